What follows belongs to an exercise in optimizing a design on an open flow for small area; a production flow would make more cautious choices. At most, simulation tests tie the RTL to the original design; equivalence was not proved. The runs stand in the order in which they began. Some may have run side by side, so a run need not build on the results above it, and the first need not be the original design. Not every run is shown, and edits may drop behaviour that the tests do not exercise. No functional check of the RTL was part of runs 8 to 11. In runs 13 to 19 and 21 the design's own scripts or RTL, not TritonCTS, make the clock network. The clock input has no modelled driver; a real chip could not lean on it and would need a root buffer or a full tree. Power is estimated from default activity; no workload was simulated.

==> flow/design.v <==
`timescale 1ns / 1ps
module display7(clk, seg_number, an_number, seg, an, btnU
    );
    input clk, btnU;
    output reg [7:0] seg;
    output reg [3:0] an;
    input wire [3:0] seg_number;
    input wire [1:0] an_number;
    always @ (*)
    begin 
        case(seg_number)
            4'h0: seg = 8'b11000000;
            4'h1: seg = 8'b11111001;
            4'h2: seg = 8'b10100100;
            4'h3: seg = 8'b10110000;
            4'h4: seg = 8'b10011001;
            4'h5: seg = 8'b10010010;
            4'h6: seg = 8'b10000010;
            4'h7: seg = 8'b11111000;
            4'h8: seg = 8'b10000000;
            4'h9: seg = 8'b10010000;
            default: seg = 8'b00000000;
        endcase
        case(an_number)
            2'b00: an = 4'b0111;
            2'b01:
            begin
            an = 4'b1011;
            seg[7] = 0;
            end
            2'b10: an = 4'b1101;
            2'b11: an = 4'b1110;
            default: an = 4'b0000;
        endcase
     end 
endmodule
`timescale 1ns / 1ps
module notes(clk, rst, speaker, signal
    );
    input clk;
    input rst;
    input [1:0] signal;
    output reg speaker;
    reg [3:0] seg_number;
    reg [1:0] an_number;
    reg [7:0] counter;
    always @(posedge clk)
    begin
        if (rst)
        begin
            counter <= 0;
            speaker <= 0;
        end
        else if (signal == 2'b00)
        begin
            counter <= 0;
            speaker <= 0;
        end  
        else if (signal == 2'b01)
        begin
            if(counter==55) counter <= 0; else counter <= counter+1;
            speaker <= counter[5];
        end
        else  
        begin
            if(counter==221) counter <= 0; else counter <= counter+1;
            speaker <= counter[7];
        end
    end
endmodule
`timescale 1ns / 1ps
module randomNumber #(parameter BITS = 5)(
    input clk,
    input rst,
    output reg [4:0] data
    );
   reg [4:0] data_next;
   always @* begin
    data_next[4] = data[4]^data[1];
    data_next[3] = data[3]^data[0];
    data_next[2] = data[2]^data_next[4];
    data_next[1] = data[1]^data_next[3];
    data_next[0] = data[0]^data_next[2];
   end
   always @(posedge clk) begin
    if(rst)
        data <= 5'h1f;
    else
        data <= data_next;
   end
endmodule
`timescale 1ns / 1ps
module clock_1hz(clk, rst, clk_1hz
    );
    input clk;
    input rst;
    output clk_1hz;
    reg clk_1hz;
    reg [12:0] counter;
    always @ (posedge clk)
        if (rst)
            begin
                counter <= 0;
                clk_1hz <= 0;
            end
        else if (counter == 13'd4999)
            begin
                counter <= 0;
                clk_1hz <= 1;
            end
        else
            begin
                clk_1hz <= 0;
                counter <= counter + 1;
            end    
endmodule
`timescale 1ns / 1ps
module clock_500hz(clk, rst, clk_500hz
    );
    input clk;
    input rst;
    output clk_500hz;
    reg clk_500hz;
    reg [3:0] counter;
    always @ (posedge clk)
        begin
            if (rst)
            begin
                counter <= 0;
                clk_500hz <= 0;
            end
            else if (counter == 4'd9)
            begin
                counter <= 0;
                clk_500hz <= 1;
            end
            else
            begin
                clk_500hz <= 0;
                counter <= counter + 1;
            end    
        end
endmodule
`timescale 1ns / 1ps
module bopit(clk, rst, btnR, btnD, btnL, btnU, btnS, sw, seg, an, led, speaker 
    );
    input clk;
    input rst;
    input btnR, btnS, btnD, btnU, btnL;
    input [7:0] sw;
    output reg [7:0] led;
    output [7:0] seg;
    output [3:0] an;
    reg [3:0] seg_number;
    reg [1:0] an_number;
    wire clk_1hz;  
    wire clk_500hz;  
    wire [4:0] randomBop;  
    output wire speaker;
    reg [1:0] signal;  
    reg [7:0] ledCode;
    reg [3:0] bopCode; 
    reg [3:0] ones_seconds;
    reg [3:0] tens_seconds;
    reg [3:0] ones_score;
    reg [3:0] tens_score;
    integer an_toggle;
    integer an_index;
    integer gameOn;
    integer command_type;
    integer command_number;
    integer roundWon;
    integer roundDelay;
    integer fail_count;
    notes bop_notes(
        .clk(clk),
        .rst(rst),
        .signal(signal),
        .speaker(speaker)
    );
    randomNumber randomNum (
        .clk(clk),
        .rst(rst),
        .data(randomBop)
    );
    clock_1hz clock_1 (
		.clk(clk), 
		.rst(rst),
		.clk_1hz(clk_1hz)
	);
    clock_500hz clock_500 (
        .clk(clk),
        .rst(rst),
        .clk_500hz(clk_500hz)
    );
    display7 segmentDisplay (
            .clk(clk), 
            .seg_number(seg_number), 
            .an_number(an_number), 
            .seg(seg), 
            .an(an), 
            .btnU(btnU) 
    );
    always @ (posedge clk)
    if (rst)
    begin
        ones_seconds <= 0;
        tens_seconds <= 0;
        command_type <= 10;
        command_number <= 8;
        an_toggle <= 0;
        an_index <= 0;
        ones_score <= 0;
        tens_score <= 0;
        bopCode <= 0;
        ledCode <= 0;
        gameOn <= 1;
        roundWon <= 0;
        roundDelay <= 0;
        signal <= 0;
        fail_count <= 0;
        seg_number <= 0;
        an_number <= 0;
        led <= 0;
    end
    else
    begin
        if (btnS)
        begin
            roundWon <= 0;
            roundDelay <= 0;
            gameOn <= 1;
            ones_score <= 0;
            tens_score <= 0;
            ones_seconds <= 0;
            tens_seconds <= 0;
            bopCode <= randomBop % 12;
            fail_count <= 0;
        end
        if (!roundWon)
        begin
        case(bopCode)
            0:
            begin  
                if (sw[0])
                begin
                    roundWon <= 1;
                end
                else if(sw[7:0] || btnU || btnL || btnD || btnR)
                begin
                    gameOn <= 0;
                end
            end
            1:
            begin  
                if (sw[1])
                begin
                    roundWon <= 1;
                end
                else if(sw[7:0] || btnU || btnL || btnD || btnR)
                begin
                    gameOn <= 0;
                end
            end
            2:
            begin  
                if (sw[2])
                begin
                    roundWon <= 1;
                end
                else if(sw[7:0] || btnU || btnL || btnD || btnR)
                begin
                    gameOn <= 0;
                end
            end
            3:
            begin  
                if (sw[3])
                begin
                    roundWon <= 1;
                end
                else if(sw[7:0] || btnU || btnL || btnD || btnR)
                begin
                    gameOn <= 0;
                end
            end
            4:
            begin  
                if (sw[4])
                begin
                    roundWon <= 1;
                end
                else if(sw[7:0] || btnU || btnL || btnD || btnR)
                begin
                    gameOn <= 0;
                end
            end
            5:
            begin  
                if (sw[5])
                begin
                    roundWon <= 1;
                end
                else if(sw[7:0] || btnU || btnL || btnD || btnR)
                begin
                    gameOn <= 0;
                end
            end
            6:
            begin  
                if (sw[6])
                begin
                    roundWon <= 1;
                end
                else if(sw[7:0] || btnU || btnL || btnD || btnR)
                begin
                    gameOn <= 0;
                end
            end
            7:
            begin  
                if (sw[7])
                begin
                    roundWon <= 1;
                end
                else if(sw[7:0] || btnU || btnL || btnD || btnR)
                begin
                    gameOn <= 0;
                end
            end
            8:
            begin  
                if (btnU)
                begin
                    roundWon <= 1;
                end
                else if(sw[7:0] || btnU || btnL || btnD || btnR)
                begin
                    gameOn <= 0;
                end
            end
            9:
            begin  
                if (btnR)
                begin
                    roundWon <= 1;
                end
                else if(sw[7:0] || btnU || btnL || btnD || btnR)
                begin
                    gameOn <= 0;
                end
            end
            10:
            begin  
                if (btnD)
                begin
                    roundWon <= 1;
                end
                else if(sw[7:0] || btnU || btnL || btnD || btnR)
                begin
                    gameOn <= 0;
                end
            end
            11:
            begin  
                if (btnL)
                begin
                    roundWon <= 1;
                end
                else if(sw[7:0] || btnU || btnL || btnD || btnR)
                begin
                    gameOn <= 0;
                end
            end
        endcase
        end
        if (clk_1hz && gameOn)
        begin
            if (roundWon)
            begin
                if (roundDelay == 0)
                    signal <= 1;
                if (roundDelay == 1)
                    signal <= 0;
                if (roundDelay == 3)
                begin
                    roundWon <= 0;
                    roundDelay <= 0;
                    bopCode <= randomBop % 12;
                    if (ones_score == 4'b1001)
                    begin
                       ones_score <= 0; 
                       tens_score <= tens_score + 1;
                    end
                    else
                    begin
                       ones_score <= ones_score + 1;
                    end
                end
                else
                begin
                    roundDelay <= roundDelay + 1;
                end
                   ones_seconds <= 0;
                   tens_seconds <= 0;
            end
            else
            begin 
                ones_seconds <= ones_seconds + 1;
                if (ones_seconds == 4'b1001)
                begin
                    ones_seconds <= 0; 
                    tens_seconds <= tens_seconds + 1;
                end
            end
        end
        if (tens_seconds == 4'b0001)
        begin
            ones_seconds <= 0;
            tens_seconds <= 0;
            gameOn <= 0;
        end
        if (clk_500hz && gameOn)  
        begin
            an_index <= an_toggle % 4;
            case(an_index)
                0:
                begin
                    if (bopCode > 4'b0111)  
                    begin
                        seg_number <= 4'b1000;
                        ledCode <= 8'b00000000;
                        led [7:0] <= ledCode [7:0];
                    end
                    else  
                    begin
                        seg_number <= 4'b0101;
                        ledCode <= 8'b00000001 << (bopCode % 8);
                        led [7:0] <= ledCode [7:0];
                    end
                    an_number <= an_index;
                end
                1:
                begin
                    seg_number <= bopCode % 8; 
                    an_number <= an_index;
                end
                2:
                begin
                    seg_number <= tens_seconds;
                    an_number <= an_index;
                end
                3:
                begin
                    seg_number <= ones_seconds;
                    an_number <= an_index;                  
                end
                default:
                begin
                    seg_number <= 0;
                    an_number <= 0;
                end
            endcase
            an_toggle <= an_toggle + 1;
        end
        else if (clk_500hz && !gameOn)
        begin
            if (fail_count != 500)
            begin
                signal <= 2;
                fail_count <= fail_count + 1;
            end
            if (fail_count == 500)
                signal <= 0;
            an_index <= an_toggle % 4;
            case(an_index)
                0:
                begin
                    seg_number <= 0;
                    an_number <= an_index;
                end
                1:
                begin
                    seg_number <= 0;
                    an_number <= an_index;
                end
                2:
                begin
                    seg_number <= tens_score;
                    an_number <= an_index;
                end
                3:
                begin
                    seg_number <= ones_score;
                    an_number <= an_index;                  
                end
                default:
                begin
                    seg_number <= 0;
                    an_number <= 0;
                end
            endcase
            an_toggle <= an_toggle + 1;
        end
    end
endmodule
==> flow/run.sh <==
#!/bin/bash
# synth_recipe.tcl (not shown) runs the flow's synth.tcl, then flattens the netlist and writes it again
# the make line also repeats each setting of config.mk as NAME=value (left out here)
make -C /OpenROAD-flow-scripts/flow DESIGN_CONFIG=/design/flow/config.mk WORK_HOME=/design/flow/orfs CLKGATE_MAP_FILE= SYNTH_SCRIPT=/design/flow/synth_recipe.tcl finish
==> flow/config.mk <==
export PLATFORM = sky130hd
export DESIGN_NAME = bopit
export DESIGN_NICKNAME = bopit
export VERILOG_FILES = /design/flow/design.v
export SDC_FILE = /design/flow/constraint.sdc
export NUM_CORES = 4
export LEC_CHECK = 0
export CAP_MARGIN = 20
export CORE_MARGIN = 2
export CORE_UTILIZATION = 40
export SLEW_MARGIN = 20
==> flow/constraint.sdc <==
create_clock -name core_clock -period 10.0 [get_ports {clk}]
set_input_delay 2.0000 -clock core_clock [delete_from_list [all_inputs] [get_ports {clk}]]
set_output_delay 2.0000 -clock core_clock [all_outputs]
set_load 0.01 [all_outputs]
==> summary.txt, run 1 <==
Run status
  • Status: timing/DRC/antenna clean

Worst hold path
  • Hold Crit Start: ledCode[1]$_SDFFE_PP0P_
  • HP Class: reg2reg

Detailed routing
  • Drt total wl: between 20000 and 25000 um
  • Via count: 8934
  • 1st-pass router iterations: 5
  • Drt drc: 0
  • Wirelength per Cell: about 14 um
  • Final ANT Viol Nets: 0
  • Vias/cell: 5.27
  • Initial drt markers: 455

Critical path
  • Crit. Startpoint: sw[1]
  • Critical path class: in2reg
  • Reg-to-reg endpoint: fail_count[25]$_SDFF_PP0_
  • Crit path to: gameOn[25]$_SDFF_PP0_
  • Worst reg2reg setup slack: between 6000 and 7000 ps
  • R2R cell count: 7
  • Setup crit end kind: register
  • Worst R2R Start: gameOn[17]$_SDFF_PP0_
  • Peak fanout along the critical path: 31
  • Critical Path AT: between 4000 and 5000 ps
  • CP required: 10460 ps
  • CP Launch Type: input port

Synth
  • Unique masters post-synth: 66
  • Yosys warns: 6
  • Dominant synthesized flop cell: dfxtp_1
  • EDFF count, synth: 0
  • Post-synthesis async set-or-reset flop share: 0%
  • Seq/Total Area, Yosys: 44.4%
  • Yosys reg bits: 248
  • Mapped Avg Cell Area: approximately 8.6 um2
  • Synth area leaders: dfxtp_1, nor2_1, and2_1
  • Mapped Area: about 0.011 mm2
  • Syn Inst Count: between 1000 and 1500
  • Post-synth top area share: between 40 and 50%
  • Area leader, netlist: dfxtp_1
  • Synth Net Count: approximately 1300

Layout
  • Finished layout cell area: between 0.01 and 0.015 mm2
  • Register area: just under 0.005 mm2
  • Area of the multi-input gates: between 0.005 and 0.006 mm2
  • Final non-filler cell total: between 1500 and 2000
  • Fin nets: 1338
  • Fillcell total: 2775
  • Layout cell share with drive strength beyond 1: under 10%
  • Area growth from synthesis to layout: 12.4%
  • # diodes: 0

Timing
  • Fmax: 0.252 GHz
  • Pins Over Slew Limit: 0
  • Clock Skew: 13.1 ps
  • Final setup fails: 0
  • Fin crit share: about 40%
  • RSZ-0062 raised after global routing: no
  • Max-slew headroom: just under 30%
  • Hold Vio Cnt, Final: 0
  • Setup total negative slack: 0 ps
  • Tightest Pin Transition: about 1100 ps
  • Crit path time final: just under 4000 ps
  • Worst setup margin: a little over 6000 ps

Floorplan
  • Full die area: approximately 0.029 mm2
  • I/O pin count: 36
  • Die H: approximately 170 um
  • Core Rows: ~60
  • Initial Util: 40.4%
  • Core ar.: between 0.02 and 0.03 mm2
  • Die W: around 170 um

Clock network
  • Setup Buffers After CTS: 0
  • CTS tree: done
  • Clock sinks: around 250
  • Post-cts gate resize count: 0
  • Root Driver: clkbuf_16
  • CTS Hold Buffers Added: 0
  • Clock transition at path regs: about 60 ps
  • Worst-Skew Late Latency: 530 ps
  • H-tree Lvls: 1
  • Number of buffers created by CTS: 27
  • Clock buffer depth: 3

Pwr
  • Leak: roughly 4.5 nW
  • Worst vdd ir: approximately 0.00011 V
  • Tot Pwr: about 2.1 mW
  • Pwr dens: between 150 and 200 mW/mm2

Global routing
  • Largest net degree at the start of global routing: between 70 and 80
  • Vias in the first global route: about 8300
  • Total gr overflow: 0
  • GRT Util Overall: about 16%
  • First-pass GRT wire length: around 40000 um
  • Initial antenna violation count: 0

Placed design
  • Placed inst area: between 0.01 and 0.015 mm2
  • Placer Congestion: a little over 0.8
  • Placed cell count: 1648
  • I/O Buffers: 35
  • Post-Place Worst Slack: about 5500 ps
  • Post-DP HPWL: between 15000 and 20000 um

Run
  • Max Cap Viol: 0
==> worst min-delay path by stage <==
stage / end / slack, ps / cells after the start
after floorplan: clock_1.counter[0]$_SDFF_PP0_ / 420 / 1
after global placement: clock_1.counter[0]$_SDFF_PP0_ / 430 / 1
after detailed placement: gameOn[7]$_SDFF_PP0_ / 440 / 1
after CTS: ledCode[1]$_SDFFE_PP0P_ / 450 / 2
after global routing: ledCode[4]$_SDFFE_PP0P_ / 470 / 2
final: ledCode[1]$_SDFFE_PP0P_ / 450 / 2
==> worst max-delay path, stage by stage <==
cell	delay, ps
clkdlybuf4s50_1	440
nor4_1	300
and3_1	270
o22ai_1	110
a211oi_1	370
o31a_1	710
and2_1	220
==> power breakdown <==
| part | switching, mW | total (mW) | internal, mW |
|---|---|---|---|
| Clock | 0.391 | 0.921 | 0.531 |
| Sequential | 0.0370 | 1.04 | 1.01 |
| Combinational | 0.106 | 0.174 | 0.0682 |
==> through the flow <==
stage,hold slack (ps),util (%)
global placement,430,42.4
finish,451,45.4
detailed placement,445,42.4
floorplan,418,-
global route,472,45.4
CTS,455,45.4
==> cell usage in the layout (no fill, tap or decap), drive strengths merged, types with 5 or more instances in the layout <==
cell type	netlist	final
clkinv	1	9
and3	31	31
clkbuf	61	37
nand3b	9	9
a211oi	11	11
a21oi	77	77
nor3b	7	7
dfxtp	248	248
a31oi	15	15
o21ai	54	54
nand2b	14	14
nor2b	10	10
xnor2	32	32
or3	26	26
nand2	95	95
mux2	5	5
and2	79	79
a22oi	5	5
inv	23	23
nor2	164	164
nand3	58	58
clkdlybuf4s50	0	34
nor4	46	46
ha	24	24
nand4	31	31
xor2	40	40
nor3	24	24
or4	10	10
mux2i	29	29
or2	7	7
o21a	10	10
==> synthesized netlist by cell type (3+ instances only) <==
| library cell | count |
|---|---|
| dfxtp_1 | 248 |
| nor2_1 | 163 |
| nand2_1 | 95 |
| a21oi_1 | 77 |
| and2_1 | 77 |
| clkbuf_1 | 61 |
| nand3_1 | 58 |
| o21ai_0 | 53 |
| xor2_1 | 40 |
| nor4_1 | 37 |
| xnor2_1 | 32 |
| and3_1 | 31 |
| nand4_1 | 31 |
| mux2i_1 | 29 |
| or3_1 | 26 |
| ha_1 | 24 |
| inv_1 | 23 |
| nor3_1 | 22 |
| a31oi_1 | 15 |
| nand2b_1 | 14 |
| a211oi_1 | 11 |
| nor2b_1 | 10 |
| o21a_1 | 10 |
| or4_1 | 10 |
| nand3b_1 | 9 |
| nor3b_1 | 7 |
| nor4_2 | 7 |
| buf_1 | 6 |
| or2_2 | 6 |
| a22oi_1 | 5 |
| mux2_2 | 5 |
| and4_1 | 4 |
| nand4b_1 | 4 |
| o31a_1 | 4 |
| o31ai_1 | 4 |
| a311oi_1 | 3 |
| buf_2 | 3 |
| buf_6 | 3 |
| nor4b_1 | 3 |
| o22ai_1 | 3 |
==> flip-flops by register name, summed over array words and instances (netlist names), 5 cells and up, named ones only <==
name,cells
clock_1.counter,13
ledCode,8
gameOn,32
bop_notes.counter,8
led,8
roundWon,32
randomNum.data,5
roundDelay,32
an_toggle,32
seg,7
fail_count,32
==> logic make-up (layout without fill, tap and decap cells) <==
kind of cell | Yosys count | count (layout) | synth area share, %
buffers and inverters | 97 | 109 | 3.49
XOR/XNOR | 72 | 72 | 5.65
flip-flops | 248 | 248 | 44.4
AND/OR/NAND/NOR | 625 | 625 | 29.7
multiplexers | 34 | 34 | 3.10
adder cells (fa/ha/maj) | 24 | 24 | 2.69
AO/OA/AOI/OAI | 205 | 205 | 10.9
==> layout make-up <==
cell class                 count  area share, %
clock inverter                10          0.468
tap                          378           3.77
sequential                   248           39.5
inverter                      24          0.718
multi-input combinational    960           46.5
timing repair buffer          38           2.95
clock buffer                  37           6.08
==> layer usage <==
layer	vias up	routed length (um)	track usage [%]
li1	4564	-	-
met1	4183	11700	22.3
met2	144	9990	25.2
met3	43	920	2.71
met4	0	639	4.72
met5	-	0	0
==> run 2: changes to the inputs <==
==> flow/design.v (replaced) <==
module display7(seg_number, an_number, seg, an);
    input wire [3:0] seg_number;
    input wire [1:0] an_number;
    output reg [7:0] seg;
    output reg [3:0] an;
    always @(*)
    begin
        case(seg_number)
            4'h0: seg = 8'b11000000;
            4'h1: seg = 8'b11111001;
            4'h2: seg = 8'b10100100;
            4'h3: seg = 8'b10110000;
            4'h4: seg = 8'b10011001;
            4'h5: seg = 8'b10010010;
            4'h6: seg = 8'b10000010;
            4'h7: seg = 8'b11111000;
            4'h8: seg = 8'b10000000;
            4'h9: seg = 8'b10010000;
            default: seg = 8'b00000000;
        endcase
        if (an_number == 2'b01)
            seg[7] = 1'b0;
        case(an_number)
            2'b00: an = 4'b0111;
            2'b01: an = 4'b1011;
            2'b10: an = 4'b1101;
            default: an = 4'b1110;
        endcase
    end
endmodule
module notes(clk, rst, speaker, signal);
    input clk;
    input rst;
    input [1:0] signal;      
    output reg speaker;
    reg [7:0] counter;
    always @(posedge clk)
    begin
        if (signal == 2'b00)
            counter <= 0;
        else if (!signal[1])
            counter <= (counter == 8'd55) ? 8'd0 : counter + 8'd1;
        else
            counter <= (counter == 8'd221) ? 8'd0 : counter + 8'd1;
        if (rst || signal == 2'b00)
            speaker <= 0;
        else if (!signal[1])
            speaker <= counter[5];
        else
            speaker <= counter[7];
    end
endmodule
module randomNumber(
    input clk,
    input rst,
    output reg [4:0] data
    );
   reg [4:0] data_next;
   always @* begin
    data_next[4] = data[4]^data[1];
    data_next[3] = data[3]^data[0];
    data_next[2] = data[2]^data_next[4];
    data_next[1] = data[1]^data_next[3];
    data_next[0] = data[0]^data_next[2];
   end
   always @(posedge clk) begin
    if(rst)
        data <= 5'h1f;
    else
        data <= data_next;
   end
endmodule
module clock_1hz(clk, rst, wrap, clk_500hz, clk_1hz);
    input clk;
    input rst;
    input wrap;
    input clk_500hz;
    output clk_1hz;
    reg [8:0] hi;
    assign clk_1hz = clk_500hz & (hi == 9'd0);
    always @(posedge clk)
        if (rst)
            hi <= 9'd0;
        else if (wrap)
            hi <= (hi == 9'd499) ? 9'd0 : hi + 9'd1;
endmodule
module clock_500hz(clk, rst, clk_500hz, wrap);
    input clk;
    input rst;
    output clk_500hz;    
    output wrap;         
    reg [3:0] lo;
    assign clk_500hz = lo[3] & lo[1];
    assign wrap = lo[3] & lo[0];
    always @(posedge clk)
        if (rst)
            lo <= 4'd0;
        else if (clk_500hz)
            lo <= 4'd1;
        else
            lo <= lo + 4'd1;
endmodule
module bopit(clk, rst, btnR, btnD, btnL, btnU, btnS, sw, seg, an, led, speaker);
    input clk;
    input rst;
    input btnR, btnS, btnD, btnU, btnL;
    input [7:0] sw;
    output [7:0] led;
    output [7:0] seg;
    output [3:0] an;
    output speaker;
    wire clk_1hz, clk_500hz, wrap;
    wire [4:0] randomBop;
    reg [1:0] signal;
    reg [3:0] seg_number;
    reg [3:0] ledCode;       
    reg [3:0] ledReg;
    reg [3:0] bopCode;
    reg [3:0] ones_seconds;
    reg tens_seconds;
    reg [3:0] ones_score;
    reg [3:0] tens_score;
    reg gameOn;
    reg roundWon;
    reg [1:0] roundDelay;
    reg [8:0] fail_count;
    reg scan_start;
    reg [1:0] scan_c;
    wire [1:0] an_number = scan_start ? 2'd0 : scan_c;
    wire [1:0] an_index = scan_start ? 2'd0 : scan_c + 2'd1;
    notes bop_notes(.clk(clk), .rst(rst), .signal(signal), .speaker(speaker));
    randomNumber randomNum(.clk(clk), .rst(rst), .data(randomBop));
    clock_500hz clock_500(.clk(clk), .rst(rst), .clk_500hz(clk_500hz), .wrap(wrap));
    clock_1hz clock_1(.clk(clk), .rst(rst), .wrap(wrap), .clk_500hz(clk_500hz), .clk_1hz(clk_1hz));
    display7 segmentDisplay(.seg_number(seg_number), .an_number(an_number), .seg(seg), .an(an));
    assign led = ledReg[3] ? 8'd0 : (8'd1 << ledReg[2:0]);
    wire [3:0] newCode = randomBop % 12;
    wire anyPress = (|sw) | btnU | btnL | btnD | btnR;
    reg correct;
    always @(*)
        case (bopCode)
            4'd8: correct = btnU;
            4'd9: correct = btnR;
            4'd10: correct = btnD;
            4'd11: correct = btnL;
            default: correct = sw[bopCode[2:0]];
        endcase
    always @(posedge clk)
    if (rst)
    begin
        ones_seconds <= 0;
        tens_seconds <= 0;
        scan_start <= 1;
        scan_c <= 2;
        ones_score <= 0;
        tens_score <= 0;
        bopCode <= 0;
        ledCode <= 4'b1000;
        gameOn <= 1;
        roundWon <= 0;
        roundDelay <= 0;
        signal <= 0;
        fail_count <= 0;
        seg_number <= 0;
        ledReg <= 4'b1000;
    end
    else
    begin
        if (btnS)
        begin
            roundWon <= 0;
            roundDelay <= 0;
            gameOn <= 1;
            ones_score <= 0;
            tens_score <= 0;
            ones_seconds <= 0;
            tens_seconds <= 0;
            bopCode <= newCode;
            fail_count <= 0;
        end
        if (!roundWon)
        begin
            if (correct)
                roundWon <= 1;
            else if (anyPress)
                gameOn <= 0;
        end
        if (clk_1hz && gameOn)
        begin
            if (roundWon)
            begin
                if (roundDelay == 0)
                    signal <= 1;
                if (roundDelay == 1)
                    signal <= 0;
                if (roundDelay == 3)
                begin
                    roundWon <= 0;
                    roundDelay <= 0;
                    bopCode <= newCode;
                    if (ones_score == 4'd9)
                    begin
                        ones_score <= 0;
                        tens_score <= tens_score + 4'd1;
                    end
                    else
                        ones_score <= ones_score + 4'd1;
                end
                else
                    roundDelay <= roundDelay + 2'd1;
                ones_seconds <= 0;
                tens_seconds <= 0;
            end
            else
            begin
                ones_seconds <= ones_seconds + 4'd1;
                if (ones_seconds == 4'd9)
                begin
                    ones_seconds <= 0;
                    tens_seconds <= 1;
                end
            end
        end
        if (tens_seconds)
        begin
            ones_seconds <= 0;
            tens_seconds <= 0;
            gameOn <= 0;
        end
        if (clk_500hz)
        begin
            scan_c <= scan_c + 2'd1;
            if (scan_c == 2'd3)
                scan_start <= 0;
            if (gameOn)
            begin
                case (an_index)
                    2'd0:
                    begin
                        seg_number <= bopCode[3] ? 4'd8 : 4'd5;
                        ledCode <= bopCode;
                        ledReg <= ledCode;
                    end
                    2'd1: seg_number <= {1'b0, bopCode[2:0]};
                    2'd2: seg_number <= 4'd0;
                    default: seg_number <= ones_seconds;
                endcase
            end
            else
            begin
                if (fail_count != 9'd500)
                begin
                    signal <= 2;
                    fail_count <= fail_count + 9'd1;
                end
                else
                    signal <= 0;
                case (an_index)
                    2'd2: seg_number <= tens_score;
                    2'd3: seg_number <= ones_score;
                    default: seg_number <= 4'd0;
                endcase
            end
        end
    end
endmodule
==> summary.txt, run 2 <==
Run
  • Max Cap Viol: 0 (unchanged)

Clock network
  • Number of buffers created by CTS: 9 (-67%)
  • Clock transition at path regs: 80 ps (+20 ps)
  • CTS tree: done
  • Setup Buffers After CTS: 0 (unchanged)
  • Clock buffer depth: 2 (-1)
  • H-tree Lvls: 3 (+2)
  • Root Driver: clkbuf_8
  • Worst-Skew Late Latency: 360 ps (-170 ps)
  • CTS Hold Buffers Added: 0 (unchanged)
  • Clock sinks: 82 (-67%)
  • Post-cts gate resize count: 0 (unchanged)

Placed design
  • Placer Congestion: 0.780 (-3.8%)
  • Placed inst area: 0.00458 mm2 (-61%)
  • I/O Buffers: 35 (unchanged)
  • Post-DP HPWL: 5980 um (-60%)
  • Placed cell count: 624 (-62%)

Synth
  • Yosys warns: 6 (unchanged)
  • Mapped Area: 0.00413 mm2 (-63%)
  • Post-synthesis async set-or-reset flop share: 0% (unchanged)
  • Synth area leaders: dfxtp_1, nor2_1, ha_1
  • Top cells by count, synth: dfxtp_1, nor2_1, nand2_1
  • Seq/Total Area, Yosys: 39.7% (-4.7 points)
  • EDFF count, synth: 0 (unchanged)
  • Syn Inst Count: 466 (-64%)
  • Top-count cell post-synth: dfxtp_1
  • Yosys reg bits: 82 (-67%)
  • Area leader, netlist: dfxtp_1
  • Unique masters post-synth: 72 (+9.1%)
  • Post-synth top area share: 39.7% (-4.7 points)
  • Dominant synthesized flop cell: dfxtp_1
  • Mapped Avg Cell Area: 8.86 um2 (+3.6%)
  • Synth Net Count: 500 (-63%)

Layout
  • Area growth from synthesis to layout: 16.1%
  • Layout cell share with drive strength beyond 1: 8.33% (+2.7 points)
  • Final non-filler cell total: 640 (-62%)
  • Fillcell total: 992 (-64%)
  • Core Util, Final: 47.1% (+1.7 points)
  • Finished layout cell area: 0.00480 mm2 (-62%)
  • Area of the multi-input gates: 0.00234 mm2 (-60%)
  • Most common cell after layout, fill and taps aside: dfxtp_1
  • Fin nets: 533 (-60%)
  • # diodes: 0 (unchanged)
  • Register area: 0.00164 mm2 (-67%)
  • Commonest non-fill, non-tap cells in the layout: dfxtp_1, nor2_1, clkdlybuf4s50_1
  • Top flop regs: clock_1.hi x9, fail_count x9, bop_notes.counter x8

Timing
  • Hold Vio Cnt, Final: 0 (unchanged)
  • Pins Over Slew Limit: 0 (unchanged)
  • RSZ-0062 raised after global routing: no
  • Max-slew headroom: 53.9% (+25 points)
  • Fin crit share: 41.7% (+2.0 points)
  • Fmax: 0.240 GHz (-4.9%)
  • Min Hold Slack: 472 ps (+21.8 ps)
  • Setup total negative slack: 0 ps (unchanged)
  • Final setup fails: 0 (unchanged)
  • Clock Skew: 9.66 ps (-3.48 ps)
  • Tightest Pin Transition: 684 ps (-375 ps)
  • Crit path time final: 4170 ps (+205 ps)

Critical path
  • Peak fanout along the critical path: 14 (-55%)
  • Critical Path AT: 2170 ps (-2260 ps)
  • CP required: 8000 ps (-2460 ps)
  • Buffer and inverter count on the worst path: 1 (unchanged)
  • Worst reg2reg setup slack: 6860 ps (+100 ps)
  • Reg-to-reg endpoint: seg[4]$_DFF_P_
  • CP max stage cell: dfxtp_1
  • Critical path class: reg2out
  • R2R cell count: 9 (+2)
  • CP Launch Type: register
  • CP max stage delay: 670 ps (-40 ps)
  • Worst R2R Start: scan_c[0]$_SDFFE_PP0P_
  • Crit path cell chain: or3b_2 -> and2_1 -> clkdlybuf4s50_1
  • Crit path max-delay family: flip-flops
  • Crit. Startpoint: scan_c[0]$_SDFFE_PP0P_
  • Setup crit end kind: output pin

Floorplan
  • I/O pin count: 36 (unchanged)
  • Die W: 106 um (-38%)
  • Initial Util: 40.6% (+0.13 points)
  • Full die area: 0.0112 mm2 (-62%)
  • Die H: 106 um (-38%)
  • Core Rows: 37 (-39%)
  • Core ar.: 0.0102 mm2 (-63%)

Detailed routing
  • Drt total wl: 8550 um (-63%)
  • 1st-pass router iterations: 4 (-1)
  • Initial drt markers: 153 (-66%)
  • Via count: 3345 (-63%)
  • Wirelength per Cell: 13.4 um (-2.8%)
  • Drt drc: 0 (unchanged)
  • Vias/cell: 5.23 (-0.84%)
  • Final ANT Viol Nets: 0 (unchanged)

Global routing
  • GRT Util Overall: 16.1% (+0.19 points)
  • Largest net degree at the start of global routing: 61 (-19%)
  • Total gr overflow: 0 (unchanged)
  • Initial antenna violation count: 0 (unchanged)
  • Vias in the first global route: 3149 (-62%)
  • First-pass GRT wire length: 14700 um (-63%)

Pwr
  • Pwr dens: 146 mW/mm2 (-14%)
  • Leak: 1.76 nW (-61%)
  • Worst vdd ir: 0.0000802 V (-27%)

Worst hold path
  • Hold path endpoint: bop_notes.counter[0]$_SDFF_PP0_
  • Hold path cells: 1 (-1)
  • Hold Crit Start: bop_notes.counter[0]$_SDFF_PP0_
  • HP Class: reg2reg

Run status
  • Status: timing/DRC/antenna clean
==> run 2: cell types whose count changed in the layout (fill, tap and decap cells not counted), sizes merged, moves of 42 or more <==
cell | previous run | this run
nand3 | 58 | 16
a21oi | 77 | 25
nor2 | 164 | 72
dfxtp | 248 | 82
and2 | 79 | 9
nand2 | 95 | 33
==> run 2: worst max path at each step <==
stage                          end  slack, ps  cells after the start
floorplan           seg[4]$_DFF_P_       6460                      7
global placement    seg[4]$_DFF_P_       5790                      9
detailed placement  seg[4]$_DFF_P_       5690                      9
CTS                         seg[7]       5810                      3
global route                seg[7]       5710                      3
finish                      seg[7]       5830                      3
==> run 2: area by class of cell <==
cell class | instances | area share [%]
clock buffers | 10 | 2.66
well taps | 136 | 3.55
inverters | 19 | 1.49
repair buffers | 36 | 7.36
multi-input cells | 351 | 48.8
flip-flops and latches | 82 | 34.2
clock inverters | 6 | 1.90
==> run 2: cells by family (layout without fill, tap and decap cells) <==
kind of cell	count (synthesis)	count (layout)	synth area share [%]
buf+inv	33	71	3.73
flops	82	82	39.7
mux	18	18	5.42
xor+xnor	26	26	5.51
compound gates	83	83	13.7
fa+ha+maj	19	19	5.76
simple gates	205	205	26.1
==> run 2: layer usage <==
metal	vias up	wire [um]	track usage, %
met1	1590	4200	21.1
li1	1711	-	-
met3	5	299	4.08
met4	0	63	5.45
met5	-	0	0
met2	39	3980	25.9
==> run 2: report_power, final <==
| group | switching, mW | total (mW) | internal [mW] |
|---|---|---|---|
| clock | 0.123 | 0.265 | 0.142 |
| sequential | 0.0246 | 0.366 | 0.342 |
| combinational | 0.0337 | 0.0695 | 0.0358 |
| total | 0.181 | 0.700 | 0.519 |
==> run 2: per-stage QoR <==
| stage | power, mW | worst slack (ps) |
|---|---|---|
| global placement | 0.440 | 5790 |
| detailed placement | 0.444 | 5690 |
| finish | 0.700 | 5830 |
| global route | 0.735 | 5710 |
| floorplan | 0.421 | 6460 |
| CTS | 0.713 | 5810 |
==> run 3: changes to the inputs <==
--- a/flow/design.v
+++ b/flow/design.v
@@ -1,32 +1,22 @@
 module display7(seg_number, an_number, seg, an);
     input wire [3:0] seg_number;
     input wire [1:0] an_number;
-    output reg [7:0] seg;
-    output reg [3:0] an;
-    always @(*)
-    begin
-        case(seg_number)
-            4'h0: seg = 8'b11000000;
-            4'h1: seg = 8'b11111001;
-            4'h2: seg = 8'b10100100;
-            4'h3: seg = 8'b10110000;
-            4'h4: seg = 8'b10011001;
-            4'h5: seg = 8'b10010010;
-            4'h6: seg = 8'b10000010;
-            4'h7: seg = 8'b11111000;
-            4'h8: seg = 8'b10000000;
-            4'h9: seg = 8'b10010000;
-            default: seg = 8'b00000000;
-        endcase
-        if (an_number == 2'b01)
-            seg[7] = 1'b0;
-        case(an_number)
-            2'b00: an = 4'b0111;
-            2'b01: an = 4'b1011;
-            2'b10: an = 4'b1101;
-            default: an = 4'b1110;
-        endcase
-    end
+    output wire [7:0] seg;
+    output wire [3:0] an;
+    localparam [15:0] S0 = 16'h0012, S1 = 16'h0060, S2 = 16'h0004, S3 = 16'h0092,
+                      S4 = 16'h02ba, S5 = 16'h008e, S6 = 16'h0083, S7 = 16'h03ff;
+    assign seg[0] = S0[seg_number];
+    assign seg[1] = S1[seg_number];
+    assign seg[2] = S2[seg_number];
+    assign seg[3] = S3[seg_number];
+    assign seg[4] = S4[seg_number];
+    assign seg[5] = S5[seg_number];
+    assign seg[6] = S6[seg_number];
+    assign seg[7] = S7[seg_number] & (an_number != 2'b01);
+    assign an[3] = an_number != 2'd0;
+    assign an[2] = an_number != 2'd1;
+    assign an[1] = an_number != 2'd2;
+    assign an[0] = an_number != 2'd3;
 endmodule
 module notes(clk, rst, speaker, signal);
     input clk;
==> summary.txt, run 3 <==
Run status
  • Status: timing/DRC/antenna clean

Timing
  • RSZ-0062 raised after global routing: no
  • Hold Vio Cnt, Final: 0 (unchanged)
  • Crit path time final: 4080 ps (-88.5 ps)
  • Fmax: 0.245 GHz (+2.2%)
  • Setup total negative slack: 0 ps (unchanged)
  • Pins Over Slew Limit: 0 (unchanged)
  • Clock Skew: 17.6 ps (+7.95 ps)
  • Tightest Pin Transition: 562 ps (-123 ps)
  • Final setup fails: 0 (unchanged)
  • Worst setup margin: 5920 ps (+88.5 ps)
  • Fin crit share: 40.8% (-0.88 points)
  • Max-slew headroom: 62.3% (+8.4 points)

Pwr
  • Reg power frac: 49.6% (-2.7 points)
  • Comb power frac: 11.9% (+2.0 points)
  • Pwr dens: 146 mW/mm2 (-0.19%)
  • Part of the power in the clock network: 38.5% (+0.7 points)
  • Tot Pwr: 681 uW (-2.8%)
  • Fraction of power spent switching nets: 27.2% (+1.3 points)
  • Int Pwr: 496 uW (-4.5%)
  • Leak: 1.70 nW (-3.2%)
  • Worst vdd ir: 0.0000638 V (-20%)
  • Psw: 185 uW (+2.2%)

Floorplan
  • Full die area: 0.0109 mm2 (-2.2%)
  • Initial Util: 41.3% (+0.76 points)
  • Die H: 104 um (-1.1%)
  • I/O pin count: 36 (unchanged)
  • Die W: 104 um (-1.1%)
  • Core Rows: 36 (-2.7%)
  • Core ar.: 0.00977 mm2 (-4.0%)

Placed design
  • Placed cell count: 610 (-2.2%)
  • I/O Buffers: 35 (unchanged)
  • Post-DP HPWL: 6020 um (+0.51%)
  • Post-Place Worst Slack: 5820 ps (+125 ps)
  • Placer Congestion: 0.760 (-2.6%)

Synth
  • Dominant synthesized flop cell: dfxtp_1
  • EDFF count, synth: 0 (unchanged)
  • Post-synthesis async set-or-reset flop share: 0% (unchanged)
  • Mapped Area: 0.00404 mm2 (-2.2%)
  • Syn Inst Count: 462 (-0.86%)
  • Top cells by count, synth: dfxtp_1, nor2_1, nand2_1
  • Area leader, netlist: dfxtp_1
  • Post-synth top area share: 36.7% (-3.1 points)
  • Synth area leaders: dfxtp_1, ha_1, nor2_1
  • Mapped Avg Cell Area: 8.74 um2 (-1.4%)
  • Seq/Total Area, Yosys: 36.7% (-3.1 points)
  • Yosys reg bits: 74 (-9.8%)
  • Top-count cell post-synth: dfxtp_1
  • Synth Net Count: 497 (-0.60%)
  • Unique masters post-synth: 61 (-15%)
  • Yosys warns: 5 (-1)

Global routing
  • GRT Util Overall: 16.0% (-0.17 points)
  • First-pass GRT wire length: 14500 um (-1.2%)
  • Vias in the first global route: 3138 (-0.35%)
  • Total gr overflow: 0 (unchanged)
  • Largest net degree at the start of global routing: 45 (-26%)
  • Initial antenna violation count: 0 (unchanged)

Clock network
  • Worst-Skew Late Latency: 360 ps (about the same)
  • Setup Buffers After CTS: 0 (unchanged)
  • CTS Hold Buffers Added: 0 (unchanged)
  • Root Driver: clkbuf_8
  • H-tree Lvls: 3 (unchanged)
  • Clock sinks: 74 (-9.8%)
  • CTS tree: done
  • Number of buffers created by CTS: 9 (unchanged)
  • Post-cts gate resize count: 0 (unchanged)
  • Clock buffer depth: 2 (unchanged)
  • Clock transition at path regs: 90 ps (about the same)

Detailed routing
  • DR WL met2: 3810 um (-4.2%)
  • Wirelength per Cell: 13.4 um (+0.36%)
  • Vias/cell: 5.28 (+1.0%)
  • Max layer used: met4
  • Wire length on met1: 4140 um (-1.5%)
  • Drt total wl: 8390 um (-1.8%)
  • Initial drt markers: 106 (-31%)
  • Via count: 3305 (-1.2%)
  • 1st-pass router iterations: 4 (unchanged)
  • Drt drc: 0 (unchanged)
  • Final ANT Viol Nets: 0 (unchanged)
  • Met3 wire len: 296 um (-1.0%)

Critical path
  • Critical Path AT: 2080 ps (-90 ps)
  • CP Launch Type: register
  • R2R cell count: 6 (-3)
  • CP required: 8000 ps (about the same)
  • Peak fanout along the critical path: 11 (-3)
  • Critical path class: reg2out
  • Setup crit end kind: output pin

Layout
  • Fin nets: 523 (-1.9%)
  • Final non-filler cell total: 626 (-2.2%)
  • Top flop regs: clock_1.hi x9, fail_count x9, bop_notes.counter x8
  • Commonest non-fill, non-tap cells in the layout: dfxtp_1, nor2_1, nand2_1
  • Area growth from synthesis to layout: 15.7%
  • Layout cell share with drive strength beyond 1: 9.74% (+1.4 points)
  • # diodes: 0 (unchanged)
  • Most common cell after layout, fill and taps aside: dfxtp_1

Worst hold path
  • HP Class: reg2reg
  • Hold path cells: 1 (unchanged)

Run
  • Max Cap Viol: 0 (unchanged)
==> run 3: changes by cell type in the layout (fill, tap and decap cells not counted), moves of 5 or more <==
cell      before  now
a21boi_0       0    5
dfxtp_1       82   74
inv_1         18   13
mux2_2         4    9
nand3_1       16   29
nor2_1        71   45
==> run 3: final cells by class <==
type                       count  area, um2
fill                         970       5100
multi-input combinational    353       2390
sequential                    74       1480
timing repair buffer          36        358
tap                          133        166
clock buffer                   9        124
clock inverter                 7       98.8
inverter                      14       52.6
==> run 3: worst max-delay path: stages, from the launching register on <==
cell and delay (ps):
dfxtp_1 590, or3b_2 490, a21boi_0 140, clkdlybuf4s50_1 500
==> run 3: through the flow <==
step / instance area (um2) / hold slack, ps / util, %
after floorplan: 4040 / 433 / -
after global placement: 4450 / 453 / 45.5
final: 4670 / 479 / 47.8
after detailed placement: 4450 / 465 / 45.5
after CTS: 4670 / 483 / 47.8
after global routing: 4670 / 508 / 47.8
==> run 3: final timing paths <==
kind / startpoint / endpoint / slack (ps)
worst min register to register: bop_notes.counter[0]$_SDFF_PP0_ / bop_notes.counter[0]$_SDFF_PP0_ / 480
worst max register to register: clock_1.hi[0]$_SDFFE_PP0P_ / bopCode[2]$_SDFF_PP0_ / 8050
worst min-delay path: bop_notes.counter[0]$_SDFF_PP0_ / bop_notes.counter[0]$_SDFF_PP0_ / 480
worst max-delay path: scan_c[0]$_SDFFE_PP0P_ / seg[7] / 5920
==> run 3: metal layers <==
| metal | up-vias | track usage, % |
|---|---|---|
| li1 | 1710 | - |
| met1 | 1529 | 20.9 |
| met2 | 52 | 25.6 |
| met3 | 14 | 3.51 |
| met4 | 0 | 5.79 |
| met5 | - | 0 |
==> run 3: kinds of logic (layout without fill, tap and decap cells) <==
group                    count (synthesis)  after routing  share of synthesized area [%]
AND/OR/NAND/NOR                        207            207                           28.5
AO/OA/AOI/OAI                           78             78                           12.9
flip-flops                              74             74                           36.7
buffers and inverters                   35             66                           4.06
XOR/XNOR                                25             25                           5.42
multiplexers                            23             23                           6.29
adder cells (fa/ha/maj)                 20             20                           6.20
==> run 3: power groups by stage <==
stage | Clock [mW] | Sequential (mW) | Combinational [mW]
floorplan | 0 | 0.333 | 0.0704
global placement | 0 | 0.345 | 0.0785
detailed placement | 0 | 0.345 | 0.0809
CTS | 0.269 | 0.338 | 0.0818
global route | 0.279 | 0.343 | 0.0913
finish | 0.262 | 0.338 | 0.0812
==> run 4: changes to the inputs <==
--- a/flow/config.mk
+++ b/flow/config.mk
@@ -7,5 +7,6 @@
 export LEC_CHECK = 0
 export CAP_MARGIN = 20
 export CORE_MARGIN = 2
-export CORE_UTILIZATION = 40
+export CORE_UTILIZATION = 60
+export CTS_BUF_LIST = sky130_fd_sc_hd__clkbuf_2 sky130_fd_sc_hd__clkbuf_4
 export SLEW_MARGIN = 20
==> summary.txt, run 4 <==
Layout
  • Layout cell share with drive strength beyond 1: 9.33% (-0.41 points)
  • Final non-filler cell total: 570 (-8.9%)
  • Most common cell after layout, fill and taps aside: dfxtp_1
  • Commonest non-fill, non-tap cells in the layout: dfxtp_1, nor2_1, nand2_1
  • Fillcell total: 541 (-44%)
  • Finished layout cell area: 0.00456 mm2 (-2.4%)
  • # diodes: 0 (unchanged)
  • Area growth from synthesis to layout: 13.0%
  • Core Util, Final: 71.0% (+23 points)
  • Fin nets: 523 (unchanged)
  • Register area: 0.00148 mm2 (unchanged)
  • Area of the multi-input gates: 0.00239 mm2 (unchanged)
  • Top flop regs: clock_1.hi x9, fail_count x9, bop_notes.counter x8

Detailed routing
  • Final ANT Viol Nets: 0 (unchanged)
  • Via count: 3391 (+2.6%)
  • 1st-pass router iterations: 5 (+1)
  • Vias/cell: 5.95 (+13%)
  • Initial drt markers: 172 (+62%)
  • Drt drc: 0 (unchanged)
  • Drt total wl: 8320 um (-0.87%)
  • Wirelength per Cell: 14.6 um (+8.9%)

Clock network
  • CTS tree: done
  • Clock buffer depth: 2 (unchanged)
  • CTS Hold Buffers Added: 0 (unchanged)
  • Setup Buffers After CTS: 0 (unchanged)
  • Worst-Skew Late Latency: 420 ps (+60 ps)
  • Clock sinks: 74 (unchanged)
  • Post-cts gate resize count: 0 (unchanged)
  • Clock transition at path regs: 120 ps (+30 ps)
  • Root Driver: clkbuf_4
  • Number of buffers created by CTS: 9 (unchanged)
  • H-tree Lvls: 3 (unchanged)

Timing
  • Max-slew headroom: 61.3% (-0.94 points)
  • Fin crit share: 41.0% (+0.23 points)
  • RSZ-0062 raised after global routing: no
  • Pins Over Slew Limit: 0 (unchanged)
  • Worst setup margin: 5900 ps (-23.4 ps)
  • Crit path time final: 4100 ps (+23.4 ps)
  • Clock Skew: 11.3 ps (-6.26 ps)
  • Tightest Pin Transition: 577 ps (+15.9 ps)
  • Min Hold Slack: 483 ps (+3.54 ps)
  • Setup total negative slack: 0 ps (unchanged)
  • Final setup fails: 0 (unchanged)
  • Fmax: 0.244 GHz (-0.57%)
  • Hold Vio Cnt, Final: 0 (unchanged)

Synth
  • Syn Inst Count: 462 (unchanged)
  • Post-Synth Adder-Cell Area: 6.20% (unchanged)
  • Xor/xnor share of the synthesized area: 5.42% (unchanged)
  • Synth area leaders: dfxtp_1, ha_1, nor2_1
  • Unique masters post-synth: 61 (unchanged)
  • Seq/Total Area, Yosys: 36.7% (unchanged)
  • Proportion of synthesized area in mux cells: 6.29% (unchanged)
  • Yosys reg bits: 74 (unchanged)
  • Top-count cell post-synth: dfxtp_1
  • Compound-Gate Fraction of Synth Area: 12.9% (unchanged)
  • Mapped Area: 0.00404 mm2 (unchanged)
  • Main combinational cell family by area after synthesis: simple AND/OR/NAND/NOR gates
  • Yosys warns: 5 (unchanged)
  • Top cells by count, synth: dfxtp_1, nor2_1, nand2_1
  • Simple-gate share of the synthesized area: 28.5% (unchanged)
  • EDFF count, synth: 0 (unchanged)
  • Post-synth top area share: 36.7% (unchanged)
  • Post-synthesis async set-or-reset flop share: 0% (unchanged)
  • Synth Net Count: 497 (unchanged)
  • Mapped Avg Cell Area: 8.74 um2 (unchanged)
  • Dominant synthesized flop cell: dfxtp_1
  • Area leader, netlist: dfxtp_1

Pwr
  • Tot Pwr: 653 uW (-4.2%)
  • Leak: 1.69 nW (-1.1%)
  • Pwr dens: 143 mW/mm2 (-1.8%)
  • Worst vdd ir: 0.000108 V (+69%)

Floorplan
  • Die H: 86.0 um (-18%)
  • I/O pin count: 36 (unchanged)
  • Die W: 86.0 um (-18%)
  • Core ar.: 0.00642 mm2 (-34%)
  • Full die area: 0.00740 mm2 (-32%)
  • Core Rows: 29 (-19%)
  • Initial Util: 62.9% (+22 points)

Run
  • Max Cap Viol: 0 (unchanged)

Critical path
  • CP max stage delay: 570 ps (-20 ps)
  • Worst R2R Start: clock_1.hi[0]$_SDFFE_PP0P_
  • Crit path cell chain: or3b_2 -> a21boi_0 -> clkdlybuf4s50_1
  • Reg-to-reg endpoint: roundDelay[0]$_SDFF_PP0_
  • Crit. Startpoint: scan_c[0]$_SDFFE_PP0P_
  • Worst reg2reg setup slack: 8010 ps (-40 ps)
  • Crit path to: seg[7]
  • Buffer and inverter count on the worst path: 1 (unchanged)
  • Peak fanout along the critical path: 11 (unchanged)
  • CP max stage cell: dfxtp_1
  • Critical path class: reg2out
  • Setup crit end kind: output pin
  • CP required: 8000 ps (about the same)
  • Crit path max-delay family: flip-flops
  • Critical Path AT: 2100 ps (+20 ps)
  • Worst path depth: 3 (unchanged)
  • CP Launch Type: register
  • R2R cell count: 6 (unchanged)

Placed design
  • Placed cell count: 554 (-9.2%)
  • Post-Place Worst Slack: 5830 ps (+12.0 ps)
  • Placed inst area: 0.00438 mm2 (-1.6%)
  • I/O Buffers: 35 (unchanged)
  • Placer Congestion: 0.917 (+21%)
  • Post-DP HPWL: 5760 um (-4.2%)

Global routing
  • Largest net degree at the start of global routing: 45 (unchanged)
  • Initial antenna violation count: 0 (unchanged)
  • GRT Util Overall: 24.2% (+8.2 points)
  • Total gr overflow: 0 (unchanged)
  • Vias in the first global route: 3227 (+2.8%)
  • First-pass GRT wire length: 14500 um (-0.28%)

Worst hold path
  • HP Class: reg2reg

Run status
  • Status: timing/DRC/antenna clean
==> run 4: final cells by class <==
class                      instances  share of cell area (%)
clock buffer                      10                    1.65
clock inverter                     6                    2.30
inverter                          14                    1.15
multi-input combinational        353                    52.5
sequential                        74                    32.5
tap                               77                    2.11
timing repair buffer              36                    7.85
==> run 4: worst min-delay path by stage <==
| stage | startpoint | endpoint | cells after the start |
|---|---|---|---|
| global placement | bop_notes.counter[0]$_SDFF_PP0_ | bop_notes.counter[0]$_SDFF_PP0_ | 1 |
| finish | bop_notes.counter[0]$_SDFF_PP0_ | bop_notes.counter[0]$_SDFF_PP0_ | 1 |
| floorplan | bop_notes.counter[0]$_SDFF_PP0_ | bop_notes.counter[0]$_SDFF_PP0_ | 1 |
| CTS | ledCode[3]$_SDFFE_PP1P_ | ledReg[3]$_SDFFE_PP1P_ | 2 |
| global route | ledCode[0]$_SDFFE_PP0P_ | ledReg[0]$_SDFFE_PP0P_ | 2 |
| detailed placement | ledCode[3]$_SDFFE_PP1P_ | ledReg[3]$_SDFFE_PP1P_ | 2 |
==> run 4: power breakdown <==
group	leakage [nW]	total [mW]	switching [mW]	internal, mW
Sequential	0.600	0.340	0.0290	0.311
Combinational	0.994	0.0806	0.0388	0.0418
Clock	0.0917	0.231	0.104	0.128
Total	1.69	0.653	0.171	0.481
==> run 4: worst reg2reg max path: stages (launching register included) <==
cell and delay [ps]:
dfxtp_1 380, inv_1 80, ha_1 150, nor4b_4 500
nand4_2 290, or3_1 370, a21oi_1 160
==> run 4: cells by family after synthesis <==
| logic type | after synthesis |
|---|---|
| AOI/OAI and AO/OA | 78 |
| xor gates and xnor gates | 25 |
| adders and majority gates | 20 |
| buffers and inverters | 35 |
| DFF | 74 |
| muxes | 23 |
| and+or+nand+nor | 207 |
==> run 4: routing by layer <==
layer | vias to the layer above | wire (um) | global-route usage, %
li1 | 1711 | - | -
met1 | 1565 | 3860 | 30.3
met2 | 101 | 3900 | 40.9
met3 | 14 | 416 | 4.23
met4 | 0 | 140 | 10.4
met5 | - | 0 | 0
==> run 5: changes to the inputs <==
--- a/flow/design.v
+++ b/flow/design.v
@@ -60,28 +60,28 @@
         data <= data_next;
    end
 endmodule
-module clock_1hz(clk, rst, wrap, clk_500hz, clk_1hz);
-    input clk;
-    input rst;
-    input wrap;
+module clock_1hz(clk, rst, clk_500hz, clk_1hz);
+    input clk;
+    input rst;
     input clk_500hz;
     output clk_1hz;
+    localparam [8:0] HI_FIRST = 9'b001101110;
+    localparam [8:0] HI_LAST = 9'b000110111;
     reg [8:0] hi;
-    assign clk_1hz = clk_500hz & (hi == 9'd0);
+    wire last = (hi == HI_LAST);
+    assign clk_1hz = clk_500hz & last;
     always @(posedge clk)
         if (rst)
-            hi <= 9'd0;
-        else if (wrap)
-            hi <= (hi == 9'd499) ? 9'd0 : hi + 9'd1;
-endmodule
-module clock_500hz(clk, rst, clk_500hz, wrap);
+            hi <= HI_FIRST;
+        else if (clk_500hz)
+            hi <= {hi[7:0], hi[8] ^ hi[4] ^ last};
+endmodule
+module clock_500hz(clk, rst, clk_500hz);
     input clk;
     input rst;
     output clk_500hz;    
-    output wrap;         
     reg [3:0] lo;
     assign clk_500hz = lo[3] & lo[1];
-    assign wrap = lo[3] & lo[0];
     always @(posedge clk)
         if (rst)
             lo <= 4'd0;
@@ -99,7 +99,7 @@
     output [7:0] seg;
     output [3:0] an;
     output speaker;
-    wire clk_1hz, clk_500hz, wrap;
+    wire clk_1hz, clk_500hz;
     wire [4:0] randomBop;
     reg [1:0] signal;
     reg [3:0] seg_number;
@@ -120,8 +120,8 @@
     wire [1:0] an_index = scan_start ? 2'd0 : scan_c + 2'd1;
     notes bop_notes(.clk(clk), .rst(rst), .signal(signal), .speaker(speaker));
     randomNumber randomNum(.clk(clk), .rst(rst), .data(randomBop));
-    clock_500hz clock_500(.clk(clk), .rst(rst), .clk_500hz(clk_500hz), .wrap(wrap));
-    clock_1hz clock_1(.clk(clk), .rst(rst), .wrap(wrap), .clk_500hz(clk_500hz), .clk_1hz(clk_1hz));
+    clock_500hz clock_500(.clk(clk), .rst(rst), .clk_500hz(clk_500hz));
+    clock_1hz clock_1(.clk(clk), .rst(rst), .clk_500hz(clk_500hz), .clk_1hz(clk_1hz));
     display7 segmentDisplay(.seg_number(seg_number), .an_number(an_number), .seg(seg), .an(an));
     assign led = ledReg[3] ? 8'd0 : (8'd1 << ledReg[2:0]);
     wire [3:0] newCode = randomBop % 12;
==> flow/flow/run.sh (new file) <==
#!/bin/bash
# The standard layout, with two changes that only affect buffering:
#  - port buffers are the smallest buffer cell (buf_1) instead of clkdlybuf4s50_1
#  - clock tree synthesis adds no dummy loads
set -euo pipefail
export BUFFER_PORTS_ARGS="-buffer_cell sky130_fd_sc_hd__buf_1"
export CTS_ARGS="-sink_clustering_enable -repair_clock_nets -dont_use_dummy_load"
bash standard.sh > standard.log 2>&1
==> flow/standard.sh (new file) <==
#!/bin/bash
# synth_recipe.tcl (not shown) runs the flow's synth.tcl, then flattens the netlist and writes it again
# the make line also repeats each setting of config.mk as NAME=value (left out here)
make -C /OpenROAD-flow-scripts/flow DESIGN_CONFIG=/design/flow/config.mk WORK_HOME=/design/flow/orfs CLKGATE_MAP_FILE= SYNTH_SCRIPT=/design/flow/synth_recipe.tcl "${@:-finish}"
--- a/flow/config.mk
+++ b/flow/config.mk
@@ -7,6 +7,5 @@
 export LEC_CHECK = 0
 export CAP_MARGIN = 20
 export CORE_MARGIN = 2
-export CORE_UTILIZATION = 60
-export CTS_BUF_LIST = sky130_fd_sc_hd__clkbuf_2 sky130_fd_sc_hd__clkbuf_4
+export CORE_UTILIZATION = 40
 export SLEW_MARGIN = 20
removed: flow/run.sh
==> summary.txt, run 5 <==
Detailed routing
  • Wirelength per Cell: 13.9 um (-4.9%)
  • Drt total wl: 8440 um (+1.5%)
  • Vias/cell: 5.37 (-9.7%)
  • 1st-pass router iterations: 4 (-1)
  • Final ANT Viol Nets: 0 (unchanged)
  • Drt drc: 0 (unchanged)
  • Via count: 3266 (-3.7%)
  • Initial drt markers: 171 (-0.58%)

Synth
  • Simple-gate share of the synthesized area: 28.1% (-0.34 points)
  • Seq/Total Area, Yosys: 38.1% (+1.4 points)
  • Post-synth top area share: 38.1% (+1.4 points)
  • Syn Inst Count: 456 (-1.3%)
  • Post-synthesis async set-or-reset flop share: 0% (unchanged)
  • Synth Net Count: 489 (-1.6%)
  • Mapped Avg Cell Area: 8.53 um2 (-2.4%)
  • Main combinational cell family by area after synthesis: simple AND/OR/NAND/NOR gates
  • Synth area leaders: dfxtp_1, ha_1, mux2i_1
  • Post-Synth Adder-Cell Area: 5.79% (-0.41 points)
  • EDFF count, synth: 0 (unchanged)
  • Dominant synthesized flop cell: dfxtp_1
  • Xor/xnor share of the synthesized area: 3.83% (-1.6 points)
  • Compound-Gate Fraction of Synth Area: 13.7% (+0.87 points)
  • Top-count cell post-synth: dfxtp_1
  • Unique masters post-synth: 59 (-3.3%)
  • Yosys warns: 5 (unchanged)
  • Proportion of synthesized area in mux cells: 6.66% (+0.37 points)
  • Mapped Area: 0.00389 mm2 (-3.6%)
  • Yosys reg bits: 74 (unchanged)
  • Area leader, netlist: dfxtp_1
  • Top cells by count, synth: dfxtp_1, nand2_1, nor2_1

Clock network
  • Setup Buffers After CTS: 0 (unchanged)
  • Number of buffers created by CTS: 9 (unchanged)
  • CTS Hold Buffers Added: 0 (unchanged)
  • Clock buffer depth: 2 (unchanged)
  • CTS tree: done
  • Worst-Skew Late Latency: 340 ps (-80 ps)
  • Post-cts gate resize count: 0 (unchanged)
  • H-tree Lvls: 3 (unchanged)
  • Clock transition at path regs: 80 ps (-40 ps)
  • Clock sinks: 74 (unchanged)
  • Root Driver: clkbuf_8

Pwr
  • Worst vdd ir: 0.0000623 V (-42%)
  • Leak: 1.52 nW (-10%)
  • Pwr dens: 139 mW/mm2 (-2.6%)
  • Tot Pwr: 589 uW (-9.7%)

Worst hold path
  • HP Class: reg2reg
  • Hold Crit Start: bop_notes.counter[0]$_SDFF_PP0_

Timing
  • Crit path time final: 3680 ps (-420 ps)
  • Hold Vio Cnt, Final: 0 (unchanged)
  • Clock Skew: 25.6 ps (+14.3 ps)
  • Final setup fails: 0 (unchanged)
  • Max-slew headroom: 45.4% (-16 points)
  • Tightest Pin Transition: 811 ps (+233 ps)
  • Fin crit share: 36.8% (-4.2 points)
  • RSZ-0062 raised after global routing: no
  • Fmax: 0.272 GHz (+11%)
  • Pins Over Slew Limit: 0 (unchanged)
  • Setup total negative slack: 0 ps (unchanged)

Global routing
  • Initial antenna violation count: 0 (unchanged)
  • First-pass GRT wire length: 14100 um (-2.8%)
  • GRT Util Overall: 16.9% (-7.3 points)
  • Total gr overflow: 0 (unchanged)
  • M3 GR Usage: 2.58% (-1.7 points)
  • Met1 Use GR: 21.5% (-8.8 points)
  • Busiest grt layer: met2
  • Met2 Use GR: 28.7% (-12 points)
  • Largest net degree at the start of global routing: 48 (+6.7%)
  • Vias in the first global route: 3046 (-5.6%)

Critical path
  • R2R cell count: 5 (-1)
  • Peak fanout along the critical path: 5 (-6)
  • Critical Path AT: 1680 ps (-420 ps)
  • Worst reg2reg setup slack: 7600 ps (-410 ps)
  • Crit. Startpoint: seg_number[1]$_SDFFE_PP0P_
  • Reg-to-reg endpoint: seg_number[3]$_SDFFE_PP0P_
  • Critical path class: reg2out
  • CP required: 8000 ps (about the same)
  • CP Launch Type: register
  • Setup crit end kind: output pin
  • Crit path to: seg[5]
  • Worst R2R Start: scan_c[0]$_SDFFE_PP0P_

Run status
  • Status: timing/DRC/antenna clean

Layout
  • Top flop regs: clock_1.hi x9, fail_count x9, bop_notes.counter x8
  • Fin nets: 514 (-1.7%)
  • # diodes: 0 (unchanged)
  • Most common cell after layout, fill and taps aside: dfxtp_1
  • Layout cell share with drive strength beyond 1: 6.47% (-2.9 points)
  • Commonest non-fill, non-tap cells in the layout: dfxtp_1, nand2_1, nor2_1
  • Area growth from synthesis to layout: 8.68%

Placed design
  • I/O Buffers: 35 (unchanged)
  • Placer Congestion: 0.809 (-12%)
  • Post-DP HPWL: 5990 um (+4.0%)

Floorplan
  • Core ar.: 0.00933 mm2 (+45%)
  • I/O pin count: 36 (unchanged)
  • Full die area: 0.0105 mm2 (+42%)
  • Die H: 103 um (+19%)
  • Core Rows: 35 (+21%)
  • Die W: 103 um (+19%)
  • Initial Util: 41.7% (-21 points)

Run
  • Max Cap Viol: 0 (unchanged)
-- run 5: worst min-delay path by stage --
stage / to / slack (ps) / cells past startpoint
after floorplan: bop_notes.counter[0]$_SDFF_PP0_ / 430 / 1
after global placement: bop_notes.counter[0]$_SDFF_PP0_ / 450 / 1
after detailed placement: bop_notes.counter[0]$_SDFF_PP0_ / 460 / 1
after CTS: bop_notes.counter[0]$_SDFF_PP0_ / 480 / 1
after global routing: bop_notes.counter[0]$_SDFF_PP0_ / 490 / 1
final: bop_notes.counter[0]$_SDFF_PP0_ / 470 / 1
-- run 5: power breakdown --
part	total [mW]	internal, mW	switching (mW)	leakage, nW
Clock	0.175	0.0804	0.0948	0.0647
Combinational	0.0769	0.0389	0.0380	0.853
Sequential	0.337	0.311	0.0262	0.600
-- run 5: worst max-delay path, cell delays in order, from the launching register on --
cell and delay (ps):
dfxtp_1 430, inv_1 120, ha_1 200, or2_2 270
a21oi_1 160, buf_1 170
-- run 5: area by class of cell --
type,count,area (um2)
inverters,16,60.1
well taps,129,161
clock buffers,9,124
repair buffers,36,140
multi-input cells,344,2260
flip-flops and latches,74,1480
fillers,936,5100
-- run 5: through the flow --
step / worst slack, ps / hold WS, ps / instance area, um2 / utilization (%) / instances
3_5_place_dp: 6140 / 463 / 4110 / 44.0 / 599
6_report: 6320 / 468 / 4230 / 45.3 / 608
3_3_place_gp: 6200 / 450 / 4110 / 44.0 / 599
2_1_floorplan: 6880 / 433 / 3890 / - / 456
4_1_cts: 6310 / 481 / 4230 / 45.3 / 608
5_1_grt: 6190 / 494 / 4230 / 45.3 / 608
-- run 5: kinds of logic after synthesis --
kind of cell,after synthesis
simple gates,201
compound gates,84
flops,74
buf+inv,38
mux,24
fa+ha+maj,18
xor+xnor,17
-- run 5: metal layers --
metal  up-vias  wire length (um)
met1      1506              4070
met2        70              3890
met4         0               146
li1       1680                 -
met5         -                 0
met3        10               334
==> run 6: changes to the inputs <==
==> flow/flow/run.sh (replaced) <==
#!/bin/bash
# The standard layout (standard.sh) with these changes:
#  - synthesis is synth_recipe.tcl unchanged except that the abc pass uses
#    flow/abc_deep.script (area-oriented) instead of ORFS's speed script
#  - port buffers are buf_1 instead of clkdlybuf4s50_1
#  - clock tree synthesis adds no dummy loads
# Every tool's output is in standard.log and under orfs/logs/.
set -euo pipefail
W=$PWD
export OWN_ABC_SCRIPT=$W/flow/abc_deep.script
sed "s|^source \$::env(SCRIPTS_DIR)/synth.tcl|source $W/flow/abc_hook.tcl\nsource \$::env(SCRIPTS_DIR)/synth.tcl|" synth_recipe.tcl > own_synth.tcl
grep -q abc_hook own_synth.tcl
sed "s|/synth_recipe.tcl|/own_synth.tcl|" standard.sh > own_standard.sh
grep -q own_synth.tcl own_standard.sh
export BUFFER_PORTS_ARGS="-buffer_cell sky130_fd_sc_hd__buf_1"
export CTS_ARGS="-sink_clustering_enable -repair_clock_nets -dont_use_dummy_load ${OWN_CTS_EXTRA:-}"
bash own_standard.sh > standard.log 2>&1
==> flow/flow/abc_deep.script (new file) <==
strash
&get -n
&st
&deepsyn -T 40
&dch -f
&nf -R 1000
&put
topo
==> flow/flow/abc_hook.tcl (new file) <==
# Run Yosys's abc pass with this flow's area-oriented ABC script in place of
# the one ORFS picks; every other argument (liberty, dont_use, constraints)
# stays as ORFS gives it. Only combinational logic goes through abc.
proc abc {args} {
  set i [lsearch -exact $args -script]
  if { $i >= 0 } {
    lset args [expr { $i + 1 }] $::env(OWN_ABC_SCRIPT)
  }
  yosys abc {*}$args
}
==> summary.txt, run 6 <==
Run status
  • Status: timing/DRC/antenna clean

Critical path
  • Crit path cell chain: buf_1 -> buf_4 -> or2_0 -> nor3_1 -> nor2_1 -> a22o_1
  • CP max stage cell: nor3_1
  • R2R cell count: 10 (+5)
  • Critical Path AT: 4150 ps (+2470 ps)
  • CP required: 10220 ps (+2220 ps)
  • Crit path max-delay family: simple AND/OR/NAND/NOR gates
  • CP max stage delay: 870 ps (+440 ps)
  • Worst path depth: 6 (+1)
  • CP Launch Type: input port
  • Critical path class: in2reg
  • Crit. Startpoint: rst
  • Setup crit end kind: register
  • Peak fanout along the critical path: 27 (+22)
  • Buffer and inverter count on the worst path: 2 (unchanged)
  • Worst R2R Start: clock_1.hi[7]$_SDFFE_PP0P_

Clock network
  • CTS Hold Buffers Added: 0 (unchanged)
  • CTS tree: done
  • Worst-Skew Late Latency: 340 ps (about the same)
  • Clock transition at path regs: 80 ps (about the same)
  • Clock buffer depth: 2 (unchanged)
  • Number of buffers created by CTS: 9 (unchanged)
  • Clock sinks: 74 (unchanged)
  • Setup Buffers After CTS: 0 (unchanged)
  • Root Driver: clkbuf_8
  • Post-cts gate resize count: 0 (unchanged)
  • H-tree Lvls: 3 (unchanged)

Synth
  • Top cells by count, synth: dfxtp_1, nor2_1, nand2_1
  • Top-count cell post-synth: dfxtp_1
  • Yosys reg bits: 74 (unchanged)
  • Syn Inst Count: 378 (-17%)
  • Mapped Avg Cell Area: 8.87 um2 (+4.0%)
  • Seq/Total Area, Yosys: 44.2% (+6.1 points)
  • Synth Net Count: 411 (-16%)
  • Post-synthesis async set-or-reset flop share: 0% (unchanged)
  • EDFF count, synth: 0 (unchanged)
  • Mapped Area: 0.00335 mm2 (-14%)
  • Post-synth top area share: 44.2% (+6.1 points)
  • Area leader, netlist: dfxtp_1
  • Unique masters post-synth: 48 (-19%)
  • Yosys warns: 5 (unchanged)
  • Dominant synthesized flop cell: dfxtp_1
  • Synth area leaders: dfxtp_1, ha_1, nor2_1

Global routing
  • First-pass GRT wire length: 11200 um (-20%)
  • GRT Util Overall: 15.6% (-1.3 points)
  • Initial antenna violation count: 0 (unchanged)
  • Total gr overflow: 0 (unchanged)
  • Vias in the first global route: 2533 (-17%)
  • Largest net degree at the start of global routing: 28 (-42%)

Layout
  • Layout cell share with drive strength beyond 1: 3.31% (-3.2 points)
  • Most common cell after layout, fill and taps aside: dfxtp_1
  • Register area: 0.00148 mm2 (unchanged)
  • # diodes: 0 (unchanged)
  • Top flop regs: clock_1.hi x9, fail_count x9, bop_notes.counter x8
  • Area growth from synthesis to layout: 12.1%
  • Core Util, Final: 46.0% (+0.64 points)
  • Fillcell total: 831 (-11%)
  • Fin nets: 458 (-11%)
  • Commonest non-fill, non-tap cells in the layout: dfxtp_1, nor2_1, nand2_1, buf_1, nor3_1
  • Area of the multi-input gates: 0.00180 mm2 (-20%)

Floorplan
  • Initial Util: 41.0% (-0.70 points)
  • Full die area: 0.00913 mm2 (-13%)
  • I/O pin count: 36 (unchanged)
  • Die H: 95.6 um (-6.9%)
  • Core Rows: 33 (-5.7%)
  • Core ar.: 0.00818 mm2 (-12%)
  • Die W: 95.6 um (-6.9%)

Timing
  • Setup total negative slack: 0 ps (unchanged)
  • Crit path time final: 3920 ps (+242 ps)
  • Pins Over Slew Limit: 0 (unchanged)
  • Clock Skew: 17.6 ps (-8.06 ps)
  • Final setup fails: 0 (unchanged)
  • Hold Vio Cnt, Final: 0 (unchanged)
  • Max-slew headroom: 34.3% (-11 points)
  • Fin crit share: 39.2% (+2.4 points)
  • Fmax: 0.255 GHz (-6.2%)
  • RSZ-0062 raised after global routing: no
  • Tightest Pin Transition: 979 ps (+168 ps)

Worst hold path
  • HP Class: reg2reg
  • Hold path cells: 2 (+1)
  • Hold Crit Start: ledCode[3]$_SDFFE_PP1P_

Placed design
  • Post-DP HPWL: 5010 um (-16%)
  • Placer Congestion: 0.771 (-4.7%)
  • I/O Buffers: 35 (unchanged)

Pwr
  • Comb power frac: 13.5% (+0.5 points)
  • Fraction of power spent switching nets: 26.6% (-0.35 points)
  • Tot Pwr: 588 uW (-0.14%)
  • Pwr dens: 157 mW/mm2 (+12%)
  • Reg power frac: 57.7% (+0.5 points)
  • Worst vdd ir: 0.0000657 V (+5.5%)
  • Int Pwr: 432 uW (+0.33%)
  • Leak: 1.36 nW (-11%)
  • Psw: 157 uW (-1.4%)
  • Part of the power in the clock network: 28.8% (-0.9 points)

Detailed routing
  • Final ANT Viol Nets: 0 (unchanged)
  • Vias/cell: 5.40 (+0.59%)
  • Via count: 2853 (-13%)
  • Drt drc: 0 (unchanged)
  • Drt total wl: 6740 um (-20%)
  • 1st-pass router iterations: 5 (+1)
  • Wirelength per Cell: 12.8 um (-8.1%)
  • Initial drt markers: 103 (-40%)

Run
  • Max Cap Viol: 0 (unchanged)
## run 6: cell count changes after synthesis, sizes merged, moves of 15 or more
cell | before | now
clkinv | 1 | 19
mux2i | 18 | 2
inv | 15 | 0
nor3 | 10 | 27
nand3 | 24 | 6
clkbuf | 15 | 0
## run 6: through the flow
step / std cells / area, um2 / setup WS (ps) / hold WS [ps]
global placement: 519 / 3630 / 5800 / 439
global route: 528 / 3760 / 5850 / 483
floorplan: 378 / 3350 / 6430 / 421
detailed placement: 519 / 3630 / 5730 / 447
CTS: 528 / 3750 / 6100 / 462
finish: 528 / 3760 / 6080 / 458
## run 6: area by class of cell
class,instances,area share (%)
clock buffer,9,3.30
inverter,19,1.90
multi-input combinational,284,48.0
sequential,74,39.4
tap,105,3.50
timing repair buffer,37,3.89
## run 6: logic make-up (layout without fill, tap and decap cells)
kind of cell,after synthesis,after routing,synth area share (%)
AND/OR/NAND/NOR,156,156,22.8
AO/OA/AOI/OAI,96,96,19.5
flip-flops,74,74,44.2
buffers and inverters,20,65,2.24
adder cells (fa/ha/maj),18,18,6.72
XOR/XNOR,9,9,2.35
multiplexers,5,5,2.28
## run 6: layer usage
metal  wire [um]  vias to the layer above  GRT usage [%]  part of all wire [%]
met5           0                        -              0                     0
met4          84                        0           4.88                   1.2
met3         293                       10           4.82                   4.4
met2        3150                       56           25.9                    47
met1        3210                     1305           19.4                    48
li1            -                     1482              -                     -
## run 6: worst paths after layout
check                                                end  slack (ps)
worst max register to register  tens_score[0]$_SDFF_PP0_        6750
worst max-delay path             ledCode[0]$_SDFFE_PP0P_        6080
worst min register to register    ledReg[3]$_SDFFE_PP1P_         460
worst min-delay path              ledReg[3]$_SDFFE_PP1P_         460
## run 6: worst min-delay path, cell delays in order (launching register included)
cell and delay, ps:
dfxtp_1 310, clkinv_1 50, a21oi_1 50
## run 6: power by group through the flow
| stage | clock [mW] | sequential, mW | combinational (mW) |
|---|---|---|---|
| final | 0.170 | 0.339 | 0.0794 |
| after floorplan | 0 | 0.339 | 0.0646 |
| after detailed placement | 0 | 0.346 | 0.0797 |
| after global routing | 0.194 | 0.344 | 0.0932 |
| after CTS | 0.178 | 0.339 | 0.0805 |
| after global placement | 0 | 0.346 | 0.0770 |
==> run 7: changes to the inputs <==
==> flow/flow/run.sh (replaced) <==
#!/bin/bash
# The standard layout (standard.sh) with these changes:
#  - synthesis is synth_recipe.tcl unchanged except that the abc pass uses
#    flow/abc_deep.script (area-oriented) instead of ORFS's speed script, and
#    adders are left to abc instead of being mapped to half/full adder cells
#  - port buffers are buf_1 instead of clkdlybuf4s50_1
#  - clock tree synthesis adds no dummy loads and clusters all registers
#    under few clkbuf_8 buffers
# Every tool's output is in standard.log and under orfs/logs/.
set -euo pipefail
W=$PWD
export OWN_ABC_SCRIPT=$W/flow/abc_deep.script
sed "s|^source \$::env(SCRIPTS_DIR)/synth.tcl|source $W/flow/abc_hook.tcl\nsource \$::env(SCRIPTS_DIR)/synth.tcl|" synth_recipe.tcl > own_synth.tcl
grep -q abc_hook own_synth.tcl
sed "s|/synth_recipe.tcl|/own_synth.tcl|; s|CLKGATE_MAP_FILE= |CLKGATE_MAP_FILE= ADDER_MAP_FILE= |" standard.sh > own_standard.sh
grep -q "ADDER_MAP_FILE= " own_standard.sh
grep -q own_synth.tcl own_standard.sh
export BUFFER_PORTS_ARGS="-buffer_cell sky130_fd_sc_hd__buf_1"
export CTS_ARGS="-sink_clustering_enable -repair_clock_nets -dont_use_dummy_load -buf_list sky130_fd_sc_hd__clkbuf_8 -sink_clustering_size 100 -sink_clustering_max_diameter 500"
bash own_standard.sh > standard.log 2>&1
==> flow/flow/abc_deep.script (replaced) <==
strash
&get -n
&st
&deepsyn -T 40
&dch -f
&nf -R 1000
&put
mfs3 -a
topo
==> summary.txt, run 7 <==
Run status
  • Status: timing/DRC/antenna clean

Synth
  • Area leader, netlist: dfxtp_1
  • Mapped Area: 0.00305 mm2 (-9.1%)
  • Yosys reg bits: 74 (unchanged)
  • Top cells by count, synth: dfxtp_1, nor2_1, nand2_1
  • EDFF count, synth: 0 (unchanged)
  • Unique masters post-synth: 37 (-23%)
  • Top-count cell post-synth: dfxtp_1
  • Seq/Total Area, Yosys: 48.6% (+4.4 points)
  • Mapped Avg Cell Area: 8.68 um2 (-2.2%)
  • Post-synth top area share: 48.6% (+4.4 points)
  • Synth area leaders: dfxtp_1, nor2_1, a21oi_1
  • Syn Inst Count: 351 (-7.1%)
  • Dominant synthesized flop cell: dfxtp_1
  • Yosys warns: 5 (unchanged)
  • Post-synthesis async set-or-reset flop share: 0% (unchanged)
  • Synth Net Count: 366 (-11%)

Floorplan
  • Die H: 91.3 um (-4.5%)
  • Core ar.: 0.00733 mm2 (-10%)
  • Full die area: 0.00833 mm2 (-8.8%)
  • Initial Util: 41.6% (+0.54 points)
  • Core Rows: 31 (-6.1%)
  • Die W: 91.3 um (-4.5%)
  • I/O pin count: 36 (unchanged)

Layout
  • Fin nets: 412 (-10%)
  • Area growth from synthesis to layout: 12.4%
  • Layout cell share with drive strength beyond 1: 3.04% (-0.27 points)
  • Most common cell after layout, fill and taps aside: dfxtp_1
  • Fillcell total: 709 (-15%)
  • Top flop regs: clock_1.hi x9, fail_count x9, bop_notes.counter x8
  • Commonest non-fill, non-tap cells in the layout: dfxtp_1, nor2_1, buf_1
  • Core Util, Final: 46.7% (+0.76 points)
  • # diodes: 0 (unchanged)

Detailed routing
  • 1st-pass router iterations: 4 (-1)
  • Drt drc: 0 (unchanged)
  • Via count: 2670 (-6.4%)
  • Final ANT Viol Nets: 0 (unchanged)
  • Vias/cell: 5.40 (about the same)
  • Wirelength per Cell: 13.2 um (+3.4%)
  • Drt total wl: 6520 um (-3.3%)
  • Initial drt markers: 140 (+36%)

Critical path
  • Setup crit end kind: register
  • Worst R2R Start: gameOn$_SDFF_PP1_
  • Critical Path AT: 4300 ps (+150 ps)
  • Worst reg2reg setup slack: 6420 ps (-330 ps)
  • R2R cell count: 13 (+3)
  • Critical path class: in2reg
  • Peak fanout along the critical path: 18 (-33%)
  • CP required: 10220 ps (about the same)
  • CP Launch Type: input port
  • Reg-to-reg endpoint: tens_score[3]$_SDFF_PP0_

Timing
  • RSZ-0062 raised after global routing: no
  • Fin crit share: 40.8% (+1.6 points)
  • Setup total negative slack: 0 ps (unchanged)
  • Fmax: 0.245 GHz (-3.9%)
  • Clock Skew: 18.1 ps (+0.537 ps)
  • Max-slew headroom: 35.2% (+0.91 points)
  • Final setup fails: 0 (unchanged)
  • Tightest Pin Transition: 965 ps (-13.5 ps)
  • Min Hold Slack: 447 ps (-10.7 ps)
  • Pins Over Slew Limit: 0 (unchanged)
  • Hold Vio Cnt, Final: 0 (unchanged)
  • Crit path time final: 4080 ps (+160 ps)

Clock network
  • Clock sinks: 74 (unchanged)
  • Clock transition at path regs: 80 ps (about the same)
  • Root Driver: clkbuf_8
  • Clock buffer depth: 2 (unchanged)
  • H-tree Lvls: 3 (unchanged)
  • Worst-Skew Late Latency: 350 ps (about the same)
  • Number of buffers created by CTS: 9 (unchanged)
  • Post-cts gate resize count: 0 (unchanged)
  • Setup Buffers After CTS: 0 (unchanged)
  • CTS Hold Buffers Added: 0 (unchanged)
  • CTS tree: done

Global routing
  • M3 GR Usage: 2.99% (-1.8 points)
  • Met1 Use GR: 23.4% (+4.0 points)
  • First-pass GRT wire length: 11300 um (+0.37%)
  • Largest net degree at the start of global routing: 19 (-32%)
  • Initial antenna violation count: 0 (unchanged)
  • Vias in the first global route: 2397 (-5.4%)
  • Busiest grt layer: met2
  • Total gr overflow: 0 (unchanged)
  • GRT Util Overall: 16.7% (+1.1 points)
  • Met2 Use GR: 24.8% (-1.1 points)

Placed design
  • Post-DP HPWL: 4720 um (-5.7%)
  • I/O Buffers: 35 (unchanged)
  • Placer Congestion: 0.811 (+5.1%)

Worst hold path
  • HP Class: reg2reg
  • Hold Crit Start: ledCode[3]$_SDFFE_PP1P_
  • Hold path endpoint: ledCode[3]$_SDFFE_PP1P_
  • Hold path cells: 2 (unchanged)

Pwr
  • Leak: 1.18 nW (-13%)
  • Worst vdd ir: 0.0000840 V (+28%)
  • Pwr dens: 170 mW/mm2 (+8.6%)

Run
  • Max Cap Viol: 0 (unchanged)
run 7: changes by cell type after synthesis, sizes merged, moves of 3 or more:
cell    change
and3        +6
o21a        +5
a21oi       +5
clkinv      -4
nand3       +4
nand2b      -6
xnor2       +3
nor2        +5
ha         -18
o41ai       -3
nand2       -3
run 7: metal layers:
metal	part of all wire, %	wire length, um
met1	52	3380
met2	42	2740
met3	4.3	278
met4	1.9	121
met5	0	0
run 7: kinds of logic after synthesis:
group                  after synthesis  synth area share (%)
buffers and inverters               15                  1.85
flip-flops                          74                  48.6
AND/OR/NAND/NOR                    155                  24.0
multiplexers                         4                  2.55
XOR/XNOR                            12                  3.45
AO/OA/AOI/OAI                       91                  19.5
run 7: worst max path at each step:
stage	from	cells after the start	endpoint
2_1_floorplan	seg_number[2]$_SDFFE_PP0P_	8	seg[1]
3_3_place_gp	rst	7	fail_count[8]$_SDFF_PP0_
3_5_place_dp	rst	7	fail_count[6]$_SDFF_PP0_
4_1_cts	scan_c[1]$_SDFFE_PP1P_	4	an[1]
5_1_grt	rst	7	fail_count[8]$_SDFF_PP0_
6_report	rst	7	fail_count[6]$_SDFF_PP0_
run 7: area by class of cell:
cell class,count,area (um2),share of cell area [%]
inverters,15,56.3,1.64
well taps,99,124,3.62
flip-flops and latches,74,1480,43.2
multi-input cells,262,1510,44.0
clock buffers,9,124,3.62
repair buffers,35,131,3.83
run 7: metrics by stage:
step                      cell area [um2]  instances  power, mW  worst slack, ps
after floorplan                      3050        351      0.392             6630
after global placement               3300        485      0.415             5660
after detailed placement             3300        485      0.415             5570
after CTS                            3430        494      0.587             5880
after global routing                 3430        494      0.610             5680
final                                3430        494      0.582             5920
run 7: where the power goes:
group,internal (mW),switching [mW]
clock network,0.0803,0.0940
logic,0.0329,0.0338
registers,0.314,0.0273
total,0.427,0.155
run 7: critical path, cell delays in order:
cell      delay, ps
buf_1           630
clkinv_1        470
nand3_1         420
nor2_1          130
o21ai_0         240
and2_0          330
nor3_1           80
==> run 8: changes to the inputs <==
--- a/flow/design.v
+++ b/flow/design.v
@@ -79,16 +79,15 @@
 module clock_500hz(clk, rst, clk_500hz);
     input clk;
     input rst;
-    output clk_500hz;    
+    output clk_500hz;
     reg [3:0] lo;
-    assign clk_500hz = lo[3] & lo[1];
+    wire fb = lo[3] ? (lo[1] & ~lo[2]) : (lo[1] | lo[2] | ~lo[0]);
+    assign clk_500hz = lo[1] & ~lo[2] & ~lo[3];
     always @(posedge clk)
         if (rst)
-            lo <= 4'd0;
-        else if (clk_500hz)
-            lo <= 4'd1;
+            lo <= 4'd10;
         else
-            lo <= lo + 4'd1;
+            lo <= {lo[2:0], fb};
 endmodule
 module bopit(clk, rst, btnR, btnD, btnL, btnU, btnS, sw, seg, an, led, speaker);
     input clk;
--- a/flow/flow/run.sh
+++ b/flow/flow/run.sh
@@ -4,8 +4,8 @@
 #    flow/abc_deep.script (area-oriented) instead of ORFS's speed script, and
 #    adders are left to abc instead of being mapped to half/full adder cells
 #  - port buffers are buf_1 instead of clkdlybuf4s50_1
-#  - clock tree synthesis adds no dummy loads and clusters all registers
-#    under few clkbuf_8 buffers
+#  - clock tree synthesis adds no dummy loads; the tree has
+#    with a clkbuf_8 root and clkbuf_4 leaves
 # Every tool's output is in standard.log and under orfs/logs/.
 set -euo pipefail
 W=$PWD
@@ -16,5 +16,5 @@
 grep -q "ADDER_MAP_FILE= " own_standard.sh
 grep -q own_synth.tcl own_standard.sh
 export BUFFER_PORTS_ARGS="-buffer_cell sky130_fd_sc_hd__buf_1"
-export CTS_ARGS="-sink_clustering_enable -repair_clock_nets -dont_use_dummy_load -buf_list sky130_fd_sc_hd__clkbuf_8 -sink_clustering_size 100 -sink_clustering_max_diameter 500"
+export CTS_ARGS="-sink_clustering_enable -repair_clock_nets -dont_use_dummy_load -root_buf sky130_fd_sc_hd__clkbuf_8 -buf_list sky130_fd_sc_hd__clkbuf_4"
 bash own_standard.sh > standard.log 2>&1
==> summary.txt, run 8 <==
Clock network
  • Root Driver: clkbuf_8
  • Clock transition at path regs: 70 ps (about the same)
  • Worst-Skew Late Latency: 340 ps (about the same)
  • Clock sinks: 74 (unchanged)
  • Setup Buffers After CTS: 0 (unchanged)
  • CTS Hold Buffers Added: 0 (unchanged)
  • CTS tree: done
  • Number of buffers created by CTS: 9 (unchanged)
  • Post-cts gate resize count: 0 (unchanged)
  • Clock buffer depth: 2 (unchanged)
  • H-tree Lvls: 3 (unchanged)

Timing
  • Fmax: 0.252 GHz (+2.9%)
  • Final setup fails: 0 (unchanged)
  • Fin crit share: 39.7% (-1.2 points)
  • Hold Vio Cnt, Final: 0 (unchanged)
  • Tightest Pin Transition: 731 ps (-234 ps)
  • Pins Over Slew Limit: 0 (unchanged)
  • RSZ-0062 raised after global routing: no
  • Setup total negative slack: 0 ps (unchanged)
  • Clock Skew: 19.6 ps (+1.44 ps)
  • Crit path time final: 3970 ps (-117 ps)
  • Max-slew headroom: 50.7% (+16 points)

Floorplan
  • Full die area: 0.00831 mm2 (-0.24%)
  • Die W: 91.2 um (-0.12%)
  • Core ar.: 0.00729 mm2 (-0.53%)
  • Die H: 91.2 um (-0.12%)
  • Core Rows: 31 (unchanged)
  • I/O pin count: 36 (unchanged)
  • Initial Util: 41.7% (+0.12 points)

Critical path
  • Peak fanout along the critical path: 9 (-9)
  • CP Launch Type: register
  • Reg-to-reg endpoint: tens_score[3]$_SDFF_PP0_
  • Worst R2R Start: clock_500.lo[2]$_SDFF_PP0_
  • Crit path to: an[1]
  • Crit. Startpoint: scan_c[0]$_SDFFE_PP0P_
  • Worst reg2reg setup slack: 6430 ps (about the same)
  • Critical path class: reg2out
  • Setup crit end kind: output pin
  • CP required: 8000 ps (-2220 ps)
  • R2R cell count: 13 (unchanged)
  • Critical Path AT: 1970 ps (-2330 ps)

Synth
  • Area leader, netlist: dfxtp_1
  • Synth area leaders: dfxtp_1, nor2_1, nor3_1
  • Yosys reg bits: 74 (unchanged)
  • Mapped Area: 0.00304 mm2 (-0.25%)
  • Syn Inst Count: 341 (-2.8%)
  • Synth Net Count: 356 (-2.7%)
  • Seq/Total Area, Yosys: 48.7% (+0.12 points)
  • Post-synth top area share: 48.7% (+0.12 points)
  • Top-count cell post-synth: dfxtp_1
  • Post-synthesis async set-or-reset flop share: 0% (unchanged)
  • Dominant synthesized flop cell: dfxtp_1
  • Top cells by count, synth: dfxtp_1, nor2_1, nand2_1, nor3_1, a21oi_1
  • Unique masters post-synth: 42 (+14%)
  • Yosys warns: 5 (unchanged)
  • EDFF count, synth: 0 (unchanged)
  • Mapped Avg Cell Area: 8.91 um2 (+2.7%)

Detailed routing
  • Wirelength per Cell: 12.6 um (-4.7%)
  • Drt drc: 0 (unchanged)
  • Final ANT Viol Nets: 0 (unchanged)
  • Drt total wl: 6100 um (-6.4%)
  • Initial drt markers: 118 (-16%)
  • Vias/cell: 5.33 (-1.3%)
  • 1st-pass router iterations: 4 (unchanged)
  • Via count: 2587 (-3.1%)

Global routing
  • GRT Util Overall: 15.6% (-1.1 points)
  • Total gr overflow: 0 (unchanged)
  • Largest net degree at the start of global routing: 22 (+3)
  • Initial antenna violation count: 0 (unchanged)
  • Vias in the first global route: 2301 (-4.0%)
  • First-pass GRT wire length: 10600 um (-5.6%)

Layout
  • Commonest non-fill, non-tap cells in the layout: dfxtp_1, nor2_1, buf_1
  • Area of the multi-input gates: 0.00151 mm2 (+0.25%)
  • Fillcell total: 752 (+6.1%)
  • # diodes: 0 (unchanged)
  • Top flop regs: clock_1.hi x9, fail_count x9, bop_notes.counter x8
  • Most common cell after layout, fill and taps aside: dfxtp_1
  • Area growth from synthesis to layout: 12.7%
  • Layout cell share with drive strength beyond 1: 3.11% (+0.071 points)
  • Register area: 0.00148 mm2 (unchanged)
  • Fin nets: 403 (-2.2%)

Placed design
  • Placer Congestion: 0.751 (-7.3%)
  • Post-DP HPWL: 4460 um (-5.6%)
  • I/O Buffers: 35 (unchanged)

Pwr
  • Leak: 1.21 nW (+2.6%)
  • Worst vdd ir: 0.0000592 V (-30%)
  • Tot Pwr: 632 uW (+8.6%)
  • Pwr dens: 185 mW/mm2 (+8.6%)

Worst hold path
  • HP Class: reg2reg

Run
  • Max Cap Viol: 0 (unchanged)

Run status
  • Status: timing/DRC/antenna clean
## run 8: worst min path at each step
| stage | startpoint | endpoint | cells after the start |
|---|---|---|---|
| 6_report | clock_500.lo[2]$_SDFF_PP0_ | clock_500.lo[3]$_SDFF_PP1_ | 2 |
| 5_1_grt | clock_500.lo[2]$_SDFF_PP0_ | clock_500.lo[3]$_SDFF_PP1_ | 2 |
| 4_1_cts | clock_500.lo[2]$_SDFF_PP0_ | clock_500.lo[3]$_SDFF_PP1_ | 2 |
| 3_5_place_dp | clock_500.lo[0]$_SDFF_PP0_ | clock_500.lo[1]$_SDFF_PP1_ | 1 |
| 3_3_place_gp | clock_500.lo[0]$_SDFF_PP0_ | clock_500.lo[1]$_SDFF_PP1_ | 1 |
| 2_1_floorplan | clock_500.lo[0]$_SDFF_PP0_ | clock_500.lo[1]$_SDFF_PP1_ | 1 |
## run 8: critical path: stages (launching register included)
cell and delay, ps:
dfxtp_1 370, a21oi_1 280, clkinv_1 190, nor2_1 500
clkinv_1 140, buf_1 150
## run 8: per-layer routing
layer | GRT usage, % | vias to the layer above | wire, um
li1 | - | 1349 | -
met2 | 22.2 | 47 | 2500
met3 | 2.99 | 10 | 249
met1 | 22.6 | 1181 | 3260
met5 | 0 | - | 0
met4 | 7.07 | 0 | 89
## run 8: final cells by class
cell class,instances,area share [%]
clock buffer,9,3.62
inverter,12,1.31
multi-input combinational,255,44.2
sequential,74,43.2
tap,99,3.62
timing repair buffer,36,4.05
## run 8: cell families (layout without fill, tap and decap cells)
| family | Yosys count | in the layout | share of synthesized area, % |
|---|---|---|---|
| mux | 5 | 5 | 2.47 |
| buf+inv | 12 | 57 | 1.48 |
| flops | 74 | 74 | 48.7 |
| xor+xnor | 12 | 12 | 3.46 |
| compound gates | 89 | 89 | 20.0 |
| simple gates | 149 | 149 | 23.8 |
## run 8: stage by stage
stage	cells	worst slack (ps)	utilization, %	hold slack [ps]	cell area [um2]
after floorplan	341	6560	-	416	3040
after detailed placement	476	6060	45.3	436	3300
after CTS	485	6030	47.0	448	3430
after global placement	476	6150	45.3	440	3300
final	485	6030	47.0	443	3430
after global routing	485	5790	47.0	465	3430
## run 8: power by group
part	switching, mW	internal (mW)	total, mW	leakage, nW
clock	0.0943	0.0803	0.175	0.0647
combinational	0.0520	0.0466	0.0986	0.540
sequential	0.0354	0.324	0.359	0.603
==> run 9: changes to the inputs <==
--- a/flow/flow/run.sh
+++ b/flow/flow/run.sh
@@ -5,7 +5,7 @@
 #    adders are left to abc instead of being mapped to half/full adder cells
 #  - port buffers are buf_1 instead of clkdlybuf4s50_1
 #  - clock tree synthesis adds no dummy loads; the tree has
-#    with a clkbuf_8 root and clkbuf_4 leaves
+#    with a clkbuf_8 root and clkbuf_2 leaves
 # Every tool's output is in standard.log and under orfs/logs/.
 set -euo pipefail
 W=$PWD
@@ -16,5 +16,5 @@
 grep -q "ADDER_MAP_FILE= " own_standard.sh
 grep -q own_synth.tcl own_standard.sh
 export BUFFER_PORTS_ARGS="-buffer_cell sky130_fd_sc_hd__buf_1"
-export CTS_ARGS="-sink_clustering_enable -repair_clock_nets -dont_use_dummy_load -root_buf sky130_fd_sc_hd__clkbuf_8 -buf_list sky130_fd_sc_hd__clkbuf_4"
+export CTS_ARGS="-sink_clustering_enable -repair_clock_nets -dont_use_dummy_load -root_buf sky130_fd_sc_hd__clkbuf_8 -buf_list sky130_fd_sc_hd__clkbuf_2"
 bash own_standard.sh > standard.log 2>&1
==> summary.txt, run 9 <==
Synth
  • Area leader, netlist: dfxtp_1
  • Mapped Area: 0.00304 mm2 (unchanged)
  • Dominant synthesized flop cell: dfxtp_1
  • Syn Inst Count: 341 (unchanged)
  • Yosys warns: 5 (unchanged)
  • Yosys reg bits: 74 (unchanged)
  • EDFF count, synth: 0 (unchanged)
  • Unique masters post-synth: 42 (unchanged)
  • Mapped Avg Cell Area: 8.91 um2 (unchanged)
  • Top-count cell post-synth: dfxtp_1
  • Synth Net Count: 356 (unchanged)
  • Top cells by count, synth: dfxtp_1, nor2_1, nand2_1, nor3_1, a21oi_1
  • Post-synthesis async set-or-reset flop share: 0% (unchanged)
  • Post-synth top area share: 48.7% (unchanged)
  • Synth area leaders: dfxtp_1, nor2_1, nor3_1
  • Seq/Total Area, Yosys: 48.7% (unchanged)

Critical path
  • CP max stage delay: 500 ps (about the same)
  • Peak fanout along the critical path: 9 (unchanged)
  • Setup crit end kind: output pin
  • Buffer and inverter count on the worst path: 3 (unchanged)
  • Critical path class: reg2out
  • CP required: 8000 ps (about the same)
  • R2R cell count: 13 (unchanged)
  • Crit path cell chain: a21oi_1 -> clkinv_1 -> nor2_1 -> clkinv_1 -> buf_1
  • CP max stage cell: nor2_1
  • Crit. Startpoint: scan_c[0]$_SDFFE_PP0P_
  • Worst reg2reg setup slack: 6430 ps (about the same)
  • Most frequent CP cell: clkinv_1
  • Crit path max-delay family: simple AND/OR/NAND/NOR gates
  • Critical Path AT: 1970 ps (about the same)
  • Reg-to-reg endpoint: tens_score[3]$_SDFF_PP0_
  • Worst R2R Start: clock_500.lo[2]$_SDFF_PP0_
  • CP Launch Type: register

Detailed routing
  • Drt total wl: 6100 um (unchanged)
  • Drt drc: 0 (unchanged)
  • Max layer used: met4
  • Wire length on met1: 3260 um (unchanged)
  • Final ANT Viol Nets: 0 (unchanged)
  • 1st-pass router iterations: 4 (unchanged)
  • Initial drt markers: 118 (unchanged)
  • Met3 wire len: 249 um (unchanged)
  • DR WL met2: 2500 um (unchanged)
  • Vias/cell: 5.33 (unchanged)
  • Via count: 2587 (unchanged)
  • Wirelength per Cell: 12.6 um (unchanged)

Worst hold path
  • HP Class: reg2reg
  • Hold path endpoint: clock_500.lo[3]$_SDFF_PP1_
  • Hold Crit Start: clock_500.lo[2]$_SDFF_PP0_
  • Hold path cells: 2 (unchanged)

Timing
  • Tightest Pin Transition: 731 ps (unchanged)
  • Crit path time final: 3970 ps (unchanged)
  • Max-slew headroom: 50.7% (unchanged)
  • Setup total negative slack: 0 ps (unchanged)
  • Hold Vio Cnt, Final: 0 (unchanged)
  • Final setup fails: 0 (unchanged)
  • Pins Over Slew Limit: 0 (unchanged)
  • Fin crit share: 39.7% (unchanged)
  • Min Hold Slack: 443 ps (unchanged)
  • RSZ-0062 raised after global routing: no
  • Fmax: 0.252 GHz (unchanged)
  • Clock Skew: 19.6 ps (unchanged)

Clock network
  • Clock transition at path regs: 70 ps (about the same)
  • Root Driver: clkbuf_8
  • CTS tree: done
  • Worst-Skew Late Latency: 340 ps (about the same)
  • H-tree Lvls: 3 (unchanged)
  • Clock buffer depth: 2 (unchanged)
  • Number of buffers created by CTS: 9 (unchanged)
  • CTS Hold Buffers Added: 0 (unchanged)
  • Post-cts gate resize count: 0 (unchanged)
  • Clock sinks: 74 (unchanged)
  • Setup Buffers After CTS: 0 (unchanged)

Placed design
  • I/O Buffers: 35 (unchanged)
  • Post-DP HPWL: 4460 um (unchanged)
  • Placer Congestion: 0.751 (unchanged)

Pwr
  • Worst vdd ir: 0.0000592 V (unchanged)
  • Leak: 1.21 nW (unchanged)
  • Pwr dens: 185 mW/mm2 (unchanged)

Layout
  • Area of the multi-input gates: 0.00151 mm2 (unchanged)
  • Most common cell after layout, fill and taps aside: dfxtp_1
  • Area growth from synthesis to layout: 12.7% (unchanged)
  • Fillcell total: 752 (unchanged)
  • Fin nets: 403 (unchanged)
  • Commonest non-fill, non-tap cells in the layout: dfxtp_1, nor2_1, buf_1
  • Layout cell share with drive strength beyond 1: 3.11% (unchanged)
  • Register area: 0.00148 mm2 (unchanged)
  • Top flop regs: clock_1.hi x9, fail_count x9, bop_notes.counter x8
  • # diodes: 0 (unchanged)

Run status
  • Status: timing/DRC/antenna clean

Floorplan
  • Die W: 91.2 um (unchanged)
  • Core ar.: 0.00729 mm2 (unchanged)
  • Die H: 91.2 um (unchanged)
  • Initial Util: 41.7% (unchanged)
  • I/O pin count: 36 (unchanged)
  • Core Rows: 31 (unchanged)
  • Full die area: 0.00831 mm2 (unchanged)

Global routing
  • Total gr overflow: 0 (unchanged)
  • Vias in the first global route: 2301 (unchanged)
  • GRT Util Overall: 15.6% (unchanged)
  • First-pass GRT wire length: 10600 um (unchanged)
  • Initial antenna violation count: 0 (unchanged)
  • Largest net degree at the start of global routing: 22 (unchanged)

Run
  • Max Cap Viol: 0 (unchanged)
-- run 9: cell counts in the layout (fill, tap and decap cells not counted) --
Identical to the previous run, type by type.
-- run 9: worst register-to-register path, cell delays in order (launching register included) --
cell and delay [ps]:
dfxtp_1 300, clkinv_1 60, nand2_1 120, nor2_1 560, nand2_1 250, nor3_1 400, nand2_1 210, nor3_1 420
nand2_1 170, or2_0 260, nor2b_1 180, and2_0 260, a31o_1 190, a21oi_1 60
-- run 9: how the worst max path moves through the flow --
stage                     slack (ps)                  endpoint  cells after the start
final                           6030                     an[1]                      5
after global placement          6150  tens_score[3]$_SDFF_PP0_                      9
after floorplan                 6560  tens_score[3]$_SDFF_PP0_                      7
after global routing            5790                     an[1]                      5
after detailed placement        6060  tens_score[3]$_SDFF_PP0_                      9
after CTS                       6030                     an[1]                      5
-- run 9: final cells by class --
class | instances | share of cell area [%]
Inverter | 12 | 1.31
Tap cell | 99 | 3.62
Sequential cell | 74 | 43.2
Clock buffer | 9 | 3.62
Timing Repair Buffer | 36 | 4.05
Multi-Input combinational cell | 255 | 44.2
-- run 9: report_power, final --
part	switching, mW	internal (mW)
sequential	0.0354	0.324
clock	0.0943	0.0803
combinational	0.0520	0.0466
total	0.182	0.451
-- run 9: logic make-up (layout without fill, tap and decap cells) --
kind of cell / Yosys count / count (layout) / synth area share (%)
flip-flops: 74 / 74 / 48.7
buffers and inverters: 12 / 57 / 1.48
multiplexers: 5 / 5 / 2.47
AND/OR/NAND/NOR: 149 / 149 / 23.8
XOR/XNOR: 12 / 12 / 3.46
AO/OA/AOI/OAI: 89 / 89 / 20.0
-- run 9: metrics by stage --
stage	cell area (um2)	worst slack, ps	instances	power, mW	util, %
after floorplan	3040	6560	341	0.434	-
after global placement	3300	6150	476	0.464	45.3
after detailed placement	3300	6060	476	0.465	45.3
after CTS	3430	6030	485	0.638	47.0
after global routing	3430	5790	485	0.672	47.0
final	3430	6030	485	0.632	47.0
-- run 9: per-layer routing --
layer  track usage [%]  vias to the layer above
met5                 0                        -
met1              22.6                     1181
li1                  -                     1349
met3              2.99                       10
met4              7.07                        0
met2              22.2                       47
==> run 10: changes to the inputs <==
--- a/flow/flow/run.sh
+++ b/flow/flow/run.sh
@@ -5,7 +5,7 @@
 #    adders are left to abc instead of being mapped to half/full adder cells
 #  - port buffers are buf_1 instead of clkdlybuf4s50_1
 #  - clock tree synthesis adds no dummy loads; the tree has
-#    with a clkbuf_8 root and clkbuf_2 leaves
+#    with a clkbuf_8 root and clkbuf_4 leaves
 # Every tool's output is in standard.log and under orfs/logs/.
 set -euo pipefail
 W=$PWD
@@ -16,5 +16,5 @@
 grep -q "ADDER_MAP_FILE= " own_standard.sh
 grep -q own_synth.tcl own_standard.sh
 export BUFFER_PORTS_ARGS="-buffer_cell sky130_fd_sc_hd__buf_1"
-export CTS_ARGS="-sink_clustering_enable -repair_clock_nets -dont_use_dummy_load -root_buf sky130_fd_sc_hd__clkbuf_8 -buf_list sky130_fd_sc_hd__clkbuf_2"
+export CTS_ARGS="-sink_clustering_enable -repair_clock_nets -dont_use_dummy_load -root_buf sky130_fd_sc_hd__clkbuf_8 -tree_buf sky130_fd_sc_hd__clkbuf_4 -buf_list sky130_fd_sc_hd__clkbuf_4"
 bash own_standard.sh > standard.log 2>&1
==> summary.txt, run 10 <==
Run status
  • Status: timing/DRC/antenna clean

Synth
  • Yosys warns: 5 (unchanged)
  • Simple-gate share of the synthesized area: 23.8% (unchanged)
  • Compound-Gate Fraction of Synth Area: 20.0% (unchanged)
  • Post-Synth Adder-Cell Area: 0% (unchanged)
  • Seq/Total Area, Yosys: 48.7% (unchanged)
  • Mapped Avg Cell Area: 8.91 um2 (unchanged)
  • Xor/xnor share of the synthesized area: 3.46% (unchanged)
  • Area leader, netlist: dfxtp_1
  • EDFF count, synth: 0 (unchanged)
  • Proportion of synthesized area in mux cells: 2.47% (unchanged)
  • Unique masters post-synth: 42 (unchanged)
  • Post-synth top area share: 48.7% (unchanged)
  • Synth area leaders: dfxtp_1, nor2_1, nor3_1
  • Main combinational cell family by area after synthesis: simple AND/OR/NAND/NOR gates
  • Yosys reg bits: 74 (unchanged)
  • Mapped Area: 0.00304 mm2 (unchanged)
  • Post-synthesis async set-or-reset flop share: 0% (unchanged)
  • Synth Net Count: 356 (unchanged)
  • Syn Inst Count: 341 (unchanged)
  • Top-count cell post-synth: dfxtp_1
  • Dominant synthesized flop cell: dfxtp_1
  • Top cells by count, synth: dfxtp_1, nor2_1, nand2_1, nor3_1, a21oi_1

Clock network
  • Clock sinks: 74 (unchanged)
  • Setup Buffers After CTS: 0 (unchanged)
  • CTS tree: done
  • CTS Hold Buffers Added: 0 (unchanged)
  • H-tree Lvls: 3 (unchanged)
  • Clock transition at path regs: 70 ps (about the same)
  • Clock buffer depth: 2 (unchanged)
  • Number of buffers created by CTS: 9 (unchanged)
  • Post-cts gate resize count: 0 (unchanged)
  • Worst-Skew Late Latency: 340 ps (about the same)
  • Root Driver: clkbuf_8

Pwr
  • Worst vdd ir: 0.0000592 V (unchanged)
  • Pwr dens: 185 mW/mm2 (unchanged)
  • Leak: 1.21 nW (unchanged)

Timing
  • Hold Vio Cnt, Final: 0 (unchanged)
  • Fin crit share: 39.7% (unchanged)
  • Crit path time final: 3970 ps (unchanged)
  • Pins Over Slew Limit: 0 (unchanged)
  • Fmax: 0.252 GHz (unchanged)
  • Tightest Pin Transition: 731 ps (unchanged)
  • Final setup fails: 0 (unchanged)
  • Max-slew headroom: 50.7% (unchanged)
  • Setup total negative slack: 0 ps (unchanged)
  • Clock Skew: 19.6 ps (unchanged)
  • RSZ-0062 raised after global routing: no

Critical path
  • Peak fanout along the critical path: 9 (unchanged)
  • CP Launch Type: register
  • Critical path class: reg2out
  • Setup crit end kind: output pin
  • Critical Path AT: 1970 ps (about the same)
  • CP required: 8000 ps (about the same)

Global routing
  • Total gr overflow: 0 (unchanged)
  • Vias in the first global route: 2301 (unchanged)
  • GRT Util Overall: 15.6% (unchanged)
  • Largest net degree at the start of global routing: 22 (unchanged)
  • Initial antenna violation count: 0 (unchanged)
  • First-pass GRT wire length: 10600 um (unchanged)

Detailed routing
  • Via count: 2587 (unchanged)
  • Wirelength per Cell: 12.6 um (unchanged)
  • Final ANT Viol Nets: 0 (unchanged)
  • Drt total wl: 6100 um (unchanged)
  • 1st-pass router iterations: 4 (unchanged)
  • Drt drc: 0 (unchanged)
  • Initial drt markers: 118 (unchanged)
  • Vias/cell: 5.33 (unchanged)

Layout
  • Most common cell after layout, fill and taps aside: dfxtp_1
  • Top flop regs: clock_1.hi x9, fail_count x9, bop_notes.counter x8
  • Commonest non-fill, non-tap cells in the layout: dfxtp_1, nor2_1, buf_1
  • Core Util, Final: 47.0% (unchanged)
  • Area growth from synthesis to layout: 12.7% (unchanged)
  • Fillcell total: 752 (unchanged)
  • Fin nets: 403 (unchanged)
  • # diodes: 0 (unchanged)
  • Layout cell share with drive strength beyond 1: 3.11% (unchanged)

Floorplan
  • Die W: 91.2 um (unchanged)
  • Full die area: 0.00831 mm2 (unchanged)
  • Die H: 91.2 um (unchanged)
  • Core Rows: 31 (unchanged)
  • Core ar.: 0.00729 mm2 (unchanged)
  • Initial Util: 41.7% (unchanged)
  • I/O pin count: 36 (unchanged)

Placed design
  • I/O Buffers: 35 (unchanged)
  • Post-DP HPWL: 4460 um (unchanged)
  • Placer Congestion: 0.751 (unchanged)

Worst hold path
  • HP Class: reg2reg

Run
  • Max Cap Viol: 0 (unchanged)
## run 10: cell counts after synthesis
No cell type changed its count.
## run 10: area by class of cell
| cell class | instances | area [um2] | area share (%) |
|---|---|---|---|
| tap | 99 | 124 | 3.62 |
| clock buffer | 9 | 124 | 3.62 |
| sequential | 74 | 1480 | 43.2 |
| timing repair buffer | 36 | 139 | 4.05 |
| inverter | 12 | 45.0 | 1.31 |
| multi-input combinational | 255 | 1510 | 44.2 |
## run 10: cell families after synthesis
logic type,after synthesis
AND/OR/NAND/NOR,149
AO/OA/AOI/OAI,89
flip-flops,74
XOR/XNOR,12
buffers and inverters,12
multiplexers,5
## run 10: power breakdown
group	internal (mW)	switching, mW	total (mW)
Sequential	0.324	0.0354	0.359
Combinational	0.0466	0.0520	0.0986
Clock	0.0803	0.0943	0.175
Total	0.451	0.182	0.632
## run 10: per-stage QoR
stage	hold WS, ps	worst slack, ps	instances	instance area (um2)	power (mW)
after global placement	440	6150	476	3300	0.464
after CTS	448	6030	485	3430	0.638
after detailed placement	436	6060	476	3300	0.465
after floorplan	416	6560	341	3040	0.434
after global routing	465	5790	485	3430	0.672
final	443	6030	485	3430	0.632
## run 10: worst max-delay path, cell delays in order (launching register included)
cell and delay (ps):
dfxtp_1 370, a21oi_1 280, clkinv_1 190, nor2_1 500, clkinv_1 140, buf_1 150
## run 10: worst paths after layout
kind	start	to	slack, ps	cells past startpoint
max	scan_c[0]$_SDFFE_PP0P_	an[1]	6030	5
min	clock_500.lo[2]$_SDFF_PP0_	clock_500.lo[3]$_SDFF_PP1_	440	2
max reg2reg	clock_500.lo[2]$_SDFF_PP0_	tens_score[3]$_SDFF_PP0_	6430	13
min reg2reg	clock_500.lo[2]$_SDFF_PP0_	clock_500.lo[3]$_SDFF_PP1_	440	2
## run 10: layer usage
layer	routed length (um)	track usage, %	vias to the layer above
li1	-	-	1349
met4	89	7.07	0
met1	3260	22.6	1181
met5	0	0	-
met2	2500	22.2	47
met3	249	2.99	10
==> run 11: changes to the inputs <==
--- a/flow/flow/run.sh
+++ b/flow/flow/run.sh
@@ -5,7 +5,7 @@
 #    adders are left to abc instead of being mapped to half/full adder cells
 #  - port buffers are buf_1 instead of clkdlybuf4s50_1
 #  - clock tree synthesis adds no dummy loads; the tree has
-#    with a clkbuf_8 root and clkbuf_4 leaves
+#    with a clkbuf_8 root and clkbuf_2 leaves
 # Every tool's output is in standard.log and under orfs/logs/.
 set -euo pipefail
 W=$PWD
@@ -16,5 +16,5 @@
 grep -q "ADDER_MAP_FILE= " own_standard.sh
 grep -q own_synth.tcl own_standard.sh
 export BUFFER_PORTS_ARGS="-buffer_cell sky130_fd_sc_hd__buf_1"
-export CTS_ARGS="-sink_clustering_enable -repair_clock_nets -dont_use_dummy_load -root_buf sky130_fd_sc_hd__clkbuf_8 -tree_buf sky130_fd_sc_hd__clkbuf_4 -buf_list sky130_fd_sc_hd__clkbuf_4"
+export CTS_ARGS="-sink_clustering_enable -repair_clock_nets -dont_use_dummy_load -root_buf sky130_fd_sc_hd__clkbuf_4 -tree_buf sky130_fd_sc_hd__clkbuf_2 -buf_list sky130_fd_sc_hd__clkbuf_2"
 bash own_standard.sh > standard.log 2>&1
==> summary.txt, run 11 <==
Clock network
  • Clock sinks: 74 (unchanged)
  • Number of buffers created by CTS: 9 (unchanged)
  • Clock buffer depth: 2 (unchanged)
  • Root Driver: clkbuf_4
  • Setup Buffers After CTS: 0 (unchanged)
  • CTS tree: done
  • H-tree Lvls: 3 (unchanged)
  • Post-cts gate resize count: 0 (unchanged)
  • Clock transition at path regs: 120 ps (+50 ps)
  • Worst-Skew Late Latency: 410 ps (+70 ps)
  • CTS Hold Buffers Added: 0 (unchanged)

Worst hold path
  • Hold Crit Start: clock_500.lo[0]$_SDFF_PP0_
  • HP Class: reg2reg

Synth
  • Compound-Gate Fraction of Synth Area: 20.0% (unchanged)
  • Area leader, netlist: dfxtp_1
  • Seq/Total Area, Yosys: 48.7% (unchanged)
  • Main combinational cell family by area after synthesis: simple AND/OR/NAND/NOR gates
  • Top cells by count, synth: dfxtp_1, nor2_1, nand2_1, nor3_1, a21oi_1
  • Post-synth top area share: 48.7% (unchanged)
  • Simple-gate share of the synthesized area: 23.8% (unchanged)
  • Post-Synth Adder-Cell Area: 0% (unchanged)
  • Dominant synthesized flop cell: dfxtp_1
  • Mapped Avg Cell Area: 8.91 um2 (unchanged)
  • Unique masters post-synth: 42 (unchanged)
  • Yosys reg bits: 74 (unchanged)
  • Xor/xnor share of the synthesized area: 3.46% (unchanged)
  • EDFF count, synth: 0 (unchanged)
  • Synth Net Count: 356 (unchanged)
  • Synth area leaders: dfxtp_1, nor2_1, nor3_1
  • Mapped Area: 0.00304 mm2 (unchanged)
  • Yosys warns: 5 (unchanged)
  • Syn Inst Count: 341 (unchanged)
  • Top-count cell post-synth: dfxtp_1
  • Post-synthesis async set-or-reset flop share: 0% (unchanged)
  • Proportion of synthesized area in mux cells: 2.47% (unchanged)

Pwr
  • Fraction of power spent switching nets: 30.0% (+1.2 points)
  • Tot Pwr: 588 uW (-7.0%)
  • Comb power frac: 16.8% (+1.2 points)
  • Reg power frac: 61.1% (+4.3 points)
  • Int Pwr: 412 uW (-8.6%)
  • Pwr dens: 175 mW/mm2 (-5.4%)
  • Leak: 1.18 nW (-1.9%)
  • Part of the power in the clock network: 22.2% (-5.4 points)
  • Psw: 176 uW (-3.0%)
  • Worst vdd ir: 0.0000513 V (-13%)

Detailed routing
  • Via count: 2609 (+0.85%)
  • Wirelength per Cell: 12.6 um (+0.36%)
  • 1st-pass router iterations: 5 (+1)
  • Drt drc: 0 (unchanged)
  • Initial drt markers: 129 (+9.3%)
  • Final ANT Viol Nets: 0 (unchanged)
  • Drt total wl: 6120 um (+0.36%)
  • Vias/cell: 5.38 (+0.85%)

Layout
  • Fin nets: 403 (unchanged)
  • Most common cell after layout, fill and taps aside: dfxtp_1
  • Area growth from synthesis to layout: 10.9%
  • # diodes: 0 (unchanged)
  • Layout cell share with drive strength beyond 1: 3.11% (unchanged)
  • Top flop regs: clock_1.hi x9, fail_count x9, bop_notes.counter x8
  • Commonest non-fill, non-tap cells in the layout: dfxtp_1, nor2_1, buf_1
  • Core Util, Final: 46.2% (-0.77 points)

Floorplan
  • I/O pin count: 36 (unchanged)
  • Die W: 91.2 um (unchanged)
  • Full die area: 0.00831 mm2 (unchanged)
  • Core Rows: 31 (unchanged)
  • Die H: 91.2 um (unchanged)
  • Initial Util: 41.7% (unchanged)
  • Core ar.: 0.00729 mm2 (unchanged)

Timing
  • RSZ-0062 raised after global routing: no
  • Fin crit share: 40.4% (+0.73 points)
  • Max-slew headroom: 49.6% (-1.1 points)
  • Tightest Pin Transition: 747 ps (+16.2 ps)
  • Hold Vio Cnt, Final: 0 (unchanged)
  • Setup total negative slack: 0 ps (unchanged)
  • Fmax: 0.248 GHz (-1.8%)
  • Min Hold Slack: 444 ps (+0.676 ps)
  • Pins Over Slew Limit: 0 (unchanged)
  • Crit path time final: 4040 ps (+72.6 ps)
  • Clock Skew: 36.9 ps (+17.3 ps)
  • Final setup fails: 0 (unchanged)

Critical path
  • CP max stage cell: nor2_1
  • Critical path class: reg2out
  • Peak fanout along the critical path: 9 (unchanged)
  • Worst R2R Start: clock_500.lo[2]$_SDFF_PP0_
  • Most frequent CP cell: clkinv_1
  • Crit. Startpoint: scan_c[0]$_SDFFE_PP0P_
  • Setup crit end kind: output pin
  • Critical Path AT: 2040 ps (+70 ps)
  • CP max stage delay: 490 ps (about the same)
  • CP required: 8000 ps (about the same)
  • CP Launch Type: register
  • Crit path cell chain: a21oi_1 -> clkinv_1 -> nor2_1 -> clkinv_1 -> buf_1

Global routing
  • Total gr overflow: 0 (unchanged)
  • GRT Util Overall: 15.7% (+0.17 points)
  • Largest net degree at the start of global routing: 22 (unchanged)
  • First-pass GRT wire length: 10700 um (+0.53%)
  • Vias in the first global route: 2309 (+0.35%)
  • Initial antenna violation count: 0 (unchanged)

Run status
  • Status: timing/DRC/antenna clean

Run
  • Max Cap Viol: 0 (unchanged)

Placed design
  • Placer Congestion: 0.751 (unchanged)
  • I/O Buffers: 35 (unchanged)
  • Post-DP HPWL: 4460 um (unchanged)
## run 11: worst paths after layout
path | end | slack (ps) | cells after the start
min | clock_500.lo[1]$_SDFF_PP1_ | 440 | 1
min reg2reg | clock_500.lo[1]$_SDFF_PP1_ | 440 | 1
max reg2reg | tens_score[2]$_SDFF_PP0_ | 6410 | 13
max | an[1] | 5960 | 5
## run 11: area by class of cell
class                           instances  area (um2)
Clock buffer                            9        67.6
Fill cell                             757        3920
Inverter                               12        45.0
Multi-Input combinational cell        255        1510
Sequential cell                        74        1480
Tap cell                               99         124
Timing Repair Buffer                   36         139
## run 11: logic make-up (layout without fill, tap and decap cells)
group	after synthesis	after routing
multiplexers	5	5
XOR/XNOR	12	12
buffers and inverters	12	57
AND/OR/NAND/NOR	149	149
flip-flops	74	74
AO/OA/AOI/OAI	89	89
## run 11: power groups by stage
stage          registers (mW)  logic, mW  clock network, mW
3_5_place_dp            0.366     0.0987                  0
6_report                0.359     0.0987              0.130
5_1_grt                 0.366      0.114              0.147
4_1_cts                 0.360     0.0998              0.135
2_1_floorplan           0.355     0.0785                  0
3_3_place_gp            0.366     0.0985                  0
## run 11: critical path: cells and delay by family, from the launching register on
kind	cells	cell delay, ps
flops	1	380
simple gates	1	490
compound gates	1	280
buf+inv	3	490
## run 11: metrics by stage
step | instances | area (um2) | setup slack [ps]
floorplan | 341 | 3040 | 6560
global placement | 476 | 3300 | 6150
detailed placement | 476 | 3300 | 6060
CTS | 485 | 3370 | 5930
global route | 485 | 3370 | 5700
finish | 485 | 3370 | 5960
## run 11: per-layer routing
metal | GRT usage (%) | vias to the layer above | part of all wire, %
met3 | 2.99 | 11 | 3.2
met4 | 7.58 | 0 | 1.9
met1 | 22.5 | 1204 | 54
met5 | 0 | - | 0
met2 | 22.7 | 44 | 41
li1 | - | 1350 | -
==> run 12: changes to the inputs <==
--- a/flow/design.v
+++ b/flow/design.v
@@ -106,7 +106,7 @@
     reg [3:0] ledReg;
     reg [3:0] bopCode;
     reg [3:0] ones_seconds;
-    reg tens_seconds;
+    wire timeout = ones_seconds[3] & ones_seconds[1];
     reg [3:0] ones_score;
     reg [3:0] tens_score;
     reg gameOn;
@@ -138,7 +138,6 @@
     if (rst)
     begin
         ones_seconds <= 0;
-        tens_seconds <= 0;
         scan_start <= 1;
         scan_c <= 2;
         ones_score <= 0;
@@ -163,7 +162,6 @@
             ones_score <= 0;
             tens_score <= 0;
             ones_seconds <= 0;
-            tens_seconds <= 0;
             bopCode <= newCode;
             fail_count <= 0;
         end
@@ -198,22 +196,13 @@
                 else
                     roundDelay <= roundDelay + 2'd1;
                 ones_seconds <= 0;
-                tens_seconds <= 0;
             end
             else
-            begin
                 ones_seconds <= ones_seconds + 4'd1;
-                if (ones_seconds == 4'd9)
-                begin
-                    ones_seconds <= 0;
-                    tens_seconds <= 1;
-                end
-            end
-        end
-        if (tens_seconds)
+        end
+        if (timeout)
         begin
             ones_seconds <= 0;
-            tens_seconds <= 0;
             gameOn <= 0;
         end
         if (clk_500hz)
--- a/flow/flow/run.sh
+++ b/flow/flow/run.sh
@@ -4,8 +4,7 @@
 #    flow/abc_deep.script (area-oriented) instead of ORFS's speed script, and
 #    adders are left to abc instead of being mapped to half/full adder cells
 #  - port buffers are buf_1 instead of clkdlybuf4s50_1
-#  - clock tree synthesis adds no dummy loads; the tree has
-#    with a clkbuf_8 root and clkbuf_2 leaves
+#  - clock tree synthesis adds no dummy loads and uses only clkbuf_8
 # Every tool's output is in standard.log and under orfs/logs/.
 set -euo pipefail
 W=$PWD
@@ -16,5 +15,5 @@
 grep -q "ADDER_MAP_FILE= " own_standard.sh
 grep -q own_synth.tcl own_standard.sh
 export BUFFER_PORTS_ARGS="-buffer_cell sky130_fd_sc_hd__buf_1"
-export CTS_ARGS="-sink_clustering_enable -repair_clock_nets -dont_use_dummy_load -root_buf sky130_fd_sc_hd__clkbuf_4 -tree_buf sky130_fd_sc_hd__clkbuf_2 -buf_list sky130_fd_sc_hd__clkbuf_2"
+export CTS_ARGS="-sink_clustering_enable -repair_clock_nets -dont_use_dummy_load -root_buf sky130_fd_sc_hd__clkbuf_8 -buf_list sky130_fd_sc_hd__clkbuf_8"
 bash own_standard.sh > standard.log 2>&1
==> summary.txt, run 12 <==
Detailed routing
  • 1st-pass router iterations: 6 (+1)
  • Wire length on met1: 3120 um (-5.0%)
  • Drt total wl: 6260 um (+2.2%)
  • Vias/cell: 5.39 (+0.25%)
  • Max layer used: met4
  • Initial drt markers: 104 (-19%)
  • Wirelength per Cell: 13.3 um (+5.3%)
  • Via count: 2540 (-2.6%)
  • Drt drc: 0 (unchanged)
  • Met3 wire len: 274 um (+38%)
  • Final ANT Viol Nets: 0 (unchanged)
  • DR WL met2: 2780 um (+10%)

Synth
  • Unique masters post-synth: 38 (-9.5%)
  • Seq/Total Area, Yosys: 49.4% (+0.62 points)
  • Syn Inst Count: 327 (-4.1%)
  • Mapped Area: 0.00296 mm2 (-2.6%)
  • Top cells by count, synth: dfxtp_1, nor2_1, nor3_1
  • Post-synth top area share: 49.4% (+0.62 points)
  • Yosys warns: 5 (unchanged)
  • EDFF count, synth: 0 (unchanged)
  • Synth area leaders: dfxtp_1, nor2_1, nor3_1
  • Dominant synthesized flop cell: dfxtp_1
  • Top-count cell post-synth: dfxtp_1
  • Synth Net Count: 342 (-3.9%)
  • Yosys reg bits: 73 (-1.4%)
  • Post-synthesis async set-or-reset flop share: 0% (unchanged)
  • Area leader, netlist: dfxtp_1
  • Mapped Avg Cell Area: 9.05 um2 (+1.6%)

Placed design
  • Placer Congestion: 0.763 (+1.5%)
  • I/O Buffers: 35 (unchanged)
  • Placed inst area: 0.00322 mm2 (-2.4%)
  • Post-DP HPWL: 4600 um (+3.1%)

Timing
  • Hold Vio Cnt, Final: 0 (unchanged)
  • Setup total negative slack: 0 ps (unchanged)
  • Max-slew headroom: 31.3% (-18 points)
  • Fin crit share: 40.2% (-0.17 points)
  • Clock Skew: 17.3 ps (-19.6 ps)
  • Pins Over Slew Limit: 0 (unchanged)
  • Tightest Pin Transition: 1030 ps (+281 ps)
  • RSZ-0062 raised after global routing: no
  • Crit path time final: 4020 ps (-17.4 ps)
  • Final setup fails: 0 (unchanged)
  • Fmax: 0.249 GHz (+0.43%)
  • Min Hold Slack: 449 ps (+5.25 ps)

Floorplan
  • I/O pin count: 36 (unchanged)
  • Die H: 90.0 um (-1.2%)
  • Core ar.: 0.00721 mm2 (-1.1%)
  • Full die area: 0.00811 mm2 (-2.5%)
  • Initial Util: 41.0% (-0.64 points)
  • Core Rows: 31 (unchanged)
  • Die W: 90.0 um (-1.2%)

Critical path
  • Critical path class: reg2out
  • Critical Path AT: 2020 ps (-20 ps)
  • Peak fanout along the critical path: 9 (unchanged)
  • Setup crit end kind: output pin
  • CP Launch Type: register
  • CP required: 8000 ps (about the same)

Global routing
  • GRT Util Overall: 16.4% (+0.68 points)
  • Total gr overflow: 0 (unchanged)
  • First-pass GRT wire length: 10900 um (+2.0%)
  • Initial antenna violation count: 0 (unchanged)
  • Largest net degree at the start of global routing: 22 (unchanged)
  • Vias in the first global route: 2319 (+0.43%)

Clock network
  • Root Driver: clkbuf_8
  • Clock transition at path regs: 80 ps (-40 ps)
  • Number of buffers created by CTS: 9 (unchanged)
  • CTS tree: done
  • Post-cts gate resize count: 0 (unchanged)
  • Clock sinks: 73 (-1.4%)
  • H-tree Lvls: 3 (unchanged)
  • Worst-Skew Late Latency: 340 ps (-70 ps)
  • CTS Hold Buffers Added: 0 (unchanged)
  • Clock buffer depth: 2 (unchanged)
  • Setup Buffers After CTS: 0 (unchanged)

Layout
  • Fillcell total: 746 (-1.5%)
  • Area growth from synthesis to layout: 13.1%
  • Fin nets: 389 (-3.5%)
  • Finished layout cell area: 0.00335 mm2 (-0.67%)
  • Most common cell after layout, fill and taps aside: dfxtp_1
  • Layout cell share with drive strength beyond 1: 3.49% (+0.39 points)
  • Core Util, Final: 46.4% (+0.18 points)
  • Commonest non-fill, non-tap cells in the layout: dfxtp_1, nor2_1, buf_1
  • Top flop regs: clock_1.hi x9, fail_count x9, bop_notes.counter x8
  • # diodes: 0 (unchanged)

Worst hold path
  • HP Class: reg2reg

Pwr
  • Pwr dens: 176 mW/mm2 (+0.92%)
  • Worst vdd ir: 0.0000711 V (+38%)
  • Leak: 1.16 nW (-1.7%)

Run status
  • Status: timing/DRC/antenna clean

Run
  • Max Cap Viol: 0 (unchanged)
run 12: path summary, 6_finish.rpt:
check                              from                          to  slack (ps)  depth (start not counted)
min          clock_500.lo[2]$_SDFF_PP0_  clock_500.lo[3]$_SDFF_PP1_         450                          2
max reg2reg  clock_500.lo[2]$_SDFF_PP0_    tens_score[3]$_SDFF_PP0_        6930                         13
max              scan_c[1]$_SDFFE_PP1P_                       an[1]        5980                          3
min reg2reg  clock_500.lo[2]$_SDFF_PP0_  clock_500.lo[3]$_SDFF_PP1_         450                          2
run 12: critical path: stages, from the launching register on:
cell,delay [ps]
dfxtp_1,460
nor3b_1,870
clkinv_1,190
buf_1,170
run 12: layer usage:
metal,global-route usage (%),vias up
met5,0,-
met4,4.62,0
met3,5.20,6
met2,25.2,47
met1,22.3,1191
li1,-,1296
run 12: cells by family (layout without fill, tap and decap cells):
family,Yosys count,after routing,share of synthesized area (%)
XOR/XNOR,13,13,3.85
multiplexers,4,4,2.62
AND/OR/NAND/NOR,142,142,23.3
AO/OA/AOI/OAI,86,86,19.7
buffers and inverters,9,54,1.14
flip-flops,73,73,49.4
run 12: report_power, final:
part	switching (mW)	internal [mW]	leakage, nW
registers	0.0277	0.313	0.594
clock network	0.0891	0.0803	0.0647
logic	0.0440	0.0359	0.506
run 12: cell type report:
class | instances | area, um2 | share of cell area (%)
Multi-Input combinational cell | 245 | 1470 | 43.8
Sequential cell | 73 | 1460 | 43.7
Timing Repair Buffer | 36 | 139 | 4.15
Clock buffer | 9 | 124 | 3.70
Tap cell | 99 | 124 | 3.70
Inverter | 9 | 33.8 | 1.01
run 12: per-stage QoR:
step | total power [mW] | worst slack [ps] | std cells
6_report | 0.590 | 5980 | 471
5_1_grt | 0.625 | 5770 | 471
4_1_cts | 0.597 | 5980 | 471
3_5_place_dp | 0.426 | 6180 | 462
3_3_place_gp | 0.425 | 6320 | 462
2_1_floorplan | 0.399 | 6720 | 327
==> run 13: changes to the inputs <==
--- a/flow/flow/run.sh
+++ b/flow/flow/run.sh
@@ -4,8 +4,11 @@
 #    flow/abc_deep.script (area-oriented) instead of ORFS's speed script, and
 #    adders are left to abc instead of being mapped to half/full adder cells
 #  - port buffers are buf_1 instead of clkdlybuf4s50_1
-#  - clock tree synthesis adds no dummy loads and uses only clkbuf_8
-# Every tool's output is in standard.log and under orfs/logs/.
+#  - clock tree synthesis adds no dummy loads and uses only clkbuf_8; after
+#    it, flow/reclk.tcl replaces that tree with 3 clkbuf_16 driven by the
+#    clock port, one per third of the registers (see reclk.tcl)
+# Every tool's output is in standard.log, reclk.log, standard_finish.log and
+# under orfs/logs/.
 set -euo pipefail
 W=$PWD
 export OWN_ABC_SCRIPT=$W/flow/abc_deep.script
@@ -16,4 +19,15 @@
 grep -q own_synth.tcl own_standard.sh
 export BUFFER_PORTS_ARGS="-buffer_cell sky130_fd_sc_hd__buf_1"
 export CTS_ARGS="-sink_clustering_enable -repair_clock_nets -dont_use_dummy_load -root_buf sky130_fd_sc_hd__clkbuf_8 -buf_list sky130_fd_sc_hd__clkbuf_8"
-bash own_standard.sh > standard.log 2>&1
+bash own_standard.sh cts > standard.log 2>&1
+R=orfs/results/$FLOW_PLATFORM/bopit/base
+cat > reclk_run.tcl <<EOT
+read_liberty $FLOW_HOME/platforms/$FLOW_PLATFORM/lib/sky130_fd_sc_hd__tt_025C_1v80.lib
+read_db $R/4_1_cts.odb
+read_sdc $R/4_cts.sdc
+source $W/flow/reclk.tcl
+write_db $R/4_1_cts.odb
+EOT
+RECLK_NB=3 RECLK_BUF=sky130_fd_sc_hd__clkbuf_16 RECLK_PORT=clk openroad -no_init -exit reclk_run.tcl > reclk.log 2>&1
+grep -q "reclk: " reclk.log
+bash own_standard.sh finish > standard_finish.log 2>&1
==> flow/flow/reclk.tcl (new file) <==
# Replace the clock tree that CTS built (an H-tree of 9 clkbuf_8) with a
# single level: the clock port drives RECLK_NB clkbuf_16 buffers, each
# driving the registers of one vertical strip of the core. The strips hold
# equal numbers of registers and each buffer sits at its registers' centroid,
# so every register's clock passes through exactly one equal buffer.
source $::env(FLOW_HOME)/platforms/$::env(FLOW_PLATFORM)/setRC.tcl
set nb $::env(RECLK_NB)
set block [ord::get_db_block]
set master [[ord::get_db] findMaster $::env(RECLK_BUF)]
set clk_net [$block findNet $::env(RECLK_PORT)]

set old_nets {}
foreach inst [$block getInsts] {
  if { [string match "sky130_fd_sc_hd__clkbuf_*" [[$inst getMaster] getName]] } {
    set x [[$inst findITerm X] getNet]
    if { $x != "NULL" } { lappend old_nets $x }
    foreach it [$inst getITerms] { $it disconnect }
    odb::dbInst_destroy $inst
  }
}
set sinks {}
foreach inst [$block getInsts] {
  set it [$inst findITerm CLK]
  if { $it != "NULL" } {
    lassign [$inst getLocation] x y
    lappend sinks [list $x $y $it]
  }
}
set sinks [lsort -integer -index 0 $sinks]
set n [llength $sinks]
puts "reclk: $n register clock pins, $nb buffers"
for { set g 0 } { $g < $nb } { incr g } {
  set grp [lrange $sinks [expr { $g * $n / $nb }] [expr { ($g + 1) * $n / $nb - 1 }]]
  set sx 0
  set sy 0
  foreach s $grp {
    incr sx [lindex $s 0]
    incr sy [lindex $s 1]
  }
  set b [odb::dbInst_create $block $master "clkbuf_own_$g"]
  $b setLocation [expr { $sx / [llength $grp] }] [expr { $sy / [llength $grp] }]
  $b setPlacementStatus PLACED
  set net [odb::dbNet_create $block "clknet_own_$g"]
  $net setSigType CLOCK
  [$b findITerm A] connect $clk_net
  [$b findITerm X] connect $net
  foreach s $grp {
    set it [lindex $s 2]
    $it disconnect
    $it connect $net
  }
}
foreach net $old_nets {
  if { [llength [$net getITerms]] == 0 && [llength [$net getBTerms]] == 0 } { odb::dbNet_destroy $net }
}
detailed_placement
check_placement
estimate_parasitics -placement
set_propagated_clock [all_clocks]
report_clock_skew
report_worst_slack -max
report_worst_slack -min
report_check_types -max_slew -max_capacitance -violators
==> summary.txt, run 13 <==
Synth
  • EDFF count, synth: 0 (unchanged)
  • Top cells by count, synth: dfxtp_1, nor2_1, nor3_1
  • Mapped Avg Cell Area: 9.05 um2 (unchanged)
  • Seq/Total Area, Yosys: 49.4% (unchanged)
  • Synth Net Count: 342 (unchanged)
  • Yosys warns: 5 (unchanged)
  • Post-synth top area share: 49.4% (unchanged)
  • Top-count cell post-synth: dfxtp_1
  • Unique masters post-synth: 38 (unchanged)
  • Syn Inst Count: 327 (unchanged)
  • Area leader, netlist: dfxtp_1
  • Mapped Area: 0.00296 mm2 (unchanged)
  • Post-synthesis async set-or-reset flop share: 0% (unchanged)
  • Yosys reg bits: 73 (unchanged)
  • Dominant synthesized flop cell: dfxtp_1
  • Synth area leaders: dfxtp_1, nor2_1, nor3_1

Pwr
  • Leak: 1.14 nW (-2.4%)
  • Pwr dens: 165 mW/mm2 (-6.4%)
  • Worst vdd ir: 0.000126 V (+78%)
  • Tot Pwr: 544 uW (-7.8%)

Critical path
  • CP required: 8000 ps (about the same)
  • CP Launch Type: register
  • Worst reg2reg setup slack: 6930 ps (about the same)
  • Setup crit end kind: output pin
  • Crit. Startpoint: scan_c[1]$_SDFFE_PP1P_
  • Critical Path AT: 1840 ps (-180 ps)
  • Peak fanout along the critical path: 9 (unchanged)
  • R2R cell count: 13 (unchanged)
  • Critical path class: reg2out
  • Crit path to: an[1]
  • Worst R2R Start: clock_500.lo[2]$_SDFF_PP0_
  • Reg-to-reg endpoint: tens_score[3]$_SDFF_PP0_

Timing
  • Pins Over Slew Limit: 0 (unchanged)
  • Final setup fails: 0 (unchanged)
  • Crit path time final: 3840 ps (-186 ps)
  • RSZ-0062 raised after global routing: no
  • Min Hold Slack: 457 ps (+8.38 ps)
  • Fmax: 0.261 GHz (+4.9%)
  • Clock Skew: 7.39 ps (-9.92 ps)
  • Tightest Pin Transition: 1030 ps (-3.10 ps)
  • Hold Vio Cnt, Final: 0 (unchanged)
  • Setup total negative slack: 0 ps (unchanged)
  • Fin crit share: 38.4% (-1.9 points)
  • Max-slew headroom: 31.5% (+0.21 points)

Floorplan
  • Initial Util: 41.0% (unchanged)
  • Die H: 90.0 um (unchanged)
  • Core ar.: 0.00721 mm2 (unchanged)
  • Core Rows: 31 (unchanged)
  • I/O pin count: 36 (unchanged)
  • Full die area: 0.00811 mm2 (unchanged)
  • Die W: 90.0 um (unchanged)

Layout
  • Area growth from synthesis to layout: 11.4%
  • # diodes: 0 (unchanged)
  • Layout cell share with drive strength beyond 1: 1.91% (-1.6 points)
  • Finished layout cell area: 0.00330 mm2 (-1.5%)
  • Fillcell total: 747 (+0.13%)
  • Commonest non-fill, non-tap cells in the layout: dfxtp_1, nor2_1, buf_1
  • Fin nets: 383 (-1.5%)
  • Core Util, Final: 45.7% (-0.68 points)
  • Top flop regs: clock_1.hi x9, fail_count x9, bop_notes.counter x8
  • Most common cell after layout, fill and taps aside: dfxtp_1

Global routing
  • Largest net degree at the start of global routing: 26 (+18%)
  • GRT Util Overall: 15.6% (-0.84 points)
  • Vias in the first global route: 2271 (-2.1%)
  • Initial antenna violation count: 0 (unchanged)
  • First-pass GRT wire length: 10700 um (-1.7%)
  • Total gr overflow: 0 (unchanged)

Detailed routing
  • Initial drt markers: 118 (+13%)
  • Drt drc: 0 (unchanged)
  • Final ANT Viol Nets: 0 (unchanged)
  • 1st-pass router iterations: 4 (-2)
  • Wirelength per Cell: 13.2 um (-0.34%)
  • Drt total wl: 6160 um (-1.6%)
  • Vias/cell: 5.43 (+0.61%)
  • Via count: 2523 (-0.67%)

Clock network
  • Clock sinks: 73 (unchanged)
  • Clock transition at path regs: 90 ps (about the same)
  • CTS Hold Buffers Added: 0 (unchanged)
  • Worst-Skew Late Latency: 160 ps (-180 ps)
  • Setup Buffers After CTS: 0 (unchanged)
  • Post-cts gate resize count: 0 (unchanged)

Worst hold path
  • HP Class: reg2reg

Placed design
  • I/O Buffers: 35 (unchanged)
  • Placer Congestion: 0.763 (unchanged)
  • Post-DP HPWL: 4600 um (unchanged)
  • Placed inst area: 0.00322 mm2 (unchanged)

Run status
  • Status: timing/DRC/antenna clean

Run
  • Max Cap Viol: 0 (unchanged)
-- run 13: cell counts after synthesis --
Identical to the previous run, type by type.
-- run 13: worst min path at each step --
stage | slack (ps) | end | start | depth (start not counted)
2_1_floorplan | 420 | clock_500.lo[1]$_SDFF_PP1_ | clock_500.lo[0]$_SDFF_PP0_ | 1
3_3_place_gp | 420 | clock_500.lo[1]$_SDFF_PP1_ | clock_500.lo[0]$_SDFF_PP0_ | 1
3_5_place_dp | 440 | clock_500.lo[1]$_SDFF_PP1_ | clock_500.lo[0]$_SDFF_PP0_ | 1
4_1_cts | 450 | clock_500.lo[3]$_SDFF_PP1_ | clock_500.lo[2]$_SDFF_PP0_ | 2
5_1_grt | 480 | clock_500.lo[1]$_SDFF_PP1_ | clock_500.lo[0]$_SDFF_PP0_ | 1
6_report | 460 | clock_500.lo[1]$_SDFF_PP1_ | clock_500.lo[0]$_SDFF_PP0_ | 1
-- run 13: area by class of cell --
class / instances / area, um2 / share of cell area, %
plain buffers: 3 / 75.1 / 2.28
inverters: 9 / 33.8 / 1.02
multi-input cells: 245 / 1470 / 44.4
flip-flops and latches: 73 / 1460 / 44.3
well taps: 99 / 124 / 3.76
repair buffers: 36 / 139 / 4.21
-- run 13: through the flow --
| stage | setup WS, ps | instances |
|---|---|---|
| 4_1_cts | 5980 | 471 |
| 5_1_grt | 5970 | 465 |
| 2_1_floorplan | 6720 | 327 |
| 6_report | 6160 | 465 |
| 3_3_place_gp | 6320 | 462 |
| 3_5_place_dp | 6180 | 462 |
-- run 13: critical path, cell delays in order (launching register included) --
cell and delay (ps):
dfxtp_1 460, nor3b_1 860, clkinv_1 190, buf_1 170
-- run 13: per-layer routing --
| metal | vias to the layer above | GRT usage, % | wire length, um |
|---|---|---|---|
| met5 | - | 0 | 0 |
| met4 | 0 | 3.21 | 38 |
| met3 | 2 | 2.51 | 209 |
| met2 | 54 | 25.0 | 2800 |
| met1 | 1180 | 22.2 | 3110 |
| li1 | 1287 | - | - |
-- run 13: power by group --
part           switching, mW  total [mW]  internal, mW
registers             0.0278       0.340         0.313
logic                 0.0442      0.0801        0.0359
clock network         0.0688       0.124        0.0549
total                  0.141       0.544         0.403
-- run 13: logic make-up (layout without fill, tap and decap cells) --
| group | Yosys count | in the layout | share of synthesized area, % |
|---|---|---|---|
| XOR/XNOR | 13 | 13 | 3.85 |
| flip-flops | 73 | 73 | 49.4 |
| AO/OA/AOI/OAI | 86 | 86 | 19.7 |
| AND/OR/NAND/NOR | 142 | 142 | 23.3 |
| buffers and inverters | 9 | 48 | 1.14 |
| multiplexers | 4 | 4 | 2.62 |
==> run 14: changes to the inputs <==
--- a/flow/design.v
+++ b/flow/design.v
@@ -60,21 +60,32 @@
         data <= data_next;
    end
 endmodule
-module clock_1hz(clk, rst, clk_500hz, clk_1hz);
+module clock_1hz(clk, rst, clk_500hz, clk_1hz, scan, start);
     input clk;
     input rst;
     input clk_500hz;
     output clk_1hz;
-    localparam [8:0] HI_FIRST = 9'b001101110;
-    localparam [8:0] HI_LAST = 9'b000110111;
-    reg [8:0] hi;
-    wire last = (hi == HI_LAST);
-    assign clk_1hz = clk_500hz & last;
+    output reg [1:0] scan;
+    output start;
+    localparam [6:0] HH_START = 7'b0101010;
+    localparam [6:0] HH_LAST = 7'b1101010;
+    reg [6:0] hh;
+    wire last = (hh == HH_LAST);
+    assign start = (hh == HH_START);
+    assign clk_1hz = clk_500hz & (scan == 2'd1) & last;
     always @(posedge clk)
         if (rst)
-            hi <= HI_FIRST;
-        else if (clk_500hz)
-            hi <= {hi[7:0], hi[8] ^ hi[4] ^ last};
+        begin
+            scan <= 2'd2;
+            hh <= HH_START;
+        end
+        else
+        begin
+            if (clk_500hz)
+                scan <= scan + 2'd1;
+            if (clk_500hz && scan == 2'd3)
+                hh <= {hh[5:0], hh[6] ^ hh[0] ^ last};
+        end
 endmodule
 module clock_500hz(clk, rst, clk_500hz);
     input clk;
@@ -113,14 +124,14 @@
     reg roundWon;
     reg [1:0] roundDelay;
     reg [8:0] fail_count;
-    reg scan_start;
-    reg [1:0] scan_c;
+    wire scan_start;
+    wire [1:0] scan_c;
     wire [1:0] an_number = scan_start ? 2'd0 : scan_c;
     wire [1:0] an_index = scan_start ? 2'd0 : scan_c + 2'd1;
     notes bop_notes(.clk(clk), .rst(rst), .signal(signal), .speaker(speaker));
     randomNumber randomNum(.clk(clk), .rst(rst), .data(randomBop));
     clock_500hz clock_500(.clk(clk), .rst(rst), .clk_500hz(clk_500hz));
-    clock_1hz clock_1(.clk(clk), .rst(rst), .clk_500hz(clk_500hz), .clk_1hz(clk_1hz));
+    clock_1hz clock_1(.clk(clk), .rst(rst), .clk_500hz(clk_500hz), .clk_1hz(clk_1hz), .scan(scan_c), .start(scan_start));
     display7 segmentDisplay(.seg_number(seg_number), .an_number(an_number), .seg(seg), .an(an));
     assign led = ledReg[3] ? 8'd0 : (8'd1 << ledReg[2:0]);
     wire [3:0] newCode = randomBop % 12;
@@ -138,8 +149,6 @@
     if (rst)
     begin
         ones_seconds <= 0;
-        scan_start <= 1;
-        scan_c <= 2;
         ones_score <= 0;
         tens_score <= 0;
         bopCode <= 0;
@@ -207,9 +216,6 @@
         end
         if (clk_500hz)
         begin
-            scan_c <= scan_c + 2'd1;
-            if (scan_c == 2'd3)
-                scan_start <= 0;
             if (gameOn)
             begin
                 case (an_index)
==> summary.txt, run 14 <==
Synth
  • EDFF count, synth: 0 (unchanged)
  • Top cells by count, synth: dfxtp_1, nor2_1, nand2_1, nor3_1, a21oi_1
  • Dominant synthesized flop cell: dfxtp_1
  • Simple-gate share of the synthesized area: 23.3% (about the same)
  • Proportion of synthesized area in mux cells: 3.03% (+0.40 points)
  • Post-synthesis async set-or-reset flop share: 0% (unchanged)
  • Yosys warns: 5 (unchanged)
  • Top-count cell post-synth: dfxtp_1
  • Xor/xnor share of the synthesized area: 3.63% (-0.22 points)
  • Synth Net Count: 338 (-1.2%)
  • Mapped Avg Cell Area: 8.96 um2 (-0.99%)
  • Synth area leaders: dfxtp_1, nor2_1, a22o_1
  • Yosys reg bits: 70 (-4.1%)
  • Post-Synth Adder-Cell Area: 0% (unchanged)
  • Post-synth top area share: 48.4% (-0.96 points)
  • Area leader, netlist: dfxtp_1
  • Unique masters post-synth: 38 (unchanged)
  • Mapped Area: 0.00290 mm2 (-2.2%)
  • Compound-Gate Fraction of Synth Area: 20.2% (+0.49 points)
  • Main combinational cell family by area after synthesis: simple AND/OR/NAND/NOR gates
  • Syn Inst Count: 323 (-1.2%)
  • Seq/Total Area, Yosys: 48.4% (-0.96 points)

Layout
  • Max reg flops: 9
  • Fin nets: 380 (-0.78%)
  • Layout cell share with drive strength beyond 1: 2.20% (+0.29 points)
  • Commonest non-fill, non-tap cells in the layout: dfxtp_1, nor2_1, buf_1
  • Core Util, Final: 45.4% (-0.31 points)
  • Register area: 0.00140 mm2 (-4.1%)
  • Most common cell after layout, fill and taps aside: dfxtp_1
  • Biggest register: fail_count
  • Area of the multi-input gates: 0.00145 mm2 (-0.85%)
  • Fillcell total: 717 (-4.0%)
  • Top flop regs: fail_count x9, bop_notes.counter x8, clock_1.hh x7
  • # diodes: 0 (unchanged)
  • Area growth from synthesis to layout: 11.9%

Critical path
  • CP max stage delay: 330 ps (-530 ps)
  • CP required: 8000 ps (about the same)
  • Setup crit end kind: output pin
  • Crit. Startpoint: clock_1.hh[2]$_SDFFE_PP0P_
  • Critical Path AT: 1900 ps (+60 ps)
  • Crit path cell chain: nor3_1 -> nand4_1 -> nor2_1 -> a21oi_1 -> and2_0 -> nor2_1 -> buf_1
  • Crit path max-delay family: simple AND/OR/NAND/NOR gates
  • Critical path class: reg2out
  • Peak fanout along the critical path: 6 (-3)
  • Worst R2R Start: clock_1.hh[0]$_SDFFE_PP0P_
  • Most frequent CP cell: nor2_1
  • CP max stage cell: dfxtp_1
  • Worst reg2reg setup slack: 6160 ps (-770 ps)
  • Buffer and inverter count on the worst path: 1 (-1)
  • CP Launch Type: register

Detailed routing
  • Met3 wire len: 153 um (-27%)
  • Initial drt markers: 125 (+5.9%)
  • Wire length on met1: 3040 um (-2.1%)
  • Drt drc: 0 (unchanged)
  • DR WL met2: 2670 um (-4.8%)
  • Vias/cell: 5.21 (-4.0%)
  • Wirelength per Cell: 12.8 um (-3.1%)
  • Drt total wl: 5920 um (-3.8%)
  • Final ANT Viol Nets: 0 (unchanged)
  • 1st-pass router iterations: 6 (+2)
  • Via count: 2407 (-4.6%)
  • Max layer used: met4

Floorplan
  • Die H: 89.1 um (-1.1%)
  • Initial Util: 40.6% (-0.47 points)
  • Core ar.: 0.00714 mm2 (-1.1%)
  • I/O pin count: 36 (unchanged)
  • Die W: 89.1 um (-1.1%)
  • Core Rows: 31 (unchanged)
  • Full die area: 0.00793 mm2 (-2.1%)

Pwr
  • Reg power frac: 60.3% (-2.2 points)
  • Tot Pwr: 551 uW (+1.2%)
  • Worst vdd ir: 0.000104 V (-18%)
  • Part of the power in the clock network: 22.8% (about the same)
  • Comb power frac: 16.9% (+2.2 points)
  • Leak: 1.13 nW (-0.92%)
  • Pwr dens: 170 mW/mm2 (+3.0%)
  • Int Pwr: 402 uW (-0.44%)
  • Psw: 149 uW (+6.1%)
  • Fraction of power spent switching nets: 27.1% (+1.2 points)

Timing
  • Pins Over Slew Limit: 0 (unchanged)
  • Tightest Pin Transition: 927 ps (-98.8 ps)
  • Hold Vio Cnt, Final: 0 (unchanged)
  • Max-slew headroom: 37.8% (+6.3 points)
  • Crit path time final: 3900 ps (+68.1 ps)
  • Setup total negative slack: 0 ps (unchanged)
  • Worst setup margin: 6100 ps (-68.1 ps)
  • Clock Skew: 10.0 ps (+2.60 ps)
  • RSZ-0062 raised after global routing: no
  • Fmax: 0.256 GHz (-1.7%)
  • Fin crit share: 39.0% (+0.68 points)
  • Min Hold Slack: 460 ps (+2.72 ps)
  • Final setup fails: 0 (unchanged)

Worst hold path
  • HP Class: reg2reg
  • Hold Crit Start: clock_500.lo[2]$_SDFF_PP0_

Run status
  • Status: timing/DRC/antenna clean

Clock network
  • Clock transition at path regs: 80 ps (about the same)
  • CTS Hold Buffers Added: 0 (unchanged)
  • Worst-Skew Late Latency: 160 ps (about the same)
  • Setup Buffers After CTS: 0 (unchanged)
  • Post-cts gate resize count: 0 (unchanged)
  • Clock sinks: 70 (-4.1%)

Placed design
  • Placer Congestion: 0.816 (+6.9%)
  • Post-Place Worst Slack: 6170 ps (-10.1 ps)
  • Post-DP HPWL: 4340 um (-5.5%)
  • I/O Buffers: 35 (unchanged)

Run
  • Max Cap Viol: 0 (unchanged)

Global routing
  • First-pass GRT wire length: 9910 um (-7.6%)
  • Initial antenna violation count: 0 (unchanged)
  • GRT Util Overall: 15.5% (-0.043 points)
  • Total gr overflow: 0 (unchanged)
  • Vias in the first global route: 2173 (-4.3%)
  • Largest net degree at the start of global routing: 35 (+35%)
[run 14: cell types whose count changed in the layout (fill, tap and decap cells not counted), moves of 4 or more]
cell     change
nand2_1      +4
nor3_1       -4
nor2_1       -5
and3_1       -5
or2_0        +4
[run 14: path summary, 6_finish.rpt]
| kind | endpoint | cells past startpoint |
|---|---|---|
| setup / recovery | seg[7] | 7 |
| hold / removal | clock_500.lo[3]$_SDFF_PP1_ | 1 |
| setup reg to reg | tens_score[3]$_SDFF_PP0_ | 18 |
| hold reg to reg | clock_500.lo[3]$_SDFF_PP1_ | 1 |
[run 14: power groups by stage]
stage	combinational, mW	sequential (mW)	clock, mW
6_report	0.0931	0.332	0.126
3_5_place_dp	0.0933	0.338	0
2_1_floorplan	0.0727	0.329	0
4_1_cts	0.0937	0.332	0.175
5_1_grt	0.106	0.337	0.140
3_3_place_gp	0.0923	0.338	0
[run 14: layout make-up]
type / count / share of cell area (%)
plain buffers: 3 / 2.32
well taps: 99 / 3.82
inverters: 11 / 1.27
repair buffers: 37 / 4.52
flip-flops and latches: 70 / 43.2
multi-input cells: 242 / 44.8
[run 14: worst reg2reg max path, cell delays in order (launching register included)]
cell and delay (ps):
dfxtp_1 380, nor3_1 60, nand4_1 150, nor2_1 110, a21oi_1 330, and2_0 400
clkinv_1 150, nor3_1 380, nand2_1 180, nor2_1 170, nand2_1 80, or2_0 260
nor2_1 250, nand3_1 170, nor2b_1 210, and2_0 220, nand2_1 100, nand3_1 80
o21ai_0 70
[run 14: logic make-up after synthesis]
family	after synthesis
and+or+nand+nor	140
AOI/OAI and AO/OA	85
DFF	70
xor gates and xnor gates	12
buffers and inverters	11
muxes	5
[run 14: through the flow]
| step | std cells | cell area, um2 |
|---|---|---|
| 2_1_floorplan | 323 | 2900 |
| 3_3_place_gp | 459 | 3170 |
| 3_5_place_dp | 459 | 3170 |
| 4_1_cts | 468 | 3290 |
| 5_1_grt | 462 | 3240 |
| 6_report | 462 | 3240 |
[run 14: metal layers]
layer  up-vias  GRT usage [%]
li1       1263              -
met1      1106           22.5
met5         -              0
met4         0           3.39
met3         5           2.68
met2        33           24.4
==> run 15: changes to the inputs <==
--- a/flow/design.v
+++ b/flow/design.v
@@ -124,6 +124,8 @@
     reg roundWon;
     reg [1:0] roundDelay;
     reg [8:0] fail_count;
+    localparam [8:0] FAIL_END = 9'd67;
+    wire fail_done = (fail_count == FAIL_END);
     wire scan_start;
     wire [1:0] scan_c;
     wire [1:0] an_number = scan_start ? 2'd0 : scan_c;
@@ -232,10 +234,10 @@
             end
             else
             begin
-                if (fail_count != 9'd500)
+                if (!fail_done)
                 begin
                     signal <= 2;
-                    fail_count <= fail_count + 9'd1;
+                    fail_count <= {fail_count[7:0], ~(fail_count[8] ^ fail_count[4])};
                 end
                 else
                     signal <= 0;
==> summary.txt, run 15 <==
Run status
  • Status: timing/DRC/antenna clean

Floorplan
  • I/O pin count: 36 (unchanged)
  • Initial Util: 41.8% (+1.2 points)
  • Core ar.: 0.00683 mm2 (-4.3%)
  • Die H: 88.5 um (-0.70%)
  • Full die area: 0.00782 mm2 (-1.4%)
  • Die W: 88.5 um (-0.70%)
  • Core Rows: 30 (-3.2%)

Global routing
  • Vias in the first global route: 2212 (+1.8%)
  • Largest net degree at the start of global routing: 25 (-29%)
  • First-pass GRT wire length: 10100 um (+2.4%)
  • Initial antenna violation count: 0 (unchanged)
  • Total gr overflow: 0 (unchanged)
  • GRT Util Overall: 16.3% (+0.77 points)

Synth
  • Synth area leaders: dfxtp_1, a22o_1, nor2_1
  • Top cells by count, synth: dfxtp_1, nor2_1, a21oi_1
  • Synth Net Count: 324 (-4.1%)
  • EDFF count, synth: 0 (unchanged)
  • Post-synth top area share: 49.1% (+0.72 points)
  • Syn Inst Count: 309 (-4.3%)
  • Dominant synthesized flop cell: dfxtp_1
  • Mapped Area: 0.00285 mm2 (-1.5%)
  • Mapped Avg Cell Area: 9.23 um2 (+3.0%)
  • Post-synthesis async set-or-reset flop share: 0% (unchanged)
  • Yosys reg bits: 70 (unchanged)
  • Top-count cell post-synth: dfxtp_1
  • Area leader, netlist: dfxtp_1
  • Yosys warns: 5 (unchanged)
  • Unique masters post-synth: 41 (+7.9%)
  • Seq/Total Area, Yosys: 49.1% (+0.72 points)

Detailed routing
  • Drt total wl: 5900 um (-0.37%)
  • DR WL met2: 2590 um (-2.7%)
  • Wire length on met1: 3080 um (+1.2%)
  • Final ANT Viol Nets: 0 (unchanged)
  • Via count: 2395 (-0.50%)
  • Wirelength per Cell: 13.3 um (+3.7%)
  • Met3 wire len: 159 um (+3.9%)
  • Vias/cell: 5.39 (+3.5%)
  • Max layer used: met4
  • Drt drc: 0 (unchanged)
  • Initial drt markers: 100 (-20%)
  • 1st-pass router iterations: 4 (-2)

Pwr
  • Worst vdd ir: 0.000110 V (+5.9%)
  • Fraction of power spent switching nets: 26.9% (-0.20 points)
  • Psw: 147 uW (-1.2%)
  • Reg power frac: 60.8% (+0.5 points)
  • Pwr dens: 172 mW/mm2 (+1.2%)
  • Comb power frac: 16.8% (about the same)
  • Part of the power in the clock network: 22.4% (-0.4 points)
  • Int Pwr: 401 uW (-0.23%)
  • Leak: 1.09 nW (-3.0%)

Layout
  • # diodes: 0 (unchanged)
  • Top flop regs: fail_count x9, bop_notes.counter x8, clock_1.hh x7
  • Final non-filler cell total: 444 (-3.9%)
  • Biggest register: fail_count
  • Fin nets: 365 (-3.9%)
  • Layout cell share with drive strength beyond 1: 2.01% (-0.19 points)
  • Max reg flops: 9 (unchanged)
  • Area growth from synthesis to layout: 11.7%
  • Commonest non-fill, non-tap cells in the layout: dfxtp_1, buf_1, nor2_1
  • Core Util, Final: 46.6% (+1.2 points)
  • Most common cell after layout, fill and taps aside: dfxtp_1

Timing
  • Setup total negative slack: 0 ps (unchanged)
  • Clock Skew: 9.92 ps (-0.0756 ps)
  • Crit path time final: 3970 ps (+66.7 ps)
  • Hold Vio Cnt, Final: 0 (unchanged)
  • Max-slew headroom: 46.9% (+9.2 points)
  • RSZ-0062 raised after global routing: no
  • Worst setup margin: 6030 ps (-66.7 ps)
  • Min Hold Slack: 455 ps (-5.16 ps)
  • Final setup fails: 0 (unchanged)
  • Pins Over Slew Limit: 0 (unchanged)
  • Fmax: 0.252 GHz (-1.7%)
  • Tightest Pin Transition: 790 ps (-137 ps)
  • Fin crit share: 39.7% (+0.67 points)

Critical path
  • R2R cell count: 14 (-4)
  • Peak fanout along the critical path: 6 (unchanged)
  • CP Launch Type: register
  • CP required: 8000 ps (about the same)
  • Critical path class: reg2out
  • Setup crit end kind: output pin
  • Critical Path AT: 1970 ps (+70 ps)

Placed design
  • Post-DP HPWL: 4480 um (+3.1%)
  • I/O Buffers: 35 (unchanged)
  • Placer Congestion: 0.821 (+0.69%)
  • Post-Place Worst Slack: 6190 ps (+10.9 ps)
  • Placed cell count: 441 (-3.9%)

Worst hold path
  • HP Class: reg2reg
  • Hold path cells: 2 (+1)

Clock network
  • Worst-Skew Late Latency: 160 ps (about the same)
  • Post-cts gate resize count: 0 (unchanged)
  • Setup Buffers After CTS: 0 (unchanged)
  • CTS Hold Buffers Added: 0 (unchanged)
  • Clock transition at path regs: 90 ps (about the same)
  • Clock sinks: 70 (unchanged)

Run
  • Max Cap Viol: 0 (unchanged)
run 15: cell types whose count changed after synthesis, moves of 3 or more:
cell | before | now
o21ai_0 | 16 | 12
nand2b_1 | 7 | 4
a22o_1 | 15 | 21
nor2_1 | 43 | 34
run 15: path summary, 6_finish.rpt:
kind | slack, ps | startpoint | endpoint
hold reg to reg | 450 | clock_500.lo[2]$_SDFF_PP0_ | clock_500.lo[3]$_SDFF_PP1_
setup reg to reg | 6440 | clock_1.hh[3]$_SDFFE_PP1P_ | tens_score[3]$_SDFF_PP0_
setup / recovery | 6030 | clock_1.hh[3]$_SDFFE_PP1P_ | seg[7]
hold / removal | 450 | clock_500.lo[2]$_SDFF_PP0_ | clock_500.lo[3]$_SDFF_PP1_
run 15: stage by stage:
step,power (mW),area [um2]
finish,0.548,3190
global route,0.580,3190
CTS,0.604,3240
detailed placement,0.432,3110
global placement,0.429,3110
floorplan,0.401,2850
run 15: power by group through the flow:
stage,logic (mW),clock network [mW],registers (mW)
floorplan,0.0714,0,0.330
global placement,0.0900,0,0.339
detailed placement,0.0920,0,0.340
CTS,0.0931,0.176,0.334
global route,0.106,0.136,0.339
finish,0.0918,0.123,0.333
run 15: routing by layer:
metal / global-route usage (%) / vias up
met2: 27.1 / 42
li1: - / 1241
met3: 2.61 / 6
met1: 22.3 / 1106
met4: 3.86 / 0
met5: 0 / -
run 15: cells by family (layout without fill, tap and decap cells):
kind of cell              after synthesis  in the layout  share of synthesized area (%)
AOI/OAI and AO/OA                      90             90                           22.2
xor gates and xnor gates               12             12                           3.68
buffers and inverters                  11             50                           1.45
DFF                                    70             70                           49.1
muxes                                   4              4                           2.72
and+or+nand+nor                       122            122                           20.8
run 15: final cells by class:
class	count	area, um2
fillers	667	3640
multi-input cells	228	1410
flip-flops and latches	70	1400
repair buffers	36	139
well taps	96	120
plain buffers	3	75.1
inverters	11	41.3
run 15: worst max-delay path, stage by stage, from the launching register on:
cell	delay, ps
dfxtp_1	360
nand2_1	60
nor3_1	200
nand3_1	180
nor2_1	240
a21oi_1	140
and2_0	310
a21oi_1	160
buf_1	160
==> run 16: changes to the inputs <==
--- a/flow/design.v
+++ b/flow/design.v
@@ -43,22 +43,19 @@
 module randomNumber(
     input clk,
     input rst,
-    output reg [4:0] data
+    output [4:0] data
     );
-   reg [4:0] data_next;
-   always @* begin
-    data_next[4] = data[4]^data[1];
-    data_next[3] = data[3]^data[0];
-    data_next[2] = data[2]^data_next[4];
-    data_next[1] = data[1]^data_next[3];
-    data_next[0] = data[0]^data_next[2];
-   end
-   always @(posedge clk) begin
-    if(rst)
-        data <= 5'h1f;
-    else
-        data <= data_next;
-   end
+    reg [4:0] z;
+    assign data[0] = z[0] ^ z[1];
+    assign data[1] = z[0] ^ z[1] ^ z[4];
+    assign data[2] = z[0] ^ z[2];
+    assign data[3] = z[1];
+    assign data[4] = z[0] ^ z[1] ^ z[2] ^ z[3];
+    always @(posedge clk)
+        if (rst)
+            z <= 5'd14;
+        else
+            z <= {z[3:0], z[4] ^ z[3] ^ z[1] ^ z[0]};
 endmodule
 module clock_1hz(clk, rst, clk_500hz, clk_1hz, scan, start);
     input clk;
--- a/flow/flow/run.sh
+++ b/flow/flow/run.sh
@@ -1,7 +1,8 @@
 #!/bin/bash
 # The standard layout (standard.sh) with these changes:
 #  - synthesis is synth_recipe.tcl unchanged except that the abc pass uses
-#    flow/abc_deep.script (area-oriented) instead of ORFS's speed script, and
+#    flow/abc_deep.script (area-oriented) instead of ORFS's speed script,
+#    run with six random seeds keeping the smallest result (abc_hook.tcl), and
 #    adders are left to abc instead of being mapped to half/full adder cells
 #  - port buffers are buf_1 instead of clkdlybuf4s50_1
 #  - clock tree synthesis adds no dummy loads and uses only clkbuf_8; after
@@ -12,6 +13,9 @@
 set -euo pipefail
 W=$PWD
 export OWN_ABC_SCRIPT=$W/flow/abc_deep.script
+export OWN_ABC_SEEDS="1 2 3 4 5 6"
+mkdir -p $W/abc
+export OWN_ABC_DIR=$W/abc
 sed "s|^source \$::env(SCRIPTS_DIR)/synth.tcl|source $W/flow/abc_hook.tcl\nsource \$::env(SCRIPTS_DIR)/synth.tcl|" synth_recipe.tcl > own_synth.tcl
 grep -q abc_hook own_synth.tcl
 sed "s|/synth_recipe.tcl|/own_synth.tcl|; s|CLKGATE_MAP_FILE= |CLKGATE_MAP_FILE= ADDER_MAP_FILE= |" standard.sh > own_standard.sh
==> flow/flow/abc_deep.script (replaced) <==
strash
&get -n
&st
&deepsyn -T 30 -S @SEED@
&dch -f
&nf -R 1000
&put
mfs3 -a
topo
==> flow/flow/abc_hook.tcl (replaced) <==
# Run Yosys's abc pass with this flow's area-oriented ABC script
# (flow/abc_deep.script) in place of the one ORFS picks; every other argument
# (liberty, dont_use, constraints) stays as ORFS gives it. Only combinational
# logic goes through abc. The script's &deepsyn is randomised, so abc runs
# once per seed in OWN_ABC_SEEDS and the result with the smallest cell area
# is kept.
proc abc {args} {
  set i [lsearch -exact $args -script]
  set lib [lindex $args [expr { [lsearch -exact $args -liberty] + 1 }]]
  set fh [open $::env(OWN_ABC_SCRIPT) r]
  set template [read $fh]
  close $fh
  yosys design -save own_pre_abc
  set best_area -1
  foreach seed $::env(OWN_ABC_SEEDS) {
    yosys design -load own_pre_abc
    set script $::env(OWN_ABC_DIR)/abc_seed_$seed.script
    set fh [open $script w]
    puts -nonewline $fh [string map [list @SEED@ $seed] $template]
    close $fh
    lset args [expr { $i + 1 }] $script
    yosys abc {*}$args
    set stat $::env(OWN_ABC_DIR)/abc_seed_$seed.stat
    yosys tee -q -o $stat stat -liberty $lib
    set fh [open $stat r]
    set text [read $fh]
    close $fh
    regexp {Chip area for module '[^']*': ([0-9.]+)} $text -> area
    puts "own abc: seed $seed cell area $area"
    if { $best_area < 0 || $area < $best_area } {
      set best_area $area
      yosys design -save own_best_abc
    }
  }
  yosys design -load own_best_abc
  puts "own abc: kept cell area $best_area"
}
==> summary.txt, run 16 <==
Synth
  • Area leader, netlist: dfxtp_1
  • Seq/Total Area, Yosys: 49.6% (+0.52 points)
  • Unique masters post-synth: 38 (-7.3%)
  • Post-synth top area share: 49.6% (+0.52 points)
  • EDFF count, synth: 0 (unchanged)
  • Post-synthesis async set-or-reset flop share: 0% (unchanged)
  • Mapped Area: 0.00282 mm2 (-1.1%)
  • Top-count cell post-synth: dfxtp_1
  • Synth area leaders: dfxtp_1, a22o_1, nor2_1
  • Yosys warns: 5 (unchanged)
  • Yosys reg bits: 70 (unchanged)
  • Mapped Avg Cell Area: 9.05 um2 (-2.0%)
  • Top cells by count, synth: dfxtp_1, nor2_1, nand2_1
  • Syn Inst Count: 312 (+0.97%)
  • Dominant synthesized flop cell: dfxtp_1
  • Synth Net Count: 327 (+0.93%)

Critical path
  • Worst path depth: 6 (-2)
  • R2R cell count: 14 (unchanged)
  • Buffer and inverter count on the worst path: 1 (unchanged)
  • CP max stage delay: 340 ps (-20 ps)
  • Peak fanout along the critical path: 5 (-1)
  • CP Launch Type: register
  • CP max stage cell: dfxtp_1
  • CP required: 8000 ps (about the same)
  • Crit path cell chain: nor3_1 -> nand4_1 -> nor2_1 -> a21oi_1 -> a21oi_1 -> buf_1
  • Critical path class: reg2out
  • Most frequent CP cell: a21oi_1
  • Setup crit end kind: output pin
  • Worst reg2reg setup slack: 6690 ps (+250 ps)
  • Crit path max-delay family: simple AND/OR/NAND/NOR gates
  • Critical Path AT: 1610 ps (-360 ps)

Global routing
  • Largest net degree at the start of global routing: 28 (+12%)
  • Total gr overflow: 0 (unchanged)
  • Vias in the first global route: 2138 (-3.3%)
  • First-pass GRT wire length: 10000 um (-1.4%)
  • Initial antenna violation count: 0 (unchanged)
  • GRT Util Overall: 16.1% (-0.25 points)

Layout
  • Area growth from synthesis to layout: 11.8%
  • Top flop regs: fail_count x9, bop_notes.counter x8, clock_1.hh x7
  • Max reg flops: 9 (unchanged)
  • Layout cell share with drive strength beyond 1: 1.99% (-0.017 points)
  • Register area: 0.00140 mm2 (unchanged)
  • Area of the multi-input gates: 0.00139 mm2 (-1.6%)
  • Finished layout cell area: 0.00316 mm2 (-0.94%)
  • # diodes: 0 (unchanged)
  • Fillcell total: 677 (+1.5%)
  • Core Util, Final: 46.5% (-0.18 points)
  • Biggest register: fail_count
  • Commonest non-fill, non-tap cells in the layout: dfxtp_1, nor2_1, nand2_1
  • Fin nets: 368 (+0.82%)
  • Most common cell after layout, fill and taps aside: dfxtp_1

Floorplan
  • Die W: 88.0 um (-0.50%)
  • Full die area: 0.00774 mm2 (-1.0%)
  • I/O pin count: 36 (unchanged)
  • Core ar.: 0.00679 mm2 (-0.55%)
  • Die H: 88.0 um (-0.50%)
  • Initial Util: 41.5% (-0.21 points)
  • Core Rows: 30 (unchanged)

Detailed routing
  • 1st-pass router iterations: 5 (+1)
  • Via count: 2323 (-3.0%)
  • Final ANT Viol Nets: 0 (unchanged)
  • Drt total wl: 5910 um (about the same)
  • Vias/cell: 5.20 (-3.7%)
  • Wirelength per Cell: 13.2 um (-0.60%)
  • Initial drt markers: 111 (+11%)
  • Drt drc: 0 (unchanged)

Timing
  • Crit path time final: 3610 ps (-361 ps)
  • Final setup fails: 0 (unchanged)
  • Max-slew headroom: 57.3% (+10 points)
  • Pins Over Slew Limit: 0 (unchanged)
  • Fin crit share: 36.1% (-3.6 points)
  • RSZ-0062 raised after global routing: no
  • Hold Vio Cnt, Final: 0 (unchanged)
  • Tightest Pin Transition: 635 ps (-155 ps)
  • Clock Skew: 10.5 ps (+0.550 ps)
  • Fmax: 0.277 GHz (+10%)
  • Setup total negative slack: 0 ps (unchanged)

Clock network
  • Post-cts gate resize count: 0 (unchanged)
  • CTS Hold Buffers Added: 0 (unchanged)
  • Clock transition at path regs: 80 ps (about the same)
  • Clock sinks: 70 (unchanged)
  • Setup Buffers After CTS: 0 (unchanged)
  • Worst-Skew Late Latency: 160 ps (about the same)

Pwr
  • Leak: 1.09 nW (-0.40%)
  • Worst vdd ir: 0.000125 V (+14%)
  • Tot Pwr: 521 uW (-4.9%)
  • Pwr dens: 165 mW/mm2 (-4.0%)

Placed design
  • Post-DP HPWL: 4430 um (-1.2%)
  • I/O Buffers: 35 (unchanged)
  • Placed inst area: 0.00308 mm2 (-0.96%)
  • Placer Congestion: 0.761 (-7.4%)

Run
  • Max Cap Viol: 0 (unchanged)

Worst hold path
  • Hold path cells: 2 (unchanged)
  • HP Class: reg2reg

Run status
  • Status: timing/DRC/antenna clean
## run 16: layer usage
metal	GRT usage (%)	up-vias	share of wire, %	routed length (um)
met3	2.64	5	2.7	161
met2	26.0	25	46	2700
met4	3.08	0	0.75	44
li1	-	1225	-	-
met1	22.8	1068	51	3000
met5	0	-	0	0
## run 16: tightest hold or removal path: stages, from the launching register on
cell,delay (ps)
dfxtp_1,310
clkinv_1,60
nand2_1,40
## run 16: per-stage QoR
stage	std cells	setup slack, ps	hold WS [ps]
3_5_place_dp	444	6220	438
4_1_cts	453	6170	452
6_report	447	6390	452
2_1_floorplan	312	6690	416
3_3_place_gp	444	6270	436
5_1_grt	447	6190	473
## run 16: cell families (layout without fill, tap and decap cells)
| group | Yosys count | after routing | synth area share, % |
|---|---|---|---|
| xor+xnor | 11 | 11 | 3.41 |
| flops | 70 | 70 | 49.6 |
| buf+inv | 9 | 48 | 1.20 |
| mux | 5 | 5 | 3.15 |
| compound gates | 82 | 82 | 20.6 |
| simple gates | 135 | 135 | 22.0 |
## run 16: cell type report
| type | instances | share of cell area [%] |
|---|---|---|
| timing repair buffer | 36 | 4.40 |
| tap | 96 | 3.80 |
| buffer | 3 | 2.38 |
| multi-input combinational | 233 | 44.0 |
| sequential | 70 | 44.4 |
| inverter | 9 | 1.07 |
## run 16: final timing paths
check	from	endpoint
min reg2reg	clock_500.lo[2]$_SDFF_PP0_	clock_500.lo[3]$_SDFF_PP1_
min	clock_500.lo[2]$_SDFF_PP0_	clock_500.lo[3]$_SDFF_PP1_
max reg2reg	clock_1.hh[0]$_SDFFE_PP0P_	tens_score[3]$_SDFF_PP0_
max	clock_1.hh[2]$_SDFFE_PP0P_	seg[7]
## run 16: power by group
| part | internal (mW) | total [mW] | switching, mW |
|---|---|---|---|
| Sequential | 0.298 | 0.320 | 0.0223 |
| Clock | 0.0550 | 0.125 | 0.0696 |
| Combinational | 0.0360 | 0.0768 | 0.0408 |
| Total | 0.389 | 0.521 | 0.133 |
==> run 17: changes to the inputs <==
--- a/flow/flow/run.sh
+++ b/flow/flow/run.sh
@@ -2,18 +2,18 @@
 # The standard layout (standard.sh) with these changes:
 #  - synthesis is synth_recipe.tcl unchanged except that the abc pass uses
 #    flow/abc_deep.script (area-oriented) instead of ORFS's speed script,
-#    run with six random seeds keeping the smallest result (abc_hook.tcl), and
+#    run with twelve random seeds keeping the smallest result (abc_hook.tcl), and
 #    adders are left to abc instead of being mapped to half/full adder cells
 #  - port buffers are buf_1 instead of clkdlybuf4s50_1
 #  - clock tree synthesis adds no dummy loads and uses only clkbuf_8; after
-#    it, flow/reclk.tcl replaces that tree with 3 clkbuf_16 driven by the
-#    clock port, one per third of the registers (see reclk.tcl)
+#    it, flow/reclk.tcl replaces that tree with 4 clkbuf_8 driven by the
+#    clock port, one per quarter of the registers (see reclk.tcl)
 # Every tool's output is in standard.log, reclk.log, standard_finish.log and
 # under orfs/logs/.
 set -euo pipefail
 W=$PWD
 export OWN_ABC_SCRIPT=$W/flow/abc_deep.script
-export OWN_ABC_SEEDS="1 2 3 4 5 6"
+export OWN_ABC_SEEDS="1 2 3 4 5 6 7 8 9 10 11 12"
 mkdir -p $W/abc
 export OWN_ABC_DIR=$W/abc
 sed "s|^source \$::env(SCRIPTS_DIR)/synth.tcl|source $W/flow/abc_hook.tcl\nsource \$::env(SCRIPTS_DIR)/synth.tcl|" synth_recipe.tcl > own_synth.tcl
@@ -32,6 +32,6 @@
 source $W/flow/reclk.tcl
 write_db $R/4_1_cts.odb
 EOT
-RECLK_NB=3 RECLK_BUF=sky130_fd_sc_hd__clkbuf_16 RECLK_PORT=clk openroad -no_init -exit reclk_run.tcl > reclk.log 2>&1
+RECLK_NB=4 RECLK_BUF=sky130_fd_sc_hd__clkbuf_8 RECLK_PORT=clk openroad -no_init -exit reclk_run.tcl > reclk.log 2>&1
 grep -q "reclk: " reclk.log
 bash own_standard.sh finish > standard_finish.log 2>&1
--- a/flow/flow/reclk.tcl
+++ b/flow/flow/reclk.tcl
@@ -1,5 +1,5 @@
 # Replace the clock tree that CTS built (an H-tree of 9 clkbuf_8) with a
-# single level: the clock port drives RECLK_NB clkbuf_16 buffers, each
+# single level: the clock port drives RECLK_NB buffers (RECLK_BUF), each
 # driving the registers of one vertical strip of the core. The strips hold
 # equal numbers of registers and each buffer sits at its registers' centroid,
 # so every register's clock passes through exactly one equal buffer.
==> summary.txt, run 17 <==
Pwr
  • Fraction of power spent switching nets: 26.3% (+0.84 points)
  • Tot Pwr: 503 uW (-3.5%)
  • Comb power frac: 15.2% (+0.5 points)
  • Reg power frac: 63.6% (+2.2 points)
  • Worst vdd ir: 0.000127 V (+1.4%)
  • Leak: 1.08 nW (-0.75%)
  • Int Pwr: 371 uW (-4.5%)
  • Psw: 132 uW (-0.26%)
  • Pwr dens: 160 mW/mm2 (-2.8%)
  • Part of the power in the clock network: 21.1% (-2.8 points)

Timing
  • Fmax: 0.276 GHz (-0.45%)
  • Setup total negative slack: 0 ps (unchanged)
  • Min Hold Slack: 447 ps (-4.65 ps)
  • Tightest Pin Transition: 632 ps (-3.29 ps)
  • Fin crit share: 36.3% (+0.17 points)
  • Clock Skew: 10.7 ps (+0.227 ps)
  • Worst setup margin: 6370 ps (-16.5 ps)
  • Pins Over Slew Limit: 0 (unchanged)
  • Max-slew headroom: 57.6% (+0.22 points)
  • RSZ-0062 raised after global routing: no
  • Crit path time final: 3630 ps (+16.5 ps)
  • Final setup fails: 0 (unchanged)
  • Hold Vio Cnt, Final: 0 (unchanged)

Critical path
  • Worst path depth: 6 (unchanged)
  • Crit path cell chain: nor3_1 -> nand4_1 -> nor2_1 -> a21oi_1 -> a21oi_1 -> buf_1
  • Most frequent CP cell: a21oi_1
  • CP max stage cell: dfxtp_1
  • Critical path class: reg2out
  • Peak fanout along the critical path: 5 (unchanged)
  • Worst R2R Start: clock_1.hh[0]$_SDFFE_PP0P_
  • Buffer and inverter count on the worst path: 1 (unchanged)
  • Crit path max-delay family: simple AND/OR/NAND/NOR gates
  • CP required: 8000 ps (about the same)
  • CP Launch Type: register
  • CP max stage delay: 340 ps (about the same)
  • Crit. Startpoint: clock_1.hh[2]$_SDFFE_PP0P_
  • Setup crit end kind: output pin
  • R2R cell count: 14 (unchanged)
  • Critical Path AT: 1630 ps (+20 ps)

Synth
  • Seq/Total Area, Yosys: 49.6% (unchanged)
  • Yosys warns: 5 (unchanged)
  • Post-synthesis async set-or-reset flop share: 0% (unchanged)
  • Top cells by count, synth: dfxtp_1, nor2_1, nand2_1
  • Mapped Area: 0.00282 mm2 (unchanged)
  • Yosys reg bits: 70 (unchanged)
  • Area leader, netlist: dfxtp_1
  • Synth area leaders: dfxtp_1, a22o_1, nor2_1
  • Mapped Avg Cell Area: 9.05 um2 (unchanged)
  • Top-count cell post-synth: dfxtp_1
  • Syn Inst Count: 312 (unchanged)
  • Dominant synthesized flop cell: dfxtp_1
  • Unique masters post-synth: 38 (unchanged)
  • EDFF count, synth: 0 (unchanged)
  • Synth Net Count: 327 (unchanged)
  • Post-synth top area share: 49.6% (unchanged)

Global routing
  • First-pass GRT wire length: 10200 um (+1.4%)
  • Initial antenna violation count: 0 (unchanged)
  • Total gr overflow: 0 (unchanged)
  • GRT Util Overall: 16.3% (+0.29 points)
  • Vias in the first global route: 2163 (+1.2%)
  • Largest net degree at the start of global routing: 28 (unchanged)

Placed design
  • Post-DP HPWL: 4430 um (unchanged)
  • Placed inst area: 0.00308 mm2 (unchanged)
  • Post-Place Worst Slack: 6220 ps (unchanged)
  • Placer Congestion: 0.761 (unchanged)
  • Placed cell count: 444 (unchanged)
  • I/O Buffers: 35 (unchanged)

Detailed routing
  • Final ANT Viol Nets: 0 (unchanged)
  • Wirelength per Cell: 13.2 um (+0.22%)
  • Drt drc: 0 (unchanged)
  • 1st-pass router iterations: 4 (-1)
  • Initial drt markers: 120 (+8.1%)
  • Drt total wl: 5930 um (+0.44%)
  • Vias/cell: 5.26 (+1.2%)
  • Via count: 2357 (+1.5%)

Clock network
  • Clock sinks: 70 (unchanged)
  • Worst-Skew Late Latency: 160 ps (about the same)
  • CTS Hold Buffers Added: 0 (unchanged)
  • Post-cts gate resize count: 0 (unchanged)
  • Clock transition at path regs: 110 ps (+30 ps)
  • Setup Buffers After CTS: 0 (unchanged)

Layout
  • Layout cell share with drive strength beyond 1: 2.27% (+0.28 points)
  • # diodes: 0 (unchanged)
  • Final non-filler cell total: 448 (+0.22%)
  • Area growth from synthesis to layout: 11.1%
  • Most common cell after layout, fill and taps aside: dfxtp_1
  • Max reg flops: 9 (unchanged)
  • Top flop regs: fail_count x9, bop_notes.counter x8, clock_1.hh x7
  • Commonest non-fill, non-tap cells in the layout: dfxtp_1, nor2_1, nand2_1
  • Biggest register: fail_count
  • Core Util, Final: 46.2% (-0.29 points)
  • Finished layout cell area: 0.00314 mm2 (-0.63%)
  • Fin nets: 369 (+0.27%)

Floorplan
  • Full die area: 0.00774 mm2 (unchanged)
  • Die H: 88.0 um (unchanged)
  • Initial Util: 41.5% (unchanged)
  • Core Rows: 30 (unchanged)
  • Die W: 88.0 um (unchanged)
  • Core ar.: 0.00679 mm2 (unchanged)
  • I/O pin count: 36 (unchanged)

Worst hold path
  • HP Class: reg2reg
  • Hold path cells: 2 (unchanged)
  • Hold Crit Start: clock_500.lo[2]$_SDFF_PP0_

Run status
  • Status: timing/DRC/antenna clean

Run
  • Max Cap Viol: 0 (unchanged)
## run 17: cell counts after synthesis
No cell type changed its count.
## run 17: worst paths after layout
path              slack (ps)                         end
setup / recovery        6370                      seg[7]
hold / removal           450  clock_500.lo[3]$_SDFF_PP1_
setup reg to reg        6710    tens_score[3]$_SDFF_PP0_
hold reg to reg          450  clock_500.lo[3]$_SDFF_PP1_
## run 17: kinds of logic (layout without fill, tap and decap cells)
group | after synthesis | count (layout) | synth area share (%)
compound gates | 82 | 82 | 20.6
xor+xnor | 11 | 11 | 3.41
buf+inv | 9 | 49 | 1.20
flops | 70 | 70 | 49.6
mux | 5 | 5 | 3.15
simple gates | 135 | 135 | 22.0
## run 17: final cells by class
class / instances / area [um2]
Inverter: 9 / 33.8
Tap cell: 96 / 120
Multi-Input combinational cell: 233 / 1390
Fill cell: 682 / 3660
Timing Repair Buffer: 36 / 139
Sequential cell: 70 / 1400
Buffer: 4 / 55.1
## run 17: worst min-delay path, stage by stage (launching register included)
cell and delay, ps:
dfxtp_1 310, clkinv_1 60, nand2_1 40
## run 17: layer usage
layer | track usage (%) | part of all wire [%]
met5 | 0 | 0
met4 | 2.94 | 0.72
met2 | 26.4 | 46
met1 | 23.1 | 51
met3 | 3.02 | 3.1
## run 17: power by group through the flow
stage	combinational (mW)	clock, mW	sequential [mW]
3_3_place_gp	0.0768	0	0.326
3_5_place_dp	0.0773	0	0.327
4_1_cts	0.0776	0.173	0.321
6_report	0.0767	0.106	0.320
2_1_floorplan	0.0591	0	0.320
5_1_grt	0.0873	0.120	0.324
==> run 18: changes to the inputs <==
--- a/flow/design.v
+++ b/flow/design.v
@@ -23,21 +23,30 @@
     input rst;
     input [1:0] signal;      
     output reg speaker;
-    reg [7:0] counter;
+    reg [2:0] cnt_hi;
+    reg [4:0] cnt_lo;
+    wire lo_last = (cnt_lo == 5'd16);
+    wire wrap = signal[1] ? (cnt_hi == 3'd6 && cnt_lo == 5'd20)
+                          : (cnt_hi == 3'd1 && cnt_lo == 5'd23);
     always @(posedge clk)
     begin
-        if (signal == 2'b00)
-            counter <= 0;
-        else if (!signal[1])
-            counter <= (counter == 8'd55) ? 8'd0 : counter + 8'd1;
-        else
-            counter <= (counter == 8'd221) ? 8'd0 : counter + 8'd1;
+        if (signal == 2'b00 || wrap)
+        begin
+            cnt_hi <= 0;
+            cnt_lo <= 0;
+        end
+        else
+        begin
+            cnt_lo <= {cnt_lo[3:0], cnt_lo[4] ^ cnt_lo[2] ^ (cnt_lo[3:0] == 4'd0)};
+            if (lo_last)
+                cnt_hi <= cnt_hi + 3'd1;
+        end
         if (rst || signal == 2'b00)
             speaker <= 0;
         else if (!signal[1])
-            speaker <= counter[5];
-        else
-            speaker <= counter[7];
+            speaker <= cnt_hi[0];
+        else
+            speaker <= cnt_hi[2];
     end
 endmodule
 module randomNumber(
==> summary.txt, run 18 <==
Synth
  • Yosys reg bits: 70 (unchanged)
  • Top-count cell post-synth: dfxtp_1
  • Post-synthesis async set-or-reset flop share: 0% (unchanged)
  • Top cells by count, synth: dfxtp_1, nor2_1, nand2_1
  • Mapped Area: 0.00283 mm2 (+0.13%)
  • EDFF count, synth: 0 (unchanged)
  • Seq/Total Area, Yosys: 49.6% (-0.066 points)
  • Post-synth top area share: 49.6% (-0.066 points)
  • Dominant synthesized flop cell: dfxtp_1
  • Synth Net Count: 320 (-2.1%)
  • Mapped Avg Cell Area: 9.27 um2 (+2.4%)
  • Syn Inst Count: 305 (-2.2%)
  • Unique masters post-synth: 37 (-2.6%)
  • Synth area leaders: dfxtp_1, a22o_1, nor2_1
  • Yosys warns: 5 (unchanged)
  • Area leader, netlist: dfxtp_1

Layout
  • Commonest non-fill, non-tap cells in the layout: dfxtp_1, nor2_1, buf_1
  • Biggest register: fail_count
  • Max reg flops: 9 (unchanged)
  • # diodes: 0 (unchanged)
  • Top flop regs: fail_count x9, clock_1.hh x7
  • Fillcell total: 684 (+0.29%)
  • Core Util, Final: 46.0% (-0.20 points)
  • Layout cell share with drive strength beyond 1: 2.32% (+0.046 points)
  • Most common cell after layout, fill and taps aside: dfxtp_1
  • Area growth from synthesis to layout: 11.1% (about the same)
  • Finished layout cell area: 0.00314 mm2 (+0.12%)
  • Fin nets: 362 (-1.9%)

Pwr
  • Comb power frac: 16.4% (+1.2 points)
  • Leak: 1.07 nW (-0.78%)
  • Reg power frac: 62.7% (-0.9 points)
  • Fraction of power spent switching nets: 26.8% (+0.55 points)
  • Part of the power in the clock network: 20.9% (-0.2 points)
  • Pwr dens: 162 mW/mm2 (+1.0%)
  • Tot Pwr: 509 uW (+1.2%)
  • Int Pwr: 372 uW (+0.40%)
  • Worst vdd ir: 0.000111 V (-12%)
  • Psw: 137 uW (+3.3%)

Clock network
  • Clock transition at path regs: 110 ps (about the same)
  • Worst-Skew Late Latency: 170 ps (about the same)
  • CTS Hold Buffers Added: 0 (unchanged)
  • Post-cts gate resize count: 0 (unchanged)
  • Setup Buffers After CTS: 0 (unchanged)
  • Clock sinks: 70 (unchanged)

Detailed routing
  • Via count: 2361 (+0.17%)
  • Drt total wl: 5960 um (+0.44%)
  • Drt drc: 0 (unchanged)
  • Wirelength per Cell: 13.5 um (+2.0%)
  • Initial drt markers: 92 (-23%)
  • Final ANT Viol Nets: 0 (unchanged)
  • Vias/cell: 5.35 (+1.8%)
  • 1st-pass router iterations: 4 (unchanged)

Timing
  • Setup total negative slack: 0 ps (unchanged)
  • Tightest Pin Transition: 713 ps (+80.9 ps)
  • Final setup fails: 0 (unchanged)
  • Crit path time final: 3840 ps (+212 ps)
  • Worst setup margin: 6160 ps (-212 ps)
  • Fmax: 0.260 GHz (-5.5%)
  • Hold Vio Cnt, Final: 0 (unchanged)
  • Pins Over Slew Limit: 0 (unchanged)
  • RSZ-0062 raised after global routing: no
  • Fin crit share: 38.4% (+2.1 points)
  • Clock Skew: 8.03 ps (-2.67 ps)
  • Max-slew headroom: 52.1% (-5.4 points)

Floorplan
  • Core Rows: 30 (unchanged)
  • Initial Util: 41.4% (-0.17 points)
  • I/O pin count: 36 (unchanged)
  • Full die area: 0.00775 mm2 (+0.12%)
  • Die H: 88.1 um (about the same)
  • Core ar.: 0.00683 mm2 (+0.55%)
  • Die W: 88.1 um (about the same)

Global routing
  • Initial antenna violation count: 0 (unchanged)
  • Total gr overflow: 0 (unchanged)
  • First-pass GRT wire length: 9810 um (-3.4%)
  • Largest net degree at the start of global routing: 29 (+3.6%)
  • Vias in the first global route: 2094 (-3.2%)
  • GRT Util Overall: 15.9% (-0.41 points)

Critical path
  • Worst reg2reg setup slack: 6380 ps (-330 ps)
  • Critical path class: reg2out
  • Peak fanout along the critical path: 7 (+2)
  • Setup crit end kind: output pin
  • CP required: 8000 ps (about the same)
  • Critical Path AT: 1840 ps (+210 ps)
  • Worst R2R Start: clock_1.hh[2]$_SDFFE_PP0P_
  • CP Launch Type: register
  • Crit. Startpoint: clock_1.hh[2]$_SDFFE_PP0P_

Placed design
  • Post-DP HPWL: 4440 um (+0.25%)
  • Post-Place Worst Slack: 6360 ps (+139 ps)
  • Placed inst area: 0.00309 mm2 (+0.12%)
  • I/O Buffers: 35 (unchanged)
  • Placer Congestion: 0.897 (+18%)

Worst hold path
  • HP Class: reg2reg
  • Hold Crit Start: clock_500.lo[2]$_SDFF_PP0_

Run
  • Max Cap Viol: 0 (unchanged)

Run status
  • Status: timing/DRC/antenna clean
## run 18: cells by family (layout without fill, tap and decap cells)
kind of cell	count (synthesis)	in the layout	synth area share, %
XOR/XNOR	12	12	3.72
buffers and inverters	7	47	0.930
flip-flops	70	70	49.6
AND/OR/NAND/NOR	134	134	22.8
AO/OA/AOI/OAI	78	78	20.3
multiplexers	4	4	2.74
## run 18: final timing paths
| path | endpoint | depth (start not counted) |
|---|---|---|
| setup / recovery | seg[7] | 7 |
| hold / removal | clock_500.lo[3]$_SDFF_PP1_ | 2 |
| setup reg to reg | tens_score[3]$_SDFF_PP0_ | 13 |
| hold reg to reg | clock_500.lo[3]$_SDFF_PP1_ | 2 |
## run 18: routing by layer
metal / part of all wire, % / global-route usage (%) / routed length (um) / up-vias
met3: 5.3 / 3.77 / 318 / 6
met5: 0 / 0 / 0 / -
li1: - / - / - / 1210
met1: 47 / 22.0 / 2830 / 1084
met2: 46 / 25.8 / 2750 / 61
met4: 1.1 / 3.03 / 63 / 0
## run 18: final cells by class
| type | instances | area (um2) | share of cell area [%] |
|---|---|---|---|
| Multi-Input combinational cell | 228 | 1400 | 44.5 |
| Timing Repair Buffer | 36 | 139 | 4.42 |
| Tap cell | 96 | 120 | 3.82 |
| Inverter | 7 | 26.3 | 0.837 |
| Sequential cell | 70 | 1400 | 44.6 |
| Buffer | 4 | 55.1 | 1.75 |
## run 18: power groups by stage
stage | Clock, mW | Sequential (mW) | Combinational [mW]
after detailed placement | 0 | 0.326 | 0.0838
after global placement | 0 | 0.325 | 0.0833
final | 0.107 | 0.319 | 0.0835
after CTS | 0.172 | 0.320 | 0.0842
after global routing | 0.121 | 0.322 | 0.0949
after floorplan | 0 | 0.318 | 0.0643
## run 18: worst max-delay path: stages (launching register included)
cell and delay (ps):
dfxtp_1 370, nor3_1 70, nand4_1 170, nor2_1 100
a21oi_1 420, nand2_1 230, and2_0 200, buf_1 120
## run 18: per-stage QoR
stage	cells	hold slack (ps)
final	441	449
after global routing	441	473
after CTS	446	449
after detailed placement	437	442
after global placement	437	431
after floorplan	305	416
==> run 19: changes to the inputs <==
--- a/flow/design.v
+++ b/flow/design.v
@@ -23,30 +23,21 @@
     input rst;
     input [1:0] signal;      
     output reg speaker;
-    reg [2:0] cnt_hi;
-    reg [4:0] cnt_lo;
-    wire lo_last = (cnt_lo == 5'd16);
-    wire wrap = signal[1] ? (cnt_hi == 3'd6 && cnt_lo == 5'd20)
-                          : (cnt_hi == 3'd1 && cnt_lo == 5'd23);
+    reg [7:0] counter;
     always @(posedge clk)
     begin
-        if (signal == 2'b00 || wrap)
-        begin
-            cnt_hi <= 0;
-            cnt_lo <= 0;
-        end
-        else
-        begin
-            cnt_lo <= {cnt_lo[3:0], cnt_lo[4] ^ cnt_lo[2] ^ (cnt_lo[3:0] == 4'd0)};
-            if (lo_last)
-                cnt_hi <= cnt_hi + 3'd1;
-        end
+        if (signal == 2'b00)
+            counter <= 0;
+        else if (!signal[1])
+            counter <= (counter == 8'd55) ? 8'd0 : counter + 8'd1;
+        else
+            counter <= (counter == 8'd221) ? 8'd0 : counter + 8'd1;
         if (rst || signal == 2'b00)
             speaker <= 0;
         else if (!signal[1])
-            speaker <= cnt_hi[0];
-        else
-            speaker <= cnt_hi[2];
+            speaker <= counter[5];
+        else
+            speaker <= counter[7];
     end
 endmodule
 module randomNumber(
@@ -153,106 +144,102 @@
             4'd11: correct = btnL;
             default: correct = sw[bopCode[2:0]];
         endcase
-    always @(posedge clk)
-    if (rst)
-    begin
-        ones_seconds <= 0;
-        ones_score <= 0;
-        tens_score <= 0;
-        bopCode <= 0;
-        ledCode <= 4'b1000;
-        gameOn <= 1;
-        roundWon <= 0;
-        roundDelay <= 0;
-        signal <= 0;
-        fail_count <= 0;
-        seg_number <= 0;
-        ledReg <= 4'b1000;
-    end
-    else
-    begin
-        if (btnS)
-        begin
+    wire tick1 = clk_1hz & gameOn;               
+    wire winTick = tick1 & roundWon;
+    wire endRound = winTick & (roundDelay == 2'd3);
+    wire wrongPress = ~roundWon & ~correct & anyPress;
+    wire ledLoad = clk_500hz & gameOn & (an_index == 2'd0);
+    always @(posedge clk)
+        if (rst)
             roundWon <= 0;
+        else if (roundWon)
+            roundWon <= ~(btnS | (tick1 & (roundDelay == 2'd3)));
+        else
+            roundWon <= correct;
+    always @(posedge clk)
+        if (rst)
+            gameOn <= 1;
+        else if (timeout | wrongPress)
+            gameOn <= 0;
+        else if (btnS)
+            gameOn <= 1;
+    always @(posedge clk)
+        if (rst)
             roundDelay <= 0;
-            gameOn <= 1;
+        else if (winTick)
+            roundDelay <= roundDelay + 2'd1;
+        else if (btnS)
+            roundDelay <= 0;
+    always @(posedge clk)
+        if (rst | timeout)
+            ones_seconds <= 0;
+        else if (tick1)
+            ones_seconds <= roundWon ? 4'd0 : ones_seconds + 4'd1;
+        else if (btnS)
+            ones_seconds <= 0;
+    always @(posedge clk)
+        if (rst)
+            signal <= 0;
+        else if (winTick & (roundDelay == 2'd0))
+            signal <= 1;
+        else if (winTick & (roundDelay == 2'd1))
+            signal <= 0;
+        else if (clk_500hz & ~gameOn)
+            signal <= fail_done ? 2'd0 : 2'd2;
+    always @(posedge clk)
+        if (rst)
+            fail_count <= 0;
+        else if (clk_500hz & ~gameOn & ~fail_done)
+            fail_count <= {fail_count[7:0], ~(fail_count[8] ^ fail_count[4])};
+        else if (btnS)
+            fail_count <= 0;
+    always @(posedge clk)
+        if (rst)
+            bopCode <= 0;
+        else if (btnS | endRound)
+            bopCode <= newCode;
+    always @(posedge clk)
+        if (rst)
             ones_score <= 0;
+        else if (endRound)
+            ones_score <= (ones_score == 4'd9) ? 4'd0 : ones_score + 4'd1;
+        else if (btnS)
+            ones_score <= 0;
+    always @(posedge clk)
+        if (rst)
             tens_score <= 0;
-            ones_seconds <= 0;
-            bopCode <= newCode;
-            fail_count <= 0;
-        end
-        if (!roundWon)
-        begin
-            if (correct)
-                roundWon <= 1;
-            else if (anyPress)
-                gameOn <= 0;
-        end
-        if (clk_1hz && gameOn)
-        begin
-            if (roundWon)
-            begin
-                if (roundDelay == 0)
-                    signal <= 1;
-                if (roundDelay == 1)
-                    signal <= 0;
-                if (roundDelay == 3)
-                begin
-                    roundWon <= 0;
-                    roundDelay <= 0;
-                    bopCode <= newCode;
-                    if (ones_score == 4'd9)
-                    begin
-                        ones_score <= 0;
-                        tens_score <= tens_score + 4'd1;
-                    end
-                    else
-                        ones_score <= ones_score + 4'd1;
-                end
-                else
-                    roundDelay <= roundDelay + 2'd1;
-                ones_seconds <= 0;
-            end
-            else
-                ones_seconds <= ones_seconds + 4'd1;
-        end
-        if (timeout)
-        begin
-            ones_seconds <= 0;
-            gameOn <= 0;
-        end
-        if (clk_500hz)
+        else if (endRound & (ones_score == 4'd9))
+            tens_score <= tens_score + 4'd1;
+        else if (btnS)
+            tens_score <= 0;
+    always @(posedge clk)
+        if (rst)
+            seg_number <= 0;
+        else if (clk_500hz)
         begin
             if (gameOn)
-            begin
                 case (an_index)
-                    2'd0:
-                    begin
-                        seg_number <= bopCode[3] ? 4'd8 : 4'd5;
-                        ledCode <= bopCode;
-                        ledReg <= ledCode;
-                    end
+                    2'd0: seg_number <= bopCode[3] ? 4'd8 : 4'd5;
                     2'd1: seg_number <= {1'b0, bopCode[2:0]};
                     2'd2: seg_number <= 4'd0;
                     default: seg_number <= ones_seconds;
                 endcase
-            end
             else
-            begin
-                if (!fail_done)
-                begin
-                    signal <= 2;
-                    fail_count <= {fail_count[7:0], ~(fail_count[8] ^ fail_count[4])};
-                end
-                else
-                    signal <= 0;
                 case (an_index)
                     2'd2: seg_number <= tens_score;
                     2'd3: seg_number <= ones_score;
                     default: seg_number <= 4'd0;
                 endcase
-            end
-        end
-    end
-endmodule
+        end
+    always @(posedge clk)
+        if (rst)
+        begin
+            ledCode <= 4'b1000;
+            ledReg <= 4'b1000;
+        end
+        else if (ledLoad)
+        begin
+            ledCode <= bopCode;
+            ledReg <= ledCode;
+        end
+endmodule
==> summary.txt, run 19 <==
Critical path
  • Worst reg2reg setup slack: 6480 ps (+100 ps)
  • Critical path class: in2reg
  • R2R cell count: 16 (+3)
  • Buffer and inverter count on the worst path: 3 (+2)
  • Most frequent CP cell: o21ai_0
  • CP max stage delay: 310 ps (-110 ps)
  • CP required: 10060 ps (+2060 ps)
  • CP Launch Type: input port
  • Peak fanout along the critical path: 21 (+14)
  • Crit. Startpoint: rst
  • Setup crit end kind: register
  • Critical Path AT: 3910 ps (+2070 ps)
  • Worst R2R Start: clock_1.hh[2]$_SDFFE_PP0P_
  • Crit path cell chain: buf_1 -> buf_4 -> nor3b_1 -> and2_0 -> nand2_1 -> nor3_1 -> nand3_1 -> o21ai_0 -> clkinv_1 -> o21ai_0 -> o21ai_0
  • Crit path max-delay family: simple AND/OR/NAND/NOR gates
  • Worst path depth: 11 (+4)
  • CP max stage cell: and2_0

Synth
  • Synth area leaders: dfxtp_1, a22o_1, nand2_1
  • Unique masters post-synth: 35 (-5.4%)
  • Synth Net Count: 326 (+1.9%)
  • Proportion of synthesized area in mux cells: 3.51% (+0.77 points)
  • Xor/xnor share of the synthesized area: 3.43% (-0.29 points)
  • Mapped Area: 0.00281 mm2 (-0.49%)
  • Post-synthesis async set-or-reset flop share: 0% (unchanged)
  • Dominant synthesized flop cell: dfxtp_1
  • EDFF count, synth: 0 (unchanged)
  • Syn Inst Count: 311 (+2.0%)
  • Simple-gate share of the synthesized area: 21.9% (-0.82 points)
  • Mapped Avg Cell Area: 9.04 um2 (-2.4%)
  • Post-Synth Adder-Cell Area: 0% (unchanged)
  • Main combinational cell family by area after synthesis: simple AND/OR/NAND/NOR gates
  • Yosys warns: 5 (unchanged)
  • Area leader, netlist: dfxtp_1
  • Yosys reg bits: 70 (unchanged)
  • Top-count cell post-synth: dfxtp_1
  • Compound-Gate Fraction of Synth Area: 20.0% (-0.30 points)
  • Top cells by count, synth: dfxtp_1, nand2_1, nor2_1
  • Seq/Total Area, Yosys: 49.8% (+0.24 points)
  • Post-synth top area share: 49.8% (+0.24 points)

Timing
  • Fmax: 0.259 GHz (-0.51%)
  • Tightest Pin Transition: 671 ps (-41.8 ps)
  • Fin crit share: 38.6% (+0.20 points)
  • Final setup fails: 0 (unchanged)
  • Clock Skew: 10.7 ps (+2.68 ps)
  • RSZ-0062 raised after global routing: no
  • Hold Vio Cnt, Final: 0 (unchanged)
  • Pins Over Slew Limit: 0 (unchanged)
  • Crit path time final: 3860 ps (+19.7 ps)
  • Setup total negative slack: 0 ps (unchanged)
  • Max-slew headroom: 55.1% (+3.0 points)

Pwr
  • Leak: 1.08 nW (+0.98%)
  • Pwr dens: 161 mW/mm2 (-0.45%)
  • Worst vdd ir: 0.000124 V (+11%)

Layout
  • Most common cell after layout, fill and taps aside: dfxtp_1
  • Fin nets: 368 (+1.7%)
  • Max reg flops: 9 (unchanged)
  • Layout cell share with drive strength beyond 1: 2.28% (-0.040 points)
  • Core Util, Final: 46.0% (+0.051 points)
  • Area growth from synthesis to layout: 11.2% (about the same)
  • Commonest non-fill, non-tap cells in the layout: dfxtp_1, nand2_1, nor2_1, buf_1, o21ai_0
  • # diodes: 0 (unchanged)
  • Fillcell total: 672 (-1.8%)
  • Biggest register: fail_count
  • Top flop regs: fail_count x9, bop_notes.counter x8, clock_1.hh x7

Clock network
  • Post-cts gate resize count: 0 (unchanged)
  • Clock sinks: 70 (unchanged)
  • Worst-Skew Late Latency: 160 ps (about the same)
  • Setup Buffers After CTS: 0 (unchanged)
  • CTS Hold Buffers Added: 0 (unchanged)
  • Clock transition at path regs: 110 ps (about the same)

Floorplan
  • Core ar.: 0.00679 mm2 (-0.55%)
  • Die H: 87.9 um (-0.23%)
  • Initial Util: 41.4% (about the same)
  • I/O pin count: 36 (unchanged)
  • Core Rows: 30 (unchanged)
  • Die W: 87.9 um (-0.23%)
  • Full die area: 0.00772 mm2 (-0.47%)

Global routing
  • Met2 Use GR: 28.2% (+2.3 points)
  • Largest net degree at the start of global routing: 22 (-24%)
  • Total gr overflow: 0 (unchanged)
  • First-pass GRT wire length: 9490 um (-3.3%)
  • Met1 Use GR: 18.6% (-3.3 points)
  • GRT Util Overall: 15.3% (-0.64 points)
  • M3 GR Usage: 2.83% (-0.94 points)
  • Busiest grt layer: met2
  • Vias in the first global route: 2104 (+0.48%)
  • Initial antenna violation count: 0 (unchanged)

Run status
  • Status: timing/DRC/antenna clean

Placed design
  • Placer Congestion: 0.753 (-16%)
  • I/O Buffers: 35 (unchanged)
  • Post-DP HPWL: 4290 um (-3.5%)

Run
  • Max Cap Viol: 0 (unchanged)

Worst hold path
  • Hold Crit Start: ledCode[3]$_SDFFE_PP1P_
  • Hold path cells: 2 (unchanged)
  • HP Class: reg2reg

Detailed routing
  • Initial drt markers: 89 (-3.3%)
  • Vias/cell: 5.20 (-2.8%)
  • Drt drc: 0 (unchanged)
  • Final ANT Viol Nets: 0 (unchanged)
  • Via count: 2325 (-1.5%)
  • Drt total wl: 5710 um (-4.1%)
  • 1st-pass router iterations: 4 (unchanged)
  • Wirelength per Cell: 12.8 um (-5.4%)
==> run 19: cell count changes after synthesis, sizes merged, moves of 3 or more <==
| cell | before | now |
|---|---|---|
| nand2 | 23 | 37 |
| o21ai | 8 | 22 |
| nor2 | 44 | 35 |
| a221oi | 8 | 2 |
| a22oi | 0 | 4 |
| nor2b | 7 | 3 |
| clkinv | 7 | 10 |
| nor4 | 8 | 5 |
| xor2 | 4 | 1 |
==> run 19: cell type report <==
| class | count | area [um2] | share of cell area, % |
|---|---|---|---|
| sequential | 70 | 1400 | 44.8 |
| multi-input combinational | 231 | 1370 | 43.9 |
| timing repair buffer | 36 | 139 | 4.44 |
| tap | 96 | 120 | 3.84 |
| buffer | 4 | 55.1 | 1.76 |
| inverter | 10 | 37.5 | 1.20 |
==> run 19: final timing paths <==
| check | to |
|---|---|
| worst min-delay path | ledCode[3]$_SDFFE_PP1P_ |
| worst max register to register | tens_score[3]$_SDFFE_PP0P_ |
| worst max-delay path | tens_score[3]$_SDFFE_PP0P_ |
| worst min register to register | ledCode[3]$_SDFFE_PP1P_ |
==> run 19: metrics by stage <==
stage	hold WS, ps	worst slack, ps	instances	total power, mW	instance area (um2)
floorplan	416	6490	311	0.378	2810
global placement	433	6030	443	0.406	3070
detailed placement	437	5960	443	0.406	3070
CTS	448	6090	452	0.573	3200
global route	469	5760	447	0.529	3130
finish	453	6140	447	0.505	3130
==> run 19: kinds of logic after synthesis <==
group / Yosys count
buf+inv: 10
compound gates: 82
xor+xnor: 11
simple gates: 132
flops: 70
mux: 6
==> run 19: tightest hold or removal path, cell delays in order (launching register included) <==
cell and delay, ps:
dfxtp_1 320, clkinv_1 50, a21oi_1 50
==> run 19: routing by layer <==
metal  vias up  part of all wire [%]
li1       1211                     -
met1      1074                    48
met2        36                    47
met3         4                   3.4
met4         0                  0.82
met5         -                     0
==> run 19: power by group <==
part           switching (mW)  leakage (nW)  internal [mW]  total (mW)
Clock                  0.0681        0.0288         0.0372       0.105
Sequential             0.0255         0.569          0.297       0.323
Combinational          0.0390         0.484         0.0372      0.0762
==> run 20: changes to the inputs <==
--- a/flow/flow/run.sh
+++ b/flow/flow/run.sh
@@ -1,8 +1,9 @@
 #!/bin/bash
 # The standard layout (standard.sh) with these changes:
 #  - synthesis is synth_recipe.tcl unchanged except that the abc pass uses
-#    flow/abc_deep.script (area-oriented) instead of ORFS's speed script,
-#    run with twelve random seeds keeping the smallest result (abc_hook.tcl), and
+#    flow/abc_deep.script or abc_deep_p.script (area-oriented) instead of
+#    ORFS's speed script, each run with ten random seeds, keeping the smallest
+#    result (abc_hook.tcl), and
 #    adders are left to abc instead of being mapped to half/full adder cells
 #  - port buffers are buf_1 instead of clkdlybuf4s50_1
 #  - clock tree synthesis adds no dummy loads and uses only clkbuf_8; after
@@ -12,8 +13,8 @@
 # under orfs/logs/.
 set -euo pipefail
 W=$PWD
-export OWN_ABC_SCRIPT=$W/flow/abc_deep.script
-export OWN_ABC_SEEDS="1 2 3 4 5 6 7 8 9 10 11 12"
+export OWN_ABC_SCRIPTS="$W/flow/abc_deep.script $W/flow/abc_deep_p.script"
+export OWN_ABC_SEEDS="1 2 3 4 5 6 7 8 9 10"
 mkdir -p $W/abc
 export OWN_ABC_DIR=$W/abc
 sed "s|^source \$::env(SCRIPTS_DIR)/synth.tcl|source $W/flow/abc_hook.tcl\nsource \$::env(SCRIPTS_DIR)/synth.tcl|" synth_recipe.tcl > own_synth.tcl
==> flow/flow/abc_deep_p.script (new file) <==
strash
&get -n
&st
&deepsyn -T 30 -S @SEED@
&dch -f
&nf -R 1000 -p
&put
mfs3 -a
topo
==> flow/flow/abc_hook.tcl (replaced) <==
# Run Yosys's abc pass with this flow's area-oriented ABC scripts in place of
# the one ORFS picks; every other argument (liberty, dont_use, constraints)
# stays as ORFS gives it. Only combinational logic goes through abc. The
# scripts' &deepsyn is randomised, so abc runs once per script in
# OWN_ABC_SCRIPTS and seed in OWN_ABC_SEEDS, and the result with the smallest
# cell area is kept.
proc abc {args} {
  set i [lsearch -exact $args -script]
  set lib [lindex $args [expr { [lsearch -exact $args -liberty] + 1 }]]
  yosys design -save own_pre_abc
  set best_area -1
  set n 0
  foreach template_file $::env(OWN_ABC_SCRIPTS) {
    set fh [open $template_file r]
    set template [read $fh]
    close $fh
    foreach seed $::env(OWN_ABC_SEEDS) {
      incr n
      yosys design -load own_pre_abc
      set script $::env(OWN_ABC_DIR)/abc_run_$n.script
      set fh [open $script w]
      puts -nonewline $fh [string map [list @SEED@ $seed] $template]
      close $fh
      lset args [expr { $i + 1 }] $script
      yosys abc {*}$args
      set stat $::env(OWN_ABC_DIR)/abc_run_$n.stat
      yosys tee -q -o $stat stat -liberty $lib
      set fh [open $stat r]
      set text [read $fh]
      close $fh
      regexp {Chip area for module '[^']*': ([0-9.]+)} $text -> area
      puts "own abc: [file tail $template_file] seed $seed cell area $area"
      if { $best_area < 0 || $area < $best_area } {
        set best_area $area
        yosys design -save own_best_abc
      }
    }
  }
  yosys design -load own_best_abc
  puts "own abc: kept cell area $best_area"
}
==> summary.txt, run 20 <==
Run status
  • Status: did not finish
  • Fail Step: synthesis
  • First error: ERROR: ABC failed with status 6

Synth
  • Yosys warns: 5 (unchanged)
==> run 21: changes to the inputs <==
--- a/flow/flow/run.sh
+++ b/flow/flow/run.sh
@@ -1,9 +1,8 @@
 #!/bin/bash
 # The standard layout (standard.sh) with these changes:
 #  - synthesis is synth_recipe.tcl unchanged except that the abc pass uses
-#    flow/abc_deep.script or abc_deep_p.script (area-oriented) instead of
-#    ORFS's speed script, each run with ten random seeds, keeping the smallest
-#    result (abc_hook.tcl), and
+#    flow/abc_deep.script (area-oriented) instead of ORFS's speed script,
+#    run with sixteen random seeds keeping the smallest result (abc_hook.tcl), and
 #    adders are left to abc instead of being mapped to half/full adder cells
 #  - port buffers are buf_1 instead of clkdlybuf4s50_1
 #  - clock tree synthesis adds no dummy loads and uses only clkbuf_8; after
@@ -13,8 +12,8 @@
 # under orfs/logs/.
 set -euo pipefail
 W=$PWD
-export OWN_ABC_SCRIPTS="$W/flow/abc_deep.script $W/flow/abc_deep_p.script"
-export OWN_ABC_SEEDS="1 2 3 4 5 6 7 8 9 10"
+export OWN_ABC_SCRIPT=$W/flow/abc_deep.script
+export OWN_ABC_SEEDS="1 2 3 4 5 6 7 8 9 10 11 12 13 14 15 16"
 mkdir -p $W/abc
 export OWN_ABC_DIR=$W/abc
 sed "s|^source \$::env(SCRIPTS_DIR)/synth.tcl|source $W/flow/abc_hook.tcl\nsource \$::env(SCRIPTS_DIR)/synth.tcl|" synth_recipe.tcl > own_synth.tcl
==> flow/flow/abc_hook.tcl (replaced) <==
# Run Yosys's abc pass with this flow's area-oriented ABC script
# (flow/abc_deep.script) in place of the one ORFS picks; every other argument
# (liberty, dont_use, constraints) stays as ORFS gives it. Only combinational
# logic goes through abc. The script's &deepsyn is randomised, so abc runs
# once per seed in OWN_ABC_SEEDS and the result with the smallest cell area
# is kept.
proc abc {args} {
  set i [lsearch -exact $args -script]
  set lib [lindex $args [expr { [lsearch -exact $args -liberty] + 1 }]]
  set fh [open $::env(OWN_ABC_SCRIPT) r]
  set template [read $fh]
  close $fh
  yosys design -save own_pre_abc
  set best_area -1
  foreach seed $::env(OWN_ABC_SEEDS) {
    yosys design -load own_pre_abc
    set script $::env(OWN_ABC_DIR)/abc_seed_$seed.script
    set fh [open $script w]
    puts -nonewline $fh [string map [list @SEED@ $seed] $template]
    close $fh
    lset args [expr { $i + 1 }] $script
    yosys abc {*}$args
    set stat $::env(OWN_ABC_DIR)/abc_seed_$seed.stat
    yosys tee -q -o $stat stat -liberty $lib
    set fh [open $stat r]
    set text [read $fh]
    close $fh
    regexp {Chip area for module '[^']*': ([0-9.]+)} $text -> area
    puts "own abc: seed $seed cell area $area"
    if { $best_area < 0 || $area < $best_area } {
      set best_area $area
      yosys design -save own_best_abc
    }
  }
  yosys design -load own_best_abc
  puts "own abc: kept cell area $best_area"
}
--- a/flow/config.mk
+++ b/flow/config.mk
@@ -5,7 +5,7 @@
 export SDC_FILE = /design/flow/constraint.sdc
 export NUM_CORES = 4
 export LEC_CHECK = 0
-export CAP_MARGIN = 20
+export CAP_MARGIN = 0
 export CORE_MARGIN = 2
 export CORE_UTILIZATION = 40
-export SLEW_MARGIN = 20
+export SLEW_MARGIN = 0
removed: flow/flow/abc_deep_p.script
==> summary.txt, run 21 <==
Timing
  • Setup total negative slack: 0 ps
  • Tightest Pin Transition: 671 ps
  • Crit path time final: ~3900 ps
  • Pins Over Slew Limit: 0
  • Max-slew headroom: approximately 55%
  • Hold Vio Cnt, Final: 0
  • Final setup fails: 0
  • Fin crit share: around 39%
  • Clock Skew: about 11 ps
  • Min Hold Slack: approximately 450 ps
  • Worst setup margin: approximately 6100 ps
  • Fmax: 0.259 GHz
  • RSZ-0062 raised after global routing: no

Layout
  • Area growth from synthesis to layout: 11.2%
  • Register area: between 0.001 and 0.0015 mm2
  • Fillcell total: approximately 670
  • Final non-filler cell total: around 450
  • # diodes: 0
  • Commonest non-fill, non-tap cells in the layout: dfxtp_1, nand2_1, nor2_1, buf_1, o21ai_0
  • Most common cell after layout, fill and taps aside: dfxtp_1
  • Finished layout cell area: roughly 0.0031 mm2
  • Layout cell share with drive strength beyond 1: around 2.3%
  • Fin nets: approximately 370
  • Area of the multi-input gates: ~0.0014 mm2
  • Top flop regs: fail_count x9, bop_notes.counter x8, clock_1.hh x7
  • Biggest register: fail_count
  • Max reg flops: 9

Detailed routing
  • Initial drt markers: 89
  • Vias/cell: 5.20
  • Drt drc: 0
  • 1st-pass router iterations: 4
  • Wirelength per Cell: between 10 and 15 um
  • Via count: approximately 2300
  • Final ANT Viol Nets: 0
  • Drt total wl: approximately 5700 um

Critical path
  • CP max stage cell: and2_0
  • Reg-to-reg endpoint: tens_score[3]$_SDFFE_PP0P_
  • Worst reg2reg setup slack: about 6500 ps
  • Buffer and inverter count on the worst path: 3
  • Setup crit end kind: register
  • CP Launch Type: input port
  • Most frequent CP cell: o21ai_0
  • Peak fanout along the critical path: 21
  • R2R cell count: 16
  • Crit. Startpoint: rst
  • Crit path to: tens_score[3]$_SDFFE_PP0P_
  • Crit path max-delay family: simple AND/OR/NAND/NOR gates
  • CP max stage delay: slightly above 300 ps
  • Worst path depth: 11
  • Crit path cell chain: buf_1 -> buf_4 -> nor3b_1 -> and2_0 -> nand2_1 -> nor3_1 -> nand3_1 -> o21ai_0 -> clkinv_1 -> o21ai_0 -> o21ai_0
  • Critical path class: in2reg
  • Worst R2R Start: clock_1.hh[2]$_SDFFE_PP0P_
  • CP required: 10060 ps
  • Critical Path AT: just under 4000 ps

Global routing
  • Initial antenna violation count: 0
  • Vias in the first global route: ~2100
  • Total gr overflow: 0
  • Largest net degree at the start of global routing: 22
  • First-pass GRT wire length: approximately 9500 um
  • GRT Util Overall: between 15 and 20%

Synth
  • Syn Inst Count: 311
  • Main combinational cell family by area after synthesis: simple AND/OR/NAND/NOR gates
  • Yosys warns: 5 (unchanged)
  • Post-synthesis async set-or-reset flop share: 0%
  • Post-Synth Adder-Cell Area: 0%
  • Proportion of synthesized area in mux cells: around 3.5%
  • Mapped Avg Cell Area: 9.04 um2
  • Synth Net Count: between 300 and 400
  • Top-count cell post-synth: dfxtp_1
  • Area leader, netlist: dfxtp_1
  • EDFF count, synth: 0
  • Synth area leaders: dfxtp_1, a22o_1, nand2_1
  • Top cells by count, synth: dfxtp_1, nand2_1, nor2_1
  • Compound-Gate Fraction of Synth Area: ~20%
  • Dominant synthesized flop cell: dfxtp_1
  • Yosys reg bits: 70
  • Xor/xnor share of the synthesized area: ~3.4%
  • Seq/Total Area, Yosys: between 40% and 50%
  • Post-synth top area share: between 40 and 50%
  • Unique masters post-synth: 35
  • Simple-gate share of the synthesized area: ~22%
  • Mapped Area: roughly 0.0028 mm2

Placed design
  • Placed inst area: ~0.0031 mm2
  • Post-DP HPWL: roughly 4300 um
  • Post-Place Worst Slack: around 6000 ps
  • Placed cell count: 443
  • I/O Buffers: 35
  • Placer Congestion: approximately 0.75

Run status
  • Status: timing/DRC/antenna clean

Floorplan
  • Full die area: 0.00772 mm2
  • Die H: roughly 88 um
  • Initial Util: 41.4%
  • Core ar.: 0.00679 mm2
  • I/O pin count: 36
  • Core Rows: 30
  • Die W: 87.9 um

Clock network
  • Worst-Skew Late Latency: 160 ps
  • CTS Hold Buffers Added: 0
  • Setup Buffers After CTS: 0
  • Post-cts gate resize count: 0
  • Clock sinks: 70
  • Clock transition at path regs: approximately 110 ps

Worst hold path
  • HP Class: reg2reg
  • Hold Crit Start: ledCode[3]$_SDFFE_PP1P_

Pwr
  • Pwr dens: ~160 mW/mm2
  • Reg power frac: between 60% and 70%
  • Leak: between 1 and 1.5 nW
  • Psw: 133 uW
  • Part of the power in the clock network: around a fifth
  • Worst vdd ir: 0.000124 V
  • Fraction of power spent switching nets: between 20% and 30%
  • Comb power frac: between 10% and 20%
  • Int Pwr: ~370 uW

Run
  • Max Cap Viol: 0
## run 21: worst min-delay path by stage
| stage | end | slack [ps] | cells after the start |
|---|---|---|---|
| floorplan | clock_500.lo[1]$_SDFF_PP1_ | 420 | 1 |
| global placement | ledCode[3]$_SDFFE_PP1P_ | 430 | 2 |
| detailed placement | ledReg[3]$_SDFFE_PP1P_ | 440 | 2 |
| CTS | ledReg[3]$_SDFFE_PP1P_ | 450 | 2 |
| global route | ledReg[3]$_SDFFE_PP1P_ | 470 | 2 |
| finish | ledCode[3]$_SDFFE_PP1P_ | 450 | 2 |
## run 21: through the flow
step	util, %	power (mW)
4_1_cts	47.0	0.573
3_3_place_gp	45.2	0.406
5_1_grt	46.0	0.529
3_5_place_dp	45.2	0.406
2_1_floorplan	-	0.378
6_report	46.0	0.505
## run 21: cell families (layout without fill, tap and decap cells)
group / count (synthesis) / in the layout
compound gates: 82 / 82
xor+xnor: 11 / 11
buf+inv: 10 / 50
flops: 70 / 70
mux: 6 / 6
simple gates: 132 / 132
## run 21: cell type report
class | count | area share (%)
Sequential cell | 70 | 44.8
Multi-Input combinational cell | 231 | 43.9
Timing Repair Buffer | 36 | 4.44
Tap cell | 96 | 3.84
Buffer | 4 | 1.76
Inverter | 10 | 1.20
## run 21: worst register-to-register path: stages (launching register included)
cell	delay [ps]
dfxtp_1	390
nor3_1	70
nand4_1	160
nor2_1	100
a21oi_1	250
nand2_1	180
nor3_1	410
nand2_1	200
nor3b_1	270
and2_0	310
nand2_1	110
nor3_1	290
nand3_1	160
o21ai_0	140
clkinv_1	120
o21ai_0	140
o21ai_0	90
## run 21: layer usage
layer,track usage (%),wire (um)
met5,0,0
met4,2.94,47
met3,2.83,196
met2,28.2,2710
met1,18.6,2760
## run 21: power by group through the flow
stage	clock network [mW]	logic [mW]	registers [mW]
5_1_grt	0.118	0.0852	0.325
6_report	0.105	0.0762	0.323
2_1_floorplan	0	0.0590	0.319
4_1_cts	0.173	0.0772	0.323
3_3_place_gp	0	0.0761	0.329
3_5_place_dp	0	0.0766	0.330

## afterwards: timing with drivers on the ports
The flow's constraints put no driver on any port. The routed layouts listed below were extracted and timed again, unchanged, in two steps. Step 1: set_driving_cell puts a clkbuf_16 on clk and a buf_2 on each other input, an assumption about the parent block. Step 2 adds t to the input delays and takes it off the output delays; t is the mean of the earliest and latest rising clock arrival at the registers after step 1. Input paths then give back, and output paths get back, about the clock's delay inside the block. a / b / c = ideal / step 1 / step 2; a / b = the first two.
| run | shift t [ns] | setup WS [ns] | worst setup path after step 2 |
|---|---|---|---|
| run 1 | 0.573 | 6.038 / 6.061 / 5.488 | input to register |
| run 2 | 0.388 | 5.833 / 5.801 / 5.655 | input to register |
| run 3 | 0.387 | 5.922 / 5.888 / 5.850 | input to register |
| run 4 | 0.440 | 5.898 / 5.872 / 5.846 | input to register |
| run 5 | 0.365 | 6.318 / 6.285 / 6.147 | input to register |
| run 6 | 0.358 | 6.076 / 6.084 / 5.726 | input to register |
| run 7 | 0.367 | 5.915 / 5.911 / 5.552 | input to register |
| run 8 | 0.362 | 6.032 / 6.005 / 6.052 | input to register |
| run 9 | 0.362 | 6.032 / 6.005 / 6.052 | input to register |
| run 10 | 0.362 | 6.032 / 6.005 / 6.052 | input to register |
| run 11 | 0.423 | 5.960 / 5.932 / 6.053 | input to register |
| run 12 | 0.358 | 5.977 / 5.946 / 6.177 | input to register |
| run 13 | 0.211 | 6.164 / 6.104 / 6.202 | input to register |
| run 14 | 0.211 | 6.095 / 6.036 / 6.162 | register to register |
| run 15 | 0.209 | 6.029 / 5.971 / 6.180 | register to output |
| run 16 | 0.209 | 6.389 / 6.331 / 6.219 | input to register |
| run 17 | 0.212 | 6.373 / 6.319 / 6.221 | input to register |
| run 18 | 0.215 | 6.161 / 6.107 / 6.322 | register to output |
| run 19 | 0.211 | 6.141 / 6.175 / 5.963 | input to register |
| run 21 | 0.211 | 6.141 / 6.175 / 5.963 | input to register |
After both steps setup and hold are still met in every run listed. For run 1, which loses most, drivers alone change the setup slack by +0.023 ns; drivers and shift together by -0.550 ns.
